From an optimization exercise on the open Yosys and OpenROAD flow, aimed at small area; shortcuts taken in it are not production practice. Only simulation tests tie the RTL to the original design; equivalence was not proved. The runs stand in the order in which they began. Some may have run side by side, so a run need not build on the results above it, and the first need not be the original design. The series may have gaps, and a smaller design here may also do less where the tests do not look. No driver is modelled on the clock port, so clocking that relies on it looks cheaper here than on a real chip. No activity file was given, so power comes from the tool's default toggle rates.

`flow/design.v`:
```
`timescale 1ns / 1ps
module Register #(parameter [15:0] RESET_VALUE = 16'h0000) (I, E, FunSel, Clock, Reset, Q);
    input wire [15:0] I;
    input wire E;
    input wire [2:0] FunSel;
    input wire Clock;
    input wire Reset;  
    output reg [15:0] Q;
    always @(posedge Clock) begin
        if (~Reset)
            Q <= RESET_VALUE;
        else if(E) begin
            case(FunSel)
                3'b000: Q <= Q - 16'd1;
                3'b001: Q <= Q + 16'd1;
                3'b010: Q <= I;
                3'b011: Q <= 16'b0;
                3'b100: Q <= {8'b0, I[7:0]};
                3'b101: Q[7:0] <= I[7:0];
                3'b110: Q[15:8] <= I[7:0];
                3'b111: Q[15:0] <= { {8{I[7]}}, I[7:0] };
            endcase
        end
    end
endmodule
`timescale 1ns / 1ps
module RegisterFile(I, OutASel, OutBSel, FunSel, RegSel, ScrSel, Clock, Reset, OutA, OutB);
    input wire [15:0] I;
    input wire [2:0] OutASel;
    input wire [2:0] OutBSel;
    input wire [2:0] FunSel;
    input wire [3:0] RegSel;
    input wire [3:0] ScrSel;
    input wire Clock;
    input wire Reset;
    output reg [15:0] OutA;
    output reg [15:0] OutB;
    wire [15:0] R1_Q, R2_Q, R3_Q, R4_Q;
    wire [15:0] S1_Q, S2_Q, S3_Q, S4_Q;
    Register R1(.I(I), .E(~RegSel[3]), .FunSel(FunSel), .Clock(Clock), .Reset(Reset), .Q(R1_Q));
    Register R2(.I(I), .E(~RegSel[2]), .FunSel(FunSel), .Clock(Clock), .Reset(Reset), .Q(R2_Q));
    Register R3(.I(I), .E(~RegSel[1]), .FunSel(FunSel), .Clock(Clock), .Reset(Reset), .Q(R3_Q));
    Register R4(.I(I), .E(~RegSel[0]), .FunSel(FunSel), .Clock(Clock), .Reset(Reset), .Q(R4_Q));
    Register S1(.I(I), .E(~ScrSel[3]), .FunSel(FunSel), .Clock(Clock), .Reset(Reset), .Q(S1_Q));
    Register S2(.I(I), .E(~ScrSel[2]), .FunSel(FunSel), .Clock(Clock), .Reset(Reset), .Q(S2_Q));
    Register S3(.I(I), .E(~ScrSel[1]), .FunSel(FunSel), .Clock(Clock), .Reset(Reset), .Q(S3_Q));
    Register S4(.I(I), .E(~ScrSel[0]), .FunSel(FunSel), .Clock(Clock), .Reset(Reset), .Q(S4_Q));
    always @(*) begin
        case(OutASel)
            3'b000: OutA = R1_Q;
            3'b001: OutA = R2_Q;
            3'b010: OutA = R3_Q;
            3'b011: OutA = R4_Q;
            3'b100: OutA = S1_Q;
            3'b101: OutA = S2_Q;
            3'b110: OutA = S3_Q;
            3'b111: OutA = S4_Q;
        endcase
        case(OutBSel)
            3'b000: OutB = R1_Q;
            3'b001: OutB = R2_Q;
            3'b010: OutB = R3_Q;
            3'b011: OutB = R4_Q;
            3'b100: OutB = S1_Q;
            3'b101: OutB = S2_Q;
            3'b110: OutB = S3_Q;
            3'b111: OutB = S4_Q;
        endcase
    end
endmodule
`timescale 1ns / 1ps
module AddressRegisterFile(I, OutCSel, OutDSel, FunSel, RegSel, Clock, Reset, OutC, OutD);
    input wire [15:0] I;
    input wire [1:0] OutCSel;
    input wire [1:0] OutDSel;
    input wire [2:0] FunSel;
    input wire [2:0] RegSel;
    input Clock;
    input Reset;
    output reg [15:0] OutC;
    output reg [15:0] OutD;
    wire [15:0] PC_Q, AR_Q, SP_Q;
    Register #(.RESET_VALUE(16'd0))   PC(.I(I), .E(~RegSel[2]), .FunSel(FunSel), .Clock(Clock), .Reset(Reset), .Q(PC_Q));
    Register #(.RESET_VALUE(16'd0))   AR(.I(I), .E(~RegSel[1]), .FunSel(FunSel), .Clock(Clock), .Reset(Reset), .Q(AR_Q));
    Register #(.RESET_VALUE(16'd255)) SP(.I(I), .E(~RegSel[0]), .FunSel(FunSel), .Clock(Clock), .Reset(Reset), .Q(SP_Q));
    always @(*) begin
        case(OutCSel)
            2'b00: OutC = PC_Q;
            2'b01: OutC = PC_Q;
            2'b10: OutC = AR_Q;
            2'b11: OutC = SP_Q;
        endcase
        case(OutDSel)
            2'b00: OutD = PC_Q;
            2'b01: OutD = PC_Q;
            2'b10: OutD = AR_Q;
            2'b11: OutD = SP_Q;
        endcase
    end
endmodule
`timescale 1ns / 1ps
module InstructionRegister(I, Write, LH, Clock, Reset, IROut, IRNext);
    input wire [7:0] I;
    input wire Write;
    input wire LH;
    input wire Clock;
    input wire Reset;
    output reg [15:0] IROut;
    output reg [15:0] IRNext;  
    always @(*) begin
        IRNext = IROut;
        if(Write) begin
            case(LH)
                1'b0: IRNext[7:0] = I;
                1'b1: IRNext[15:8] = I;
            endcase
        end
        if (~Reset)
            IRNext = 16'b0;
    end
    always @(posedge Clock) begin
        IROut <= IRNext;
    end
endmodule
`timescale 1ns / 1ps
module ArithmeticLogicUnit(A, B, FunSel, WF, Clock, Reset, ALUOut, FlagsOut, FlagsNext);
    input wire [15:0] A;
    input wire [15:0] B;
    input wire [4:0] FunSel;
    input wire WF;
    input wire Clock;
    input wire Reset;
    output reg [15:0] ALUOut;
    output reg [3:0] FlagsOut;  
    output reg [3:0] FlagsNext;  
    reg Z, C, N, O;
    reg [15:0] comp;  
    always @(*) begin
        C = 1'b0;
        N = 1'b0;
        O = 1'b0;
        comp = ~B;
        ALUOut = 16'b0;
        case(FunSel)
            5'b00000: ALUOut = {8'b0, A[7:0]};
            5'b00001: ALUOut = {8'b0, B[7:0]};
            5'b00010: ALUOut = {8'b0, ~A[7:0]};
            5'b00011: ALUOut = {8'b0, ~B[7:0]};
            5'b00100:  begin  
                ALUOut = 16'b0;
                {C, ALUOut[7:0]} = A[7:0] + B[7:0];
                    if ((~A[7] == ALUOut[7]) && (~B[7] == ALUOut[7]))
                       O = 1;
                   else
                       O = 0;
            end
            5'b00101:  begin  
                ALUOut = 16'b0;
                {C, ALUOut[7:0]} = A[7:0] + B[7:0] + FlagsOut[2];
                    if ((~A[7] == ALUOut[7]) && (~B[7] == ALUOut[7]))
                       O = 1;
                   else
                       O = 0;
            end
            5'b00110: begin  
                ALUOut = 16'b0;
                {C, ALUOut[7:0]} = A[7:0] + comp[7:0] + 1;
                if ((~A[7] == ALUOut[7]) && (B[7] == ALUOut[7]))
                    O = 1;
                else
                    O = 0;
            end
            5'b00111: ALUOut = {8'b0, A[7:0] & B[7:0]};
            5'b01000: ALUOut = {8'b0, A[7:0] | B[7:0]};
            5'b01001: ALUOut = {8'b0, A[7:0] ^ B[7:0]};
            5'b01010: ALUOut = {8'b0, ~(A[7:0] & B[7:0])};
            5'b01011: begin  
                ALUOut = {8'b0, A[6:0], 1'b0};
                C = A[7];
            end
            5'b01100: begin  
                ALUOut = {8'b0, 1'b0, A[7:1]};
                C = A[0];
            end
            5'b01101: begin  
                ALUOut = {8'b0, A[7], A[7:1]};
                C = A[0];
            end
            5'b01110: begin  
                C = A[7];
                ALUOut = {8'b0, A[6:0], FlagsOut[2]};
            end
            5'b01111: begin  
                C = A[0];
                ALUOut = {8'b0, FlagsOut[2], A[7:1]};
            end
            5'b10000: ALUOut = A;
            5'b10001: ALUOut = B;
            5'b10010: ALUOut = ~A;
            5'b10011: ALUOut = ~B;
            5'b10100: begin  
                {C, ALUOut} = A + B;
                if ((~A[15] == ALUOut[15]) && (~B[15] == ALUOut[15]))
                    O = 1;
                else
                    O = 0;
            end
            5'b10101: begin  
                {C, ALUOut} = A + B + FlagsOut[2];
                if ((~A[15] == ALUOut[15]) && (~B[15] == ALUOut[15]))
                    O = 1;
                else
                    O = 0;
            end
            5'b10110: begin  
                {C, ALUOut} = A + comp + 1;
                if ((~A[15] == ALUOut[15]) && (B[15] == ALUOut[15]))
                    O = 1;
                else
                    O = 0;
            end
            5'b10111: ALUOut = A & B;
            5'b11000: ALUOut = A | B;
            5'b11001: ALUOut = A ^ B;
            5'b11010: ALUOut = ~(A & B);
            5'b11011: begin  
                ALUOut = {A[14:0], 1'b0};
                C = A[15];
            end
            5'b11100: begin  
                ALUOut = {1'b0, A[15:1]};
                C = A[0];
            end
            5'b11101: begin  
                ALUOut = {A[15], A[15:1]};
                C = A[0];
            end
            5'b11110: begin  
                C = A[15];
                ALUOut = {A[14:0], FlagsOut[2]};
            end
            5'b11111: begin  
                C = A[0];
                ALUOut = {FlagsOut[2], A[15:1]};
            end
        endcase
        if ((FunSel[4] && ALUOut == 16'b0) || (~FunSel[4] && ALUOut[7:0] == 8'b0))
            Z = 1;
        else
            Z = 0;
        if ((FunSel != 5'b01101) && (FunSel != 5'b11101)) begin
            if ((FunSel[4] && ALUOut[15]) || (~FunSel[4] && ALUOut[7]))
                N = 1;
            else
                N = 0;
        end
    end
    always @(*) begin
        FlagsNext = FlagsOut;
        if(WF) begin
            case (FunSel[3:0])
                4'b0100: begin
                    FlagsNext[0] = O;
                    FlagsNext[2] = C;
                end
                4'b0101: begin
                    FlagsNext[0] = O;
                    FlagsNext[2] = C;
                end
                4'b0110: begin
                    FlagsNext[0] = O;
                    FlagsNext[2] = C;
                end
                4'b1011: FlagsNext[2] = C;
                4'b1100: FlagsNext[2] = C;
                4'b1101: FlagsNext[2] = C;
                4'b1110: FlagsNext[2] = C;
                4'b1111: FlagsNext[2] = C;
                default: ;
            endcase
            if ((FunSel != 5'b01101) && (FunSel != 5'b11101))
                FlagsNext[1] = N;
            FlagsNext[3] = Z;
        end
        if (~Reset)
            FlagsNext = 4'b0;
    end
    always @(posedge Clock) begin
        FlagsOut <= FlagsNext;
    end
endmodule
`timescale 1ns / 1ps
module ArithmeticLogicUnitSystem(
    RF_OutASel, RF_OutBSel, RF_FunSel, RF_RegSel, RF_ScrSel, ALU_FunSel, ALU_WF, ARF_OutCSel,
    ARF_OutDSel, ARF_FunSel, ARF_RegSel, IR_LH, IR_Write, Mem_WR, Mem_CS, MuxASel, MuxBSel, MuxCSel, Clock,
    Reset, MemData, Address, MuxCOut, IRNext, FlagsNext
    );
    input wire [2:0] RF_OutASel, RF_OutBSel, RF_FunSel;
    input wire [3:0] RF_RegSel, RF_ScrSel;
    input wire [4:0] ALU_FunSel;
    input wire ALU_WF;
    input wire [1:0] ARF_OutCSel, ARF_OutDSel;
    input wire [2:0] ARF_FunSel, ARF_RegSel;
    input wire IR_LH, IR_Write;
    input wire Mem_WR, Mem_CS;
    input wire [1:0] MuxASel, MuxBSel;
    input wire MuxCSel;
    input wire Clock;
    input wire Reset;
    input wire [7:0] MemData;
    output wire [15:0] Address;
    output reg [7:0] MuxCOut;
    output wire [15:0] IRNext;
    output wire [3:0] FlagsNext;
    reg [15:0] MuxAOut, MuxBOut;
    wire [15:0] OutA, OutB, OutC;
    wire [15:0] ALUOut;
    wire [15:0] IRFull;
    wire [7:0] IROut;
    wire [3:0] FlagsOut;
    wire [7:0] MemOut;
    assign MemOut = (~Mem_WR && ~Mem_CS) ? MemData : 8'h00;
    assign IROut = IRFull[7:0];
    RegisterFile RF(.I(MuxAOut), .OutASel(RF_OutASel), .OutBSel(RF_OutBSel), .FunSel(RF_FunSel),
        .RegSel(RF_RegSel), .ScrSel(RF_ScrSel), .Clock(Clock), .Reset(Reset), .OutA(OutA), .OutB(OutB));
    AddressRegisterFile ARF(.I(MuxBOut), .OutCSel(ARF_OutCSel), .OutDSel(ARF_OutDSel), .FunSel(ARF_FunSel),
        .RegSel(ARF_RegSel), .Clock(Clock), .Reset(Reset), .OutC(OutC), .OutD(Address));
    InstructionRegister IR(.I(MemOut), .Write(IR_Write), .LH(IR_LH), .Clock(Clock), .Reset(Reset),
        .IROut(IRFull), .IRNext(IRNext));
    ArithmeticLogicUnit ALU(.A(OutA), .B(OutB), .FunSel(ALU_FunSel), .WF(ALU_WF), .Clock(Clock), .Reset(Reset),
        .ALUOut(ALUOut), .FlagsOut(FlagsOut), .FlagsNext(FlagsNext));
    always @(*) begin
        case(MuxASel)
            2'b00: MuxAOut = ALUOut;
            2'b01: MuxAOut = OutC;
            2'b10: MuxAOut = {8'b0, MemOut};
            2'b11: MuxAOut = {8'b0, IROut};
        endcase
        case(MuxBSel)
            2'b00: MuxBOut = ALUOut;
            2'b01: MuxBOut = OutC;
            2'b10: MuxBOut = {8'b0, MemOut};
            2'b11: MuxBOut = {8'b0, IROut};
        endcase
        case(MuxCSel)
            1'b0: MuxCOut = ALUOut[7:0];
            1'b1: MuxCOut = ALUOut[15:8];
        endcase
    end
endmodule
`timescale 1ns / 1ps
module CPUSystem(Clock, Reset, T, Mem_Address, Mem_WData, Mem_RData, Mem_Read, Mem_Write);
    input wire Clock;
    input wire Reset;
    output wire [7:0] T;
    output wire [15:0] Mem_Address;
    output wire [7:0] Mem_WData;
    input wire [7:0] Mem_RData;
    output wire Mem_Read;
    output wire Mem_Write;
    reg [2:0] RF_OutASel, RF_OutBSel, RF_FunSel;
    reg [3:0] RF_RegSel, RF_ScrSel;
    reg [4:0] ALU_FunSel;
    reg ALU_WF;
    reg [1:0] ARF_OutCSel, ARF_OutDSel;
    reg [2:0] ARF_FunSel, ARF_RegSel;
    reg IR_LH, IR_Write;
    reg Mem_WR, Mem_CS;
    reg [1:0] MuxASel, MuxBSel;
    reg MuxCSel;
    reg [5:0] D;
    reg [1:0] RSEL;
    reg S;
    reg [2:0] DSTREG, SREG1, SREG2;
    reg [7:0] _T;
    reg [7:0] T_n;
    reg [2:0] q_RF_OutASel, q_RF_OutBSel, q_RF_FunSel;
    reg [3:0] q_RF_RegSel, q_RF_ScrSel;
    reg [4:0] q_ALU_FunSel;
    reg q_ALU_WF;
    reg [1:0] q_ARF_OutCSel, q_ARF_OutDSel;
    reg [2:0] q_ARF_FunSel, q_ARF_RegSel;
    reg q_IR_LH, q_IR_Write;
    reg q_Mem_WR, q_Mem_CS;
    reg [1:0] q_MuxASel, q_MuxBSel;
    reg q_MuxCSel;
    reg [5:0] q_D;
    reg [1:0] q_RSEL;
    reg q_S;
    reg [2:0] q_DSTREG, q_SREG1, q_SREG2;
    reg [7:0] q_T;
    reg [7:0] q_Tout;
    wire [15:0] IRNext;
    wire [3:0] FlagsNext;
    ArithmeticLogicUnitSystem _ALUSystem(.RF_OutASel(q_RF_OutASel), .RF_OutBSel(q_RF_OutBSel), .RF_FunSel(q_RF_FunSel),
        .RF_RegSel(q_RF_RegSel), .RF_ScrSel(q_RF_ScrSel), .ALU_FunSel(q_ALU_FunSel), .ALU_WF(q_ALU_WF), .ARF_OutCSel(q_ARF_OutCSel),
        .ARF_OutDSel(q_ARF_OutDSel), .ARF_FunSel(q_ARF_FunSel), .ARF_RegSel(q_ARF_RegSel), .IR_LH(q_IR_LH), .IR_Write(q_IR_Write),
        .Mem_WR(q_Mem_WR), .Mem_CS(q_Mem_CS), .MuxASel(q_MuxASel), .MuxBSel(q_MuxBSel), .MuxCSel(q_MuxCSel), .Clock(Clock),
        .Reset(Reset), .MemData(Mem_RData), .Address(Mem_Address), .MuxCOut(Mem_WData), .IRNext(IRNext), .FlagsNext(FlagsNext)
    );
    assign T = q_Tout;
    assign Mem_Read = ~q_Mem_CS & ~q_Mem_WR;
    assign Mem_Write = ~q_Mem_CS & q_Mem_WR;
    always @(posedge Clock) begin
        q_RF_OutASel <= RF_OutASel; q_RF_OutBSel <= RF_OutBSel; q_RF_FunSel <= RF_FunSel;
        q_RF_RegSel <= RF_RegSel; q_RF_ScrSel <= RF_ScrSel;
        q_ALU_FunSel <= ALU_FunSel; q_ALU_WF <= ALU_WF;
        q_ARF_OutCSel <= ARF_OutCSel; q_ARF_OutDSel <= ARF_OutDSel;
        q_ARF_FunSel <= ARF_FunSel; q_ARF_RegSel <= ARF_RegSel;
        q_IR_LH <= IR_LH; q_IR_Write <= IR_Write;
        q_Mem_WR <= Mem_WR; q_Mem_CS <= Mem_CS;
        q_MuxASel <= MuxASel; q_MuxBSel <= MuxBSel; q_MuxCSel <= MuxCSel;
        q_D <= D; q_RSEL <= RSEL; q_S <= S;
        q_DSTREG <= DSTREG; q_SREG1 <= SREG1; q_SREG2 <= SREG2;
        q_T <= _T; q_Tout <= T_n;
    end
    always @(*) begin
        RF_OutASel = q_RF_OutASel; RF_OutBSel = q_RF_OutBSel; RF_FunSel = q_RF_FunSel;
        RF_RegSel = q_RF_RegSel; RF_ScrSel = q_RF_ScrSel;
        ALU_FunSel = q_ALU_FunSel; ALU_WF = q_ALU_WF;
        ARF_OutCSel = q_ARF_OutCSel; ARF_OutDSel = q_ARF_OutDSel;
        ARF_FunSel = q_ARF_FunSel; ARF_RegSel = q_ARF_RegSel;
        IR_LH = q_IR_LH; IR_Write = q_IR_Write;
        Mem_WR = q_Mem_WR; Mem_CS = q_Mem_CS;
        MuxASel = q_MuxASel; MuxBSel = q_MuxBSel; MuxCSel = q_MuxCSel;
        D = q_D; RSEL = q_RSEL; S = q_S;
        DSTREG = q_DSTREG; SREG1 = q_SREG1; SREG2 = q_SREG2;
        _T = q_T; T_n = q_Tout;
        if (~Reset) begin
            RF_OutASel = 3'b0; RF_OutBSel = 3'b0; RF_FunSel = 3'b0;
            ALU_FunSel = 5'b0; ALU_WF = 1'b0;
            ARF_OutCSel = 2'b0; ARF_OutDSel = 2'b0; ARF_FunSel = 3'b0;
            IR_LH = 1'b0; Mem_WR = 1'b0;
            MuxASel = 2'b0; MuxBSel = 2'b0; MuxCSel = 1'b0;
            D = 6'b0; RSEL = 2'b0; S = 1'b0;
            DSTREG = 3'b0; SREG1 = 3'b0; SREG2 = 3'b0;
            T_n = 8'd0;
            _T = 8'd1;
            IR_Write = 1'b0;
            Mem_CS = 1'b1;
            resetSel();
        end
        else begin
            case (_T)
                8'd1: begin
                    T_n = _T;
                    RF_RegSel = 4'b1111;
                    RF_ScrSel = 4'b1111;
                    Mem_CS = 1'b0;
                    Mem_WR = 1'b0;
                    IR_Write = 1'b1;
                    IR_LH = 1'b0;
                    ARF_OutDSel = 2'b00;
                    ARF_RegSel = 3'b011;
                    ARF_FunSel = 3'b001;
                    _T = 8'd2;
                end
                8'd2: begin
                    T_n = _T;
                    IR_LH = 1'b1;
                    _T = 8'd4;
                end
                8'd4: begin
                    T_n = _T;
                    IR_Write = 1'b0;
                    resetSel();
                    decode(IRNext);
                    case (D)
                        6'h00: branch_1();
                        6'h01: begin
                            if (~FlagsNext[3])
                                branch_1();
                            else _T =  8'd1;
                        end
                        6'h02: begin
                            if (FlagsNext[3])
                                branch_1();
                            else _T =  8'd1;
                        end
                        6'h03: begin
                            inc_dec_sp(1'b0);
                            _T = 8'd8;
                        end
                        6'h04: push_1();
                        6'h05: inc_dec_1();
                        6'h06: inc_dec_1();
                        6'h07: one_sreg_1();
                        6'h08: one_sreg_1();
                        6'h09: one_sreg_1();
                        6'h0A: one_sreg_1();
                        6'h0B: one_sreg_1();
                        6'h0C: two_sreg_1();
                        6'h0D: two_sreg_1();
                        6'h0E: one_sreg_1();
                        6'h0F: two_sreg_1();
                        6'h10: two_sreg_1();
                        6'h11: mov(1'b1);
                        6'h12: ldr_1();
                        6'h13: str_1();
                        6'h14: mov(1'b0);
                        6'h15: two_sreg_1();
                        6'h16: two_sreg_1();
                        6'h17: two_sreg_1();
                        6'h18: one_sreg_1();
                        6'h19: two_sreg_1();
                        6'h1A: two_sreg_1();
                        6'h1B: two_sreg_1();
                        6'h1C: two_sreg_1();
                        6'h1D: two_sreg_1();
                        6'h1E: branch_1();
                        6'h1F: begin
                            inc_dec_sp(1'b0);
                            _T = 8'd8;
                        end
                        6'h20: ldrim();
                        6'h21: strim_1();
                    endcase
                end
                8'd8: begin
                    T_n = _T;
                    resetSel();
                    case (D)
                        6'h00: branch_2();
                        6'h01: branch_2();
                        6'h02: branch_2();
                        6'h03: pop_1();
                        6'h04: push_2();
                        6'h05: inc_dec_2(3'b001);
                        6'h06: inc_dec_2(3'b000);
                        6'h07: one_sreg_2(5'b11011, 1'b0);
                        6'h08: one_sreg_2(5'b11100, 1'b0);
                        6'h09: one_sreg_2(5'b11101, 1'b0);
                        6'h0A: one_sreg_2(5'b11110, 1'b0);
                        6'h0B: one_sreg_2(5'b11111, 1'b0);
                        6'h0C: two_sreg_2();
                        6'h0D: two_sreg_2();
                        6'h0E: one_sreg_2(5'b10010, 1'b0);
                        6'h0F: two_sreg_2();
                        6'h10: two_sreg_2();
                        6'h12: ldr_2();
                        6'h13: str_2();
                        6'h15: two_sreg_2();
                        6'h16: two_sreg_2();
                        6'h17: two_sreg_2();
                        6'h18: one_sreg_2(5'b10000, S);
                        6'h19: two_sreg_2();
                        6'h1A: two_sreg_2();
                        6'h1B: two_sreg_2();
                        6'h1C: two_sreg_2();
                        6'h1D: two_sreg_2();
                        6'h1E: bx_1();
                        6'h1F: bl_1();
                        6'h21: strim_2();
                    endcase
                end
                8'd16: begin
                    T_n = _T;
                    resetSel();
                    case (D)
                        6'h00: branch_3();
                        6'h01: branch_3();
                        6'h02: branch_3();
                        6'h03: pop_2();
                        6'h0C: two_sreg_3(5'b10111, 1'b0);
                        6'h0D: two_sreg_3(5'b11000, 1'b0);
                        6'h0F: two_sreg_3(5'b11001, 1'b0);
                        6'h10: two_sreg_3(5'b11010, 1'b0);
                        6'h15: two_sreg_3(5'b10100, 1'b0);
                        6'h16: two_sreg_3(5'b10101, 1'b0);
                        6'h17: two_sreg_3(5'b10110, 1'b0);
                        6'h19: two_sreg_3(5'b10100, S);
                        6'h1A: two_sreg_3(5'b10110, S);
                        6'h1B: two_sreg_3(5'b10111, S);
                        6'h1C: two_sreg_3(5'b11000, S);
                        6'h1D: two_sreg_3(5'b11001, S);
                        6'h1E: bx_2();
                        6'h1F: bl_2();
                        6'h21: strim_3();
                    endcase
                end
                8'd32: begin
                    T_n = _T;
                    resetSel();
                    case (D)
                        6'h1E: bx_3();
                        6'h1F: bl_3();
                        6'h21: strim_4();
                    endcase
                end
                 8'd64: begin
                    T_n = _T;
                    resetSel();
                    case (D)
                        6'h21: begin
                            strim_5();
                        end
                    endcase
                end
                default: resetSel();
            endcase
        end
    end
    task decode (input [15:0] IR);
    begin
        D = IR[15:10];
        RSEL = IR[9:8];
        S = IR[9];
        DSTREG = IR[8:6];
        SREG1 = IR[5:3];
        SREG2 = IR[2:0];
    end
    endtask
    task resetSel ();
    begin
        Mem_CS = 1'b1;
        ARF_RegSel = 3'b111;
        RF_RegSel = 4'b1111;
        RF_ScrSel = 4'b1111;
    end
    endtask
    task branch_1 ();
    begin
        ARF_OutCSel = 2'b00;  
        MuxASel = 2'b01;  
        RF_ScrSel = 4'b0111;  
        RF_FunSel = 3'b010;
        _T = 8'd8;
        end
    endtask
    task branch_2 ();
    begin
        MuxASel = 2'b11;  
        RF_ScrSel = 4'b1011;  
        RF_FunSel = 3'b111;
        _T = 8'd16;
    end
    endtask
    task branch_3 ();
    begin
        RF_OutASel = 3'b100;  
        RF_OutBSel = 3'b101;  
        MuxBSel = 2'b00;
        ARF_RegSel = 3'b011;  
        ARF_FunSel = 3'b010;
        ALU_FunSel = 5'b10100;
        ALU_WF = 1'b0;
        _T = 8'd1;
    end
    endtask
    task inc_dec_sp (input id);
    begin
        ARF_RegSel = 3'b110;  
        ARF_FunSel = id ? 3'b000 : 3'b001;
    end
    endtask
    task  pop_1 ();
    begin
        Mem_CS = 1'b0;
        Mem_WR = 1'b0;  
        ARF_OutDSel = 2'b11;  
        MuxASel = 2'b10;  
        case (RSEL)
            2'b00: RF_RegSel = 4'b0111;  
            2'b01: RF_RegSel = 4'b1011;  
            2'b10: RF_RegSel = 4'b1101;  
            2'b11: RF_RegSel = 4'b1110;  
        endcase
        RF_FunSel = 3'b100;
        inc_dec_sp(1'b0);
        _T = 8'd16;
    end
    endtask
    task pop_2 ();
    begin
        Mem_CS = 1'b0;
        Mem_WR = 1'b0;  
        ARF_OutDSel = 2'b11;  
        MuxASel = 2'b10;  
        case (RSEL)
            2'b00: RF_RegSel = 4'b0111;  
            2'b01: RF_RegSel = 4'b1011;  
            2'b10: RF_RegSel = 4'b1101;  
            2'b11: RF_RegSel = 4'b1110;  
        endcase
        RF_FunSel = 3'b110;
        _T = 8'd1;
    end
    endtask
    task push_1 ();
    begin
        Mem_CS = 1'b0;
        Mem_WR = 1'b1;  
        ARF_OutDSel = 2'b11;  
        RF_OutASel = {1'b0, RSEL};
        MuxCSel = 1'b1;  
        ALU_FunSel = 5'b10000;
        ALU_WF = 1'b0;
        inc_dec_sp(1'b1);
        _T = 8'd8;
    end
    endtask
    task push_2 ();
    begin
        Mem_CS = 1'b0;
        Mem_WR = 1'b1;  
        ARF_OutDSel = 2'b11;  
        RF_OutASel = {1'b0, RSEL};
        MuxCSel = 1'b0;  
        ALU_FunSel = 5'b10000;
        ALU_WF = 1'b0;
        inc_dec_sp(1'b1);
        _T = 8'd1;
    end
    endtask
    task inc_dec_1 ();
    begin
        if (DSTREG[2]) begin
            case (DSTREG)
                3'b100: RF_RegSel = 4'b0111;  
                3'b101: RF_RegSel = 4'b1011;  
                3'b110: RF_RegSel = 4'b1101;  
                3'b111: RF_RegSel = 4'b1110;  
            endcase
            RF_FunSel = 3'b010;
        end
        else begin
            case (DSTREG)
                3'b000: ARF_RegSel = 3'b011;  
                3'b001: ARF_RegSel = 3'b011;  
                3'b010: ARF_RegSel = 3'b110;  
                3'b011: ARF_RegSel = 3'b101;  
            endcase
            ARF_FunSel = 3'b010;
        end
        if (SREG1[2]) begin
            RF_OutASel = {1'b0, SREG1[1:0]};
            ALU_FunSel = 5'b10000;
            ALU_WF = 1'b0;
            if (DSTREG[2])
                MuxASel = 2'b00;  
            else
                MuxBSel = 2'b00;  
        end
        else begin
            case (SREG1)
                3'b000: ARF_OutCSel = 2'b00;  
                3'b001: ARF_OutCSel = 2'b00;  
                3'b010: ARF_OutCSel = 2'b11;  
                3'b011: ARF_OutCSel = 2'b10;  
            endcase
            if (DSTREG[2])
                MuxASel = 2'b01;  
            else
                MuxBSel = 2'b01;  
        end
        _T = 8'd8;
    end
    endtask
    task inc_dec_2 (input [2:0] opcode);
    begin
        if (DSTREG[2]) begin
            case (DSTREG)
                3'b100: RF_RegSel = 4'b0111;  
                3'b101: RF_RegSel = 4'b1011;  
                3'b110: RF_RegSel = 4'b1101;  
                3'b111: RF_RegSel = 4'b1110;  
            endcase
            RF_FunSel = opcode;
        end
        else begin
            case (DSTREG)
                3'b000: ARF_RegSel = 3'b011;  
                3'b001: ARF_RegSel = 3'b011;  
                3'b010: ARF_RegSel = 3'b110;  
                3'b011: ARF_RegSel = 3'b101;  
            endcase
            ARF_FunSel = opcode;
        end
        _T = 8'd1;
    end
    endtask
    task one_sreg_1 ();
    begin
        if (~SREG1[2]) begin
            case (SREG1)
                3'b000: ARF_OutCSel = 2'b00;  
                3'b001: ARF_OutCSel = 2'b00;  
                3'b010: ARF_OutCSel = 2'b11;  
                3'b011: ARF_OutCSel = 2'b10;  
            endcase
            RF_ScrSel = 4'b0111;  
            MuxASel = 2'b01;  
            RF_FunSel = 3'b010;
        end
        _T = 8'd8;
    end
    endtask
    task one_sreg_2 (input [4:0] opcode, input s);
    begin
        if (SREG1[2])
            RF_OutASel = {1'b0, SREG1[1:0]};
        else
            RF_OutASel = 3'b100;  
        if (DSTREG[2]) begin
            case (DSTREG)
                3'b100: RF_RegSel = 4'b0111;  
                3'b101: RF_RegSel = 4'b1011;  
                3'b110: RF_RegSel = 4'b1101;  
                3'b111: RF_RegSel = 4'b1110;  
            endcase
            RF_FunSel = 3'b010;
            MuxASel = 2'b00;  
        end
        else begin
            case (DSTREG)
                3'b000: ARF_RegSel = 3'b011;  
                3'b001: ARF_RegSel = 3'b011;  
                3'b010: ARF_RegSel = 3'b110;  
                3'b011: ARF_RegSel = 3'b101;  
            endcase
            ARF_FunSel = 3'b010;
            MuxBSel = 2'b00;  
        end
        ALU_FunSel = opcode;
        ALU_WF = s;
        _T = 8'd1;
    end
    endtask
    task two_sreg_1 ();
    begin
        if (~SREG1[2]) begin
            case (SREG1)
                3'b000: ARF_OutCSel = 2'b00;  
                3'b001: ARF_OutCSel = 2'b00;  
                3'b010: ARF_OutCSel = 2'b11;  
                3'b011: ARF_OutCSel = 2'b10;  
            endcase
            RF_ScrSel = 4'b0111;  
            MuxASel = 2'b01;  
            RF_FunSel = 3'b010;
        end
        _T = 8'd8;
    end
    endtask
    task two_sreg_2 ();
    begin
       if (~SREG2[2]) begin
            case (SREG2)
                3'b000: ARF_OutCSel = 2'b00;  
                3'b001: ARF_OutCSel = 2'b00;  
                3'b010: ARF_OutCSel = 2'b11;  
                3'b011: ARF_OutCSel = 2'b10;  
            endcase
            RF_ScrSel = 4'b1011;  
            MuxASel = 2'b01;  
            RF_FunSel = 3'b010;
        end
        _T = 8'd16;
    end
    endtask
    task two_sreg_3 (input [4:0] opcode, input s);
    begin
        if (SREG1[2]) 
            RF_OutASel = {1'b0, SREG1[1:0]};
        else
            RF_OutASel = 3'b100;  
        if (SREG2[2])
            RF_OutBSel = {1'b0, SREG2[1:0]};
        else
            RF_OutBSel = 3'b101;  
        if (DSTREG[2]) begin
            case (DSTREG)
                3'b100: RF_RegSel = 4'b0111;  
                3'b101: RF_RegSel = 4'b1011;  
                3'b110: RF_RegSel = 4'b1101;  
                3'b111: RF_RegSel = 4'b1110;  
            endcase
            RF_FunSel = 3'b010;
            MuxASel = 2'b00;  
        end
        else begin
            case (DSTREG)
                3'b000: ARF_RegSel = 3'b011;  
                3'b001: ARF_RegSel = 3'b011;  
                3'b010: ARF_RegSel = 3'b110;  
                3'b011: ARF_RegSel = 3'b101;  
            endcase
            ARF_FunSel = 3'b010;
            MuxBSel = 2'b00;  
        end
        ALU_FunSel = opcode;
        ALU_WF = s;
        _T = 8'd1;
    end
    endtask
    task mov (input lh);
    begin
        case(RSEL)
            2'b00: RF_RegSel = 4'b0111;  
            2'b01: RF_RegSel = 4'b1011;  
            2'b10: RF_RegSel = 4'b1101;  
            2'b11: RF_RegSel = 4'b1110;  
        endcase
        RF_FunSel = lh ? 3'b110 : 3'b101;
        MuxASel = 2'b11;  
        _T = 8'd1;
    end
    endtask
    task ldr_1 ();
    begin
        Mem_CS = 1'b0;
        Mem_WR = 1'b0;  
        ARF_OutDSel = 2'b10;  
        MuxASel = 2'b10;  
        case (RSEL)
            2'b00: RF_RegSel = 4'b0111;  
            2'b01: RF_RegSel = 4'b1011;  
            2'b10: RF_RegSel = 4'b1101;  
            2'b11: RF_RegSel = 4'b1110;  
        endcase
        RF_FunSel = 3'b100;
        inc_dec_sp(1'b0);
        _T = 8'd8;
    end
    endtask
    task ldr_2 ();
    begin
        Mem_CS = 1'b0;
        Mem_WR = 1'b0;  
        ARF_OutDSel = 2'b10;  
        MuxASel = 2'b10;  
        case (RSEL)
            2'b00: RF_RegSel = 4'b0111;  
            2'b01: RF_RegSel = 4'b1011;  
            2'b10: RF_RegSel = 4'b1101;  
            2'b11: RF_RegSel = 4'b1110;  
        endcase
        RF_FunSel = 3'b110;
        inc_dec_sp(1'b1);
        _T = 8'd1;
    end
    endtask
    task str_1 ();
    begin
        Mem_CS = 1'b0;
        Mem_WR = 1'b1;  
        ARF_OutDSel = 2'b10;  
        RF_OutASel = {1'b0, RSEL};
        MuxCSel = 1'b0;  
        ALU_FunSel = 5'b10000;
        ALU_WF = 1'b0;
        inc_dec_sp(1'b0);
        _T = 8'd8;
    end
    endtask
    task str_2 ();
    begin
        Mem_CS = 1'b0;
        Mem_WR = 1'b1;  
        ARF_OutDSel = 2'b10;  
        RF_OutASel = {1'b0, RSEL};
        MuxCSel = 1'b1;  
        ALU_FunSel = 5'b10000;
        ALU_WF = 1'b0;
        inc_dec_sp(1'b1);
        _T = 8'd1;
    end
    endtask
    task bx_1 ();
    begin
        Mem_CS = 1'b0;
        Mem_WR = 1'b1;  
        ARF_OutDSel = 2'b11;  
        RF_OutASel = 3'b100;  
        MuxCSel = 1'b1;  
        ALU_FunSel = 5'b10000;
        ALU_WF = 1'b0;
        inc_dec_sp(1'b1);
        _T = 8'd16;
    end
    endtask
    task bx_2 ();
    begin
        Mem_CS = 1'b0;
        Mem_WR = 1'b1;  
        ARF_OutDSel = 2'b11;  
        RF_OutASel = 3'b100;  
        MuxCSel = 1'b0;  
        ALU_FunSel = 5'b10000;
        ALU_WF = 1'b0;
        inc_dec_sp(1'b1);
        _T = 8'd32;
    end
    endtask
    task bx_3 ();
    begin
        ARF_RegSel = 3'b011;  
        ARF_FunSel = 3'b010;
        RF_OutASel = {1'b0, RSEL};
        MuxBSel = 2'b00;  
        ALU_FunSel = 5'b10000;
        ALU_WF = 1'b0;
        _T = 8'd1;
    end
    endtask
    task bl_1 ();
    begin
        Mem_CS = 1'b0;
        Mem_WR = 1'b0;  
        ARF_OutDSel = 2'b11;  
        MuxBSel = 2'b10;  
        RF_ScrSel = 4'b0111;  
        RF_FunSel = 3'b100;
        inc_dec_sp(1'b0);
        _T = 8'd16;
    end
    endtask
    task bl_2 ();
    begin
        Mem_CS = 1'b0;
        Mem_WR = 1'b0;  
        ARF_OutDSel = 2'b11;  
        MuxBSel = 2'b10;  
        RF_ScrSel = 4'b0111;  
        RF_FunSel = 3'b110;
        _T = 8'd32;
    end
    endtask
    task bl_3 ();
    begin
        ARF_RegSel = 3'b011;  
        ARF_FunSel = 3'b010;
        RF_OutASel = 3'b100;  
        MuxBSel = 2'b00;  
        ALU_FunSel = 5'b10000;
        ALU_WF = 1'b0;
        _T = 8'd1;
    end
    endtask
    task ldrim ();
    begin
        case (RSEL)
            2'b00: RF_RegSel = 4'b0111;  
            2'b01: RF_RegSel = 4'b1011;  
            2'b10: RF_RegSel = 4'b1101;  
            2'b11: RF_RegSel = 4'b1110;  
        endcase
        RF_FunSel = 3'b100;
        MuxASel = 2'b11;  
        _T = 8'd1;
    end
    endtask
    task strim_1 ();
    begin
        RF_ScrSel = 4'b0111;  
        RF_FunSel = 3'b010;
        ARF_OutCSel = 2'b10;  
        MuxASel = 2'b01;  
        _T = 8'd8;
    end
    endtask
    task strim_2 ();
    begin
        RF_ScrSel = 4'b1011;  
        RF_FunSel = 3'b010;
        MuxASel = 2'b11;  
        _T = 8'd16;
    end
    endtask
    task strim_3 ();
    begin
        RF_OutASel = 3'b100;  
        RF_OutBSel = 3'b101;  
        ALU_FunSel = 5'b10100;
        ALU_WF = 1'b0;
        ARF_RegSel = 3'b101;  
        ARF_FunSel = 3'b010;
        MuxBSel = 2'b00;  
        _T = 8'd32;
    end
    endtask
    task strim_4 ();
    begin
        Mem_CS = 1'b0;
        Mem_WR = 1'b1;  
        ARF_OutDSel = 2'b10;  
        RF_OutASel = {1'b0, RSEL};
        MuxCSel = 1'b0;  
        ALU_FunSel = 5'b10000;
        ALU_WF = 1'b0;
        ARF_RegSel = 3'b101;  
        ARF_FunSel = 3'b001;
        _T = 8'd64;
    end
    endtask
    task strim_5 ();
    begin
        Mem_CS = 1'b0;
        Mem_WR = 1'b1;  
        ARF_OutDSel = 2'b10;  
        RF_OutASel = {1'b0, RSEL};
        MuxCSel = 1'b1;  
        ALU_FunSel = 5'b10000;
        ALU_WF = 1'b0;
        ARF_RegSel = 3'b101;  
        ARF_FunSel = 3'b001;
        _T = 8'd1;
    end
    endtask
endmodule
```
`flow/run.sh`:
```
#!/bin/bash
# synth_recipe.tcl (not shown) runs the flow's synth.tcl, then flattens the netlist and writes it again
# the make line also repeats each setting of config.mk as NAME=value (left out here)
make -C /OpenROAD-flow-scripts/flow DESIGN_CONFIG=/design/flow/config.mk WORK_HOME=/design/flow/orfs CLKGATE_MAP_FILE= SYNTH_SCRIPT=/design/flow/synth_recipe.tcl finish
```
`flow/config.mk`:
```
export PLATFORM = sky130hd
export DESIGN_NAME = CPUSystem
export DESIGN_NICKNAME = CPUSystem
export VERILOG_FILES = /design/flow/design.v
export SDC_FILE = /design/flow/constraint.sdc
export NUM_CORES = 4
export LEC_CHECK = 0
export CAP_MARGIN = 20
export CORE_MARGIN = 2
export CORE_UTILIZATION = 40
export SLEW_MARGIN = 20
```
`flow/constraint.sdc`:
```
create_clock -name core_clock -period 12.0 [get_ports {Clock}]
set_input_delay 2.4000 -clock core_clock [delete_from_list [all_inputs] [get_ports {Clock}]]
set_output_delay 2.4000 -clock core_clock [all_outputs]
set_load 0.01 [all_outputs]
```
==> results of run 1 <==
-- through the flow --
step	std cells	utilization (%)	worst slack, ns	hold WS [ns]	power (mW)
after floorplan	3605	-	5.00	0.439	2.34
after global routing	4199	43.1	2.73	0.490	4.31
after detailed placement	4139	41.3	3.83	0.456	3.04
after CTS	4197	43.1	3.12	0.464	4.06
after global placement	4139	41.3	3.86	0.453	3.04
final	4199	43.1	3.07	0.466	4.10
-- power breakdown --
part / switching [mW] / internal (mW)
clock network: 0.412 / 0.604
registers: 0.165 / 0.837
logic: 1.33 / 0.747
total: 1.91 / 2.19
-- synth_stat cells (all sizes together) (38+ instances only) --
| library cell | number |
|---|---|
| nor3 | 71 |
| nor2 | 367 |
| o221ai | 69 |
| xor2 | 38 |
| xnor2 | 101 |
| nand3 | 116 |
| buf | 53 |
| a211oi | 52 |
| o22ai | 39 |
| a221oi | 50 |
| nand2 | 388 |
| clkbuf | 289 |
| ha | 68 |
| a21oi | 428 |
| mux2i | 85 |
| nand2b | 48 |
| dfxtp | 232 |
| and3 | 65 |
| or3 | 74 |
| inv | 116 |
| o21ai | 289 |
-- cell families after synthesis --
| logic type | count (synthesis) | share of synthesized area [%] |
|---|---|---|
| simple gates | 1332 | 26.2 |
| compound gates | 1247 | 32.9 |
| buf+inv | 460 | 7.28 |
| flops | 232 | 19.0 |
| xor+xnor | 139 | 4.99 |
| mux | 124 | 5.98 |
| fa+ha+maj | 70 | 3.65 |
| other cells | 1 | 0.0154 |
-- sequential cells by signal, indices dropped and copies added, names as in the netlist, 4 cells and up --
signal / flops
_ALUSystem.RF.R2.Q: 16
_ALUSystem.ARF.AR.Q: 16
q_RF_RegSel: 4
q_T: 7
_ALUSystem.ARF.SP.Q: 16
q_ALU_FunSel: 5
_ALUSystem.IR.IROut: 16
_ALUSystem.RF.S1.Q: 16
_ALUSystem.RF.R4.Q: 16
q_Tout: 7
_ALUSystem.RF.R1.Q: 16
_ALUSystem.ARF.PC.Q: 16
_ALUSystem.RF.R3.Q: 16
q_D: 6
_ALUSystem.RF.S2.Q: 16
-- how the worst max path moves through the flow --
stage,slack (ns),depth (start not counted),end,start
4_1_cts,3.12,16,Mem_WData[6],q_RF_OutBSel[2]
3_5_place_dp,3.83,16,Mem_WData[6],q_RF_OutBSel[2]
5_1_grt,2.73,16,Mem_WData[6],q_RF_OutBSel[2]
2_1_floorplan,5.00,18,Mem_WData[6],q_RF_OutBSel[2]
3_3_place_gp,3.86,16,Mem_WData[6],q_RF_OutBSel[2]
6_report,3.07,16,Mem_WData[6],q_RF_OutBSel[2]
-- tightest hold or removal path: cells and delay by family, from the launching register on --
family	cells	cell delay, ns
flip-flops	1	0.31
AND/OR/NAND/NOR	1	0.05
AO/OA/AOI/OAI	1	0.05
-- metal layers --
metal | track usage [%] | vias to the layer above | routed length [um]
met5 | 0 | - | 11
met1 | 40.2 | 12924 | 40900
li1 | - | 12762 | -
met2 | 48.4 | 1423 | 44500
met4 | 16.5 | 2 | 6190
met3 | 4.49 | 295 | 8520
-- cell type report --
| type | count | area (um2) |
|---|---|---|
| multi-input cells | 2913 | 18000 |
| inverters | 118 | 443 |
| clock buffers | 42 | 887 |
| clock inverters | 16 | 205 |
| fillers | 6387 | 34300 |
| repair buffers | 96 | 825 |
| well taps | 782 | 978 |
| flip-flops and latches | 232 | 4650 |
==> impl_metrics.py, run 1 <==
metrics = {
    "setup_path": {
        "path_cells": "nor2b_1 > a221o_1 > a22oi_1 > a21o_1 > inv_1 > fa_1 > a211o_1 > a21oi_2 > nor3_1 > nor4_4 > nand3_1 > nor4_4 > a211oi_1 > a211o_1 > mux2_2 > clkdlybuf4s50_1",
        "cp.required_ns": 9.60,
        "critPathMaxStageDelay_ns": 0.99,
        "rr_startpoint": "q_RF_OutBSel[2]",
        "critPathCaptureType": "output port",
        "cp_top_family": "compound AO/OA/AOI/OAI gates",
        "worstSetupPathType": "register to output port",
        "cp_num_buf_inv": 2,
        "worstRegToRegCells": 19,
        "rrSetupSlack_ns": 4.57,
        "slowest_stage": "dfxtp_2",
        "critPathLaunchType": "register",
        "arrival_ns": 6.53,
        "cp_max_fo": 46,
        "r2r-end": "_ALUSystem.RF.R4.Q[13]",
    },
    "drt": {
        "postRouteAntennaNets": 0,
        "drc": 0,
        "wl_mm": 100,
        "drt-initial-drc-count": 3713,
        "vias": 27406,
        "vias_per_cell": 6.53,
        "wl_per_cell_um": 23.8,
        "dr.pass1.iters": 6,
    },
    "cts": {
        "clock_latency_ns": 0.63,
        "tritoncts": "yes",
        "cts_root_buf": "clkbuf_16",
        "cts.reportedPaths.clkPinSlew_ns": 0.06,
        "cts_resized": 0,
        "clk_path_buf_depth": 3,
        "cts_setup_buffers": 0,
        "cts.sinks": 232,
        "cts_hold_buf": 0,
        "cts_max_level": 1,
        "cts_buffers": 31,
    },
    "finish": {
        "drive_gt1_share_pct": 6.35,
        "final_nets": 3472,
        "diodes": 0,
        "final_cell_mix": "422 x a21oi_1, 387 x nand2_1, 365 x nor2_1",
        "design_area_um2": 26000,
        "syn_to_final_growth_pct": 6.68,
        "final_common_cell": "a21oi_1",
    },
    "logic_synthesis": {
        "synth_ff_type": "dfxtp_1",
        "synth_top_area_cell": "dfxtp_1",
        "syn_area_um2": 24400,
        "async_reset_ff_share_pct": 0,
        "synth_nets": 3685,
        "ys_seq_area_share_pct": 19.0,
        "yosysWarnings": 9,
        "avgSynthCellArea_um2": 6.77,
        "synth_cell_types": 99,
        "synth-seq-cells": 232,
        "yosys-top-cells-area": "dfxtp_1 19%, a21oi_1 8.8%, nand2_1 6.0%",
        "synth_top_area_share_pct": 19.0,
        "syn_inst": 3605,
        "synth_edf_count": 0,
    },
    "floorplan": {
        "initial_core_util_pct": 40.4,
        "core.rowCount": 90,
        "core_region_area_um2": 60400,
        "die_y_um": 251,
        "die_w_um": 251,
        "dieArea_um2": 63000,
        "io_pins": 44,
    },
    "timing": {
        "max_freq_ghz": 0.112,
        "fin_crit_sh_pct": 74.4,
        "tightest_slew_ns": 1.21,
        "tns_ns": 0,
        "slew_viol_final": 0,
        "fin_crit_ns": 8.93,
        "skew_ns": 0.0467,
        "rsz0062_at_grt": "no",
        "setup_viol": 0,
        "hold_viol": 0,
        "slew_headroom_pct": 18.3,
    },
    "hold_path": {
        "hold_start": "q_Tout[6]",
        "hold_depth": 2,
        "hold_class": "register to register",
        "hold_end": "q_Tout[6]",
    },
    "global_route": {
        "grt_usage_pct": 30.6,
        "grt_pass1_wl_mm": 152,
        "grt_pass1_vias": 24358,
        "grt_overflow": 0,
        "antenna_found_initial": 1,
        "grt_max_degree": 104,
    },
    "pwr": {
        "max-vdd-ir-drop_v": 0.000129,
        "leakagePower_nw": 9.60,
        "powerDensity_nw_per_um2": 158,
    },
    "place": {
        "globalplace.congestion": 1.02,
        "placed_cell_area_um2": 24900,
        "dp_hpwl_mm": 73.9,
        "port_buffers": 42,
    },
    "outcome": {
        "status": "no timing/DRC/antenna violations",
    },
    "run": {
        "drv_cap": 0,
    },
}
==> inputs of run 2 (changes only) <==
==> flow/design.v (replaced) <==
`timescale 1ns / 1ps
module CPUSystem(Clock, Reset, T, Mem_Address, Mem_WData, Mem_RData, Mem_Read, Mem_Write);
    input wire Clock;
    input wire Reset;
    output wire [7:0] T;
    output wire [15:0] Mem_Address;
    output wire [7:0] Mem_WData;
    input wire [7:0] Mem_RData;
    output wire Mem_Read;
    output wire Mem_Write;
    reg [6:0] P;                  
    reg [15:0] IR;
    reg [15:0] R0, R1, R2, R3;    
    reg [15:0] S1, S2;            
    reg [15:0] PC, AR, SP;
    reg Z, C;
    reg wf;                       
    reg [3:0] op;                 
    reg [2:0] asel, bsel;         
    reg [2:0] blsrc;              
    wire p0 = ~|P;
    wire p1 = P[0], p2 = P[1], p4 = P[2], p8 = P[3], p16 = P[4], p32 = P[5], p64 = P[6];
    wire fetch = p1 | p2;
    wire [5:0] D = IR[15:10];
    wire [1:0] RS = IR[9:8];
    wire Sb = IR[9];
    wire [2:0] DST = IR[8:6];
    wire [2:0] SR1 = IR[5:3];
    wire [2:0] SR2 = IR[2:0];
    wire [7:0] IMM = IR[7:0];
    wire iBRA = D == 6'h00, iBNE = D == 6'h01, iBEQ = D == 6'h02;
    wire iBR = iBRA | iBNE | iBEQ;
    wire iPOP = D == 6'h03, iPSH = D == 6'h04;
    wire iINC = D == 6'h05, iDEC = D == 6'h06;
    wire iID = iINC | iDEC;
    wire iMOVS = D == 6'h18;
    wire iONE = (D >= 6'h07 && D <= 6'h0B) || D == 6'h0E || iMOVS;
    wire iTWO = D == 6'h0C || D == 6'h0D || D == 6'h0F || D == 6'h10 ||
                (D >= 6'h15 && D <= 6'h17) || (D >= 6'h19 && D <= 6'h1D);
    wire iMOVH = D == 6'h11, iLDR = D == 6'h12, iSTR = D == 6'h13, iMOVL = D == 6'h14;
    wire iBX = D == 6'h1E, iBL = D == 6'h1F, iLDRIM = D == 6'h20, iSTRIM = D == 6'h21;
    wire iUND = D >= 6'h22;
    wire taken = iBRA | (iBNE & ~Z) | (iBEQ & Z);
    localparam [3:0] F_A = 4'b0000, F_NOT = 4'b0010, F_ADD = 4'b0100, F_ADC = 4'b0101,
                     F_SUB = 4'b0110, F_AND = 4'b0111, F_OR = 4'b1000, F_XOR = 4'b1001,
                     F_NAND = 4'b1010, F_LSL = 4'b1011, F_LSR = 4'b1100, F_ASR = 4'b1101,
                     F_CSL = 4'b1110, F_CSR = 4'b1111;
    reg [3:0] op_dec;
    always @(*) begin
        case (D)
            6'h07: op_dec = F_LSL;
            6'h08: op_dec = F_LSR;
            6'h09: op_dec = F_ASR;
            6'h0A: op_dec = F_CSL;
            6'h0B: op_dec = F_CSR;
            6'h0E: op_dec = F_NOT;
            6'h0C, 6'h1B: op_dec = F_AND;
            6'h0D, 6'h1C: op_dec = F_OR;
            6'h0F, 6'h1D: op_dec = F_XOR;
            6'h10: op_dec = F_NAND;
            6'h15, 6'h19: op_dec = F_ADD;
            6'h16: op_dec = F_ADC;
            6'h17, 6'h1A: op_dec = F_SUB;
            default: op_dec = F_A;
        endcase
    end
    wire [2:0] asrc1 = SR1[2] ? {1'b0, SR1[1:0]} : 3'b100;
    wire [2:0] bsrc2 = SR2[2] ? {1'b0, SR2[1:0]} : 3'b100;
    wire alu_id = p4 & iID & SR1[2];    
    reg set_alu, set_b, wf_n;
    reg [3:0] op_n;
    reg [2:0] asel_n, bsel_n;
    always @(*) begin
        set_alu = 1'b0; set_b = 1'b0; wf_n = 1'b0; op_n = F_A;
        asel_n = {1'b0, RS}; bsel_n = 3'b100;
        if (p4 & (iPSH | iSTR)) set_alu = 1'b1;
        if (alu_id) begin set_alu = 1'b1; asel_n = {1'b0, SR1[1:0]}; end
        if (p8 & (iPSH | iSTR)) set_alu = 1'b1;
        if (p8 & iBX) begin set_alu = 1'b1; asel_n = 3'b100; end
        if (p8 & iONE) begin set_alu = 1'b1; op_n = op_dec; wf_n = iMOVS & Sb; asel_n = asrc1; end
        if (p16 & (iBR | iSTRIM)) begin set_alu = 1'b1; set_b = 1'b1; op_n = F_ADD; asel_n = 3'b100; bsel_n = 3'b100; end
        if (p16 & iTWO) begin set_alu = 1'b1; set_b = 1'b1; op_n = op_dec; wf_n = (D >= 6'h19) & Sb; asel_n = asrc1; bsel_n = bsrc2; end
        if (p16 & iBX) begin set_alu = 1'b1; asel_n = 3'b100; end
        if (p32 & (iBX | iSTRIM)) set_alu = 1'b1;
        if (p32 & iBL) begin set_alu = 1'b1; asel_n = 3'b100; end
        if (p64) set_alu = 1'b1;
    end
    wire [3:0] op_e = set_alu ? op_n : op;
    wire wf_e = set_alu ? wf_n : wf;
    wire [2:0] asel_e = set_alu ? asel_n : asel;
    wire [2:0] bsel_e = set_b ? bsel_n : bsel;
    reg [15:0] A, B;
    always @(*) begin
        case (asel_e)
            3'b000: A = R0;
            3'b001: A = R1;
            3'b010: A = R2;
            3'b011: A = R3;
            default: A = S1;
        endcase
        case (bsel_e)
            3'b000: B = R0;
            3'b001: B = R1;
            3'b010: B = R2;
            3'b011: B = R3;
            default: B = S2;
        endcase
    end
    wire a_sub = (op_e == F_SUB) & ~alu_id;
    wire a_dec = p4 & iDEC;
    wire [15:0] Bx = ({16{~alu_id}} & B) ^ {16{a_sub | a_dec}};
    wire a_cin = a_sub | (alu_id & ~a_dec) | ((op_e == F_ADC) & C);
    wire [16:0] sum = {1'b0, A} + {1'b0, Bx} + {16'b0, a_cin};
    reg [15:0] alu;
    always @(*) begin
        if (alu_id) alu = sum[15:0];
        else case (op_e)
            F_NOT: alu = ~A;
            F_ADD, F_ADC, F_SUB: alu = sum[15:0];
            F_AND: alu = A & B;
            F_OR: alu = A | B;
            F_XOR: alu = A ^ B;
            F_NAND: alu = ~(A & B);
            F_LSL: alu = {A[14:0], 1'b0};
            F_LSR: alu = {1'b0, A[15:1]};
            F_ASR: alu = {A[15], A[15:1]};
            F_CSL: alu = {A[14:0], C};
            F_CSR: alu = {C, A[15:1]};
            default: alu = A;
        endcase
    end
    reg [1:0] dsel;
    always @(*) begin
        if (fetch) dsel = 2'b00;
        else if (iLDR | iSTR | iSTRIM) dsel = 2'b11;
        else if (iPSH | iPOP | iBL | (iBX & ~p4)) dsel = 2'b10;
        else if (p8 & iTWO) dsel = SR2[1:0];
        else if (iID | iONE | iTWO) dsel = SR1[1:0];
        else dsel = 2'b00;
    end
    wire [15:0] Dm = dsel[1] ? (dsel[0] ? AR : SP) : PC;
    wire id_dec = ~fetch & (iPSH | iBX | iDEC);
    wire [15:0] incdec = id_dec ? Dm - 16'd1 : Dm + 16'd1;
    wire dst_we = ~DST[2] & ((p4 & iID) | (p8 & iONE) | (p16 & iTWO));
    wire PC_we = fetch | (dst_we & ~DST[1]) | (p16 & iBR) | (p32 & (iBX | iBL));
    wire SP_we = (p4 & (iPOP | iBL | iPSH)) | (p8 & (iPOP | iPSH | iBX | iBL)) | (p16 & iBX) |
                 (dst_we & DST[1] & ~DST[0]);
    wire AR_we = ((p16 | p32) & iSTRIM) | p64 | (dst_we & DST[1] & DST[0]);
    wire a_use_alu = alu_id | (p8 & iONE) | (p16 & (iTWO | iBR | iSTRIM)) | (p32 & (iBX | iBL));
    wire [15:0] awd = a_use_alu ? alu : incdec;
    wire [1:0] r_idx = (iID | iONE | iTWO) ? DST[1:0] : RS;
    wire r_full = (p4 & iID & DST[2]) | (p4 & (iLDRIM | iLDR)) | (p8 & iPOP) |
                  (p8 & iONE & DST[2]) | (p16 & iTWO & DST[2]);
    wire r_lo = r_full | (p4 & iMOVL);
    wire r_hi = r_full | (p4 & iMOVH) | (p8 & iLDR) | (p16 & iPOP);
    wire s1_full = (p4 & ((iBR & taken) | iBX | ((iONE | iTWO) & ~SR1[2]) | iSTRIM)) | (p8 & iBL);
    wire s1_hi = s1_full | (p16 & iBL);
    wire s2_full = p8 & (iBR | (iTWO & ~SR2[2]) | iSTRIM);
    reg [7:0] blx;
    always @(*) begin
        case (blsrc)
            3'b000, 3'b001: blx = alu[7:0];
            3'b010: blx = Mem_RData;
            3'b011: blx = IMM;
            3'b100, 3'b101: blx = PC[7:0];
            3'b110: blx = SP[7:0];
            default: blx = AR[7:0];
        endcase
    end
    reg [7:0] LB, HB;
    always @(*) begin
        if (iBL) begin LB = blx; HB = 8'h00; end
        else if ((p4 & iID & ~SR1[2])) begin LB = incdec[7:0]; HB = incdec[15:8]; end
        else if ((p4 & iID) | (p8 & iONE) | (p16 & iTWO)) begin LB = alu[7:0]; HB = alu[15:8]; end
        else if (iLDR | iPOP) begin LB = Mem_RData; HB = 8'h00; end
        else if (iMOVH | iMOVL | iLDRIM | (p8 & iSTRIM)) begin LB = IMM; HB = 8'h00; end
        else if (p8 & iBR) begin LB = IMM; HB = {8{IMM[7]}}; end
        else begin LB = Dm[7:0]; HB = Dm[15:8]; end
    end
    wire hionly = (p4 & iMOVH) | (p8 & iLDR) | (p16 & (iPOP | iBL));
    wire [7:0] HW = hionly ? LB : HB;
    reg [2:0] blsrc_n;
    always @(*) begin
        blsrc_n = blsrc;
        if (p4) begin
            if ((iBR & taken) | iBX) blsrc_n = 3'b100;
            if (iID & DST[2]) blsrc_n = SR1[2] ? 3'b000 : {1'b1, SR1[1:0]};
            if (iID & ~DST[2] & ~SR1[2] & blsrc[2]) blsrc_n = {1'b1, SR1[1:0]};
            if ((iONE | iTWO) & ~SR1[2]) blsrc_n = {1'b1, SR1[1:0]};
            if (iMOVH | iMOVL | iLDRIM) blsrc_n = 3'b011;
            if (iLDR) blsrc_n = 3'b010;
            if (iSTRIM) blsrc_n = 3'b111;
        end
        if (p8) begin
            if (iBR | iSTRIM) blsrc_n = 3'b011;
            if (iPOP | iLDR) blsrc_n = 3'b010;
            if (iONE & DST[2]) blsrc_n = 3'b000;
            if (iTWO & ~SR2[2]) blsrc_n = {1'b1, SR2[1:0]};
        end
        if (p16) begin
            if (iPOP) blsrc_n = 3'b010;
            if (iTWO & DST[2]) blsrc_n = 3'b000;
        end
    end
    wire to1_4 = iMOVH | iMOVL | iLDRIM | (iBNE & Z) | (iBEQ & ~Z);
    wire [6:0] P_n;
    assign P_n[0] = p0 | (p4 & to1_4) | (p8 & (iPSH | iID | iONE | iLDR | iSTR)) |
                    (p16 & (iBR | iPOP | iTWO)) | (p32 & (iBX | iBL)) | p64;
    assign P_n[1] = p1;
    assign P_n[2] = p2 | (p4 & iUND);
    assign P_n[3] = p4 & ~to1_4 & ~iUND;
    assign P_n[4] = p8 & (iBR | iPOP | iTWO | iBX | iBL | iSTRIM);
    assign P_n[5] = p16 & (iBX | iBL | iSTRIM);
    assign P_n[6] = p32 & iSTRIM;
    assign T = {1'b0, P};
    assign Mem_Address = Dm;
    assign Mem_Read = fetch | (p4 & iLDR) | (p8 & (iPOP | iLDR | iBL)) | (p16 & (iPOP | iBL));
    assign Mem_Write = (p4 & (iPSH | iSTR)) | (p8 & (iPSH | iSTR | iBX)) | (p16 & iBX) |
                       (p32 & iSTRIM) | p64;
    wire whi = p64 | (p4 & iPSH) | (p8 & (iSTR | iBX));
    assign Mem_WData = whi ? A[15:8] : A[7:0];
    always @(posedge Clock) begin
        if (p1) IR[7:0] <= Mem_RData;
        if (p2) IR[15:8] <= Mem_RData;
        if (s1_full) S1[7:0] <= LB;
        if (s1_hi) S1[15:8] <= HW;
        if (s2_full) S2 <= {HW, LB};
        if (set_b) bsel <= bsel_n;
        if (~Reset) begin
            P <= 7'd0;
            R0 <= 16'd0; R1 <= 16'd0; R2 <= 16'd0; R3 <= 16'd0;
            PC <= 16'd0; AR <= 16'd0; SP <= 16'd255;
            Z <= 1'b0; C <= 1'b0;
            wf <= 1'b0; op <= F_A; asel <= 3'b000; blsrc <= 3'b000;
        end else begin
            P <= P_n;
            if (r_lo & (r_idx == 2'd0)) R0[7:0] <= LB;
            if (r_hi & (r_idx == 2'd0)) R0[15:8] <= HW;
            if (r_lo & (r_idx == 2'd1)) R1[7:0] <= LB;
            if (r_hi & (r_idx == 2'd1)) R1[15:8] <= HW;
            if (r_lo & (r_idx == 2'd2)) R2[7:0] <= LB;
            if (r_hi & (r_idx == 2'd2)) R2[15:8] <= HW;
            if (r_lo & (r_idx == 2'd3)) R3[7:0] <= LB;
            if (r_hi & (r_idx == 2'd3)) R3[15:8] <= HW;
            if (PC_we) PC <= awd;
            if (SP_we) SP <= awd;
            if (AR_we) AR <= awd;
            if (wf_e) begin
                Z <= alu == 16'd0;
                if (op_e == F_ADD || op_e == F_SUB) C <= sum[16];
            end
            wf <= wf_e; op <= op_e; asel <= asel_e;
            blsrc <= blsrc_n;
        end
    end
endmodule
--- a/flow/config.mk
+++ b/flow/config.mk
@@ -5,6 +5,7 @@
 export SDC_FILE = /design/flow/constraint.sdc
 export NUM_CORES = 4
 export LEC_CHECK = 0
+export ABC_AREA = 1
 export CAP_MARGIN = 20
 export CORE_MARGIN = 2
 export CORE_UTILIZATION = 40
==> impl_metrics.py, run 2 <==
metrics = {
    "pwr": {
        "powerDensity_nw_per_um2": 103,
        "power_frac_clock_pct": 35.3,
        "max-vdd-ir-drop_v": 0.000107,
        "leakagePower_nw": 7.73,
        "p_seq_share_pct": 42.2,
        "p_int_mw": 1.10,
        "power_frac_comb_pct": 22.5,
        "switching_share_pct": 33.3,
        "switchingPower_mw": 0.547,
    },
    "timing": {
        "skew_ns": 0.0144,
        "tightest_slew_ns": 1.05,
        "slew_viol_final": 0,
        "rsz0062_at_grt": "no",
        "hold_viol": 0,
        "tns_ns": 0,
        "fin_crit_sh_pct": 65.3,
        "slew_headroom_pct": 29.6,
        "fin_crit_ns": 7.83,
        "holdWs_ns": 0.504,
        "setup_viol": 0,
        "max_freq_ghz": 0.128,
    },
    "setup_path": {
        "cp.required_ns": 9.60,
        "cp-endpoint": "Mem_WData[6]",
        "rrSetupSlack_ns": 4.73,
        "worstSetupPathType": "register to output port",
        "slowest_stage": "nor2_2",
        "arrival_ns": 5.43,
        "crit_top_cell": "nand2_1",
        "r2r-end": "Z",
        "cp_max_fo": 29,
        "critPathLaunchType": "register",
        "critPathMaxStageDelay_ns": 0.89,
        "critPathCaptureType": "output port",
        "cp_top_family": "simple AND/OR/NAND/NOR gates",
        "startpoint": "IR[15]",
        "worst-path-stages": 18,
        "rr_startpoint": "IR[15]",
        "worstRegToRegCells": 39,
        "cp_num_buf_inv": 2,
        "path_cells": "nor2_2 > nand3_1 > nor2_1 > nand3_2 > nand2_1 > nor2_4 > nand2_8 > inv_6 > nand2_1 > nand2_2 > nor2_2 > nand2_1 > o21ai_1 > nor2_1 > nand2_1 > nand2_1 > o21ai_0 > clkdlybuf4s50_1",
    },
    "drt": {
        "postRouteAntennaNets": 0,
        "vias_per_cell": 5.55,
        "drt-initial-drc-count": 1789,
        "wl_mm": 52.3,
        "wl_per_cell_um": 19.1,
        "vias": 15233,
        "drc": 0,
        "dr.pass1.iters": 6,
    },
    "place": {
        "globalplace.congestion": 0.960,
        "port_buffers": 42,
        "dp_hpwl_mm": 39.9,
    },
    "cts": {
        "cts_hold_buf": 0,
        "cts_resized": 0,
        "cts_root_buf": "clkbuf_16",
        "cts_setup_buffers": 0,
        "clk_path_buf_depth": 2,
        "cts_buffers": 17,
        "cts.reportedPaths.clkPinSlew_ns": 0.07,
        "cts_max_level": 4,
        "cts.sinks": 187,
        "tritoncts": "yes",
        "clock_latency_ns": 0.46,
    },
    "logic_synthesis": {
        "yosys-top-cells-area": "dfxtp_1 19%, nand2_1 14%, edfxtp_1 9.9%",
        "synth_cell_types": 63,
        "yosysMostFrequentCell": "nand2_1",
        "synth.top_cells.by_count": "540 x nand2_1, 304 x inv_1, 204 x nor2_1, 197 x o21ai_0, 176 x a21oi_1",
        "synth-seq-cells": 187,
        "synth_ff_type": "dfxtp_1",
        "synth_edf_count": 48,
        "yosysWarnings": 1,
        "synth_top_area_cell": "dfxtp_1",
        "synth_top_area_share_pct": 19.1,
        "avgSynthCellArea_um2": 6.40,
        "syn_area_um2": 14600,
        "async_reset_ff_share_pct": 0,
        "syn_inst": 2284,
        "ys_seq_area_share_pct": 28.9,
        "synth_nets": 2362,
    },
    "finish": {
        "seq_area_um2": 4220,
        "final_nets": 2348,
        "syn_to_final_growth_pct": 8.69,
        "final_util_pct": 44.4,
        "final_common_cell": "nand2_1",
        "diodes": 0,
        "drive_gt1_share_pct": 7.27,
        "multi_input_area_um2": 8690,
        "final_cell_mix": "539 x nand2_1, 304 x inv_1, 204 x nor2_1",
        "nFillCells": 3784,
    },
    "global_route": {
        "grt_pass1_vias": 14077,
        "grt_max_degree": 79,
        "grt_usage_pct": 27.7,
        "grt_overflow": 0,
        "antenna_found_initial": 0,
        "grt_pass1_wl_mm": 81.8,
    },
    "floorplan": {
        "io_pins": 44,
        "die_y_um": 195,
        "dieArea_um2": 38100,
        "initial_core_util_pct": 40.9,
        "die_w_um": 195,
        "core.rowCount": 69,
        "core_region_area_um2": 35700,
    },
    "run": {
        "drv_cap": 0,
    },
    "hold_path": {
        "hold_class": "register to register",
    },
    "outcome": {
        "status": "no timing/DRC/antenna violations",
    },
}
[run 2: cell count changes after synthesis, moves of 67 or more]
cell and change:
o221ai_1 -67, inv_1 +189, a21oi_1 -251, clkbuf_1 -236, nor2_1 -162, mux2i_1 -85
o21ai_0 -88, nand2_1 +153, xnor2_1 -93, dfxtp_1 -93, or3_1 -74
[run 2: worst min path at each step]
stage / slack [ns] / end / from / depth (start not counted)
3_5_place_dp: 0.49 / SP[7] / SP[7] / 2
6_report: 0.50 / SP[7] / SP[7] / 2
4_1_cts: 0.51 / asel[1] / asel[1] / 2
2_1_floorplan: 0.46 / SP[1] / SP[1] / 2
3_3_place_gp: 0.48 / asel[1] / asel[1] / 2
5_1_grt: 0.54 / SP[5] / SP[5] / 2
[run 2: worst min-delay path: cells and delay by family (launching register included)]
| kind | cells | cell delay, ns |
|---|---|---|
| simple gates | 1 | 0.06 |
| flops | 1 | 0.35 |
| compound gates | 1 | 0.06 |
[run 2: layer usage]
metal | GRT usage, % | wire, um | vias to the layer above
met2 | 42.1 | 22300 | 677
li1 | - | - | 7447
met4 | 9.67 | 1560 | 0
met5 | 0 | 0 | -
met3 | 4.70 | 4760 | 91
met1 | 39.4 | 23700 | 7018
[run 2: final cells by class]
cell class | instances | share of cell area (%)
sequential | 187 | 26.6
inverter | 343 | 8.14
tap | 461 | 3.63
multi-input combinational | 1666 | 54.7
clock buffer | 20 | 2.75
timing repair buffer | 55 | 3.26
clock inverter | 12 | 0.875
[run 2: kinds of logic (layout without fill, tap and decap cells)]
family | Yosys count | in the layout | synth area share, %
AOI/OAI and AO/OA | 519 | 519 | 20.0
xor gates and xnor gates | 40 | 40 | 2.40
adders and majority gates | 68 | 68 | 5.98
buffers and inverters | 431 | 430 | 11.7
DFF | 187 | 187 | 28.9
other | 1 | 1 | 0.0257
and+or+nand+nor | 1038 | 1038 | 31.0
[run 2: through the flow]
stage / power, mW / setup slack [ns] / area [um2] / std cells
CTS: 1.64 / 4.19 / 15900 / 2744
finish: 1.64 / 4.17 / 15900 / 2744
floorplan: 0.931 / 6.64 / 14600 / 2284
global route: 1.71 / 3.64 / 15900 / 2744
detailed placement: 1.07 / 4.70 / 15300 / 2712
global placement: 1.06 / 4.86 / 15300 / 2711
[run 2: power by group through the flow]
stage | clock [mW] | combinational (mW) | sequential [mW]
finish | 0.579 | 0.369 | 0.694
global route | 0.611 | 0.405 | 0.696
CTS | 0.586 | 0.362 | 0.693
detailed placement | 0 | 0.360 | 0.707
global placement | 0 | 0.358 | 0.707
floorplan | 0 | 0.233 | 0.698
==> inputs of run 3 (changes only) <==
--- a/flow/design.v
+++ b/flow/design.v
@@ -106,29 +106,43 @@
             default: B = S2;
         endcase
     end
-    wire a_sub = (op_e == F_SUB) & ~alu_id;
-    wire a_dec = p4 & iDEC;
-    wire [15:0] Bx = ({16{~alu_id}} & B) ^ {16{a_sub | a_dec}};
-    wire a_cin = a_sub | (alu_id & ~a_dec) | ((op_e == F_ADC) & C);
-    wire [16:0] sum = {1'b0, A} + {1'b0, Bx} + {16'b0, a_cin};
-    reg [15:0] alu;
-    always @(*) begin
-        if (alu_id) alu = sum[15:0];
-        else case (op_e)
-            F_NOT: alu = ~A;
-            F_ADD, F_ADC, F_SUB: alu = sum[15:0];
-            F_AND: alu = A & B;
-            F_OR: alu = A | B;
-            F_XOR: alu = A ^ B;
-            F_NAND: alu = ~(A & B);
-            F_LSL: alu = {A[14:0], 1'b0};
-            F_LSR: alu = {1'b0, A[15:1]};
-            F_ASR: alu = {A[15], A[15:1]};
-            F_CSL: alu = {A[14:0], C};
-            F_CSR: alu = {C, A[15:1]};
-            default: alu = A;
-        endcase
-    end
+    reg [3:0] tt;
+    reg [1:0] gt;
+    reg a_cin, shl, shr, sin;
+    always @(*) begin
+        tt = 4'b1100; gt = 2'b00; a_cin = 1'b0; shl = 1'b0; shr = 1'b0; sin = 1'b0;
+        if (alu_id) begin
+            if (iDEC) begin tt = 4'b0011; gt = 2'b11; end
+            else a_cin = 1'b1;
+        end else case (op_e)
+            F_NOT: tt = 4'b0011;
+            F_ADD: begin tt = 4'b0110; gt = 2'b10; end
+            F_ADC: begin tt = 4'b0110; gt = 2'b10; a_cin = C; end
+            F_SUB: begin tt = 4'b1001; gt = 2'b01; a_cin = 1'b1; end
+            F_AND: tt = 4'b1000;
+            F_OR: tt = 4'b1110;
+            F_XOR: tt = 4'b0110;
+            F_NAND: tt = 4'b0111;
+            F_LSL: shl = 1'b1;
+            F_CSL: begin shl = 1'b1; sin = C; end
+            F_LSR: shr = 1'b1;
+            F_ASR: begin shr = 1'b1; sin = A[15]; end
+            F_CSR: begin shr = 1'b1; sin = C; end
+            default: ;
+        endcase
+    end
+    wire [15:0] ap, ag;
+    wire [16:0] ac;
+    assign ac[0] = a_cin;
+    genvar i;
+    generate for (i = 0; i < 16; i = i + 1) begin : alu_bit
+        assign ap[i] = tt[{A[i], B[i]}];
+        assign ag[i] = A[i] & gt[B[i]];
+        assign ac[i+1] = ag[i] | (ap[i] & ac[i]);
+    end endgenerate
+    wire [15:0] apx = shl ? {A[14:0], sin} : shr ? {sin, A[15:1]} : ap;
+    wire [15:0] alu = apx ^ ac[15:0];
+    wire cout = ac[16];
     reg [1:0] dsel;
     always @(*) begin
         if (fetch) dsel = 2'b00;
@@ -140,14 +154,20 @@
     end
     wire [15:0] Dm = dsel[1] ? (dsel[0] ? AR : SP) : PC;
     wire id_dec = ~fetch & (iPSH | iBX | iDEC);
-    wire [15:0] incdec = id_dec ? Dm - 16'd1 : Dm + 16'd1;
+    wire id_pass = (p4 & (iBR | iBX | iONE | iTWO | iSTRIM)) | (p8 & iTWO);
+    wire [16:0] idc_c;
+    assign idc_c[0] = ~id_pass;
+    generate for (i = 0; i < 16; i = i + 1) begin : idc_bit
+        assign idc_c[i+1] = idc_c[i] & (Dm[i] ^ id_dec);
+    end endgenerate
+    wire [15:0] incdec = Dm ^ idc_c[15:0];
     wire dst_we = ~DST[2] & ((p4 & iID) | (p8 & iONE) | (p16 & iTWO));
     wire PC_we = fetch | (dst_we & ~DST[1]) | (p16 & iBR) | (p32 & (iBX | iBL));
     wire SP_we = (p4 & (iPOP | iBL | iPSH)) | (p8 & (iPOP | iPSH | iBX | iBL)) | (p16 & iBX) |
                  (dst_we & DST[1] & ~DST[0]);
     wire AR_we = ((p16 | p32) & iSTRIM) | p64 | (dst_we & DST[1] & DST[0]);
     wire a_use_alu = alu_id | (p8 & iONE) | (p16 & (iTWO | iBR | iSTRIM)) | (p32 & (iBX | iBL));
-    wire [15:0] awd = a_use_alu ? alu : incdec;
+    wire [15:0] Y = a_use_alu ? alu : incdec;    
     wire [1:0] r_idx = (iID | iONE | iTWO) ? DST[1:0] : RS;
     wire r_full = (p4 & iID & DST[2]) | (p4 & (iLDRIM | iLDR)) | (p8 & iPOP) |
                   (p8 & iONE & DST[2]) | (p16 & iTWO & DST[2]);
@@ -170,12 +190,10 @@
     reg [7:0] LB, HB;
     always @(*) begin
         if (iBL) begin LB = blx; HB = 8'h00; end
-        else if ((p4 & iID & ~SR1[2])) begin LB = incdec[7:0]; HB = incdec[15:8]; end
-        else if ((p4 & iID) | (p8 & iONE) | (p16 & iTWO)) begin LB = alu[7:0]; HB = alu[15:8]; end
         else if (iLDR | iPOP) begin LB = Mem_RData; HB = 8'h00; end
         else if (iMOVH | iMOVL | iLDRIM | (p8 & iSTRIM)) begin LB = IMM; HB = 8'h00; end
         else if (p8 & iBR) begin LB = IMM; HB = {8{IMM[7]}}; end
-        else begin LB = Dm[7:0]; HB = Dm[15:8]; end
+        else begin LB = Y[7:0]; HB = Y[15:8]; end
     end
     wire hionly = (p4 & iMOVH) | (p8 & iLDR) | (p16 & (iPOP | iBL));
     wire [7:0] HW = hionly ? LB : HB;
@@ -242,12 +260,12 @@
             if (r_hi & (r_idx == 2'd2)) R2[15:8] <= HW;
             if (r_lo & (r_idx == 2'd3)) R3[7:0] <= LB;
             if (r_hi & (r_idx == 2'd3)) R3[15:8] <= HW;
-            if (PC_we) PC <= awd;
-            if (SP_we) SP <= awd;
-            if (AR_we) AR <= awd;
+            if (PC_we) PC <= Y;
+            if (SP_we) SP <= Y;
+            if (AR_we) AR <= Y;
             if (wf_e) begin
                 Z <= alu == 16'd0;
-                if (op_e == F_ADD || op_e == F_SUB) C <= sum[16];
+                if (op_e == F_ADD || op_e == F_SUB) C <= cout;
             end
             wf <= wf_e; op <= op_e; asel <= asel_e;
             blsrc <= blsrc_n;
==> flow/flow/run.sh (new file) <==
#!/bin/bash
# Standard synthesis, then an area re-mapping of the combinational logic (flip-flops kept),
# then the standard layout from floorplan to finish.
set -euo pipefail
W=$(pwd)
RES=$W/orfs/results/sky130hd/CPUSystem/base
bash standard.sh synth > "$W/flow_synth.log" 2>&1
cp "$RES/1_2_yosys.v" "$W/std_1_2_yosys.v"
bash flow/remap.sh "$W/std_1_2_yosys.v" "$W/remap_1_2_yosys.v" > "$W/flow_remap.log" 2>&1
cp "$W/remap_1_2_yosys.v" "$RES/1_2_yosys.v"
touch "$RES/1_2_yosys.v"
bash standard.sh finish > "$W/flow_finish.log" 2>&1
==> flow/flow/dontuse.txt (new file) <==
-dont_use sky130_fd_sc_hd__lpflow_bleeder_1 -dont_use sky130_fd_sc_hd__lpflow_clkbufkapwr_1 -dont_use sky130_fd_sc_hd__lpflow_clkbufkapwr_16 -dont_use sky130_fd_sc_hd__lpflow_clkbufkapwr_2 -dont_use sky130_fd_sc_hd__lpflow_clkbufkapwr_4 -dont_use sky130_fd_sc_hd__lpflow_clkbufkapwr_8 -dont_use sky130_fd_sc_hd__lpflow_clkinvkapwr_1 -dont_use sky130_fd_sc_hd__lpflow_clkinvkapwr_16 -dont_use sky130_fd_sc_hd__lpflow_clkinvkapwr_2 -dont_use sky130_fd_sc_hd__lpflow_clkinvkapwr_4 -dont_use sky130_fd_sc_hd__lpflow_clkinvkapwr_8 -dont_use sky130_fd_sc_hd__lpflow_decapkapwr_12 -dont_use sky130_fd_sc_hd__lpflow_decapkapwr_3 -dont_use sky130_fd_sc_hd__lpflow_decapkapwr_4 -dont_use sky130_fd_sc_hd__lpflow_decapkapwr_6 -dont_use sky130_fd_sc_hd__lpflow_decapkapwr_8 -dont_use sky130_fd_sc_hd__lpflow_inputiso0n_1 -dont_use sky130_fd_sc_hd__lpflow_inputiso0p_1 -dont_use sky130_fd_sc_hd__lpflow_inputiso1n_1 -dont_use sky130_fd_sc_hd__lpflow_inputiso1p_1 -dont_use sky130_fd_sc_hd__lpflow_inputisolatch_1 -dont_use sky130_fd_sc_hd__lpflow_isobufsrc_1 -dont_use sky130_fd_sc_hd__lpflow_isobufsrc_16 -dont_use sky130_fd_sc_hd__lpflow_isobufsrc_2 -dont_use sky130_fd_sc_hd__lpflow_isobufsrc_4 -dont_use sky130_fd_sc_hd__lpflow_isobufsrc_8 -dont_use sky130_fd_sc_hd__lpflow_isobufsrckapwr_16 -dont_use sky130_fd_sc_hd__lpflow_lsbuf_lh_hl_isowell_tap_1 -dont_use sky130_fd_sc_hd__lpflow_lsbuf_lh_hl_isowell_tap_2 -dont_use sky130_fd_sc_hd__lpflow_lsbuf_lh_hl_isowell_tap_4 -dont_use sky130_fd_sc_hd__lpflow_lsbuf_lh_isowell_4 -dont_use sky130_fd_sc_hd__lpflow_lsbuf_lh_isowell_tap_1 -dont_use sky130_fd_sc_hd__lpflow_lsbuf_lh_isowell_tap_2 -dont_use sky130_fd_sc_hd__lpflow_lsbuf_lh_isowell_tap_4 -dont_use sky130_fd_sc_hd__probe_p_8 -dont_use sky130_fd_sc_hd__probec_p_8 
==> flow/flow/remap.abc (new file) <==
&get -n
&st
&syn2
&dch -f
&nf -a -R 1000
&st
&syn2
&dch -f
&nf -a -R 1000
&put
==> flow/flow/remap.sh (new file) <==
#!/bin/bash
# Re-map the combinational logic of a synthesised netlist for area with ABC.
# Every flip-flop instance is kept as it is (cell type and name).
# usage: remap.sh IN.v OUT.v
set -euo pipefail
IN=$1; OUT=$2
HERE=$(cd "$(dirname "$0")" && pwd)
LIB=$FLOW_HOME/platforms/sky130hd/lib/sky130_fd_sc_hd__tt_025C_1v80.lib
YOSYS=$FLOW_HOME/../tools/install/yosys/bin/yosys
[[ -x $YOSYS ]] || YOSYS=yosys
SEQ=$(grep -o "sky130_fd_sc_hd__[a-z0-9_]*" "$IN" | sort -u | grep -E "__(df|edf|sdf|dlx|dlr|dlc|sdl)" | tr '\n' ' ')
DU=$(cat "$HERE/dontuse.txt")
cat > remap.ys <<EOS
read_liberty -ignore_miss_func $LIB
blackbox $SEQ
read_verilog $IN
hierarchy -top CPUSystem
flatten
opt_clean -purge
abc -script $HERE/remap.abc -liberty $LIB $DU
opt_clean -purge
hilomap -singleton -hicell sky130_fd_sc_hd__conb_1 HI -locell sky130_fd_sc_hd__conb_1 LO
splitnets
opt_clean -purge
stat -liberty $LIB
write_verilog -noattr -noexpr -nohex -nodec $OUT
EOS
"$YOSYS" -s remap.ys
==> flow/standard.sh (new file) <==
#!/bin/bash
# synth_recipe.tcl (not shown) runs the flow's synth.tcl, then flattens the netlist and writes it again
# the make line also repeats each setting of config.mk as NAME=value (left out here)
make -C /OpenROAD-flow-scripts/flow DESIGN_CONFIG=/design/flow/config.mk WORK_HOME=/design/flow/orfs CLKGATE_MAP_FILE= SYNTH_SCRIPT=/design/flow/synth_recipe.tcl "${@:-finish}"
removed: flow/run.sh
==> impl_metrics.py, run 3 <==
metrics = {
    "drt": {
        "postRouteAntennaNets": 0,
        "wl_per_cell_um": 21.7,
        "drc": 0,
        "vias": 11528,
        "vias_per_cell": 6.20,
        "dr.pass1.iters": 6,
        "drt-initial-drc-count": 1426,
        "wl_mm": 40.4,
    },
    "floorplan": {
        "core_region_area_um2": 26800,
        "initial_core_util_pct": 40.4,
        "die_w_um": 169,
        "io_pins": 44,
        "die_y_um": 169,
        "dieArea_um2": 28400,
        "core.rowCount": 60,
    },
    "timing": {
        "rsz0062_at_grt": "no",
        "fin_crit_sh_pct": 82.8,
        "max_freq_ghz": 0.101,
        "tns_ns": 0,
        "worst_slack_ns": 2.07,
        "hold_viol": 0,
        "slew_viol_final": 0,
        "slew_headroom_pct": 31.5,
        "skew_ns": 0.0147,
        "tightest_slew_ns": 1.02,
        "setup_viol": 0,
        "fin_crit_ns": 9.93,
    },
    "place": {
        "dp_hpwl_mm": 29.0,
        "globalplace.congestion": 0.931,
        "port_buffers": 42,
        "pre_cts_ws_ns": 2.38,
    },
    "global_route": {
        "grt_usage_pct": 28.6,
        "grt_pass1_wl_mm": 63.6,
        "grt_pass1_vias": 10993,
        "antenna_found_initial": 0,
        "grt_max_degree": 68,
        "grt_overflow": 0,
    },
    "cts": {
        "cts_resized": 0,
        "cts_root_buf": "clkbuf_16",
        "cts_setup_buffers": 0,
        "clk_path_buf_depth": 2,
        "tritoncts": "yes",
        "clock_latency_ns": 0.45,
        "cts_max_level": 4,
        "cts_buffers": 17,
        "cts.sinks": 187,
        "cts_hold_buf": 0,
        "cts.reportedPaths.clkPinSlew_ns": 0.08,
    },
    "finish": {
        "syn_to_final_growth_pct": 16.3,
        "final_nets": 1514,
        "final_cell_mix": "229 x o21ai_0, 207 x a21oi_1, 185 x nand2_1",
        "drive_gt1_share_pct": 5.01,
        "diodes": 0,
        "final_common_cell": "o21ai_0",
    },
    "pwr": {
        "switching_share_pct": 33.2,
        "power_frac_comb_pct": 19.2,
        "switchingPower_mw": 0.528,
        "p_int_mw": 1.06,
        "max-vdd-ir-drop_v": 0.0000659,
        "powerDensity_nw_per_um2": 127,
        "p_seq_share_pct": 44.0,
        "leakagePower_nw": 4.39,
        "power_frac_clock_pct": 36.8,
        "total_power_mw": 1.59,
    },
    "hold_path": {
        "hold_class": "register to register",
        "hold_start": "SP[5]",
        "hold_end": "SP[5]",
        "hold_depth": 2,
    },
    "setup_path": {
        "rrSetupSlack_ns": 2.07,
        "critPathLaunchType": "register",
        "slowest_stage": "nor2_1",
        "cp_max_fo": 21,
        "rr_startpoint": "IR[10]",
        "r2r-end": "S1[15]",
        "cp.required_ns": 12.18,
        "crit_top_cell": "a21oi_1",
        "critPathCaptureType": "register",
        "arrival_ns": 10.12,
        "critPathMaxStageDelay_ns": 0.69,
        "worstSetupPathType": "register to register",
        "worstRegToRegCells": 44,
    },
    "logic_synthesis": {
        "synth_nets": 1419,
        "yosysWarnings": 1,
        "syn_inst": 1409,
        "syn_area_um2": 10800,
        "avgSynthCellArea_um2": 7.69,
    },
    "outcome": {
        "status": "no timing/DRC/antenna violations",
    },
    "run": {
        "drv_cap": 0,
    },
}
==> run 3: cell count changes in the layout (fill, tap and decap cells not counted), moves of 35 or more <==
| cell | change |
|---|---|
| clkinv_1 | +35 |
| ha_1 | -65 |
| inv_1 | -304 |
| nand2_1 | -354 |
| nand2_2 | -42 |
| nand3_1 | -118 |
| nor2_1 | -43 |
| o21ai_1 | -35 |
==> run 3: final cells by class <==
| class | instances | area [um2] |
|---|---|---|
| clock inverters | 15 | 194 |
| flip-flops and latches | 187 | 4220 |
| repair buffers | 76 | 673 |
| multi-input cells | 1176 | 6480 |
| fillers | 2676 | 14200 |
| well taps | 341 | 427 |
| inverters | 46 | 173 |
| clock buffers | 17 | 425 |
==> run 3: critical path, delay by kind of cell (launching register included) <==
| kind | cells | cell delay (ns) |
|---|---|---|
| compound gates | 25 | 5.01 |
| flops | 1 | 0.65 |
| xor+xnor | 1 | 0.41 |
| simple gates | 16 | 3.16 |
| buf+inv | 2 | 0.40 |
==> run 3: worst max path at each step <==
stage	cells after the start	endpoint	startpoint	slack, ns
finish	44	S1[15]	IR[10]	2.07
global route	44	S1[15]	IR[10]	1.13
CTS	44	S1[15]	IR[10]	2.32
detailed placement	44	S1[15]	IR[10]	2.38
global placement	44	S1[15]	IR[10]	2.63
floorplan	46	S1[15]	IR[10]	2.46
==> run 3: per-stage QoR <==
step | utilization [%] | hold slack (ns) | area [um2] | std cells
floorplan | - | 0.464 | 10800 | 1409
global placement | 44.6 | 0.493 | 12000 | 1826
detailed placement | 44.6 | 0.493 | 12000 | 1826
CTS | 47.0 | 0.513 | 12600 | 1858
global route | 47.0 | 0.545 | 12600 | 1858
finish | 47.0 | 0.508 | 12600 | 1858
==> run 3: layer usage <==
metal / global-route usage (%) / part of all wire (%) / vias up
li1: - / - / 5478
met1: 38.7 / 43 / 5421
met2: 46.0 / 46 / 536
met3: 4.40 / 7.4 / 93
met4: 11.8 / 3.8 / 0
met5: 0 / 0 / -
==> run 3: power groups by stage <==
stage	registers, mW	logic, mW	clock network (mW)
after floorplan	0.706	0.181	0
final	0.701	0.305	0.587
after global placement	0.715	0.298	0
after CTS	0.700	0.301	0.588
after detailed placement	0.714	0.300	0
after global routing	0.704	0.333	0.615
==> inputs of run 4 (changes only) <==
--- a/flow/flow/run.sh
+++ b/flow/flow/run.sh
@@ -9,4 +9,6 @@
 bash flow/remap.sh "$W/std_1_2_yosys.v" "$W/remap_1_2_yosys.v" > "$W/flow_remap.log" 2>&1
 cp "$W/remap_1_2_yosys.v" "$RES/1_2_yosys.v"
 touch "$RES/1_2_yosys.v"
-bash standard.sh finish > "$W/flow_finish.log" 2>&1
+BUFFER_PORTS_ARGS="-buffer_cell sky130_fd_sc_hd__buf_1" \
+CTS_ARGS="-sink_clustering_enable -repair_clock_nets -dont_use_dummy_load" \
+  bash standard.sh finish > "$W/flow_finish.log" 2>&1
--- a/flow/config.mk
+++ b/flow/config.mk
@@ -6,7 +6,8 @@
 export NUM_CORES = 4
 export LEC_CHECK = 0
 export ABC_AREA = 1
-export CAP_MARGIN = 20
+export CAP_MARGIN = 0
 export CORE_MARGIN = 2
 export CORE_UTILIZATION = 40
-export SLEW_MARGIN = 20
+export GPL_TIMING_DRIVEN = 0
+export SLEW_MARGIN = 0
==> impl_metrics.py, run 4 <==
metrics = {
    "pwr": {
        "leakagePower_nw": 4.19,
        "p_seq_share_pct": 47.8,
        "max-vdd-ir-drop_v": 0.0000923,
        "powerDensity_nw_per_um2": 120,
        "p_int_mw": 1.01,
        "switchingPower_mw": 0.462,
        "switching_share_pct": 31.4,
        "total_power_mw": 1.47,
        "power_frac_comb_pct": 19.5,
        "power_frac_clock_pct": 32.7,
    },
    "setup_path": {
        "crit_top_cell": "a21oi_1",
        "slowest_stage": "edfxtp_1",
        "cp_num_buf_inv": 3,
        "cp_max_fo": 27,
        "worst-path-stages": 48,
        "worstRegToRegCells": 48,
        "critPathCaptureType": "register",
        "worstSetupPathType": "register to register",
        "critPathLaunchType": "register",
        "arrival_ns": 11.61,
        "critPathMaxStageDelay_ns": 0.74,
        "cp_top_family": "compound AO/OA/AOI/OAI gates",
        "cp.required_ns": 12.16,
    },
    "hold_path": {
        "hold_depth": 2,
        "hold_class": "register to register",
    },
    "cts": {
        "clk_path_buf_depth": 2,
        "cts_max_level": 4,
        "clock_latency_ns": 0.44,
        "cts_buffers": 17,
        "cts.reportedPaths.clkPinSlew_ns": 0.07,
        "tritoncts": "yes",
        "cts_root_buf": "clkbuf_16",
        "cts.sinks": 187,
    },
    "drt": {
        "vias_per_cell": 6.36,
        "postRouteAntennaNets": 0,
        "drt-initial-drc-count": 1439,
        "wl_mm": 40.2,
        "drc": 0,
        "dr.pass1.iters": 6,
        "wl_per_cell_um": 22.1,
        "vias": 11600,
    },
    "finish": {
        "final_nets": 1496,
        "multi_input_area_um2": 6570,
        "final_cell_mix": "227 x o21ai_0, 206 x a21oi_1, 185 x nand2_1",
        "final_util_pct": 45.6,
        "nFillCells": 2691,
        "diodes": 0,
        "seq_area_um2": 4220,
        "syn_to_final_growth_pct": 12.8,
        "drive_gt1_share_pct": 3.91,
        "final_common_cell": "o21ai_0",
    },
    "timing": {
        "holdWs_ns": 0.507,
        "hold_viol": 0,
        "fin_crit_sh_pct": 95.4,
        "slew_headroom_pct": 11.2,
        "skew_ns": 0.0267,
        "fin_crit_ns": 11.45,
        "slew_viol_final": 0,
        "rsz0062_at_grt": "no",
        "setup_viol": 0,
        "tns_ns": 0,
        "tightest_slew_ns": 1.33,
        "max_freq_ghz": 0.0873,
        "worst_slack_ns": 0.548,
    },
    "floorplan": {
        "die_w_um": 169,
        "die_y_um": 169,
        "initial_core_util_pct": 40.4,
        "io_pins": 44,
        "core.rowCount": 60,
        "dieArea_um2": 28400,
        "core_region_area_um2": 26800,
    },
    "outcome": {
        "status": "no timing/DRC/antenna violations",
    },
    "logic_synthesis": {
        "syn_area_um2": 10800,
        "syn_inst": 1409,
        "yosysWarnings": 1,
        "avgSynthCellArea_um2": 7.69,
        "synth_nets": 1419,
    },
    "global_route": {
        "grt_pass1_wl_mm": 60.7,
        "antenna_found_initial": 0,
        "grt_overflow": 0,
        "grt_max_degree": 58,
        "grt_pass1_vias": 10275,
        "grt_usage_pct": 27.5,
    },
    "run": {
        "drv_cap": 0,
    },
    "place": {
        "pre_cts_ws_ns": -0.951,
        "globalplace.congestion": 0.963,
        "dp_hpwl_mm": 28.1,
        "port_buffers": 42,
    },
}
## run 4: final cells by class
type / count / area share [%]
flip-flops and latches: 187 / 34.6
clock buffers: 17 / 3.48
repair buffers: 58 / 3.28
multi-input cells: 1176 / 53.8
inverters: 46 / 1.41
well taps: 341 / 3.49
## run 4: power by group through the flow
stage	Sequential, mW	Combinational (mW)	Clock, mW
5_1_grt	0.706	0.312	0.506
6_report	0.703	0.287	0.481
3_3_place_gp	0.716	0.271	0
3_5_place_dp	0.717	0.280	0
4_1_cts	0.703	0.281	0.484
2_1_floorplan	0.706	0.181	0
## run 4: worst paths after layout
check	slack, ns	start	to
worst max-delay path	0.55	IR[11]	S1[15]
worst min register to register	0.51	SP[2]	SP[2]
worst min-delay path	0.51	SP[2]	SP[2]
worst max register to register	0.55	IR[11]	S1[15]
## run 4: tightest hold or removal path: cells and delay by family (launching register included)
family / cells / cell delay, ns
flops: 1 / 0.35
mux: 1 / 0.07
simple gates: 1 / 0.06
## run 4: repair_timing
item | CTS | global route
pin swaps | 0 | 0
cloned | 0 | 0
setup buffers | 0 | 1
resized for setup | 5 | 6
endpoints found under the setup margin | 27 | 17
hold buffers | 0 | 0
## run 4: metal layers
metal  global-route usage (%)  up-vias  share of wire [%]
li1                         -     5422                  -
met1                     38.1     5440                 43
met2                     43.6      636                 45
met3                     3.65      102                8.3
met4                     10.8        0                3.7
met5                        0        -                  0
## run 4: stage by stage
| step | instances | instance area [um2] |
|---|---|---|
| floorplan | 1409 | 10800 |
| global placement | 1792 | 11400 |
| detailed placement | 1807 | 11700 |
| CTS | 1824 | 12200 |
| global route | 1825 | 12200 |
| finish | 1825 | 12200 |
==> inputs of run 5 (changes only) <==
--- a/flow/design.v
+++ b/flow/design.v
@@ -8,7 +8,8 @@
     input wire [7:0] Mem_RData;
     output wire Mem_Read;
     output wire Mem_Write;
-    reg [6:0] P;                  
+    reg [2:0] ST;                 
+    wire [6:0] P;
     reg [15:0] IR;
     reg [15:0] R0, R1, R2, R3;    
     reg [15:0] S1, S2;            
@@ -18,7 +19,8 @@
     reg [3:0] op;                 
     reg [2:0] asel, bsel;         
     reg [2:0] blsrc;              
-    wire p0 = ~|P;
+    assign P = {ST == 3'd7, ST == 3'd6, ST == 3'd5, ST == 3'd4, ST == 3'd3, ST == 3'd2, ST == 3'd1};
+    wire p0 = ST == 3'd0;
     wire p1 = P[0], p2 = P[1], p4 = P[2], p8 = P[3], p16 = P[4], p32 = P[5], p64 = P[6];
     wire fetch = p1 | p2;
     wire [5:0] D = IR[15:10];
@@ -176,25 +178,15 @@
     wire s1_full = (p4 & ((iBR & taken) | iBX | ((iONE | iTWO) & ~SR1[2]) | iSTRIM)) | (p8 & iBL);
     wire s1_hi = s1_full | (p16 & iBL);
     wire s2_full = p8 & (iBR | (iTWO & ~SR2[2]) | iSTRIM);
-    reg [7:0] blx;
-    always @(*) begin
-        case (blsrc)
-            3'b000, 3'b001: blx = alu[7:0];
-            3'b010: blx = Mem_RData;
-            3'b011: blx = IMM;
-            3'b100, 3'b101: blx = PC[7:0];
-            3'b110: blx = SP[7:0];
-            default: blx = AR[7:0];
-        endcase
-    end
-    reg [7:0] LB, HB;
-    always @(*) begin
-        if (iBL) begin LB = blx; HB = 8'h00; end
-        else if (iLDR | iPOP) begin LB = Mem_RData; HB = 8'h00; end
-        else if (iMOVH | iMOVL | iLDRIM | (p8 & iSTRIM)) begin LB = IMM; HB = 8'h00; end
-        else if (p8 & iBR) begin LB = IMM; HB = {8{IMM[7]}}; end
-        else begin LB = Y[7:0]; HB = Y[15:8]; end
-    end
+    wire bl_alu = iBL & ~blsrc[2] & ~blsrc[1];
+    wire bl_q = iBL & blsrc[2];
+    wire sel_mem = iLDR | iPOP | (iBL & ~blsrc[2] & blsrc[1] & ~blsrc[0]);
+    wire sel_imm = iMOVH | iMOVL | iLDRIM | (p8 & (iBR | iSTRIM)) | (iBL & ~blsrc[2] & blsrc[1] & blsrc[0]);
+    wire sel_y = ~(iBL | iLDR | iPOP | iMOVH | iMOVL | iLDRIM | (p8 & (iBR | iSTRIM)));
+    wire [7:0] Q = blsrc[1] ? (blsrc[0] ? AR[7:0] : Dm[7:0]) : PC[7:0];
+    wire [7:0] LB = ({8{sel_y}} & Y[7:0]) | ({8{bl_alu}} & alu[7:0]) | ({8{sel_mem}} & Mem_RData) |
+                    ({8{sel_imm}} & IMM) | ({8{bl_q}} & Q);
+    wire [7:0] HB = ({8{sel_y}} & Y[15:8]) | ({8{p8 & iBR}} & {8{IMM[7]}});
     wire hionly = (p4 & iMOVH) | (p8 & iLDR) | (p16 & (iPOP | iBL));
     wire [7:0] HW = hionly ? LB : HB;
     reg [2:0] blsrc_n;
@@ -245,13 +237,13 @@
         if (s2_full) S2 <= {HW, LB};
         if (set_b) bsel <= bsel_n;
         if (~Reset) begin
-            P <= 7'd0;
+            ST <= 3'd0;
             R0 <= 16'd0; R1 <= 16'd0; R2 <= 16'd0; R3 <= 16'd0;
             PC <= 16'd0; AR <= 16'd0; SP <= 16'd255;
             Z <= 1'b0; C <= 1'b0;
             wf <= 1'b0; op <= F_A; asel <= 3'b000; blsrc <= 3'b000;
         end else begin
-            P <= P_n;
+            ST <= {P_n[3] | P_n[4] | P_n[5] | P_n[6], P_n[1] | P_n[2] | P_n[5] | P_n[6], P_n[0] | P_n[2] | P_n[4] | P_n[6]};
             if (r_lo & (r_idx == 2'd0)) R0[7:0] <= LB;
             if (r_hi & (r_idx == 2'd0)) R0[15:8] <= HW;
             if (r_lo & (r_idx == 2'd1)) R1[7:0] <= LB;
--- a/flow/flow/run.sh
+++ b/flow/flow/run.sh
@@ -10,5 +10,5 @@
 cp "$W/remap_1_2_yosys.v" "$RES/1_2_yosys.v"
 touch "$RES/1_2_yosys.v"
 BUFFER_PORTS_ARGS="-buffer_cell sky130_fd_sc_hd__buf_1" \
-CTS_ARGS="-sink_clustering_enable -repair_clock_nets -dont_use_dummy_load" \
+CTS_ARGS="-sink_clustering_enable -repair_clock_nets -dont_use_dummy_load -buf_list sky130_fd_sc_hd__clkbuf_8 -sink_clustering_size 25" \
   bash standard.sh finish > "$W/flow_finish.log" 2>&1
==> impl_metrics.py, run 5 <==
metrics = {
    "outcome": {
        "status": "no timing/DRC/antenna violations",
    },
    "cts": {
        "cts_setup_buffers": 0,
        "cts.sinks": 183,
        "tritoncts": "yes",
        "cts_max_level": 4,
        "cts_buffers": 17,
        "clk_path_buf_depth": 2,
        "cts_root_buf": "clkbuf_8",
        "cts_resized": 0,
        "clock_latency_ns": 0.48,
        "cts_hold_buf": 0,
        "cts.reportedPaths.clkPinSlew_ns": 0.09,
    },
    "timing": {
        "fin_crit_sh_pct": 90.4,
        "worst_slack_ns": 1.16,
        "rsz0062_at_grt": "no",
        "tightest_slew_ns": 1.42,
        "fin_crit_ns": 10.84,
        "slew_headroom_pct": 4.69,
        "max_freq_ghz": 0.0922,
        "slew_viol_final": 0,
        "hold_viol": 0,
        "setup_viol": 0,
        "skew_ns": 0.0416,
    },
    "floorplan": {
        "initial_core_util_pct": 40.7,
        "io_pins": 44,
        "dieArea_um2": 27800,
        "core.rowCount": 59,
        "core_region_area_um2": 26100,
        "die_y_um": 167,
        "die_w_um": 167,
    },
    "drt": {
        "wl_per_cell_um": 21.2,
        "postRouteAntennaNets": 0,
        "vias_per_cell": 6.16,
        "wl_mm": 36.5,
        "vias": 10634,
        "dr.pass1.iters": 6,
        "drc": 0,
        "drt-initial-drc-count": 1317,
    },
    "logic_synthesis": {
        "avgSynthCellArea_um2": 8.07,
        "yosysWarnings": 1,
        "synth_nets": 1324,
        "syn_area_um2": 10600,
        "syn_inst": 1314,
    },
    "setup_path": {
        "worst-path-stages": 43,
        "cp_num_buf_inv": 2,
        "rr_startpoint": "IR[12]",
        "critPathCaptureType": "register",
        "rrSetupSlack_ns": 1.16,
        "cp_max_fo": 17,
        "worstSetupPathType": "register to register",
        "critPathLaunchType": "register",
        "critPathMaxStageDelay_ns": 0.85,
        "cp_top_family": "simple AND/OR/NAND/NOR gates",
        "startpoint": "IR[12]",
        "r2r-end": "S1[15]",
        "worstRegToRegCells": 43,
        "cp.required_ns": 12.17,
        "crit_top_cell": "a21oi_1",
        "cp-endpoint": "S1[15]",
        "slowest_stage": "nor2_1",
        "arrival_ns": 11.01,
    },
    "place": {
        "dp_hpwl_mm": 26.5,
        "placed_cell_area_um2": 11500,
        "dp.cells": 1707,
        "globalplace.congestion": 0.947,
        "pre_cts_ws_ns": 0.732,
        "port_buffers": 42,
    },
    "finish": {
        "diodes": 0,
        "nFillCells": 2613,
        "final_cell_mix": "204 x a21oi_1, 185 x o21ai_0, 137 x nor2_1",
        "multi_input_area_um2": 6400,
        "design_area_um2": 11800,
        "fin_cells": 1725,
        "seq_area_um2": 4140,
        "drive_gt1_share_pct": 3.74,
        "final_nets": 1402,
        "syn_to_final_growth_pct": 11.1,
        "final_common_cell": "a21oi_1",
    },
    "pwr": {
        "max-vdd-ir-drop_v": 0.0000699,
        "leakagePower_nw": 4.08,
        "switchingPower_mw": 0.406,
        "powerDensity_nw_per_um2": 108,
        "switching_share_pct": 31.9,
        "p_int_mw": 0.869,
        "power_frac_clock_pct": 25.3,
        "power_frac_comb_pct": 21.5,
        "p_seq_share_pct": 53.2,
    },
    "global_route": {
        "grt_overflow": 0,
        "grt_usage_pct": 26.0,
        "grt_pass1_vias": 9777,
        "antenna_found_initial": 0,
        "grt_pass1_wl_mm": 56.9,
        "grt_max_degree": 43,
    },
    "hold_path": {
        "hold_class": "register to register",
        "hold_depth": 2,
    },
    "run": {
        "drv_cap": 0,
    },
}
-- run 5: worst min-delay path by stage --
| stage | start | endpoint | slack (ns) |
|---|---|---|---|
| 2_1_floorplan | SP[0] | SP[0] | 0.45 |
| 3_3_place_gp | SP[4] | SP[4] | 0.47 |
| 3_5_place_dp | SP[6] | SP[6] | 0.47 |
| 4_1_cts | SP[6] | SP[6] | 0.49 |
| 5_1_grt | SP[6] | SP[6] | 0.51 |
| 6_report | SP[4] | SP[4] | 0.49 |
-- run 5: tightest hold or removal path, delay by kind of cell (launching register included) --
kind             cells  cell delay (ns)
AO/OA/AOI/OAI        1             0.07
flip-flops           1             0.32
AND/OR/NAND/NOR      1             0.05
-- run 5: area by class of cell --
type / instances / share of cell area (%)
inverter: 45 / 1.43
clock buffer: 17 / 1.99
timing repair buffer: 59 / 3.43
sequential: 183 / 35.2
tap: 335 / 3.56
multi-input combinational: 1086 / 54.4
-- run 5: layer usage --
layer | vias up | track usage [%] | wire length (um)
met1 | 4998 | 37.3 | 17100
met2 | 450 | 39.3 | 15800
li1 | 5139 | - | -
met3 | 47 | 4.82 | 2800
met4 | 0 | 8.58 | 826
met5 | - | 0 | 0
-- run 5: stage by stage --
stage                     utilization, %  hold slack (ns)  total power [mW]  setup TNS, ns
after detailed placement            44.1            0.471             0.958              0
after global placement              42.9            0.465             0.945         -34.68
after CTS                           45.0            0.491              1.27              0
final                               45.2            0.489              1.27              0
after global routing                45.2            0.506              1.33              0
after floorplan                        -            0.454             0.857              0
-- run 5: power by group through the flow --
stage,Clock [mW],Sequential (mW),Combinational [mW]
floorplan,0,0.684,0.173
global placement,0,0.691,0.254
detailed placement,0,0.691,0.267
CTS,0.326,0.677,0.269
global route,0.351,0.680,0.300
finish,0.323,0.678,0.274
==> inputs of run 6 (changes only) <==
--- a/flow/flow/run.sh
+++ b/flow/flow/run.sh
@@ -10,5 +10,5 @@
 cp "$W/remap_1_2_yosys.v" "$RES/1_2_yosys.v"
 touch "$RES/1_2_yosys.v"
 BUFFER_PORTS_ARGS="-buffer_cell sky130_fd_sc_hd__buf_1" \
-CTS_ARGS="-sink_clustering_enable -repair_clock_nets -dont_use_dummy_load -buf_list sky130_fd_sc_hd__clkbuf_8 -sink_clustering_size 25" \
+CTS_ARGS="-sink_clustering_enable -repair_clock_nets -dont_use_dummy_load -buf_list sky130_fd_sc_hd__clkbuf_16 -sink_clustering_size 50 -sink_clustering_max_diameter 200" \
   bash standard.sh finish > "$W/flow_finish.log" 2>&1
==> flow/flow/remap.sh (replaced) <==
#!/bin/bash
# Re-map the combinational logic of a synthesised netlist for area with ABC, trying each
# remap*.abc script beside this file and keeping the smallest result.
# Every flip-flop instance is kept as it is (cell type and name).
# usage: remap.sh IN.v OUT.v
set -euo pipefail
IN=$1; OUT=$2
HERE=$(cd "$(dirname "$0")" && pwd)
LIB=$FLOW_HOME/platforms/sky130hd/lib/sky130_fd_sc_hd__tt_025C_1v80.lib
YOSYS=$FLOW_HOME/../tools/install/yosys/bin/yosys
[[ -x $YOSYS ]] || YOSYS=yosys
SEQ=$(grep -o "sky130_fd_sc_hd__[a-z0-9_]*" "$IN" | sort -u | grep -E "__(df|edf|sdf|dlx|dlr|dlc|sdl)" | tr '\n' ' ')
DU=$(cat "$HERE/dontuse.txt")
run_one() {
  local SCR=$1 N
  N=$(basename "$SCR" .abc)
  cat > $N.ys <<EOS
read_liberty -ignore_miss_func $LIB
blackbox $SEQ
read_verilog $IN
hierarchy -top CPUSystem
flatten
opt_clean -purge
abc -script $SCR -liberty $LIB $DU
opt_clean -purge
hilomap -singleton -hicell sky130_fd_sc_hd__conb_1 HI -locell sky130_fd_sc_hd__conb_1 LO
splitnets
opt_clean -purge
stat -liberty $LIB
write_verilog -noattr -noexpr -nohex -nodec $N.v
EOS
  "$YOSYS" -l $N.log -s $N.ys > /dev/null 2>&1 || echo "$N failed"
}
for SCR in "$HERE"/remap*.abc; do run_one "$SCR" & done
wait
BEST=""; BESTA=""
for SCR in "$HERE"/remap*.abc; do
  N=$(basename "$SCR" .abc)
  [[ -s $N.v ]] || continue
  A=$(grep "Chip area for module" $N.log | tail -1 | awk '{print $NF}')
  echo "$N area $A"
  if [[ -n "$A" ]] && { [[ -z "$BESTA" ]] || awk -v a="$A" -v b="$BESTA" 'BEGIN{exit !(a<b)}'; }; then
    BEST=$N; BESTA=$A
  fi
done
echo "chosen $BEST area $BESTA"
cp $BEST.v "$OUT"
==> flow/flow/remap1.abc (new file) <==
strash
ifraig
dc2
balance; rewrite; refactor; balance; rewrite; rewrite -z; balance; refactor -z; rewrite -z; balance
dch -f
amap -F 100 -A 50
strash
dc2
balance; rewrite; refactor; balance; rewrite; rewrite -z; balance; refactor -z; rewrite -z; balance
dch -f
amap -F 100 -A 50
==> flow/flow/remap2.abc (new file) <==
strash
ifraig
dc2
balance; rewrite; refactor; balance; rewrite; rewrite -z; balance; refactor -z; rewrite -z; balance
dch -f
amap -F 100 -A 50
strash
ifraig
dc2
balance; rewrite; refactor; balance; rewrite; rewrite -z; balance; refactor -z; rewrite -z; balance
dch -f
amap -F 100 -A 50
strash
ifraig
dc2
balance; rewrite; refactor; balance; rewrite; rewrite -z; balance; refactor -z; rewrite -z; balance
dch -f
amap -F 100 -A 50
==> flow/flow/remap3.abc (new file) <==
strash
ifraig
dc2
balance; rewrite; refactor; balance; rewrite; rewrite -z; balance; refactor -z; rewrite -z; balance
dch -f
amap -F 100 -A 50
==> flow/flow/remap4.abc (new file) <==
strash
dc2
balance; rewrite; refactor; balance; rewrite; rewrite -z; balance; refactor -z; rewrite -z; balance
dch -f
amap
topo
==> flow/flow/remap5.abc (new file) <==
&get -n
&st
&syn2
&dch -f
&nf -a -R 1000
&st
&syn2
&dch -f
&nf -a -R 1000
&put
==> flow/flow/remap6.abc (new file) <==
strash
ifraig
dc2
balance; rewrite; refactor; balance; rewrite; rewrite -z; balance; refactor -z; rewrite -z; balance
balance; rewrite; refactor; balance; rewrite; rewrite -z; balance; refactor -z; rewrite -z; balance
dch -f
amap -F 200 -A 100
==> flow/flow/remap7.abc (new file) <==
strash
ifraig
dc2
balance; rewrite; refactor; balance; rewrite; rewrite -z; balance; refactor -z; rewrite -z; balance
dc2
dch -f -r
amap -F 100 -A 50
==> flow/flow/remap8.abc (new file) <==
strash
ifraig
dc2
balance; rewrite; refactor; balance; rewrite; rewrite -z; balance; refactor -z; rewrite -z; balance
dch -f
amap -F 100 -A 50
strash
ifraig
dc2
balance; rewrite; refactor; balance; rewrite; rewrite -z; balance; refactor -z; rewrite -z; balance
dch -f
amap -F 100 -A 50
strash
ifraig
dc2
balance; rewrite; refactor; balance; rewrite; rewrite -z; balance; refactor -z; rewrite -z; balance
dch -f
amap -F 100 -A 50
strash
ifraig
dc2
balance; rewrite; refactor; balance; rewrite; rewrite -z; balance; refactor -z; rewrite -z; balance
dch -f
amap -F 100 -A 50
==> flow/flow/remap9.abc (new file) <==
strash
ifraig
dc2
balance; rewrite; refactor; balance; rewrite; rewrite -z; balance; refactor -z; rewrite -z; balance
dch -f
amap -F 100 -A 50
strash
dc2
balance; rewrite; refactor; balance; rewrite; rewrite -z; balance; refactor -z; rewrite -z; balance
dch -f
amap -F 100 -A 50
strash
dc2
balance; rewrite; refactor; balance; rewrite; rewrite -z; balance; refactor -z; rewrite -z; balance
dch -f
amap -F 100 -A 50
strash
dc2
balance; rewrite; refactor; balance; rewrite; rewrite -z; balance; refactor -z; rewrite -z; balance
dch -f
amap -F 100 -A 50
strash
dc2
balance; rewrite; refactor; balance; rewrite; rewrite -z; balance; refactor -z; rewrite -z; balance
dch -f
amap -F 100 -A 50
==> flow/flow/remapA.abc (new file) <==
&get -n
&st
&syn2
&dch -f
&nf -a -R 1000
&st
&dc2
&dch -f
&nf -a -R 1000
&put
==> flow/flow/remapB.abc (new file) <==
strash
ifraig
dc2
balance; rewrite; refactor; balance; rewrite; rewrite -z; balance; refactor -z; rewrite -z; balance
dch
amap -F 100 -A 50
strash
dc2
balance; rewrite; refactor; balance; rewrite; rewrite -z; balance; refactor -z; rewrite -z; balance
dch
amap -F 100 -A 50
==> flow/flow/remapC.abc (new file) <==
strash
ifraig
dc2
balance; rewrite; refactor; balance; rewrite; rewrite -z; balance; refactor -z; rewrite -z; balance
dch -f
amap -F 100 -A 50
strash
dch -f
amap -F 200 -A 100
--- a/flow/config.mk
+++ b/flow/config.mk
@@ -6,8 +6,8 @@
 export NUM_CORES = 4
 export LEC_CHECK = 0
 export ABC_AREA = 1
-export CAP_MARGIN = 0
+export CAP_MARGIN = 10
 export CORE_MARGIN = 2
 export CORE_UTILIZATION = 40
 export GPL_TIMING_DRIVEN = 0
-export SLEW_MARGIN = 0
+export SLEW_MARGIN = 10
removed: flow/flow/remap.abc
==> impl_metrics.py, run 6 <==
metrics = {
    "outcome": {
        "status": "no timing/DRC/antenna violations",
    },
    "pwr": {
        "power_frac_clock_pct": 33.2,
        "p_seq_share_pct": 47.5,
        "leakagePower_nw": 3.59,
        "switchingPower_mw": 0.446,
        "powerDensity_nw_per_um2": 126,
        "power_frac_comb_pct": 19.3,
        "max-vdd-ir-drop_v": 0.0000744,
        "switching_share_pct": 31.4,
        "p_int_mw": 0.977,
    },
    "hold_path": {
        "hold_depth": 2,
        "hold_end": "R2[8]",
        "hold_class": "register to register",
        "hold_start": "R2[8]",
    },
    "place": {
        "placed_cell_area_um2": 10800,
        "dp_hpwl_mm": 27.7,
        "port_buffers": 42,
        "pre_cts_ws_ns": 0.679,
        "globalplace.congestion": 0.994,
    },
    "setup_path": {
        "slowest_stage": "edfxtp_1",
        "startpoint": "IR[10]",
        "worstRegToRegCells": 56,
        "cp_max_fo": 17,
        "critPathCaptureType": "register",
        "critPathMaxStageDelay_ns": 0.59,
        "rrSetupSlack_ns": 1.16,
        "arrival_ns": 11.17,
        "crit_top_cell": "nor2_1",
        "r2r-end": "R0[15]",
        "cp.required_ns": 12.33,
        "worstSetupPathType": "register to register",
        "rr_startpoint": "IR[10]",
        "critPathLaunchType": "register",
    },
    "global_route": {
        "grt_pass1_vias": 9768,
        "grt_overflow": 0,
        "antenna_found_initial": 0,
        "grt_usage_pct": 28.9,
        "grt_max_degree": 47,
        "grt_pass1_wl_mm": 58.5,
    },
    "timing": {
        "tightest_slew_ns": 1.16,
        "fin_crit_sh_pct": 90.4,
        "fin_crit_ns": 10.84,
        "worst_slack_ns": 1.16,
        "hold_viol": 0,
        "setup_viol": 0,
        "slew_headroom_pct": 21.8,
        "skew_ns": 0.0477,
        "slew_viol_final": 0,
        "max_freq_ghz": 0.0922,
    },
    "finish": {
        "diodes": 0,
        "nFillCells": 2365,
        "final_util_pct": 46.2,
        "final_cell_mix": "181 x clkinv_1, 177 x nor2_1, 135 x dfxtp_1",
        "final_nets": 1313,
        "drive_gt1_share_pct": 4.23,
        "final_common_cell": "clkinv_1",
        "design_area_um2": 11300,
        "syn_to_final_growth_pct": 12.7,
    },
    "floorplan": {
        "io_pins": 44,
        "die_w_um": 162,
        "dieArea_um2": 26400,
        "initial_core_util_pct": 41.0,
        "core_region_area_um2": 24500,
        "core.rowCount": 57,
        "die_y_um": 162,
    },
    "logic_synthesis": {
        "syn_inst": 1227,
        "synth_nets": 1237,
        "avgSynthCellArea_um2": 8.18,
        "syn_area_um2": 10000,
        "yosysWarnings": 1,
    },
    "drt": {
        "postRouteAntennaNets": 0,
        "drt-initial-drc-count": 1422,
        "wl_mm": 38.5,
        "vias": 10809,
        "wl_per_cell_um": 23.7,
        "dr.pass1.iters": 6,
        "drc": 0,
        "vias_per_cell": 6.65,
    },
    "run": {
        "drv_cap": 0,
    },
    "cts": {
        "cts.reportedPaths.clkPinSlew_ns": 0.07,
        "cts.sinks": 183,
        "cts_max_level": 4,
        "tritoncts": "yes",
        "clock_latency_ns": 0.46,
        "cts_buffers": 17,
        "clk_path_buf_depth": 2,
        "cts_root_buf": "clkbuf_16",
    },
}
## run 6: power by group through the flow
stage	Sequential [mW]	Clock (mW)	Combinational, mW
6_report	0.676	0.473	0.274
5_1_grt	0.678	0.502	0.295
4_1_cts	0.676	0.477	0.265
3_5_place_dp	0.689	0	0.263
3_3_place_gp	0.689	0	0.255
2_1_floorplan	0.682	0	0.163
## run 6: metrics by stage
step	std cells	power, mW	hold WS (ns)	setup TNS (ns)
CTS	1623	1.42	0.456	0
finish	1625	1.42	0.456	0
floorplan	1227	0.845	0.431	0
global route	1625	1.47	0.471	-0.0278
detailed placement	1606	0.952	0.448	0
global placement	1593	0.944	0.442	-47.53
## run 6: worst max path at each step
| stage | slack, ns | endpoint | cells past startpoint |
|---|---|---|---|
| after floorplan | 2.61 | R1[15] | 55 |
| after global placement | -1.57 | R1[15] | 53 |
| after detailed placement | 0.68 | R2[15] | 57 |
| after CTS | 0.61 | R0[15] | 57 |
| after global routing | -0.02 | R0[15] | 57 |
| final | 1.16 | R0[15] | 56 |
## run 6: cell type report
class | instances | area, um2 | share of cell area [%]
Inverter | 182 | 684 | 6.05
Clock buffer | 17 | 425 | 3.76
Multi-Input combinational cell | 862 | 5310 | 47.0
Timing Repair Buffer | 57 | 342 | 3.02
Tap cell | 324 | 405 | 3.58
Sequential cell | 183 | 4140 | 36.6
## run 6: repair_timing
action | in CTS | in global routing
gates resized for setup | 0 | 10
hold buffers | 0 | 0
setup buffers | 0 | 2
endpoints found under the setup margin | 0 | 29
## run 6: worst max-delay path, delay by kind of cell (launching register included)
kind | cells | cell delay (ns)
buffers and inverters | 8 | 1.95
flip-flops | 1 | 0.59
AO/OA/AOI/OAI | 11 | 2.85
AND/OR/NAND/NOR | 37 | 5.34
## run 6: per-layer routing
metal | track usage, % | vias up | share of wire [%]
li1 | - | 4975 | -
met1 | 40.7 | 5137 | 43
met2 | 44.1 | 623 | 44
met3 | 5.58 | 74 | 9.4
met4 | 10.9 | 0 | 3.3
met5 | 0 | - | 0
==> inputs of run 7 (changes only) <==
--- a/flow/flow/run.sh
+++ b/flow/flow/run.sh
@@ -9,6 +9,7 @@
 bash flow/remap.sh "$W/std_1_2_yosys.v" "$W/remap_1_2_yosys.v" > "$W/flow_remap.log" 2>&1
 cp "$W/remap_1_2_yosys.v" "$RES/1_2_yosys.v"
 touch "$RES/1_2_yosys.v"
+PRE_CTS_TCL="$W/flow/cts_pre.tcl" \
 BUFFER_PORTS_ARGS="-buffer_cell sky130_fd_sc_hd__buf_1" \
-CTS_ARGS="-sink_clustering_enable -repair_clock_nets -dont_use_dummy_load -buf_list sky130_fd_sc_hd__clkbuf_16 -sink_clustering_size 50 -sink_clustering_max_diameter 200" \
+CTS_ARGS="-sink_clustering_enable -repair_clock_nets -dont_use_dummy_load -buf_list sky130_fd_sc_hd__clkbuf_4" \
   bash standard.sh finish > "$W/flow_finish.log" 2>&1
==> flow/flow/cts_pre.tcl (new file) <==
# Before CTS: wrap clock_tree_synthesis so that, right after it, clock buffers whose
# flip-flop loads see a slow clock edge are upsized (clkbuf_2 -> 4 -> 8 -> 16).
# upsize clock buffers whose flip-flop loads see a slow clock edge
proc clk_worst_load_slew {inst} {
  set worst 0
  foreach it [[[$inst findITerm X] getNet] getITerms] {
    if {[$it isInputSignal]} {
      set p [get_pins [[$it getInst] getName]/[[$it getMTerm] getName]]
      foreach e {rise fall} { set s [get_property $p slew_max_$e]; if {$s > $worst} {set worst $s} }
    }
  }
  return $worst
}
proc fix_clk_slew {limit} {
  set next [dict create sky130_fd_sc_hd__clkbuf_2 sky130_fd_sc_hd__clkbuf_4 sky130_fd_sc_hd__clkbuf_4 sky130_fd_sc_hd__clkbuf_8 sky130_fd_sc_hd__clkbuf_8 sky130_fd_sc_hd__clkbuf_16]
  for {set pass 0} {$pass < 4} {incr pass} {
    estimate_parasitics -placement
    set n 0
    foreach inst [[ord::get_db_block] getInsts] {
      set m [[$inst getMaster] getName]
      if {![dict exists $next $m]} continue
      if {[clk_worst_load_slew $inst] > $limit} { replace_cell [get_cells [$inst getName]] [dict get $next $m]; incr n }
    }
    puts "fix_clk_slew pass $pass upsized $n"
    if {$n == 0} break
  }
}
rename clock_tree_synthesis my_orig_clock_tree_synthesis
proc clock_tree_synthesis {args} {
  my_orig_clock_tree_synthesis {*}$args
  fix_clk_slew 0.1
}
==> impl_metrics.py, run 7 <==
metrics = {
    "floorplan": {
        "initial_core_util_pct": 41.0,
        "die_w_um": 162,
        "dieArea_um2": 26400,
        "core.rowCount": 57,
        "die_y_um": 162,
        "core_region_area_um2": 24500,
        "io_pins": 44,
    },
    "timing": {
        "fin_crit_ns": 10.80,
        "fin_crit_sh_pct": 90.0,
        "skew_ns": 0.0234,
        "max_freq_ghz": 0.0926,
        "tightest_slew_ns": 1.18,
        "slew_headroom_pct": 21.0,
        "slew_viol_final": 0,
        "hold_viol": 0,
        "setup_viol": 0,
    },
    "drt": {
        "drc": 0,
        "wl_per_cell_um": 23.6,
        "dr.pass1.iters": 8,
        "wl_mm": 38.4,
        "drt-initial-drc-count": 1432,
        "vias": 10780,
        "postRouteAntennaNets": 0,
        "vias_per_cell": 6.63,
    },
    "finish": {
        "syn_to_final_growth_pct": 11.3,
        "drive_gt1_share_pct": 4.38,
        "nFillCells": 2393,
        "diodes": 0,
        "final_common_cell": "clkinv_1",
        "final_cell_mix": "181 x clkinv_1, 177 x nor2_1, 135 x dfxtp_1",
        "final_nets": 1313,
        "final_util_pct": 45.7,
        "design_area_um2": 11200,
    },
    "global_route": {
        "grt_pass1_vias": 9743,
        "grt_max_degree": 47,
        "antenna_found_initial": 0,
        "grt_usage_pct": 28.7,
        "grt_pass1_wl_mm": 58.2,
        "grt_overflow": 0,
    },
    "setup_path": {
        "cp_max_fo": 17,
        "worst-path-stages": 54,
        "critPathLaunchType": "register",
        "worstSetupPathType": "register to register",
        "cp_top_family": "simple AND/OR/NAND/NOR gates",
        "slowest_stage": "nor3_1",
        "critPathMaxStageDelay_ns": 0.82,
        "cp_num_buf_inv": 6,
        "crit_top_cell": "nor2_1",
        "critPathCaptureType": "register",
        "arrival_ns": 11.08,
        "worstRegToRegCells": 54,
        "cp.required_ns": 12.28,
    },
    "pwr": {
        "switchingPower_mw": 0.433,
        "switching_share_pct": 32.8,
        "p_seq_share_pct": 51.2,
        "leakagePower_nw": 3.53,
        "power_frac_comb_pct": 20.7,
        "p_int_mw": 0.886,
        "powerDensity_nw_per_um2": 118,
        "power_frac_clock_pct": 28.1,
        "max-vdd-ir-drop_v": 0.0000687,
    },
    "run": {
        "drv_cap": 0,
    },
    "cts": {
        "tritoncts": "yes",
        "cts.sinks": 183,
        "cts_hold_buf": 0,
        "cts_buffers": 17,
        "cts.reportedPaths.clkPinSlew_ns": 0.09,
        "clock_latency_ns": 0.41,
    },
    "place": {
        "globalplace.congestion": 0.994,
        "dp_hpwl_mm": 27.7,
        "port_buffers": 42,
        "placed_cell_area_um2": 10800,
    },
    "logic_synthesis": {
        "avgSynthCellArea_um2": 8.18,
        "synth_nets": 1237,
        "syn_area_um2": 10000,
        "yosysWarnings": 1,
        "syn_inst": 1227,
    },
    "hold_path": {
        "hold_class": "register to register",
        "hold_depth": 2,
    },
    "outcome": {
        "status": "no timing/DRC/antenna violations",
    },
}
## run 7: cell count changes in the layout (fill, tap and decap cells not counted)
cell	delta
clkbuf_4	+2
or2_1	-1
a22oi_2	+1
a22oi_1	-1
clkbuf_8	+10
clkbuf_16	-12
or2_2	+1
## run 7: per-stage QoR
| step | hold slack, ns | total power, mW | instances | setup TNS [ns] | setup WS (ns) |
|---|---|---|---|---|---|
| floorplan | 0.431 | 0.845 | 1227 | 0 | 2.61 |
| global placement | 0.442 | 0.944 | 1593 | -47.53 | -1.57 |
| detailed placement | 0.448 | 0.952 | 1606 | 0 | 0.679 |
| CTS | 0.458 | 1.31 | 1623 | 0 | 0.583 |
| global route | 0.474 | 1.37 | 1625 | -0.00147 | -0.00147 |
| finish | 0.461 | 1.32 | 1625 | 0 | 1.20 |
## run 7: layout make-up
| type | count | area (um2) | share of cell area, % |
|---|---|---|---|
| multi-input combinational | 862 | 5320 | 47.6 |
| timing repair buffer | 57 | 342 | 3.06 |
| sequential | 183 | 4140 | 37.1 |
| inverter | 182 | 684 | 6.13 |
| clock buffer | 17 | 278 | 2.49 |
| tap | 324 | 405 | 3.63 |
## run 7: tightest hold or removal path, delay by kind of cell (launching register included)
kind | cells | cell delay (ns)
AOI/OAI and AO/OA | 1 | 0.05
buffers and inverters | 1 | 0.05
DFF | 1 | 0.32
## run 7: repair_timing
| item | CTS | global route |
|---|---|---|
| buffers inserted | 0 | 2 |
| endpoints found under the setup margin | 0 | 30 |
| gates resized for setup | 0 | 11 |
## run 7: power groups by stage
| stage | combinational, mW | clock (mW) | sequential, mW |
|---|---|---|---|
| 2_1_floorplan | 0.163 | 0 | 0.682 |
| 3_3_place_gp | 0.255 | 0 | 0.689 |
| 3_5_place_dp | 0.263 | 0 | 0.689 |
| 4_1_cts | 0.264 | 0.374 | 0.675 |
| 5_1_grt | 0.294 | 0.396 | 0.677 |
| 6_report | 0.273 | 0.371 | 0.675 |
## run 7: path summary, 6_finish.rpt
check	from	endpoint	slack (ns)
setup / recovery	IR[10]	R0[15]	1.20
hold / removal	R2[8]	R2[8]	0.46
hold reg to reg	R2[8]	R2[8]	0.46
setup reg to reg	IR[10]	R0[15]	1.20
## run 7: routing by layer
metal	GRT usage, %	routed length [um]	vias up
met5	0	0	-
met4	10.5	1330	0
met3	4.69	3540	77
met1	40.9	16600	5137
li1	-	-	4979
met2	43.9	16900	587
==> inputs of run 8 (changes only) <==
--- a/flow/config.mk
+++ b/flow/config.mk
@@ -8,6 +8,6 @@
 export ABC_AREA = 1
 export CAP_MARGIN = 10
 export CORE_MARGIN = 2
-export CORE_UTILIZATION = 40
+export CORE_UTILIZATION = 65
 export GPL_TIMING_DRIVEN = 0
 export SLEW_MARGIN = 10
==> impl_metrics.py, run 8 <==
metrics = {
    "outcome": {
        "status": "no timing/DRC/antenna violations",
    },
    "pwr": {
        "switching_share_pct": 32.8,
        "power_frac_comb_pct": 21.4,
        "power_frac_clock_pct": 25.7,
        "powerDensity_nw_per_um2": 117,
        "p_int_mw": 0.856,
        "switchingPower_mw": 0.418,
        "p_seq_share_pct": 52.9,
        "leakagePower_nw": 3.48,
        "max-vdd-ir-drop_v": 0.0000911,
        "total_power_mw": 1.27,
    },
    "hold_path": {
        "hold_start": "SP[14]",
        "hold_class": "register to register",
        "hold_end": "SP[14]",
        "hold_depth": 2,
    },
    "place": {
        "placed_cell_area_um2": 10600,
        "dp_hpwl_mm": 25.5,
        "port_buffers": 42,
        "globalplace.congestion": 1.02,
    },
    "global_route": {
        "grt_usage_pct": 42.7,
        "grt_pass1_vias": 9900,
        "antenna_found_initial": 0,
        "grt_pass1_wl_mm": 54.2,
        "grt_overflow": 0,
        "grt_max_degree": 54,
    },
    "setup_path": {
        "critPathMaxStageDelay_ns": 0.59,
        "cp_max_fo": 17,
        "rr_startpoint": "IR[10]",
        "cp_num_buf_inv": 8,
        "critPathCaptureType": "register",
        "worstRegToRegCells": 57,
        "arrival_ns": 11.26,
        "critPathLaunchType": "register",
        "crit_top_cell": "nor2_1",
        "worstSetupPathType": "register to register",
        "r2r-end": "R2[15]",
        "cp.required_ns": 12.34,
        "rrSetupSlack_ns": 1.08,
        "slowest_stage": "edfxtp_1",
        "cp_top_family": "simple AND/OR/NAND/NOR gates",
    },
    "timing": {
        "slew_headroom_pct": 7.65,
        "fin_crit_ns": 10.92,
        "tightest_slew_ns": 1.37,
        "holdWs_ns": 0.461,
        "skew_ns": 0.0306,
        "hold_viol": 0,
        "rsz0062_at_grt": "no",
        "tns_ns": 0,
        "fin_crit_sh_pct": 91.0,
        "setup_viol": 0,
        "max_freq_ghz": 0.0916,
        "slew_viol_final": 0,
    },
    "logic_synthesis": {
        "syn_inst": 1227,
        "avgSynthCellArea_um2": 8.18,
        "yosysWarnings": 1,
        "synth_nets": 1237,
        "syn_area_um2": 10000,
    },
    "finish": {
        "seq_area_um2": 4140,
        "nFillCells": 1221,
        "syn_to_final_growth_pct": 8.54,
        "design_area_um2": 10900,
        "multi_input_area_um2": 5290,
        "drive_gt1_share_pct": 3.54,
        "final_util_pct": 71.9,
        "final_nets": 1310,
        "final_common_cell": "clkinv_1",
        "diodes": 0,
        "final_cell_mix": "182 x clkinv_1, 179 x nor2_1, 135 x dfxtp_1",
    },
    "drt": {
        "vias": 10942,
        "wl_mm": 34.9,
        "wl_per_cell_um": 23.5,
        "dr.pass1.iters": 8,
        "vias_per_cell": 7.36,
        "drc": 0,
        "postRouteAntennaNets": 0,
        "drt-initial-drc-count": 1709,
    },
    "cts": {
        "cts.reportedPaths.clkPinSlew_ns": 0.09,
        "cts_hold_buf": 0,
        "cts_buffers": 17,
        "clock_latency_ns": 0.41,
        "cts.sinks": 183,
        "tritoncts": "yes",
    },
    "floorplan": {
        "core.rowCount": 45,
        "dieArea_um2": 16400,
        "die_y_um": 128,
        "initial_core_util_pct": 66.3,
        "core_region_area_um2": 15100,
        "io_pins": 44,
        "die_w_um": 128,
    },
    "run": {
        "drv_cap": 0,
    },
}
==> run 8: through the flow <==
stage | setup slack [ns] | cells
after floorplan | 2.61 | 1227
after global placement | -0.751 | 1457
after CTS | 0.695 | 1485
after detailed placement | 0.764 | 1468
after global routing | 0.102 | 1486
final | 1.08 | 1486
==> run 8: how the worst max path moves through the flow <==
stage,from,endpoint,cells after the start
detailed placement,ST[0],R2[15],54
global placement,IR[13],R1[15],54
CTS,ST[0],R2[15],54
global route,IR[10],R2[15],57
floorplan,IR[13],R1[15],55
finish,IR[10],R2[15],57
==> run 8: worst register-to-register path: cells and delay by family, from the launching register on <==
kind	cells	cell delay (ns)
DFF	1	0.59
buffers and inverters	8	1.91
and+or+nand+nor	38	5.51
AOI/OAI and AO/OA	11	2.85
==> run 8: power by group through the flow <==
stage / registers (mW) / clock network, mW / logic (mW)
final: 0.675 / 0.327 / 0.273
after global routing: 0.676 / 0.347 / 0.291
after CTS: 0.674 / 0.322 / 0.259
after detailed placement: 0.688 / 0 / 0.258
after global placement: 0.688 / 0 / 0.249
after floorplan: 0.682 / 0 / 0.163
==> run 8: layout make-up <==
| class | count | area share, % |
|---|---|---|
| Clock buffer | 17 | 2.12 |
| Inverter | 182 | 6.27 |
| Multi-Input combinational cell | 862 | 48.6 |
| Sequential cell | 183 | 38.0 |
| Tap cell | 188 | 2.16 |
| Timing Repair Buffer | 54 | 2.80 |
==> run 8: repair_timing <==
| item | in CTS | in global routing |
|---|---|---|
| gates resized for setup | 0 | 6 |
| buffers inserted | 0 | 0 |
| setup endpoints to repair | 0 | 15 |
==> run 8: metal layers <==
| layer | track usage (%) | routed length (um) |
|---|---|---|
| met3 | 8.72 | 4430 |
| met1 | 58.5 | 13500 |
| met5 | 0 | 0 |
| met2 | 65.0 | 15300 |
| met4 | 19.9 | 1670 |
==> inputs of run 9 (changes only) <==
==> flow/flow/remapD.abc (new file) <==
strash
ifraig
dc2
balance; rewrite; refactor; balance; rewrite; rewrite -z; balance; refactor -z; rewrite -z; balance
dch -f
amap -F 100 -A 50
strash
dc2
balance; rewrite; refactor; balance; rewrite; rewrite -z; balance; refactor -z; rewrite -z; balance
dch -f
amap -F 100 -A 50
strash
dch -f
amap -F 200 -A 200
==> flow/flow/remapE.abc (new file) <==
strash
ifraig
dc2
balance; rewrite; refactor; balance; rewrite; rewrite -z; balance; refactor -z; rewrite -z; balance
dch -f
if -K 4 -a
mfs2 -W 4
strash
dch -f
amap -F 100 -A 50
strash
dch -f
amap -F 100 -A 50
==> impl_metrics.py, run 9 <==
metrics = {
    "floorplan": {
        "die_w_um": 128,
        "die_y_um": 128,
        "io_pins": 44,
        "initial_core_util_pct": 66.2,
        "core_region_area_um2": 15100,
        "core.rowCount": 45,
        "dieArea_um2": 16400,
    },
    "hold_path": {
        "hold_depth": 2,
        "hold_start": "R0[13]",
        "hold_class": "register to register",
        "hold_end": "R0[13]",
    },
    "setup_path": {
        "critPathMaxStageDelay_ns": 0.72,
        "arrival_ns": 11.56,
        "slowest_stage": "nor3_2",
        "cp.required_ns": 12.33,
        "cp_max_fo": 18,
        "worst-path-stages": 50,
        "cp_num_buf_inv": 5,
        "r2r-end": "R1[15]",
        "critPathCaptureType": "register",
        "worstSetupPathType": "register to register",
        "worstRegToRegCells": 50,
        "rrSetupSlack_ns": 0.77,
        "rr_startpoint": "IR[10]",
        "cp_top_family": "simple AND/OR/NAND/NOR gates",
        "critPathLaunchType": "register",
        "crit_top_cell": "nor2_1",
    },
    "pwr": {
        "leakagePower_nw": 3.49,
        "powerDensity_nw_per_um2": 117,
        "total_power_mw": 1.26,
        "p_seq_share_pct": 53.3,
        "max-vdd-ir-drop_v": 0.0000908,
        "switchingPower_mw": 0.414,
        "power_frac_clock_pct": 24.8,
        "switching_share_pct": 32.7,
        "power_frac_comb_pct": 22.0,
        "p_int_mw": 0.850,
    },
    "drt": {
        "vias": 11238,
        "drt-initial-drc-count": 1990,
        "wl_mm": 36.3,
        "drc": 0,
        "vias_per_cell": 7.38,
        "postRouteAntennaNets": 0,
        "dr.pass1.iters": 21,
        "wl_per_cell_um": 23.8,
    },
    "place": {
        "port_buffers": 42,
        "pre_cts_ws_ns": 0.675,
        "dp_hpwl_mm": 25.6,
        "globalplace.congestion": 1.01,
    },
    "global_route": {
        "grt_overflow": 0,
        "grt_pass1_wl_mm": 54.9,
        "antenna_found_initial": 0,
        "grt_usage_pct": 43.6,
        "grt_pass1_vias": 9842,
        "grt_max_degree": 51,
    },
    "cts": {
        "cts.sinks": 183,
        "clock_latency_ns": 0.41,
        "cts_hold_buf": 0,
        "cts_buffers": 17,
        "tritoncts": "yes",
        "cts.reportedPaths.clkPinSlew_ns": 0.10,
    },
    "logic_synthesis": {
        "yosysWarnings": 1,
        "syn_area_um2": 9990,
        "syn_inst": 1263,
        "avgSynthCellArea_um2": 7.91,
        "synth_nets": 1273,
    },
    "timing": {
        "setup_viol": 0,
        "max_freq_ghz": 0.0891,
        "fin_crit_sh_pct": 93.6,
        "rsz0062_at_grt": "no",
        "fin_crit_ns": 11.23,
        "skew_ns": 0.0351,
        "worst_slack_ns": 0.772,
        "tightest_slew_ns": 1.27,
        "slew_headroom_pct": 15.4,
        "hold_viol": 0,
        "slew_viol_final": 0,
    },
    "finish": {
        "nFillCells": 1261,
        "multi_input_area_um2": 5190,
        "seq_area_um2": 4140,
        "final_common_cell": "nor2_1",
        "final_nets": 1347,
        "diodes": 0,
        "syn_to_final_growth_pct": 8.32,
        "drive_gt1_share_pct": 3.90,
        "final_cell_mix": "205 x nor2_1, 191 x clkinv_1, 135 x dfxtp_1",
    },
    "outcome": {
        "status": "no timing/DRC/antenna violations",
    },
    "run": {
        "drv_cap": 0,
    },
}
-- run 9: how the worst max path moves through the flow --
| stage | from | endpoint | slack, ns |
|---|---|---|---|
| finish | IR[10] | R1[15] | 0.77 |
| global route | IR[10] | R2[15] | 0.08 |
| CTS | ST[0] | R1[15] | 0.54 |
| detailed placement | ST[0] | R2[15] | 0.68 |
| global placement | IR[10] | R2[15] | -1.65 |
| floorplan | IR[13] | R0[15] | 2.30 |
-- run 9: routing by layer --
metal  global-route usage (%)  share of wire [%]
met2                     64.9                 43
met1                     58.2                 37
met3                     9.93                 14
met5                        0                  0
met4                     25.9                6.4
-- run 9: timing repair --
| item | 4_1_cts | 5_1_grt |
|---|---|---|
| setup buffers | 0 | 0 |
| endpoints found under the setup margin | 0 | 28 |
| gates resized for setup | 0 | 4 |
-- run 9: worst register-to-register path: cells and delay by family, from the launching register on --
kind	cells	cell delay, ns
and+or+nand+nor	36	6.32
AOI/OAI and AO/OA	9	2.56
buffers and inverters	5	1.75
DFF	1	0.57
-- run 9: stage by stage --
step                instances  hold slack (ns)  setup TNS [ns]  area, um2  utilization [%]
floorplan                1263            0.428               0       9990                -
global placement         1493            0.442          -61.05      10400             68.8
detailed placement       1506            0.443               0      10600             70.0
CTS                      1523            0.454               0      10800             71.5
global route             1523            0.482               0      10800             71.7
finish                   1523            0.455               0      10800             71.7
-- run 9: power by group through the flow --
| stage | logic (mW) | registers, mW | clock network (mW) |
|---|---|---|---|
| floorplan | 0.169 | 0.682 | 0 |
| detailed placement | 0.263 | 0.687 | 0 |
| global placement | 0.255 | 0.686 | 0 |
| global route | 0.295 | 0.675 | 0.330 |
| CTS | 0.264 | 0.673 | 0.308 |
| finish | 0.278 | 0.673 | 0.313 |
-- run 9: layout make-up --
cell class / count / area share, %
multi-input combinational: 887 / 48.0
sequential: 183 / 38.3
inverter: 193 / 6.74
timing repair buffer: 55 / 2.78
tap: 188 / 2.17
clock buffer: 17 / 2.02
==> inputs of run 10 (changes only) <==
--- a/flow/config.mk
+++ b/flow/config.mk
@@ -8,6 +8,6 @@
 export ABC_AREA = 1
 export CAP_MARGIN = 10
 export CORE_MARGIN = 2
-export CORE_UTILIZATION = 65
+export CORE_UTILIZATION = 40
 export GPL_TIMING_DRIVEN = 0
 export SLEW_MARGIN = 10
==> impl_metrics.py, run 10 <==
metrics = {
    "place": {
        "dp_hpwl_mm": 27.6,
        "globalplace.congestion": 1.00,
        "pre_cts_ws_ns": 0.643,
        "dp.cells": 1643,
        "placed_cell_area_um2": 10800,
        "port_buffers": 42,
    },
    "drt": {
        "wl_per_cell_um": 23.3,
        "postRouteAntennaNets": 0,
        "drc": 0,
        "drt-initial-drc-count": 1638,
        "vias": 10973,
        "wl_mm": 38.7,
        "dr.pass1.iters": 8,
        "vias_per_cell": 6.60,
    },
    "hold_path": {
        "hold_start": "PC[15]",
        "hold_end": "PC[15]",
        "hold_class": "register to register",
        "hold_depth": 2,
    },
    "finish": {
        "nFillCells": 2540,
        "fin_cells": 1662,
        "final_cell_mix": "204 x nor2_1, 192 x clkinv_1, 135 x dfxtp_1",
        "final_util_pct": 45.4,
        "syn_to_final_growth_pct": 10.9,
        "design_area_um2": 11100,
        "drive_gt1_share_pct": 4.19,
        "diodes": 0,
        "final_common_cell": "nor2_1",
        "final_nets": 1350,
    },
    "timing": {
        "tns_ns": 0,
        "skew_ns": 0.0328,
        "slew_headroom_pct": 15.9,
        "fin_crit_ns": 11.06,
        "rsz0062_at_grt": "no",
        "hold_viol": 0,
        "max_freq_ghz": 0.0904,
        "worst_slack_ns": 0.944,
        "setup_viol": 0,
        "tightest_slew_ns": 1.26,
        "holdWs_ns": 0.459,
        "slew_viol_final": 0,
        "fin_crit_sh_pct": 92.1,
    },
    "cts": {
        "cts_hold_buf": 0,
        "cts.reportedPaths.clkPinSlew_ns": 0.10,
        "cts_buffers": 17,
        "tritoncts": "yes",
        "cts.sinks": 183,
        "clock_latency_ns": 0.41,
    },
    "global_route": {
        "grt_overflow": 0,
        "grt_pass1_vias": 9903,
        "grt_max_degree": 40,
        "grt_pass1_wl_mm": 58.4,
        "grt_usage_pct": 28.9,
        "antenna_found_initial": 0,
    },
    "setup_path": {
        "rrSetupSlack_ns": 0.94,
        "cp_max_fo": 18,
        "worstRegToRegCells": 51,
        "worstSetupPathType": "register to register",
        "r2r-end": "R0[15]",
        "rr_startpoint": "IR[10]",
        "critPathCaptureType": "register",
        "critPathLaunchType": "register",
        "crit_top_cell": "nor2_1",
        "cp_num_buf_inv": 7,
        "critPathMaxStageDelay_ns": 0.57,
        "cp_top_family": "simple AND/OR/NAND/NOR gates",
        "arrival_ns": 11.40,
        "slowest_stage": "o221ai_1",
        "cp.required_ns": 12.34,
    },
    "outcome": {
        "status": "no timing/DRC/antenna violations",
    },
    "floorplan": {
        "die_w_um": 162,
        "io_pins": 44,
        "initial_core_util_pct": 40.9,
        "die_y_um": 162,
        "core_region_area_um2": 24400,
        "core.rowCount": 57,
        "dieArea_um2": 26200,
    },
    "pwr": {
        "leakagePower_nw": 3.53,
        "total_power_mw": 1.30,
        "max-vdd-ir-drop_v": 0.0000657,
        "powerDensity_nw_per_um2": 117,
    },
    "logic_synthesis": {
        "syn_inst": 1263,
        "avgSynthCellArea_um2": 7.91,
        "yosysWarnings": 1,
        "syn_area_um2": 9990,
        "synth_nets": 1273,
    },
    "run": {
        "drv_cap": 0,
    },
}
## run 10: worst max path at each step
stage / startpoint / end / slack, ns / depth (start not counted)
2_1_floorplan: IR[13] / R0[15] / 2.30 / 56
3_3_place_gp: IR[10] / R0[15] / -2.08 / 50
3_5_place_dp: IR[10] / R1[15] / 0.64 / 55
4_1_cts: IR[10] / R0[15] / 0.57 / 55
5_1_grt: IR[10] / R1[15] / 0.06 / 51
6_report: IR[10] / R0[15] / 0.94 / 51
## run 10: area by class of cell
type | count | area, um2 | share of cell area [%]
Multi-Input combinational cell | 887 | 5220 | 47.1
Tap cell | 324 | 405 | 3.66
Sequential cell | 183 | 4140 | 37.4
Inverter | 193 | 726 | 6.55
Clock buffer | 17 | 249 | 2.25
Timing Repair Buffer | 58 | 333 | 3.01
## run 10: metal layers
metal,global-route usage (%),share of wire (%)
met3,5.59,10
met2,43.7,44
met5,0,0
met1,40.9,43
met4,10.9,2.9
## run 10: worst min-delay path: stages (launching register included)
cell      delay [ns]
dfxtp_1         0.30
clkinv_1        0.05
a221oi_1        0.06
## run 10: timing repair
item / 4_1_cts / 5_1_grt
resized for setup: 0 / 7
setup endpoints to repair: 0 / 21
setup buffers: 0 / 2
## run 10: power breakdown
| part | switching, mW | internal, mW | leakage [nW] |
|---|---|---|---|
| sequential | 0.0133 | 0.659 | 1.53 |
| combinational | 0.207 | 0.0716 | 1.86 |
| clock | 0.206 | 0.139 | 0.130 |
==> inputs of run 11 (changes only) <==
==> flow/flow/remapF.abc (new file) <==
strash
ifraig
dc2
balance; rewrite; refactor; balance; rewrite; rewrite -z; balance; refactor -z; rewrite -z; balance
dch -f
amap -F 100 -A 50
strash
dc2
balance; rewrite; refactor; balance; rewrite; rewrite -z; balance; refactor -z; rewrite -z; balance
dch -f
amap -F 100 -A 50
strash
dch -f
amap -F 200 -A 200
strash
dch -f
amap -F 200 -A 200
--- a/flow/config.mk
+++ b/flow/config.mk
@@ -8,6 +8,6 @@
 export ABC_AREA = 1
 export CAP_MARGIN = 10
 export CORE_MARGIN = 2
-export CORE_UTILIZATION = 40
+export CORE_UTILIZATION = 65
 export GPL_TIMING_DRIVEN = 0
 export SLEW_MARGIN = 10
==> impl_metrics.py, run 11 <==
metrics = {
    "outcome": {
        "status": "no timing/DRC/antenna violations",
    },
    "global_route": {
        "use_met2_pct": 66.3,
        "grt_overflow": 0,
        "grt_use_met3_pct": 9.93,
        "grt_pass1_wl_mm": 54.6,
        "busiest_layer": "met2",
        "grt_pass1_vias": 9817,
        "antenna_found_initial": 0,
        "grt_usage_pct": 43.4,
        "gr-usage-met1_pct": 57.8,
        "grt_max_degree": 48,
    },
    "logic_synthesis": {
        "syn_inst": 1252,
        "syn_area_um2": 9960,
        "synth_nets": 1262,
        "yosysWarnings": 1,
        "avgSynthCellArea_um2": 7.95,
    },
    "cts": {
        "tritoncts": "yes",
        "cts.reportedPaths.clkPinSlew_ns": 0.10,
        "cts_hold_buf": 0,
        "clock_latency_ns": 0.41,
        "cts.sinks": 183,
        "cts_buffers": 17,
    },
    "setup_path": {
        "startpoint": "IR[10]",
        "critPathCaptureType": "register",
        "rrSetupSlack_ns": 0.84,
        "critPathLaunchType": "register",
        "r2r-end": "R3[14]",
        "worstRegToRegCells": 54,
        "cp.required_ns": 12.33,
        "worstSetupPathType": "register to register",
        "arrival_ns": 11.49,
        "cp-endpoint": "R3[14]",
        "cp_top_family": "compound AO/OA/AOI/OAI gates",
        "slowest_stage": "a22oi_1",
        "cp_num_buf_inv": 6,
        "rr_startpoint": "IR[10]",
        "worst-path-stages": 54,
        "critPathMaxStageDelay_ns": 0.56,
        "cp_max_fo": 17,
        "crit_top_cell": "nor2_1",
    },
    "pwr": {
        "max-vdd-ir-drop_v": 0.0000956,
        "powerDensity_nw_per_um2": 117,
        "leakagePower_nw": 3.46,
    },
    "drt": {
        "vias_per_cell": 7.46,
        "vias": 11279,
        "postRouteAntennaNets": 0,
        "dr.pass1.iters": 8,
        "wl_per_cell_um": 23.7,
        "drt-initial-drc-count": 2049,
        "wl_mm": 35.8,
        "drc": 0,
    },
    "place": {
        "globalplace.congestion": 1.03,
        "port_buffers": 42,
        "placed_cell_area_um2": 10500,
        "pre_cts_ws_ns": 0.183,
        "dp_hpwl_mm": 25.2,
    },
    "floorplan": {
        "initial_core_util_pct": 66.0,
        "core.rowCount": 45,
        "io_pins": 44,
        "die_y_um": 128,
        "dieArea_um2": 16300,
        "core_region_area_um2": 15100,
        "die_w_um": 128,
    },
    "finish": {
        "final_nets": 1336,
        "final_cell_mix": "196 x nor2_1, 193 x clkinv_1, 135 x dfxtp_1",
        "design_area_um2": 10800,
        "nFillCells": 1251,
        "final_common_cell": "nor2_1",
        "diodes": 0,
        "drive_gt1_share_pct": 4.15,
        "syn_to_final_growth_pct": 8.86,
    },
    "hold_path": {
        "hold_start": "PC[14]",
        "hold_class": "register to register",
    },
    "timing": {
        "fin_crit_ns": 11.16,
        "tightest_slew_ns": 1.25,
        "skew_ns": 0.0336,
        "slew_viol_final": 0,
        "worst_slack_ns": 0.840,
        "max_freq_ghz": 0.0896,
        "holdWs_ns": 0.459,
        "setup_viol": 0,
        "fin_crit_sh_pct": 93.0,
        "rsz0062_at_grt": "no",
        "hold_viol": 0,
        "slew_headroom_pct": 16.2,
    },
    "run": {
        "drv_cap": 0,
    },
}
[run 11: layout make-up]
| cell class | count | area, um2 | area share [%] |
|---|---|---|---|
| Clock buffer | 17 | 226 | 2.09 |
| Sequential cell | 183 | 4140 | 38.2 |
| Tap cell | 188 | 235 | 2.17 |
| Multi-Input combinational cell | 873 | 5190 | 47.9 |
| Inverter | 196 | 741 | 6.83 |
| Timing Repair Buffer | 55 | 303 | 2.79 |
[run 11: worst min-delay path by stage]
stage,cells after the start,slack (ns),endpoint
finish,2,0.46,PC[14]
global route,2,0.48,SP[15]
CTS,2,0.46,PC[15]
detailed placement,2,0.45,PC[15]
global placement,2,0.44,R0[9]
floorplan,2,0.43,R0[9]
[run 11: tightest hold or removal path, cell delays in order (launching register included)]
cell      delay, ns
dfxtp_1        0.31
clkinv_1       0.04
a221oi_1       0.06
[run 11: stage by stage]
step | setup TNS (ns) | power (mW) | util [%] | std cells
2_1_floorplan | 0 | 0.852 | - | 1252
3_3_place_gp | -162.29 | 0.938 | 68.6 | 1482
3_5_place_dp | 0 | 0.947 | 69.8 | 1494
4_1_cts | 0 | 1.25 | 71.3 | 1511
5_1_grt | 0 | 1.30 | 71.8 | 1512
6_report | 0 | 1.27 | 71.8 | 1512
[run 11: routing by layer]
layer	share of wire, %	wire, um
met4	5.4	1930
met3	14	5060
met1	36	13100
met2	44	15800
met5	0	0
[run 11: report_power, final]
part	switching, mW	internal, mW	total [mW]
sequential	0.0135	0.660	0.673
clock	0.192	0.124	0.315
combinational	0.206	0.0712	0.277
[run 11: what timing repair did]
action / in CTS / in global routing
resized for setup: 0 / 12
endpoints found under the setup margin: 0 / 37
buffers inserted: 0 / 0
hold endpoints to repair: 0 / 0
==> inputs of run 12 (changes only) <==
--- a/flow/config.mk
+++ b/flow/config.mk
@@ -6,8 +6,8 @@
 export NUM_CORES = 4
 export LEC_CHECK = 0
 export ABC_AREA = 1
-export CAP_MARGIN = 10
+export CAP_MARGIN = 5
 export CORE_MARGIN = 2
 export CORE_UTILIZATION = 65
 export GPL_TIMING_DRIVEN = 0
-export SLEW_MARGIN = 10
+export SLEW_MARGIN = 5
removed: flow/flow/remapF.abc
==> impl_metrics.py, run 12 <==
metrics = {
    "global_route": {
        "grt_usage_pct": 43.9,
        "grt_overflow": 0,
        "grt_pass1_wl_mm": 55.3,
        "antenna_found_initial": 1,
        "grt_max_degree": 51,
        "grt_pass1_vias": 9886,
    },
    "place": {
        "dp_hpwl_mm": 25.4,
        "port_buffers": 42,
        "pre_cts_ws_ns": 0.637,
        "globalplace.congestion": 1.01,
    },
    "logic_synthesis": {
        "synth_nets": 1273,
        "yosysWarnings": 1,
        "avgSynthCellArea_um2": 7.91,
        "syn_inst": 1263,
        "syn_area_um2": 9990,
    },
    "drt": {
        "vias_per_cell": 7.37,
        "dr.pass1.iters": 15,
        "postRouteAntennaNets": 0,
        "met2_length_mm": 15.5,
        "drt-initial-drc-count": 2183,
        "wl_met3_mm": 5.22,
        "wl_per_cell_um": 23.9,
        "wl_mm": 36.3,
        "highest_layer": "met4",
        "wl_met1_mm": 13.4,
        "vias": 11213,
        "drc": 0,
    },
    "timing": {
        "skew_ns": 0.0323,
        "setup_viol": 0,
        "hold_viol": 0,
        "tightest_slew_ns": 1.30,
        "fin_crit_sh_pct": 95.4,
        "rsz0062_at_grt": "no",
        "max_freq_ghz": 0.0874,
        "worst_slack_ns": 0.552,
        "slew_headroom_pct": 12.9,
        "fin_crit_ns": 11.45,
        "slew_viol_final": 0,
    },
    "outcome": {
        "status": "no timing/DRC/antenna violations",
    },
    "pwr": {
        "p_seq_share_pct": 52.9,
        "switchingPower_mw": 0.417,
        "power_frac_clock_pct": 25.3,
        "leakagePower_nw": 3.48,
        "switching_share_pct": 32.8,
        "total_power_mw": 1.27,
        "powerDensity_nw_per_um2": 118,
        "power_frac_comb_pct": 21.8,
        "p_int_mw": 0.856,
        "max-vdd-ir-drop_v": 0.0000915,
    },
    "floorplan": {
        "dieArea_um2": 16400,
        "core.rowCount": 45,
        "io_pins": 44,
        "die_y_um": 128,
        "initial_core_util_pct": 66.2,
        "core_region_area_um2": 15100,
        "die_w_um": 128,
    },
    "finish": {
        "multi_input_area_um2": 5180,
        "final_util_pct": 71.5,
        "final_nets": 1344,
        "final_cell_mix": "206 x nor2_1, 191 x clkinv_1, 135 x dfxtp_1",
        "final_common_cell": "nor2_1",
        "drive_gt1_share_pct": 3.53,
        "seq_area_um2": 4140,
        "nFillCells": 1216,
        "syn_to_final_growth_pct": 8.11,
    },
    "setup_path": {
        "critPathCaptureType": "register",
        "cp.required_ns": 12.34,
        "critPathMaxStageDelay_ns": 0.68,
        "arrival_ns": 11.79,
        "cp_num_buf_inv": 6,
        "worstSetupPathType": "register to register",
        "slowest_stage": "nor3_2",
        "critPathLaunchType": "register",
        "cp_max_fo": 18,
        "cp_top_family": "simple AND/OR/NAND/NOR gates",
        "crit_top_cell": "nor2_1",
    },
    "hold_path": {
        "hold_class": "register to register",
    },
    "cts": {
        "cts.sinks": 183,
        "tritoncts": "yes",
        "clock_latency_ns": 0.40,
        "cts_buffers": 17,
        "cts_setup_buffers": 0,
        "cts.reportedPaths.clkPinSlew_ns": 0.10,
    },
    "run": {
        "drv_cap": 0,
    },
}
-- run 12: worst min-delay path: cells and delay by family (launching register included) --
kind	cells	cell delay, ns
DFF	1	0.32
AOI/OAI and AO/OA	1	0.05
buffers and inverters	1	0.05
-- run 12: path summary, 6_finish.rpt --
kind,to,depth (start not counted),slack [ns],from
worst min-delay path,R0[13],2,0.46,R0[13]
worst min register to register,R0[13],2,0.46,R0[13]
worst max register to register,R1[15],50,0.55,IR[10]
worst max-delay path,R1[15],50,0.55,IR[10]
-- run 12: timing repair --
action                     in CTS  in global routing
hold buffers                    0                  0
resized for setup               0                  3
setup endpoints to repair       0                 23
-- run 12: layout make-up --
type	instances	area share, %
clock buffers	17	2.14
flip-flops and latches	183	38.4
inverters	193	6.76
well taps	188	2.18
multi-input cells	887	48.0
repair buffers	52	2.50
diodes	1	0.0232
-- run 12: stage by stage --
step | hold slack [ns] | instance area (um2) | TNS, ns | std cells
finish | 0.460 | 10800 | 0 | 1521
detailed placement | 0.443 | 10500 | 0 | 1503
global placement | 0.442 | 10400 | -61.05 | 1493
global route | 0.478 | 10800 | 0 | 1520
CTS | 0.457 | 10800 | 0 | 1520
floorplan | 0.428 | 9990 | 0 | 1263
-- run 12: power by group through the flow --
stage / logic (mW) / registers [mW] / clock network, mW
final: 0.278 / 0.673 / 0.323
after floorplan: 0.169 / 0.682 / 0
after CTS: 0.263 / 0.673 / 0.316
after global routing: 0.294 / 0.675 / 0.336
after global placement: 0.255 / 0.686 / 0
after detailed placement: 0.261 / 0.687 / 0
-- run 12: per-layer routing --
layer	track usage, %	vias to the layer above
li1	-	5033
met5	0	-
met3	9.56	169
met2	65.8	998
met1	59.1	5013
met4	24.4	0
==> inputs of run 13 (changes only) <==
==> flow/flow/remapF.abc (new file) <==
strash
ifraig
dc2
balance; rewrite; refactor; balance; rewrite; rewrite -z; balance; refactor -z; rewrite -z; balance
dch -f
amap -F 100 -A 50
strash
dc2
balance; rewrite; refactor; balance; rewrite; rewrite -z; balance; refactor -z; rewrite -z; balance
dch -f
amap -F 100 -A 50
strash
dch -f
amap -F 200 -A 200
strash
dch -f
amap -F 200 -A 200
--- a/flow/config.mk
+++ b/flow/config.mk
@@ -6,8 +6,8 @@
 export NUM_CORES = 4
 export LEC_CHECK = 0
 export ABC_AREA = 1
-export CAP_MARGIN = 5
+export CAP_MARGIN = 10
 export CORE_MARGIN = 2
-export CORE_UTILIZATION = 65
+export CORE_UTILIZATION = 55
 export GPL_TIMING_DRIVEN = 0
-export SLEW_MARGIN = 5
+export SLEW_MARGIN = 10
==> impl_metrics.py, run 13 <==
metrics = {
    "timing": {
        "holdWs_ns": 0.455,
        "rsz0062_at_grt": "no",
        "skew_ns": 0.0340,
        "fin_crit_sh_pct": 92.4,
        "slew_viol_final": 0,
        "setup_viol": 0,
        "worst_slack_ns": 0.909,
        "fin_crit_ns": 11.09,
        "max_freq_ghz": 0.0902,
        "tightest_slew_ns": 1.21,
        "slew_headroom_pct": 19.0,
        "hold_viol": 0,
    },
    "logic_synthesis": {
        "syn_area_um2": 9960,
        "synth_nets": 1262,
        "syn_inst": 1252,
        "avgSynthCellArea_um2": 7.95,
        "yosysWarnings": 1,
    },
    "setup_path": {
        "rrSetupSlack_ns": 0.91,
        "cp.required_ns": 12.30,
        "slowest_stage": "nor2_2",
        "critPathLaunchType": "register",
        "cp_max_fo": 17,
        "critPathCaptureType": "register",
        "crit_top_cell": "nor2_1",
        "arrival_ns": 11.39,
        "critPathMaxStageDelay_ns": 0.57,
        "worstSetupPathType": "register to register",
        "worstRegToRegCells": 55,
        "rr_startpoint": "IR[10]",
        "r2r-end": "R3[15]",
    },
    "finish": {
        "drive_gt1_share_pct": 4.24,
        "diodes": 0,
        "nFillCells": 1629,
        "final_nets": 1333,
        "final_common_cell": "clkinv_1",
        "syn_to_final_growth_pct": 9.51,
        "fin_cells": 1550,
        "final_cell_mix": "194 x clkinv_1, 192 x nor2_1, 135 x dfxtp_1",
        "design_area_um2": 10900,
    },
    "drt": {
        "dr.pass1.iters": 9,
        "vias": 11063,
        "postRouteAntennaNets": 0,
        "vias_per_cell": 7.14,
        "drt-initial-drc-count": 1705,
        "wl_per_cell_um": 24.4,
        "drc": 0,
        "wl_mm": 37.8,
    },
    "hold_path": {
        "hold_start": "PC[8]",
        "hold_end": "PC[8]",
        "hold_class": "register to register",
        "hold_depth": 2,
    },
    "cts": {
        "cts_hold_buf": 0,
        "tritoncts": "yes",
        "cts.reportedPaths.clkPinSlew_ns": 0.09,
        "cts.sinks": 183,
        "clock_latency_ns": 0.40,
        "cts_buffers": 17,
    },
    "place": {
        "port_buffers": 42,
        "placed_cell_area_um2": 10600,
        "globalplace.congestion": 1.00,
        "dp.cells": 1532,
        "pre_cts_ws_ns": 0.160,
        "dp_hpwl_mm": 26.9,
    },
    "global_route": {
        "grt_pass1_vias": 10202,
        "grt_pass1_wl_mm": 57.6,
        "grt_overflow": 0,
        "grt_max_degree": 48,
        "grt_usage_pct": 38.2,
        "antenna_found_initial": 2,
    },
    "pwr": {
        "leakagePower_nw": 3.46,
        "max-vdd-ir-drop_v": 0.000106,
        "powerDensity_nw_per_um2": 119,
        "total_power_mw": 1.29,
    },
    "floorplan": {
        "io_pins": 44,
        "core_region_area_um2": 17800,
        "initial_core_util_pct": 55.8,
        "dieArea_um2": 19200,
        "core.rowCount": 49,
        "die_w_um": 139,
        "die_y_um": 139,
    },
    "outcome": {
        "status": "no timing/DRC/antenna violations",
    },
    "run": {
        "drv_cap": 0,
    },
}
## run 13: layout make-up
| class | count | area (um2) | area share, % |
|---|---|---|---|
| Sequential cell | 183 | 4140 | 38.0 |
| Timing Repair Buffer | 52 | 273 | 2.50 |
| Clock buffer | 17 | 243 | 2.23 |
| Multi-Input combinational cell | 873 | 5220 | 47.9 |
| Inverter | 196 | 737 | 6.76 |
| Tap cell | 229 | 287 | 2.63 |
## run 13: timing repair
action / CTS / global route
setup buffers: 0 / 1
gates resized for setup: 0 / 18
setup endpoints to repair: 0 / 48
## run 13: worst max-delay path by stage
stage	start	end	slack, ns	cells after the start
after floorplan	IR[10]	R2[15]	1.77	54
after global placement	IR[10]	R3[15]	-2.50	54
after detailed placement	IR[10]	R2[15]	0.16	57
after CTS	IR[10]	R3[15]	0.08	57
after global routing	IR[10]	R3[15]	0.08	60
final	IR[10]	R3[15]	0.91	55
## run 13: per-layer routing
metal  wire length, um  track usage (%)  part of all wire [%]  up-vias
met5                13                0                 0.034        -
met4              2100             19.2                   5.6        2
met3              4340             9.91                    11      154
met2             16500             58.9                    44      726
met1             14800             50.0                    39     5174
li1                  -                -                     -     5007
## run 13: power breakdown
| part | switching [mW] | leakage (nW) | total [mW] | internal, mW |
|---|---|---|---|---|
| Combinational | 0.217 | 1.80 | 0.287 | 0.0704 |
| Clock | 0.198 | 0.127 | 0.333 | 0.135 |
| Sequential | 0.0155 | 1.54 | 0.675 | 0.660 |
| Total | 0.430 | 3.46 | 1.29 | 0.865 |
## run 13: worst max-delay path: cells and delay by family (launching register included)
| kind | cells | cell delay [ns] |
|---|---|---|
| flops | 1 | 0.56 |
| simple gates | 35 | 5.19 |
| buf+inv | 7 | 1.88 |
| compound gates | 13 | 3.34 |
## run 13: through the flow
stage	TNS, ns	util, %
2_1_floorplan	0	-
3_3_place_gp	-143.45	58.3
3_5_place_dp	0	59.3
4_1_cts	0	60.6
5_1_grt	0	61.1
6_report	0	61.1

## re-timing with driven ports
The flow's constraints put no driver on any port. The routed layouts listed below were extracted and timed again, unchanged, in two steps. Step 1 sets driving cells, clkbuf_16 on the clock port and buf_2 on the other inputs (assumed; they add their load-dependent delay and slew). Step 2 also shifts input and output timing later by t, the mid clock arrival at the registers, as if the neighbouring blocks saw the same clock. Slacks: ideal ports / drivers / drivers and shift; pairs: ideal ports / drivers.
| run | t (ns) | setup slack, ns | clock arrival spread, ns |
|---|---|---|---|
| run 1 | 0.673 | 3.069 / 3.004 / 3.677 | 0.046 / 0.046 |
| run 2 | 0.499 | 4.166 / 4.116 / 4.615 | 0.015 / 0.014 |
| run 3 | 0.494 | 2.069 / 2.069 / 2.069 | 0.015 / 0.014 |
| run 4 | 0.482 | 0.548 / 0.548 / 0.548 | 0.027 / 0.027 |
| run 5 | 0.503 | 1.158 / 1.158 / 1.158 | 0.041 / 0.042 |
| run 6 | 0.483 | 1.157 / 1.157 / 1.157 | 0.048 / 0.048 |
| run 7 | 0.442 | 1.203 / 1.203 / 1.203 | 0.024 / 0.024 |
| run 8 | 0.444 | 1.079 / 1.079 / 1.079 | 0.030 / 0.031 |
| run 9 | 0.435 | 0.772 / 0.772 / 0.772 | 0.035 / 0.035 |
| run 10 | 0.440 | 0.944 / 0.944 / 0.944 | 0.033 / 0.032 |
| run 11 | 0.438 | 0.840 / 0.840 / 0.840 | 0.034 / 0.033 |
| run 12 | 0.429 | 0.552 / 0.552 / 0.552 | 0.032 / 0.032 |
| run 13 | 0.434 | 0.909 / 0.909 / 0.909 | 0.035 / 0.034 |
After both steps every run listed still meets setup and hold.
